From an optimization exercise on the open Yosys and OpenROAD flow, aimed at small area; shortcuts taken in it are not production practice. RTL that was checked went through simulation tests only; none was proved equivalent to the original. Runs are listed by start time; runs that overlapped did not see each other's results, and the first one shown may already differ from the original design. Some runs may be left out. An edit can pass the tests and still lose a function that they never use. Function not checked in runs 1 to 4 and 6 to 8: the RTL went through the layout flow alone.

`flow/run.sh`:
```
#!/bin/bash
# synth_recipe.tcl (not shown) runs the flow's synth.tcl, then flattens the netlist and writes it again
# the make line also repeats each setting of config.mk as NAME=value (left out here)
make -C /OpenROAD-flow-scripts/flow DESIGN_CONFIG=/design/flow/config.mk WORK_HOME=/design/flow/orfs CLKGATE_MAP_FILE= SYNTH_SCRIPT=/design/flow/synth_recipe.tcl finish
```
`flow/config.mk`:
```
export PLATFORM = sky130hd
export DESIGN_NAME = R2Sdf
export DESIGN_NICKNAME = R2Sdf
export VERILOG_FILES = /design/flow/design.v
export SDC_FILE = /design/flow/constraint.sdc
export NUM_CORES = 4
export LEC_CHECK = 0
export CAP_MARGIN = 20
export CORE_MARGIN = 2
export CORE_UTILIZATION = 40
export SLEW_MARGIN = 20
```
`flow/constraint.sdc`:
```
create_clock -name core_clock -period 12.0 [get_ports {clk}]
set_input_delay 2.4000 -clock core_clock [delete_from_list [all_inputs] [get_ports {clk}]]
set_output_delay 2.4000 -clock core_clock [all_outputs]
set_load 0.01 [all_outputs]
```
`flow/design.v`:
```
package R2SdfDefinesPkg;
  localparam int DW = 16, FW = DW - 1;
  function automatic logic signed [DW-1:0] cmul_re(
      input logic signed [DW-1:0] ar, input logic signed [DW-1:0] ai,
      input logic signed [DW-1:0] br, input logic signed [DW-1:0] bi);
    logic signed [DW*2-1:0] p;
    p = (DW * 2)'(ar) * br - (DW * 2)'(ai) * bi;
    cmul_re = p[FW+DW-1:FW];
  endfunction
  function automatic logic signed [DW-1:0] cmul_im(
      input logic signed [DW-1:0] ar, input logic signed [DW-1:0] ai,
      input logic signed [DW-1:0] br, input logic signed [DW-1:0] bi);
    logic signed [DW*2-1:0] p;
    p = (DW * 2)'(ar) * bi + (DW * 2)'(ai) * br;
    cmul_im = p[FW+DW-1:FW];
  endfunction
  function automatic logic signed [DW-1:0] radd(
      input logic signed [DW-1:0] a, input logic signed [DW-1:0] b, input logic sc);
    logic signed [DW:0] s;
    s = ((DW + 1)'(a) + b) >>> sc;
    radd = s[DW-1:0];
  endfunction
  function automatic logic signed [DW-1:0] rsub(
      input logic signed [DW-1:0] a, input logic signed [DW-1:0] b, input logic sc);
    logic signed [DW:0] s;
    s = ((DW + 1)'(a) - b) >>> sc;
    rsub = s[DW-1:0];
  endfunction
endpackage
module DelayChain #(
    parameter int DW  = 8,
    parameter int LEN = 4
) (
    input  wire             clk,
    input  wire             rst_n,
    input  wire             en,
    input  wire  [DW-1 : 0] in,
    output logic [DW-1 : 0] out
);
  generate
    if (LEN == 0) begin : g_wire
      assign out = in;
    end else begin : g_chain
      logic [DW-1 : 0] dly[LEN];
      always_ff @(posedge clk, negedge rst_n) begin
        if (!rst_n) begin
          for (int i = 0; i < LEN; i++) dly[i] <= '0;
        end else if (en) begin
          dly[0] <= in;
          for (int i = 1; i < LEN; i++) dly[i] <= dly[i-1];
        end
      end
      assign out = dly[LEN-1];
    end
  endgenerate
endmodule
module DelayChainMem #(
    parameter int DW  = 8,
    parameter int LEN = 4
) (
    input  wire             clk,
    input  wire             rst_n,
    input  wire             en,
    input  wire  [DW-1 : 0] din,
    output logic [DW-1 : 0] dout
);
  logic [DW-1 : 0] dly[LEN];
  always_ff @(posedge clk) begin
    if (en) begin
      dly[0] <= din;
      for (int i = 1; i < LEN; i++) dly[i] <= dly[i-1];
    end
  end
  assign dout = dly[LEN-1];
endmodule
module R2SdfCoefRom #(
    parameter int    DW = 16,
    parameter int    AW = 8,
    parameter        RI = "Real"
) (
  input  wire                      clk,
  input  wire                      en,
  input  wire         [AW - 1 : 0] addr,
  output logic signed [DW - 1 : 0] qout
);
  logic signed [15:0] rom_q;
  generate
    if (AW == 1 && RI == "Real") begin : g_real1
      always_comb begin
        case (addr)
          1'd0: rom_q = 16'sd32767;
          1'd1: rom_q = 16'sd0;
          default: rom_q = 16'sd0;
        endcase
      end
    end
    else if (AW == 1 && RI == "Imag") begin : g_imag1
      always_comb begin
        case (addr)
          1'd0: rom_q = 16'sd0;
          1'd1: rom_q = 16'sd32767;
          default: rom_q = 16'sd0;
        endcase
      end
    end
    else if (AW == 2 && RI == "Real") begin : g_real2
      always_comb begin
        case (addr)
          2'd0: rom_q = 16'sd32767;
          2'd1: rom_q = 16'sd23170;
          2'd2: rom_q = 16'sd0;
          2'd3: rom_q = -16'sd23170;
          default: rom_q = 16'sd0;
        endcase
      end
    end
    else if (AW == 2 && RI == "Imag") begin : g_imag2
      always_comb begin
        case (addr)
          2'd0: rom_q = 16'sd0;
          2'd1: rom_q = 16'sd23170;
          2'd2: rom_q = 16'sd32767;
          2'd3: rom_q = 16'sd23170;
          default: rom_q = 16'sd0;
        endcase
      end
    end
    else if (AW == 3 && RI == "Real") begin : g_real3
      always_comb begin
        case (addr)
          3'd0: rom_q = 16'sd32767;
          3'd1: rom_q = 16'sd30273;
          3'd2: rom_q = 16'sd23170;
          3'd3: rom_q = 16'sd12539;
          3'd4: rom_q = 16'sd0;
          3'd5: rom_q = -16'sd12539;
          3'd6: rom_q = -16'sd23170;
          3'd7: rom_q = -16'sd30273;
          default: rom_q = 16'sd0;
        endcase
      end
    end
    else if (AW == 3 && RI == "Imag") begin : g_imag3
      always_comb begin
        case (addr)
          3'd0: rom_q = 16'sd0;
          3'd1: rom_q = 16'sd12539;
          3'd2: rom_q = 16'sd23170;
          3'd3: rom_q = 16'sd30273;
          3'd4: rom_q = 16'sd32767;
          3'd5: rom_q = 16'sd30273;
          3'd6: rom_q = 16'sd23170;
          3'd7: rom_q = 16'sd12539;
          default: rom_q = 16'sd0;
        endcase
      end
    end
    else if (AW == 4 && RI == "Real") begin : g_real4
      always_comb begin
        case (addr)
          4'd0: rom_q = 16'sd32767;
          4'd1: rom_q = 16'sd32137;
          4'd2: rom_q = 16'sd30273;
          4'd3: rom_q = 16'sd27245;
          4'd4: rom_q = 16'sd23170;
          4'd5: rom_q = 16'sd18204;
          4'd6: rom_q = 16'sd12539;
          4'd7: rom_q = 16'sd6393;
          4'd8: rom_q = 16'sd0;
          4'd9: rom_q = -16'sd6393;
          4'd10: rom_q = -16'sd12539;
          4'd11: rom_q = -16'sd18204;
          4'd12: rom_q = -16'sd23170;
          4'd13: rom_q = -16'sd27245;
          4'd14: rom_q = -16'sd30273;
          4'd15: rom_q = -16'sd32137;
          default: rom_q = 16'sd0;
        endcase
      end
    end
    else if (AW == 4 && RI == "Imag") begin : g_imag4
      always_comb begin
        case (addr)
          4'd0: rom_q = 16'sd0;
          4'd1: rom_q = 16'sd6393;
          4'd2: rom_q = 16'sd12539;
          4'd3: rom_q = 16'sd18204;
          4'd4: rom_q = 16'sd23170;
          4'd5: rom_q = 16'sd27245;
          4'd6: rom_q = 16'sd30273;
          4'd7: rom_q = 16'sd32137;
          4'd8: rom_q = 16'sd32767;
          4'd9: rom_q = 16'sd32137;
          4'd10: rom_q = 16'sd30273;
          4'd11: rom_q = 16'sd27245;
          4'd12: rom_q = 16'sd23170;
          4'd13: rom_q = 16'sd18204;
          4'd14: rom_q = 16'sd12539;
          4'd15: rom_q = 16'sd6393;
          default: rom_q = 16'sd0;
        endcase
      end
    end
    else if (AW == 5 && RI == "Real") begin : g_real5
      always_comb begin
        case (addr)
          5'd0: rom_q = 16'sd32767;
          5'd1: rom_q = 16'sd32609;
          5'd2: rom_q = 16'sd32137;
          5'd3: rom_q = 16'sd31356;
          5'd4: rom_q = 16'sd30273;
          5'd5: rom_q = 16'sd28898;
          5'd6: rom_q = 16'sd27245;
          5'd7: rom_q = 16'sd25329;
          5'd8: rom_q = 16'sd23170;
          5'd9: rom_q = 16'sd20787;
          5'd10: rom_q = 16'sd18204;
          5'd11: rom_q = 16'sd15446;
          5'd12: rom_q = 16'sd12539;
          5'd13: rom_q = 16'sd9512;
          5'd14: rom_q = 16'sd6393;
          5'd15: rom_q = 16'sd3212;
          5'd16: rom_q = 16'sd0;
          5'd17: rom_q = -16'sd3212;
          5'd18: rom_q = -16'sd6393;
          5'd19: rom_q = -16'sd9512;
          5'd20: rom_q = -16'sd12539;
          5'd21: rom_q = -16'sd15446;
          5'd22: rom_q = -16'sd18204;
          5'd23: rom_q = -16'sd20787;
          5'd24: rom_q = -16'sd23170;
          5'd25: rom_q = -16'sd25329;
          5'd26: rom_q = -16'sd27245;
          5'd27: rom_q = -16'sd28898;
          5'd28: rom_q = -16'sd30273;
          5'd29: rom_q = -16'sd31356;
          5'd30: rom_q = -16'sd32137;
          5'd31: rom_q = -16'sd32609;
          default: rom_q = 16'sd0;
        endcase
      end
    end
    else if (AW == 5 && RI == "Imag") begin : g_imag5
      always_comb begin
        case (addr)
          5'd0: rom_q = 16'sd0;
          5'd1: rom_q = 16'sd3212;
          5'd2: rom_q = 16'sd6393;
          5'd3: rom_q = 16'sd9512;
          5'd4: rom_q = 16'sd12539;
          5'd5: rom_q = 16'sd15446;
          5'd6: rom_q = 16'sd18204;
          5'd7: rom_q = 16'sd20787;
          5'd8: rom_q = 16'sd23170;
          5'd9: rom_q = 16'sd25329;
          5'd10: rom_q = 16'sd27245;
          5'd11: rom_q = 16'sd28898;
          5'd12: rom_q = 16'sd30273;
          5'd13: rom_q = 16'sd31356;
          5'd14: rom_q = 16'sd32137;
          5'd15: rom_q = 16'sd32609;
          5'd16: rom_q = 16'sd32767;
          5'd17: rom_q = 16'sd32609;
          5'd18: rom_q = 16'sd32137;
          5'd19: rom_q = 16'sd31356;
          5'd20: rom_q = 16'sd30273;
          5'd21: rom_q = 16'sd28898;
          5'd22: rom_q = 16'sd27245;
          5'd23: rom_q = 16'sd25329;
          5'd24: rom_q = 16'sd23170;
          5'd25: rom_q = 16'sd20787;
          5'd26: rom_q = 16'sd18204;
          5'd27: rom_q = 16'sd15446;
          5'd28: rom_q = 16'sd12539;
          5'd29: rom_q = 16'sd9512;
          5'd30: rom_q = 16'sd6393;
          5'd31: rom_q = 16'sd3212;
          default: rom_q = 16'sd0;
        endcase
      end
    end
    else begin : g_none
      always_comb rom_q = 16'sd0;
    end
  endgenerate
  always_ff @(posedge clk) begin
    if (en) qout <= DW'(rom_q);
  end
endmodule
module Bf2 (
    input  wire  signed [15:0] x0_re,
    input  wire  signed [15:0] x0_im,
    input  wire  signed [15:0] x1_re,
    input  wire  signed [15:0] x1_im,
    output logic signed [15:0] z0_re,
    output logic signed [15:0] z0_im,
    output logic signed [15:0] z1_re,
    output logic signed [15:0] z1_im,
    input  wire                sel,
    input  wire                scale
);
  always_comb z0_re = ~sel ? x0_re : R2SdfDefinesPkg::radd(x0_re, x1_re, scale);
  always_comb z0_im = ~sel ? x0_im : R2SdfDefinesPkg::radd(x0_im, x1_im, scale);
  always_comb z1_re = ~sel ? x1_re : R2SdfDefinesPkg::rsub(x0_re, x1_re, scale);
  always_comb z1_im = ~sel ? x1_im : R2SdfDefinesPkg::rsub(x0_im, x1_im, scale);
endmodule
module R2Sdf #(
    parameter int STG = 4
) (
    input  wire                clk,
    input  wire                rst_n,
    input  wire                en,
    input  wire                scale,
    input  wire                invexp,
    input  wire  signed [15:0] in_re,
    input  wire  signed [15:0] in_im,
    input  wire                in_sync,
    output logic signed [15:0] out_re,
    output logic signed [15:0] out_im,
    output logic               out_sync
);
  logic [STG - 1 : 0] ccnt, ccnt_next;
  assign ccnt_next = in_sync ? '0 : ccnt + 1'b1;
  always_ff @(posedge clk, negedge rst_n) begin
    if (!rst_n) ccnt <= '0;
    else if (en) ccnt <= ccnt_next;
  end
  always_ff @(posedge clk, negedge rst_n) begin
    if (!rst_n) out_sync <= '0;
    else if (en) out_sync <= ccnt == STG'(STG * 2 - 4);
  end
  logic [STG-1:0][15:0] bf2_x0_re, bf2_x1_re, bf2_z0_re, bf2_z1_re;
  logic [STG-1:0][15:0] bf2_x0_im, bf2_x1_im, bf2_z0_im, bf2_z1_im;
  assign bf2_x1_re[STG-1] = in_re;
  assign bf2_x1_im[STG-1] = in_im;
  always_ff @(posedge clk, negedge rst_n) begin
    if (!rst_n) begin
      out_re <= '0;
      out_im <= '0;
    end else if (en) begin
      out_re <= bf2_z0_re[0];
      out_im <= bf2_z0_im[0];
    end
  end
  generate
    for (genvar s = STG - 1; s >= 0; s--) begin : g_bfStg
      logic s_dly;
      DelayChain #(
          .DW(1),
          .LEN(2 * (STG - s - 1))
      ) dlyCnt (
          .clk  (clk),
          .rst_n(rst_n),
          .en   (en),
          .in   (ccnt[s]),
          .out  (s_dly)
      );
      Bf2 theBf2 (
          .x0_re(bf2_x0_re[s]),
          .x0_im(bf2_x0_im[s]),
          .x1_re(bf2_x1_re[s]),
          .x1_im(bf2_x1_im[s]),
          .z0_re(bf2_z0_re[s]),
          .z0_im(bf2_z0_im[s]),
          .z1_re(bf2_z1_re[s]),
          .z1_im(bf2_z1_im[s]),
          .sel  (s_dly),
          .scale(scale)
      );
      DelayChainMem #(
          .DW(32),
          .LEN(2 ** s)
      ) dcBf2Real (
          .clk  (clk),
          .rst_n(rst_n),
          .en   (en),
          .din  ({bf2_z1_re[s], bf2_z1_im[s]}),
          .dout ({bf2_x0_re[s], bf2_x0_im[s]})
      );
    end
  endgenerate
  generate
    for (genvar s = STG - 2; s >= 0; s--) begin : g_mulStg
      logic [s+1 : 0] cnt_dly;
      DelayChain #(
          .DW(s + 2),
          .LEN(2 * (STG - s - 2))
      ) dlyCnt (
          .clk  (clk),
          .rst_n(rst_n),
          .en   (en),
          .in   (ccnt[s+1 : 0]),
          .out  (cnt_dly)
      );
      logic signed [15:0] mulin_re, mulin_im, w_re, w_im, wc_im;
      logic [s : 0] waddr;
      always_ff @(posedge clk, negedge rst_n) begin
        if (!rst_n) begin
          mulin_re <= '0;
          mulin_im <= '0;
        end else if (en) begin
          mulin_re <= bf2_z0_re[s+1];
          mulin_im <= bf2_z0_im[s+1];
        end
      end
      assign waddr = cnt_dly[s+1] ? '0 : cnt_dly[s : 0];
      R2SdfCoefRom #(
          .DW(16),
          .AW(s + 1),
          .RI("Real")
      ) wReal (
          .clk (clk),
          .en  (en),
          .addr(waddr),
          .qout(w_re)
      );
      R2SdfCoefRom #(
          .DW(16),
          .AW(s + 1),
          .RI("Imag")
      ) wImag (
          .clk (clk),
          .en  (en),
          .addr(waddr),
          .qout(w_im)
      );
      assign wc_im = invexp ? -w_im : w_im;
      always_ff @(posedge clk, negedge rst_n) begin
        if (!rst_n) begin
          bf2_x1_re[s] <= '0;
          bf2_x1_im[s] <= '0;
        end else if (en) begin
          bf2_x1_re[s] <= R2SdfDefinesPkg::cmul_re(mulin_re, mulin_im, w_re, wc_im);
          bf2_x1_im[s] <= R2SdfDefinesPkg::cmul_im(mulin_re, mulin_im, w_re, wc_im);
        end
      end
    end
  endgenerate
endmodule
```
==> impl_metrics.tcl, run 1 <==
set metrics [dict create \
    synth_area_leaders "fa_1, edfxtp_1, ha_1, inv_1, dfrtp_1" \
    grt_setup_unrepaired "no" \
    initial_core_util_pct 40.3 \
    cts-buffers-inserted 85 \
    whs_ps 401 \
    synth.distinct_cells 87 \
    port_buffers 70 \
    wl_per_cell_um 18.8 \
    clockBufferDepth 3 \
    synth_top_area_cell "fa_1" \
    final_max_slew_viol_count 0 \
    yosys_warnings 26 \
    boundaryPins 71 \
    cap_violations 0 \
    cp_max_fo 17 \
    synth-seq-cells 749 \
    clkTransAtPathRegs_ps 90 \
    cts_resized 0 \
    grt_max_degree 194 \
    wl_met3_um 17500 \
    drt-initial-drc-count 5010 \
    grt_pass1_wl_um 543000 \
    period_needed_ps 10580 \
    place.gp.congestion 0.917 \
    dpl.cell_count 17700 \
    dieArea_um2 344000 \
    skew_ps 48.9 \
    drc 0 \
    hold_path_startpoint "g_bfStg[3].dcBf2Real.dly[6][3]" \
    yosys.area.top_type_share_pct 43.6 \
    synth_ff_type "edfxtp_1" \
    cts_hold_buf 0 \
    via_count 86000 \
    syn_area_um2 136000 \
    synth_nets 17500 \
    topRoutingLayerUsed "met5" \
    antenna_found_initial 12 \
    cp_data_arrival_time_ps 11170 \
    r2r_slack_ps 2970 \
    drt_pass1_iterations 6 \
    max_stage_delay_ps 700 \
    drive_gt1_share_pct 2.96 \
    postCtsSetupRepairBufs 0 \
    hp-class "register to register" \
    wl_met2_um 159000 \
    crit_type "input pin to register" \
    clock_latency_ps 730 \
    grt_pass1_vias 93200 \
    fin_setup_tns_ps 0 \
    cp_common_cell "fa_1" \
    min_delay_worst_endpoint "g_bfStg[3].dcBf2Real.dly[7][3]" \
    critPathCaptureType "register" \
    startpoint_type "input pin" \
    max-slew-margin-rel_pct 25.3 \
    timing.rr.start "g_mulStg[2].wImag.qout[13]" \
    m1WireLength_um 151000 \
    worst_pin_slew_ps 1120 \
    setup_viol 0 \
    nNetsFinal 17400 \
    hpwl_um 278000 \
    crit_slowest_cell "xnor2_2" \
    synthToLayoutAreaGrowth_pct 6.49 \
    cts_tree "done" \
    routed_wl_um 335000 \
    track_usage_pct 20.2 \
    final_cell_count_no_fill 17800 \
    die_x_um 587 \
    synthesis.instances 13400 \
    synthArstFlopShare_pct 32.2 \
    via_per_inst 4.83 \
    cp.required_ps 12590 \
    r2r_cells 31 \
    htree_num_levels 3 \
    synth_edf_count 508 \
    hold_path_depth 0 \
    hold_viol 0 \
    grt_overflow 0 \
    clock.fmax_mhz 94.6 \
    ant_nets 0 \
    finalCritPeriodShare_pct 88.1 \
    dieHeight_um 587 \
    seq_area_frac_synth_pct 15.7 \
    run_status "no timing/DRC/antenna violations" \
    clockRootBuffer "clkbuf_16" \
    cts.sinks 749 \
    r2r-end "bf2_x1_im[47]" \
    placementRows 213 \
    avgSynthCellArea_um2 10.1 \
    core-area_um2 337000 \
]
## metal layers
layer	global-route usage, %	vias to the layer above
li1	-	39700
met3	2.63	284
met2	33.0	1764
met4	3.63	6
met5	0	-
met1	28.9	44300
## Yosys cell counts (50+ instances only)
master and count:
o21ai_0 247, inv_1 3685, mux2i_1 172, edfxtp_1 508, and2_1 562, nand2b_1 112
dfrtp_1 241, nand2_1 901, a21oi_1 472, nor3_1 89, nor2_1 542, fa_1 2961
clkbuf_1 436, a211oi_1 50, a31oi_1 55, xor2_1 108, xnor2_1 351, nor2b_1 80
nand3_1 59, ha_1 1131
## worst max-delay path by stage
stage | cells after the start | start | slack (ps) | end
floorplan | 24 | invexp | 1390 | bf2_x1_re[30]
global placement | 29 | invexp | 670 | bf2_x1_im[42]
detailed placement | 29 | invexp | 500 | bf2_x1_im[42]
CTS | 29 | invexp | 1320 | bf2_x1_im[42]
global route | 29 | invexp | 900 | bf2_x1_im[15]
finish | 30 | invexp | 1420 | bf2_x1_im[47]
## state kept, by name, indices dropped and copies added (netlist names), 4 cells and up
register	count
g_mulStg.wReal.qout	17
g_mulStg.dlyCnt.g_chain.dly	10
out_re	16
out_im	16
g_mulStg.wImag.qout	11
g_bfStg.dcBf2Real.dly	480
bf2_x1_re	48
ccnt	4
g_mulStg.mulin_re	48
g_mulStg.mulin_im	48
bf2_x1_im	48
## through the flow
stage	util (%)	instance area (um2)	worst slack (ps)
6_report	42.9	145000	1420
5_1_grt	42.9	145000	897
4_1_cts	42.9	145000	1320
3_5_place_dp	42.0	142000	502
3_3_place_gp	42.0	142000	669
2_1_floorplan	-	136000	1390
## worst max-delay path: cells and delay by family
kind / cells / cell delay, ps
mux: 1 / 90
xor+xnor: 2 / 850
buf+inv: 9 / 1320
simple gates: 3 / 770
compound gates: 6 / 1450
fa+ha+maj: 9 / 4230
## logic make-up after synthesis
family | after synthesis | synth area share (%)
simple gates | 2509 | 8.83
flops | 749 | 15.7
xor+xnor | 459 | 2.96
buf+inv | 4164 | 11.5
fa+ha+maj | 4093 | 54.1
compound gates | 1209 | 5.43
other cells | 1 | 0.00276
mux | 207 | 1.56
## cell type report
| type | count | area, um2 |
|---|---|---|
| timing repair buffer | 219 | 1870 |
| clock inverter | 53 | 684 |
| inverter | 3689 | 13900 |
| tap | 4515 | 5650 |
| clock buffer | 104 | 2250 |
| sequential | 749 | 21300 |
| antenna | 3 | 7.51 |
| multi-input combinational | 8478 | 99100 |
| fill | 32600 | 193000 |
## layout by cell type (no fill, tap or decap), types with 43 or more instances in the layout
master           count
clkbuf_16           85
fa_1              2961
o21bai_1            46
nor3_1              89
edfxtp_1           508
mux2i_1            171
and2_1             562
a211oi_1            50
xnor2_1            344
nor2_1             542
o21ai_0            245
dfrtp_1            237
clkdlybuf4s50_1     66
a21o_1              46
nand2b_1           112
nor2b_1             79
nand2_1            901
xor2_1             108
a21oi_1            472
buf_4              146
nand3_1             59
o21a_1              43
a31oi_1             55
ha_1              1131
inv_1             3685
Power of run 1 is left out: the tool's default activity adds up to more than one toggle a clock period on the data nets, which glitch-free logic cannot reach.
==> run 2: changes to the inputs <==
==> flow/design.v (replaced) <==
package R2SdfDefinesPkg;
  localparam int DW = 16, FW = DW - 1;
endpackage
module Rca #(
    parameter int W = 8
) (
    input  wire [W-1:0] a,
    input  wire [W-1:0] b,
    input  wire         cin,
    output wire [W-1:0] s
);
  wire [W:0] c;
  assign c[0] = cin;
  for (genvar i = 0; i < W; i++) begin : g_bit
    assign s[i]   = a[i] ^ b[i] ^ c[i];
    assign c[i+1] = (a[i] & b[i]) | (c[i] & (a[i] ^ b[i]));
  end
endmodule
module ShAdd #(
    parameter int WA = 8,
    parameter int WB = 8,
    parameter int SH = 0,
    parameter int WO = 8
) (
    input  wire signed [WA-1:0] a,
    input  wire signed [WB-1:0] b,
    input  wire                 neg,
    output wire        [WO-1:0] y
);
  wire signed [WO-1:0] ae = a;
  wire signed [WO-SH-1:0] bx = b;
  wire [WO-SH-1:0] be = bx ^ {(WO - SH) {neg}};
  Rca #(WO - SH) u_add (
      .a  (ae[WO-1:SH]),
      .b  (be),
      .cin(neg),
      .s  (y[WO-1:SH])
  );
  if (SH > 0) begin : g_lo
    assign y[SH-1:0] = ae[SH-1:0];
  end
endmodule
module DelayChain #(
    parameter int DW  = 8,
    parameter int LEN = 4
) (
    input  wire             clk,
    input  wire             rst_n,
    input  wire             en,
    input  wire  [DW-1 : 0] in,
    output logic [DW-1 : 0] out
);
  generate
    if (LEN == 0) begin : g_wire
      assign out = in;
    end else begin : g_chain
      logic [DW-1 : 0] dly[LEN];
      always_ff @(posedge clk, negedge rst_n) begin
        if (!rst_n) begin
          for (int i = 0; i < LEN; i++) dly[i] <= '0;
        end else if (en) begin
          dly[0] <= in;
          for (int i = 1; i < LEN; i++) dly[i] <= dly[i-1];
        end
      end
      assign out = dly[LEN-1];
    end
  endgenerate
endmodule
module DelayChainMem #(
    parameter int DW  = 8,
    parameter int LEN = 4
) (
    input  wire             clk,
    input  wire             rst_n,
    input  wire             en,
    input  wire  [DW-1 : 0] din,
    output logic [DW-1 : 0] dout
);
  logic [DW-1 : 0] dly[LEN];
  always_ff @(posedge clk) begin
    if (en) begin
      dly[0] <= din;
      for (int i = 1; i < LEN; i++) dly[i] <= dly[i-1];
    end
  end
  assign dout = dly[LEN-1];
endmodule
module Inc16 (
    input  wire [15:0] q,
    input  wire        inc,
    output wire [15:0] y
);
  Rca #(16) u_inc (
      .a  (q),
      .b  (16'd0),
      .cin(inc),
      .s  (y)
  );
endmodule
module Triv1 (
    input  wire [15:0] x,
    input  wire        neg,
    output wire [15:0] y
);
  wire pos = ~x[15];
  wire nz = |x;
  wire d = neg ? pos : (pos & nz);
  wire [16:0] b;
  wire [15:0] dec;
  assign b[0] = d;
  for (genvar i = 0; i < 16; i++) begin : g_dec
    assign dec[i] = x[i] ^ b[i];
    assign b[i+1] = b[i] & ~x[i];
  end
  wire fix = ~neg & x[15] & ~(|x[14:0]);
  assign y = neg ? ~dec : {dec[15:1], dec[0] | fix};
endmodule
module RotTriv (
    input  wire [15:0] ar,
    input  wire [15:0] ai,
    input  wire        j,
    input  wire        inv,
    output wire [15:0] re,
    output wire [15:0] im
);
  Triv1 u_re (
      .x  (j ? ai : ar),
      .neg(j & ~inv),
      .y  (re)
  );
  Triv1 u_im (
      .x  (j ? ar : ai),
      .neg(j & inv),
      .y  (im)
  );
endmodule
module Rot1 (
    input  wire [15:0] ar,
    input  wire [15:0] ai,
    input  wire        k,
    input  wire        inv,
    output wire [15:0] re,
    output wire [15:0] im
);
  RotTriv u_t (
      .ar (ar),
      .ai (ai),
      .j  (k),
      .inv(inv),
      .re (re),
      .im (im)
  );
endmodule
module Mul23170 (
    input  wire [16:0] u,
    output wire [15:0] p,
    output wire        lz
);
  wire [19:0] u5;
  wire [23:0] u65;
  wire [22:0] u45;
  wire [29:0] u11585;
  ShAdd #(17, 17, 2, 20) a5 (.a(u), .b(u), .neg(1'b0), .y(u5));
  ShAdd #(17, 17, 6, 24) a65 (.a(u), .b(u), .neg(1'b0), .y(u65));
  ShAdd #(20, 20, 3, 23) a45 (.a(u5), .b(u5), .neg(1'b0), .y(u45));
  ShAdd #(24, 23, 8, 30) a11585 (.a(u65), .b(u45), .neg(1'b0), .y(u11585));
  assign p  = u11585[29:14];
  assign lz = ~(|u11585[13:0]);
endmodule
module Rot45Part (
    input  wire [15:0] ar,
    input  wire [15:0] ai,
    input  wire        na,
    input  wire        nb,
    output wire [15:0] y
);
  wire both = na & nb;
  wire ma = na & ~both;
  wire mb = nb & ~both;
  wire [16:0] u;
  Rca #(17) u_add (
      .a  ({ar[15], ar} ^ {17{ma}}),
      .b  ({ai[15], ai} ^ {17{mb}}),
      .cin(ma | mb),
      .s  (u)
  );
  wire [15:0] p;
  wire lz;
  Mul23170 u_mul (
      .u (u),
      .p (p),
      .lz(lz)
  );
  Inc16 u_fix (
      .q  (p ^ {16{both}}),
      .inc(both & lz),
      .y  (y)
  );
endmodule
module Rot2 (
    input  wire [15:0] ar,
    input  wire [15:0] ai,
    input  wire [ 1:0] k,
    input  wire        inv,
    output wire [15:0] re,
    output wire [15:0] im
);
  wire [15:0] t_re, t_im, m_re, m_im;
  RotTriv u_t (
      .ar (ar),
      .ai (ai),
      .j  (k[1]),
      .inv(inv),
      .re (t_re),
      .im (t_im)
  );
  Rot45Part u_re (
      .ar(ar),
      .ai(ai),
      .na(k[1]),
      .nb(~inv),
      .y (m_re)
  );
  Rot45Part u_im (
      .ar(ar),
      .ai(ai),
      .na(inv),
      .nb(k[1]),
      .y (m_im)
  );
  assign re = k[0] ? m_re : t_re;
  assign im = k[0] ? m_im : t_im;
endmodule
module Mcm3 (
    input  wire [15:0] x,
    output wire [30:0] p30273,
    output wire [30:0] n12539,
    output wire [30:0] p23170
);
  wire [18:0] x5;
  wire [22:0] x65;
  wire [21:0] x45;
  wire [27:0] t;
  wire [21:0] x49;
  wire [29:0] n12, x11585;
  ShAdd #(16, 16, 2, 19) a5 (.a(x), .b(x), .neg(1'b0), .y(x5));
  ShAdd #(16, 16, 6, 23) a65 (.a(x), .b(x), .neg(1'b0), .y(x65));
  ShAdd #(19, 19, 3, 22) a45 (.a(x5), .b(x5), .neg(1'b0), .y(x45));
  ShAdd #(23, 19, 9, 28) at (.a(x65), .b(x5), .neg(1'b1), .y(t));
  ShAdd #(28, 16, 15, 31) a30273 (.a(t), .b(x), .neg(1'b0), .y(p30273));
  ShAdd #(23, 16, 4, 22) a49 (.a(x65), .b(x), .neg(1'b1), .y(x49));
  ShAdd #(19, 22, 8, 30) a12539 (.a(x5), .b(x49), .neg(1'b1), .y(n12));
  ShAdd #(23, 22, 8, 30) a11585 (.a(x65), .b(x45), .neg(1'b0), .y(x11585));
  assign n12539 = {n12[29], n12};
  assign p23170 = {x11585, 1'b0};
endmodule
module Rot3Part (
    input  wire [30:0] xa0,   
    input  wire [30:0] xa1,   
    input  wire [30:0] xa2,   
    input  wire [15:0] xt,    
    input  wire [30:0] yb0,
    input  wire [30:0] yb1,
    input  wire [30:0] yb2,
    input  wire [15:0] yt,    
    input  wire [ 3:0] xs,    
    input  wire [ 3:0] ys,
    input  wire        nx,
    input  wire        ny,
    output wire [15:0] y
);
  wire [30:0] xv = ({31{xs[0]}} & xa0) | ({31{xs[1]}} & xa1) | ({31{xs[2]}} & xa2) |
                   ({31{xs[3]}} & {{15{xt[15]}}, xt});
  wire [30:0] yv = ({31{ys[0]}} & yb0) | ({31{ys[1]}} & yb1) | ({31{ys[2]}} & yb2) |
                   ({31{ys[3]}} & {yt, 15'd0});
  wire b = nx ^ ny;
  wire c = ~nx & ny;
  wire both = nx & ny;
  wire [30:0] p;
  Rca #(31) u_add (
      .a  (xv),
      .b  (yv ^ {31{b}}),
      .cin(c),
      .s  (p)
  );
  Inc16 u_fix (
      .q  (p[30:15] ^ {16{nx}}),
      .inc(both & ~(|p[14:0])),
      .y  (y)
  );
endmodule
module Rot3 (
    input  wire [15:0] ar,
    input  wire [15:0] ai,
    input  wire [ 2:0] k,
    input  wire        inv,
    output wire [15:0] re,
    output wire [15:0] im
);
  wire [30:0] a30, a12, a23, b30, b12, b23;
  Mcm3 u_ma (
      .x(ar),
      .p30273(a30),
      .n12539(a12),
      .p23170(a23)
  );
  Mcm3 u_mb (
      .x(ai),
      .p30273(b30),
      .n12539(b12),
      .p23170(b23)
  );
  logic [3:0] xs_re, ys_re, xs_im, ys_im;
  logic nx_re, ny_re, nx_im, ny_im;
  logic [15:0] xt_re, yt_re, xt_im, yt_im;
  logic [3:0] cm, sm;   
  always_comb begin
    case (k)
      3'd1, 3'd7: begin cm = 4'b0001; sm = 4'b0010; end
      3'd3, 3'd5: begin cm = 4'b0010; sm = 4'b0001; end
      3'd2, 3'd6: begin cm = 4'b0100; sm = 4'b0100; end
      default:    begin cm = 4'b1000; sm = 4'b1000; end
    endcase
    xt_re = ar; yt_re = ar; xt_im = ai; yt_im = ai;
    if (k[1:0] == 2'd0) begin
      if (!k[2]) begin
        xt_re = ar; yt_re = ar; nx_re = 1'b1; ny_re = 1'b0;
        xt_im = ai; yt_im = ai; nx_im = 1'b1; ny_im = 1'b0;
      end else begin
        xt_re = ai; yt_re = ai; nx_re = inv; ny_re = ~inv;
        xt_im = ar; yt_im = ar; nx_im = ~inv; ny_im = inv;
      end
      xs_re = 4'b1000; ys_re = 4'b1000; xs_im = 4'b1000; ys_im = 4'b1000;
    end else begin
      xs_re = cm; nx_re = k[2] ^ cm[1];
      ys_re = sm; ny_re = ~inv ^ sm[1];
      xs_im = sm; nx_im = inv ^ sm[1];
      ys_im = cm; ny_im = k[2] ^ cm[1];
    end
  end
  Rot3Part u_re (
      .xa0(a30), .xa1(a12), .xa2(a23), .xt(xt_re),
      .yb0(b30), .yb1(b12), .yb2(b23), .yt(yt_re),
      .xs(xs_re), .ys(ys_re), .nx(nx_re), .ny(ny_re), .y(re)
  );
  Rot3Part u_im (
      .xa0(a30), .xa1(a12), .xa2(a23), .xt(xt_im),
      .yb0(b30), .yb1(b12), .yb2(b23), .yt(yt_im),
      .xs(xs_im), .ys(ys_im), .nx(nx_im), .ny(ny_im), .y(im)
  );
endmodule
module Bf2Part (
    input  wire [15:0] x0,
    input  wire [15:0] x1,
    input  wire        sel,
    input  wire        sc,
    output wire [15:0] z0,
    output wire [15:0] z1
);
  wire [16:0] x0e = {x0[15], x0};
  wire [16:0] x1e = {x1[15], x1};
  wire [16:0] s, d;
  Rca #(17) u_sum (
      .a  (x0e),
      .b  (x1e & {17{sel}}),
      .cin(1'b0),
      .s  (s)
  );
  Rca #(17) u_dif (
      .a  (x0e & {17{sel}}),
      .b  (x1e ^ {17{sel}}),
      .cin(sel),
      .s  (d)
  );
  wire sh = sel & sc;
  assign z0 = sh ? s[16:1] : s[15:0];
  assign z1 = sh ? d[16:1] : d[15:0];
endmodule
module Bf2 (
    input  wire  signed [15:0] x0_re,
    input  wire  signed [15:0] x0_im,
    input  wire  signed [15:0] x1_re,
    input  wire  signed [15:0] x1_im,
    output logic signed [15:0] z0_re,
    output logic signed [15:0] z0_im,
    output logic signed [15:0] z1_re,
    output logic signed [15:0] z1_im,
    input  wire                sel,
    input  wire                scale
);
  Bf2Part u_re (
      .x0 (x0_re),
      .x1 (x1_re),
      .sel(sel),
      .sc (scale),
      .z0 (z0_re),
      .z1 (z1_re)
  );
  Bf2Part u_im (
      .x0 (x0_im),
      .x1 (x1_im),
      .sel(sel),
      .sc (scale),
      .z0 (z0_im),
      .z1 (z1_im)
  );
endmodule
module R2Sdf #(
    parameter int STG = 4
) (
    input  wire                clk,
    input  wire                rst_n,
    input  wire                en,
    input  wire                scale,
    input  wire                invexp,
    input  wire  signed [15:0] in_re,
    input  wire  signed [15:0] in_im,
    input  wire                in_sync,
    output logic signed [15:0] out_re,
    output logic signed [15:0] out_im,
    output logic               out_sync
);
  logic [3:0] ccnt, ccnt_next;
  assign ccnt_next = in_sync ? '0 : ccnt + 1'b1;
  always_ff @(posedge clk, negedge rst_n) begin
    if (!rst_n) ccnt <= '0;
    else if (en) ccnt <= ccnt_next;
  end
  always_ff @(posedge clk, negedge rst_n) begin
    if (!rst_n) out_sync <= '0;
    else if (en) out_sync <= ccnt == 4'd4;
  end
  logic [5:0] c0d;
  logic [3:0] c1d;
  logic [1:0] c2d;
  always_ff @(posedge clk, negedge rst_n) begin
    if (!rst_n) begin
      c0d <= '0;
      c1d <= '0;
      c2d <= '0;
    end else if (en) begin
      c0d <= {c0d[4:0], ccnt[0]};
      c1d <= {c1d[2:0], ccnt[1]};
      c2d <= {c2d[0], ccnt[2]};
    end
  end
  logic [15:0] x0_3re, x0_3im, z0_3re, z0_3im, z1_3re, z1_3im;
  Bf2 bf3 (
      .x0_re(x0_3re), .x0_im(x0_3im), .x1_re(in_re), .x1_im(in_im),
      .z0_re(z0_3re), .z0_im(z0_3im), .z1_re(z1_3re), .z1_im(z1_3im),
      .sel(ccnt[3]), .scale(scale)
  );
  DelayChainMem #(.DW(32), .LEN(8)) dl3 (
      .clk(clk), .rst_n(rst_n), .en(en),
      .din({z1_3re, z1_3im}), .dout({x0_3re, x0_3im})
  );
  logic [15:0] mi2_re, mi2_im, p2_re, p2_im, x1_2re, x1_2im;
  logic [2:0] k2;
  always_ff @(posedge clk) begin
    if (en) begin
      mi2_re <= z0_3re;
      mi2_im <= z0_3im;
      k2 <= ccnt[3] ? 3'd0 : ccnt[2:0];
    end
  end
  Rot3 rot2 (.ar(mi2_re), .ai(mi2_im), .k(k2), .inv(invexp), .re(p2_re), .im(p2_im));
  always_ff @(posedge clk) begin
    if (en) begin
      x1_2re <= p2_re;
      x1_2im <= p2_im;
    end
  end
  logic [15:0] x0_2re, x0_2im, z0_2re, z0_2im, z1_2re, z1_2im;
  Bf2 bf2 (
      .x0_re(x0_2re), .x0_im(x0_2im), .x1_re(x1_2re), .x1_im(x1_2im),
      .z0_re(z0_2re), .z0_im(z0_2im), .z1_re(z1_2re), .z1_im(z1_2im),
      .sel(c2d[1]), .scale(scale)
  );
  DelayChainMem #(.DW(32), .LEN(4)) dl2 (
      .clk(clk), .rst_n(rst_n), .en(en),
      .din({z1_2re, z1_2im}), .dout({x0_2re, x0_2im})
  );
  logic [15:0] mi1_re, mi1_im, p1_re, p1_im, x1_1re, x1_1im;
  logic [1:0] k1;
  always_ff @(posedge clk) begin
    if (en) begin
      mi1_re <= z0_2re;
      mi1_im <= z0_2im;
      k1 <= c2d[1] ? 2'd0 : {c1d[1], c0d[1]};
    end
  end
  Rot2 rot1 (.ar(mi1_re), .ai(mi1_im), .k(k1), .inv(invexp), .re(p1_re), .im(p1_im));
  always_ff @(posedge clk) begin
    if (en) begin
      x1_1re <= p1_re;
      x1_1im <= p1_im;
    end
  end
  logic [15:0] x0_1re, x0_1im, z0_1re, z0_1im, z1_1re, z1_1im;
  Bf2 bf1 (
      .x0_re(x0_1re), .x0_im(x0_1im), .x1_re(x1_1re), .x1_im(x1_1im),
      .z0_re(z0_1re), .z0_im(z0_1im), .z1_re(z1_1re), .z1_im(z1_1im),
      .sel(c1d[3]), .scale(scale)
  );
  DelayChainMem #(.DW(32), .LEN(2)) dl1 (
      .clk(clk), .rst_n(rst_n), .en(en),
      .din({z1_1re, z1_1im}), .dout({x0_1re, x0_1im})
  );
  logic [15:0] mi0_re, mi0_im, p0_re, p0_im, x1_0re, x1_0im;
  logic k0;
  always_ff @(posedge clk) begin
    if (en) begin
      mi0_re <= z0_1re;
      mi0_im <= z0_1im;
      k0 <= c1d[3] ? 1'b0 : c0d[3];
    end
  end
  Rot1 rot0 (.ar(mi0_re), .ai(mi0_im), .k(k0), .inv(invexp), .re(p0_re), .im(p0_im));
  always_ff @(posedge clk) begin
    if (en) begin
      x1_0re <= p0_re;
      x1_0im <= p0_im;
    end
  end
  logic [15:0] x0_0re, x0_0im, z0_0re, z0_0im, z1_0re, z1_0im;
  Bf2 bf0 (
      .x0_re(x0_0re), .x0_im(x0_0im), .x1_re(x1_0re), .x1_im(x1_0im),
      .z0_re(z0_0re), .z0_im(z0_0im), .z1_re(z1_0re), .z1_im(z1_0im),
      .sel(c0d[5]), .scale(scale)
  );
  DelayChainMem #(.DW(32), .LEN(1)) dl0 (
      .clk(clk), .rst_n(rst_n), .en(en),
      .din({z1_0re, z1_0im}), .dout({x0_0re, x0_0im})
  );
  always_ff @(posedge clk) begin
    if (en) begin
      out_re <= z0_0re;
      out_im <= z0_0im;
    end
  end
endmodule
==> impl_metrics.tcl, run 2 <==
set metrics [dict create \
    setup_viol 29 \
    synth_ff_type "edfxtp_1" \
    drt_pass1_iterations 5 \
    top_regs "dl3.dly: 256 flops, dl2.dly: 128 flops, dl1.dly: 64 flops" \
    synth_nets 4859 \
    crit_end "x1_2re[15]" \
    clockBufferDepth 3 \
    finalCritPeriodShare_pct 121 \
    placementRows 133 \
    hold_viol 0 \
    r2r_cells 47 \
    clkTransAtPathRegs_ps 80 \
    cts-buffers-inserted 81 \
    max_stage_delay_ps 460 \
    skew_ps 23.0 \
    port_buffers 70 \
    cts.sinks 727 \
    grt_setup_unrepaired "yes" \
    yosys_warnings 10 \
    cts_hold_buf 0 \
    nNetsFinal 5243 \
    clockRootBuffer "clkbuf_16" \
    synth-seq-cells 727 \
    largest_reg_flops 256 \
    core-area_um2 131000 \
    worst_pin_slew_ps 1150 \
    routed_wl_um 122000 \
    whs_ps 395 \
    cp_max_fo 6 \
    worst-path-buf-inv 4 \
    via_per_inst 4.93 \
    synthesis.instances 3785 \
    initial_core_util_pct 40.2 \
    dieArea_um2 135000 \
    synth.most_common_cell "fa_1" \
    clock.fmax_mhz 68.7 \
    synthArstFlopShare_pct 2.34 \
    syn_area_um2 52700 \
    synth_edf_count 710 \
    r2r-end "x1_2re[15]" \
    critPathLaunch "invexp" \
    top_register "dl3.dly" \
    postLayoutCoreUtil_pct 46.8 \
    timing.final.ws_setup_ps -2560 \
    cp_data_arrival_time_ps 14980 \
    die_x_um 367 \
    gr-usage-met2_pct 30.1 \
    ant_nets 0 \
    cts_tree "done" \
    drc 0 \
    final_max_slew_viol_count 0 \
    yosys-top-cells-count "fa_1, edfxtp_1, inv_1, ha_1, nand2_1" \
    fin_area_um2 61300 \
    cp_top_family "adder cells" \
    layout_commonest_cell "edfxtp_1" \
    diodes 0 \
    antenna_found_initial 2 \
    cap_violations 0 \
    fill_cells 11800 \
    crit_slowest_cell "fa_1" \
    via_count 29500 \
    track_usage_pct 18.6 \
    timing.rr.start "mi2_re[0]" \
    fin_setup_tns_ps -37020 \
    grt_pass1_vias 31800 \
    synth_area_leaders "edfxtp_1, fa_1, ha_1, inv_1, mux2i_1" \
    avgSynthCellArea_um2 13.9 \
    grt_pass1_wl_um 190000 \
    htree_num_levels 3 \
    place_area_um2 58300 \
    boundaryPins 71 \
    yosys.area.top_type_share_pct 40.5 \
    period_needed_ps 14560 \
    final_cell_mix "edfxtp_1, fa_1, inv_1, buf_4, ha_1" \
    drt-initial-drc-count 2214 \
    place.gp.congestion 0.944 \
    drive_gt1_share_pct 20.4 \
    synth.distinct_cells 60 \
    grt_max_degree 164 \
    max-slew-margin-rel_pct 23.4 \
    cp.required_ps 12410 \
    grtUsageMet3_pct 2.53 \
    critPathCaptureType "register" \
    run_status "finished with violations" \
    seq_area_frac_synth_pct 41.3 \
    wl_per_cell_um 20.3 \
    cp_common_cell "fa_2" \
    hp-class "register to register" \
    path_depth 44 \
    crit_type "input pin to register" \
    busiest_layer "met2" \
    dieHeight_um 367 \
    synthToLayoutAreaGrowth_pct 16.4 \
    violations "negative setup slack" \
    clock_latency_ps 680 \
    startpoint_type "input pin" \
    grt_use_met1_pct 25.6 \
    hpwl_um 93900 \
    grt_overflow 0 \
    synth_top_area_cell "edfxtp_1" \
    r2r_slack_ps -1880 \
]
-- run 2: changes by cell type in the layout (fill, tap and decap cells not counted), sizes merged, moves of 448 or more --
cell	change
inv	-3188
fa	-2215
ha	-841
nand2	-659
and2	-552
nor2	-448
-- run 2: area by class of cell --
class / count / area, um2 / share of cell area [%]
timing repair buffer: 454 / 3700 / 6.04
sequential: 727 / 21800 / 35.5
clock inverter: 45 / 554 / 0.904
multi-input combinational: 2401 / 29100 / 47.4
clock buffer: 103 / 2150 / 3.50
inverter: 504 / 1890 / 3.09
tap: 1755 / 2200 / 3.58
-- run 2: worst min-delay path by stage --
stage / end / cells after the start / from
2_1_floorplan: dl1.dly[1][0] / 0 / dl1.dly[0][0]
3_3_place_gp: dl1.dly[1][19] / 0 / dl1.dly[0][19]
3_5_place_dp: dl2.dly[1][13] / 0 / dl2.dly[0][13]
4_1_cts: dl2.dly[2][6] / 0 / dl2.dly[1][6]
5_1_grt: dl2.dly[2][6] / 0 / dl2.dly[1][6]
6_report: dl2.dly[2][6] / 0 / dl2.dly[1][6]
-- run 2: cell families (layout without fill, tap and decap cells) --
| family | after synthesis | count (layout) | synth area share, % |
|---|---|---|---|
| buf+inv | 657 | 1106 | 4.85 |
| flops | 727 | 727 | 41.3 |
| xor+xnor | 277 | 277 | 4.73 |
| fa+ha+maj | 1036 | 1036 | 35.2 |
| mux | 297 | 297 | 5.96 |
| simple gates | 429 | 429 | 3.47 |
| compound gates | 362 | 362 | 4.48 |
-- run 2: worst register-to-register path: cells and delay by family, from the launching register on --
kind | cells | cell delay, ps
adders and majority gates | 31 | 11320
xor gates and xnor gates | 6 | 940
buffers and inverters | 8 | 690
AOI/OAI and AO/OA | 1 | 220
and+or+nand+nor | 1 | 80
DFF | 1 | 360
-- run 2: metrics by stage --
step	std cells	setup WS (ps)
after floorplan	3785	-3230
after global placement	5831	-3510
after detailed placement	5831	-3690
after CTS	5987	-2540
after global routing	5989	-2860
final	5989	-2560
-- run 2: routing by layer --
| layer | routed length (um) | vias up |
|---|---|---|
| met5 | 13 | - |
| met4 | 4640 | 2 |
| met3 | 4900 | 210 |
| met2 | 58200 | 648 |
| met1 | 54100 | 15100 |
| li1 | - | 13600 |
-- run 2: what timing repair did --
action / CTS / global route
resized for setup: 72 / 24
setup buffers: 9 / 3
endpoints found under the setup margin: 34 / 32
pin swaps: 44 / 26
Power of run 2 is left out for the same reason.
==> run 3: changes to the inputs <==
--- a/flow/design.v
+++ b/flow/design.v
@@ -2,7 +2,8 @@
   localparam int DW = 16, FW = DW - 1;
 endpackage
 module Rca #(
-    parameter int W = 8
+    parameter int W  = 8,
+    parameter int FS = 1000
 ) (
     input  wire [W-1:0] a,
     input  wire [W-1:0] b,
@@ -12,15 +13,23 @@
   wire [W:0] c;
   assign c[0] = cin;
   for (genvar i = 0; i < W; i++) begin : g_bit
-    assign s[i]   = a[i] ^ b[i] ^ c[i];
-    assign c[i+1] = (a[i] & b[i]) | (c[i] & (a[i] ^ b[i]));
+    assign s[i] = a[i] ^ (b[i] ^ c[i]);
+    if (i >= FS + 3 && (i - FS) % 4 == 3) begin : g_la
+      wire [3:0] gg = a[i:i-3] & b[i:i-3];
+      wire [3:0] pp = a[i:i-3] | b[i:i-3];
+      assign c[i+1] = gg[3] | (pp[3] & gg[2]) | (pp[3] & pp[2] & gg[1]) |
+                      (pp[3] & pp[2] & pp[1] & gg[0]) | (&pp & c[i-3]);
+    end else begin : g_rc
+      assign c[i+1] = (a[i] & b[i]) | (a[i] & c[i]) | (b[i] & c[i]);
+    end
   end
 endmodule
 module ShAdd #(
     parameter int WA = 8,
     parameter int WB = 8,
     parameter int SH = 0,
-    parameter int WO = 8
+    parameter int WO = 8,
+    parameter int FA = 1000    
 ) (
     input  wire signed [WA-1:0] a,
     input  wire signed [WB-1:0] b,
@@ -30,12 +39,16 @@
   wire signed [WO-1:0] ae = a;
   wire signed [WO-SH-1:0] bx = b;
   wire [WO-SH-1:0] be = bx ^ {(WO - SH) {neg}};
-  Rca #(WO - SH) u_add (
-      .a  (ae[WO-1:SH]),
-      .b  (be),
-      .cin(neg),
-      .s  (y[WO-1:SH])
-  );
+  if (FA < 0) begin : g_ks
+    assign y[WO-1:SH] = ae[WO-1:SH] + be + neg;
+  end else begin : g_rc
+    Rca #(WO - SH, (FA > SH) ? FA - SH : 0) u_add (
+        .a  (ae[WO-1:SH]),
+        .b  (be),
+        .cin(neg),
+        .s  (y[WO-1:SH])
+    );
+  end
   if (SH > 0) begin : g_lo
     assign y[SH-1:0] = ae[SH-1:0];
   end
@@ -161,52 +174,24 @@
   wire [23:0] u65;
   wire [22:0] u45;
   wire [29:0] u11585;
-  ShAdd #(17, 17, 2, 20) a5 (.a(u), .b(u), .neg(1'b0), .y(u5));
-  ShAdd #(17, 17, 6, 24) a65 (.a(u), .b(u), .neg(1'b0), .y(u65));
-  ShAdd #(20, 20, 3, 23) a45 (.a(u5), .b(u5), .neg(1'b0), .y(u45));
-  ShAdd #(24, 23, 8, 30) a11585 (.a(u65), .b(u45), .neg(1'b0), .y(u11585));
+  ShAdd #(17, 17, 2, 20, 1000) a5 (.a(u), .b(u), .neg(1'b0), .y(u5));
+  ShAdd #(17, 17, 6, 24, 1000) a65 (.a(u), .b(u), .neg(1'b0), .y(u65));
+  ShAdd #(20, 20, 3, 23, 1000) a45 (.a(u5), .b(u5), .neg(1'b0), .y(u45));
+  ShAdd #(24, 23, 8, 30, 1000) a11585 (.a(u65), .b(u45), .neg(1'b0), .y(u11585));
   assign p  = u11585[29:14];
   assign lz = ~(|u11585[13:0]);
 endmodule
-module Rot45Part (
-    input  wire [15:0] ar,
-    input  wire [15:0] ai,
-    input  wire        na,
-    input  wire        nb,
-    output wire [15:0] y
-);
-  wire both = na & nb;
-  wire ma = na & ~both;
-  wire mb = nb & ~both;
-  wire [16:0] u;
-  Rca #(17) u_add (
-      .a  ({ar[15], ar} ^ {17{ma}}),
-      .b  ({ai[15], ai} ^ {17{mb}}),
-      .cin(ma | mb),
-      .s  (u)
-  );
-  wire [15:0] p;
-  wire lz;
-  Mul23170 u_mul (
-      .u (u),
-      .p (p),
-      .lz(lz)
-  );
-  Inc16 u_fix (
-      .q  (p ^ {16{both}}),
-      .inc(both & lz),
-      .y  (y)
-  );
-endmodule
 module Rot2 (
     input  wire [15:0] ar,
     input  wire [15:0] ai,
     input  wire [ 1:0] k,
     input  wire        inv,
     output wire [15:0] re,
-    output wire [15:0] im
+    output wire [15:0] im,
+    output wire        zre,
+    output wire        zim
 );
-  wire [15:0] t_re, t_im, m_re, m_im;
+  wire [15:0] t_re, t_im;
   RotTriv u_t (
       .ar (ar),
       .ai (ai),
@@ -215,22 +200,42 @@
       .re (t_re),
       .im (t_im)
   );
-  Rot45Part u_re (
-      .ar(ar),
-      .ai(ai),
-      .na(k[1]),
-      .nb(~inv),
-      .y (m_re)
-  );
-  Rot45Part u_im (
-      .ar(ar),
-      .ai(ai),
-      .na(inv),
-      .nb(k[1]),
-      .y (m_im)
+  wire [16:0] us, ud;
+  Rca #(17, 1000) u_s (
+      .a  ({ar[15], ar}),
+      .b  ({ai[15], ai}),
+      .cin(1'b0),
+      .s  (us)
   );
-  assign re = k[0] ? m_re : t_re;
-  assign im = k[0] ? m_im : t_im;
+  Rca #(17, 1000) u_d (
+      .a  ({ar[15], ar}),
+      .b  (~{ai[15], ai}),
+      .cin(1'b1),
+      .s  (ud)
+  );
+  wire [15:0] ms, md;
+  wire zs, zd;
+  Mul23170 u_ms (
+      .u (us),
+      .p (ms),
+      .lz(zs)
+  );
+  Mul23170 u_md (
+      .u (ud),
+      .p (md),
+      .lz(zd)
+  );
+  wire re_d = (k[1] == inv);
+  wire re_n = k[1];
+  wire im_n = inv;
+  wire [15:0] m_re = re_d ? md : ms;
+  wire [15:0] m_im = re_d ? ms : md;
+  wire l_re = re_d ? zd : zs;
+  wire l_im = re_d ? zs : zd;
+  assign re = k[0] ? (m_re ^ {16{re_n}}) : t_re;
+  assign im = k[0] ? (m_im ^ {16{im_n}}) : t_im;
+  assign zre = k[0] & re_n & l_re;
+  assign zim = k[0] & im_n & l_im;
 endmodule
 module Mcm3 (
     input  wire [15:0] x,
@@ -244,14 +249,14 @@
   wire [27:0] t;
   wire [21:0] x49;
   wire [29:0] n12, x11585;
-  ShAdd #(16, 16, 2, 19) a5 (.a(x), .b(x), .neg(1'b0), .y(x5));
-  ShAdd #(16, 16, 6, 23) a65 (.a(x), .b(x), .neg(1'b0), .y(x65));
-  ShAdd #(19, 19, 3, 22) a45 (.a(x5), .b(x5), .neg(1'b0), .y(x45));
-  ShAdd #(23, 19, 9, 28) at (.a(x65), .b(x5), .neg(1'b1), .y(t));
-  ShAdd #(28, 16, 15, 31) a30273 (.a(t), .b(x), .neg(1'b0), .y(p30273));
-  ShAdd #(23, 16, 4, 22) a49 (.a(x65), .b(x), .neg(1'b1), .y(x49));
-  ShAdd #(19, 22, 8, 30) a12539 (.a(x5), .b(x49), .neg(1'b1), .y(n12));
-  ShAdd #(23, 22, 8, 30) a11585 (.a(x65), .b(x45), .neg(1'b0), .y(x11585));
+  ShAdd #(16, 16, 2, 19, 1000) a5 (.a(x), .b(x), .neg(1'b0), .y(x5));
+  ShAdd #(16, 16, 6, 23, 1000) a65 (.a(x), .b(x), .neg(1'b0), .y(x65));
+  ShAdd #(19, 19, 3, 22, 1000) a45 (.a(x5), .b(x5), .neg(1'b0), .y(x45));
+  ShAdd #(23, 19, 9, 28, 1000) at (.a(x65), .b(x5), .neg(1'b1), .y(t));
+  ShAdd #(28, 16, 15, 31, 1000) a30273 (.a(t), .b(x), .neg(1'b0), .y(p30273));
+  ShAdd #(23, 16, 4, 22, 1000) a49 (.a(x65), .b(x), .neg(1'b1), .y(x49));
+  ShAdd #(19, 22, 8, 30, 1000) a12539 (.a(x5), .b(x49), .neg(1'b1), .y(n12));
+  ShAdd #(23, 22, 8, 30, 1000) a11585 (.a(x65), .b(x45), .neg(1'b0), .y(x11585));
   assign n12539 = {n12[29], n12};
   assign p23170 = {x11585, 1'b0};
 endmodule
@@ -268,7 +273,8 @@
     input  wire [ 3:0] ys,
     input  wire        nx,
     input  wire        ny,
-    output wire [15:0] y
+    output wire [15:0] y,     
+    output wire        z
 );
   wire [30:0] xv = ({31{xs[0]}} & xa0) | ({31{xs[1]}} & xa1) | ({31{xs[2]}} & xa2) |
                    ({31{xs[3]}} & {{15{xt[15]}}, xt});
@@ -278,17 +284,14 @@
   wire c = ~nx & ny;
   wire both = nx & ny;
   wire [30:0] p;
-  Rca #(31) u_add (
+  Rca #(31, 2) u_add (
       .a  (xv),
       .b  (yv ^ {31{b}}),
       .cin(c),
       .s  (p)
   );
-  Inc16 u_fix (
-      .q  (p[30:15] ^ {16{nx}}),
-      .inc(both & ~(|p[14:0])),
-      .y  (y)
-  );
+  assign y = p[30:15] ^ {16{nx}};
+  assign z = both & ~(|p[14:0]);
 endmodule
 module Rot3 (
     input  wire [15:0] ar,
@@ -296,7 +299,9 @@
     input  wire [ 2:0] k,
     input  wire        inv,
     output wire [15:0] re,
-    output wire [15:0] im
+    output wire [15:0] im,
+    output wire        zre,
+    output wire        zim
 );
   wire [30:0] a30, a12, a23, b30, b12, b23;
   Mcm3 u_ma (
@@ -342,46 +347,50 @@
   Rot3Part u_re (
       .xa0(a30), .xa1(a12), .xa2(a23), .xt(xt_re),
       .yb0(b30), .yb1(b12), .yb2(b23), .yt(yt_re),
-      .xs(xs_re), .ys(ys_re), .nx(nx_re), .ny(ny_re), .y(re)
+      .xs(xs_re), .ys(ys_re), .nx(nx_re), .ny(ny_re), .y(re), .z(zre)
   );
   Rot3Part u_im (
       .xa0(a30), .xa1(a12), .xa2(a23), .xt(xt_im),
       .yb0(b30), .yb1(b12), .yb2(b23), .yt(yt_im),
-      .xs(xs_im), .ys(ys_im), .nx(nx_im), .ny(ny_im), .y(im)
+      .xs(xs_im), .ys(ys_im), .nx(nx_im), .ny(ny_im), .y(im), .z(zim)
   );
 endmodule
 module Bf2Part (
     input  wire [15:0] x0,
-    input  wire [15:0] x1,
+    input  wire [15:0] x1v,   
+    input  wire        x1z,
     input  wire        sel,
     input  wire        sc,
     output wire [15:0] z0,
     output wire [15:0] z1
 );
   wire [16:0] x0e = {x0[15], x0};
-  wire [16:0] x1e = {x1[15], x1};
+  wire [16:0] x1e = {x1v[15], x1v};
+  wire ov = sel & x1z & (x1v == 16'h7fff);
   wire [16:0] s, d;
   Rca #(17) u_sum (
       .a  (x0e),
       .b  (x1e & {17{sel}}),
-      .cin(1'b0),
+      .cin(x1z & sel),
       .s  (s)
   );
   Rca #(17) u_dif (
       .a  (x0e & {17{sel}}),
       .b  (x1e ^ {17{sel}}),
-      .cin(sel),
+      .cin(x1z ^ sel),
       .s  (d)
   );
   wire sh = sel & sc;
-  assign z0 = sh ? s[16:1] : s[15:0];
-  assign z1 = sh ? d[16:1] : d[15:0];
+  assign z0 = sh ? {s[16] ^ ov, s[15:1]} : s[15:0];
+  assign z1 = sh ? {d[16] ^ ov, d[15:1]} : d[15:0];
 endmodule
 module Bf2 (
     input  wire  signed [15:0] x0_re,
     input  wire  signed [15:0] x0_im,
     input  wire  signed [15:0] x1_re,
     input  wire  signed [15:0] x1_im,
+    input  wire                x1z_re,
+    input  wire                x1z_im,
     output logic signed [15:0] z0_re,
     output logic signed [15:0] z0_im,
     output logic signed [15:0] z1_re,
@@ -391,7 +400,8 @@
 );
   Bf2Part u_re (
       .x0 (x0_re),
-      .x1 (x1_re),
+      .x1v(x1_re),
+      .x1z(x1z_re),
       .sel(sel),
       .sc (scale),
       .z0 (z0_re),
@@ -399,7 +409,8 @@
   );
   Bf2Part u_im (
       .x0 (x0_im),
-      .x1 (x1_im),
+      .x1v(x1_im),
+      .x1z(x1z_im),
       .sel(sel),
       .sc (scale),
       .z0 (z0_im),
@@ -447,7 +458,7 @@
   end
   logic [15:0] x0_3re, x0_3im, z0_3re, z0_3im, z1_3re, z1_3im;
   Bf2 bf3 (
-      .x0_re(x0_3re), .x0_im(x0_3im), .x1_re(in_re), .x1_im(in_im),
+      .x0_re(x0_3re), .x0_im(x0_3im), .x1_re(in_re), .x1_im(in_im), .x1z_re(1'b0), .x1z_im(1'b0),
       .z0_re(z0_3re), .z0_im(z0_3im), .z1_re(z1_3re), .z1_im(z1_3im),
       .sel(ccnt[3]), .scale(scale)
   );
@@ -464,16 +475,20 @@
       k2 <= ccnt[3] ? 3'd0 : ccnt[2:0];
     end
   end
-  Rot3 rot2 (.ar(mi2_re), .ai(mi2_im), .k(k2), .inv(invexp), .re(p2_re), .im(p2_im));
+  logic p2z_re, p2z_im, x1z_2re, x1z_2im;
+  Rot3 rot2 (.ar(mi2_re), .ai(mi2_im), .k(k2), .inv(invexp), .re(p2_re), .im(p2_im),
+             .zre(p2z_re), .zim(p2z_im));
   always_ff @(posedge clk) begin
     if (en) begin
       x1_2re <= p2_re;
       x1_2im <= p2_im;
+      x1z_2re <= p2z_re;
+      x1z_2im <= p2z_im;
     end
   end
   logic [15:0] x0_2re, x0_2im, z0_2re, z0_2im, z1_2re, z1_2im;
   Bf2 bf2 (
-      .x0_re(x0_2re), .x0_im(x0_2im), .x1_re(x1_2re), .x1_im(x1_2im),
+      .x0_re(x0_2re), .x0_im(x0_2im), .x1_re(x1_2re), .x1_im(x1_2im), .x1z_re(x1z_2re), .x1z_im(x1z_2im),
       .z0_re(z0_2re), .z0_im(z0_2im), .z1_re(z1_2re), .z1_im(z1_2im),
       .sel(c2d[1]), .scale(scale)
   );
@@ -490,16 +505,20 @@
       k1 <= c2d[1] ? 2'd0 : {c1d[1], c0d[1]};
     end
   end
-  Rot2 rot1 (.ar(mi1_re), .ai(mi1_im), .k(k1), .inv(invexp), .re(p1_re), .im(p1_im));
+  logic p1z_re, p1z_im, x1z_1re, x1z_1im;
+  Rot2 rot1 (.ar(mi1_re), .ai(mi1_im), .k(k1), .inv(invexp), .re(p1_re), .im(p1_im),
+             .zre(p1z_re), .zim(p1z_im));
   always_ff @(posedge clk) begin
     if (en) begin
       x1_1re <= p1_re;
       x1_1im <= p1_im;
+      x1z_1re <= p1z_re;
+      x1z_1im <= p1z_im;
     end
   end
   logic [15:0] x0_1re, x0_1im, z0_1re, z0_1im, z1_1re, z1_1im;
   Bf2 bf1 (
-      .x0_re(x0_1re), .x0_im(x0_1im), .x1_re(x1_1re), .x1_im(x1_1im),
+      .x0_re(x0_1re), .x0_im(x0_1im), .x1_re(x1_1re), .x1_im(x1_1im), .x1z_re(x1z_1re), .x1z_im(x1z_1im),
       .z0_re(z0_1re), .z0_im(z0_1im), .z1_re(z1_1re), .z1_im(z1_1im),
       .sel(c1d[3]), .scale(scale)
   );
@@ -525,7 +544,7 @@
   end
   logic [15:0] x0_0re, x0_0im, z0_0re, z0_0im, z1_0re, z1_0im;
   Bf2 bf0 (
-      .x0_re(x0_0re), .x0_im(x0_0im), .x1_re(x1_0re), .x1_im(x1_0im),
+      .x0_re(x0_0re), .x0_im(x0_0im), .x1_re(x1_0re), .x1_im(x1_0im), .x1z_re(1'b0), .x1z_im(1'b0),
       .z0_re(z0_0re), .z0_im(z0_0im), .z1_re(z1_0re), .z1_im(z1_0im),
       .sel(c0d[5]), .scale(scale)
   );
==> impl_metrics.tcl, run 3 <==
set metrics [dict create \
    via_per_inst 5.10 \
    cp_top_family "adder cells" \
    drt_pass1_iterations 6 \
    finalCritPeriodShare_pct 103 \
    max_stage_delay_ps 550 \
    clock_latency_ps 700 \
    fill_cells 12100 \
    postLayoutCoreUtil_pct 45.7 \
    worst-path-buf-inv 6 \
    top_regs "dl3.dly: 256 flops, dl2.dly: 128 flops, dl1.dly: 64 flops" \
    nNetsFinal 5416 \
    track_usage_pct 18.6 \
    layout_commonest_cell "edfxtp_1" \
    hpwl_um 98900 \
    grt_setup_unrepaired "yes" \
    synthesis.instances 4165 \
    yosys-top-cells-count "fa_1, edfxtp_1, inv_1, nand2_1, ha_1" \
    synthToLayoutAreaGrowth_pct 13.6 \
    fin_area_um2 62000 \
    cap_violations 0 \
    placementRows 135 \
    cp_common_cell "fa_2" \
    synth_edf_count 714 \
    port_buffers 70 \
    r2r_cells 43 \
    clockBufferDepth 3 \
    hold_path_startpoint "dl2.dly[2][1]" \
    seq_area_frac_synth_pct 40.1 \
    min_delay_worst_endpoint "dl2.dly[3][1]" \
    whs_ps 387 \
    cts.sinks 731 \
    dieHeight_um 373 \
    cts_tree "done" \
    drive_gt1_share_pct 17.4 \
    cts-buffers-inserted 80 \
    ant_nets 0 \
    initial_core_util_pct 40.3 \
    hold_viol 0 \
    grt_pass1_wl_um 200000 \
    r2r-end "x1_1im[15]" \
    r2r_slack_ps -410 \
    cp_data_arrival_time_ps 12820 \
    multi_input_area_um2 30400 \
    drt-initial-drc-count 2041 \
    synth.most_common_cell "fa_1" \
    max-slew-margin-rel_pct 18.4 \
    grt_max_degree 188 \
    timing.final.ws_setup_ps -412 \
    violations "negative setup slack" \
    startpoint_type "register" \
    synthArstFlopShare_pct 2.33 \
    clkTransAtPathRegs_ps 60 \
    fin_setup_tns_ps -1070 \
    skew_ps 44.6 \
    dieArea_um2 139000 \
    top_register "dl3.dly" \
    setup_viol 5 \
    htree_num_levels 3 \
    routed_wl_um 127000 \
    crit_type "register to register" \
    final_max_slew_viol_count 0 \
    yosys.area.top_type_share_pct 39.3 \
    wl_per_cell_um 20.4 \
    synth-seq-cells 731 \
    place_area_um2 58700 \
    clockRootBuffer "clkbuf_16" \
    antenna_found_initial 2 \
    core-area_um2 135000 \
    synth_top_area_cell "edfxtp_1" \
    crit_slowest_cell "fa_2" \
    grt_overflow 0 \
    synth_area_leaders "edfxtp_1, fa_1, ha_1, mux2i_1, inv_1" \
    boundaryPins 71 \
    place.gp.congestion 0.947 \
    timing.rr.start "mi1_re[0]" \
    synth_ff_type "edfxtp_1" \
    largest_reg_flops 256 \
    clock.fmax_mhz 80.6 \
    avgSynthCellArea_um2 13.1 \
    yosys_warnings 10 \
    synth_nets 5177 \
    final_cell_mix "edfxtp_1, fa_1, inv_1, nand2_1, ha_1" \
    hp-class "register to register" \
    run_status "finished with violations" \
    synth.distinct_cells 90 \
    drc 0 \
    register_area_um2 21900 \
    hold_path_depth 0 \
    worst_pin_slew_ps 1220 \
    critPathCaptureType "register" \
    period_needed_ps 12410 \
    grt_pass1_vias 34400 \
    cp_max_fo 3 \
    die_x_um 373 \
    cts_hold_buf 0 \
    via_count 31900 \
    syn_area_um2 54600 \
    cp.required_ps 12400 \
]
## run 3: cell types whose count changed after synthesis, moves of 27 or more
cell	delta
inv_1	+56
nand2b_1	+27
a21oi_1	+66
o21ai_0	-33
nand2_1	+87
xnor2_1	+94
xor2_1	-101
ha_1	-32
nor2_1	+39
fa_1	-30
mux2i_1	+77
nand4_1	+36
## run 3: worst reg2reg max path: cells and delay by family (launching register included)
kind | cells | cell delay (ps)
muxes | 1 | 130
adders and majority gates | 31 | 10490
AOI/OAI and AO/OA | 1 | 90
xor gates and xnor gates | 4 | 690
buffers and inverters | 6 | 320
DFF | 1 | 410
## run 3: per-layer routing
metal	wire [um]	GRT usage, %	part of all wire, %
met2	61600	30.9	48
met3	5620	2.63	4.4
met4	4990	7.16	3.9
met5	16	0	0.013
met1	55000	24.7	43
## run 3: per-stage QoR
| step | cells | setup slack, ps |
|---|---|---|
| after floorplan | 4165 | -267 |
| after global placement | 6091 | -510 |
| after detailed placement | 6091 | -736 |
| after CTS | 6239 | -456 |
| after global routing | 6247 | -843 |
| final | 6248 | -412 |
## run 3: timing repair
item	in CTS	in global routing
pin swaps	39	52
resized for setup	62	104
endpoints found under the setup margin	12	14
setup buffers	4	9
endpoints found under the hold margin	0	0
## run 3: area by class of cell
type	instances	area share (%)
multi-input cells	2716	49.1
flip-flops and latches	731	35.3
repair buffers	313	4.13
well taps	1781	3.60
inverters	562	3.40
clock buffers	91	3.30
clock inverters	53	1.18
diodes	1	0.00404
## run 3: logic make-up after synthesis
| group | count (synthesis) | share of synthesized area, % |
|---|---|---|
| buffers and inverters | 718 | 5.32 |
| XOR/XNOR | 269 | 4.39 |
| flip-flops | 731 | 40.1 |
| AND/OR/NAND/NOR | 658 | 5.48 |
| adder cells (fa/ha/maj) | 992 | 32.5 |
| multiplexers | 377 | 7.21 |
| AO/OA/AOI/OAI | 420 | 5.00 |
## run 3: how the worst max path moves through the flow
| stage | cells past startpoint | start | slack (ps) | to |
|---|---|---|---|---|
| floorplan | 43 | mi1_im[0] | -270 | x1_1im[15] |
| global placement | 43 | mi1_re[0] | -510 | x1_1im[15] |
| detailed placement | 43 | mi1_re[0] | -740 | x1_1im[15] |
| CTS | 43 | mi1_re[0] | -460 | x1_1im[15] |
| global route | 43 | mi1_re[0] | -840 | x1_1im[15] |
| finish | 43 | mi1_re[0] | -410 | x1_1im[15] |
Power of run 3 is left out for the same reason.
==> run 4: changes to the inputs <==
--- a/flow/design.v
+++ b/flow/design.v
@@ -284,7 +284,7 @@
   wire c = ~nx & ny;
   wire both = nx & ny;
   wire [30:0] p;
-  Rca #(31, 2) u_add (
+  Rca #(31, 1000) u_add (
       .a  (xv),
       .b  (yv ^ {31{b}}),
       .cin(c),
==> impl_metrics.tcl, run 4 <==
set metrics [dict create \
    cts-buffers-inserted 80 \
    placementRows 132 \
    synthToLayoutAreaGrowth_pct 15.1 \
    seq_area_frac_synth_pct 42.1 \
    yosys.area.top_type_share_pct 41.2 \
    layout_commonest_cell "edfxtp_1" \
    synth_ff_type "edfxtp_1" \
    via_per_inst 5.04 \
    yosys-top-cells-count "fa_1, edfxtp_1, inv_1, nand2_1, ha_1" \
    worst-path-buf-inv 4 \
    fill_cells 11400 \
    max_stage_delay_ps 600 \
    core-area_um2 129000 \
    hp-class "register to register" \
    dieHeight_um 365 \
    place.gp.congestion 0.933 \
    startpoint_type "register" \
    clockBufferDepth 3 \
    crit_slowest_cell "fa_2" \
    max-slew-margin-rel_pct 30.4 \
    wl_met3_um 5110 \
    avgSynthCellArea_um2 14.2 \
    cp_top_family "adder cells" \
    htree_num_levels 3 \
    worst_pin_slew_ps 1040 \
    drive_gt1_share_pct 20.4 \
    run_status "finished with violations" \
    grt_pass1_wl_um 187000 \
    yosys_warnings 10 \
    synth-seq-cells 731 \
    clock_latency_ps 680 \
    synthArstFlopShare_pct 2.33 \
    cp_common_cell "fa_2" \
    synthesis.instances 3673 \
    cap_violations 0 \
    period_needed_ps 12720 \
    skew_ps 40.2 \
    cp_max_fo 2 \
    critPathCaptureType "register" \
    grt_setup_unrepaired "yes" \
    ant_nets 0 \
    drt-initial-drc-count 2164 \
    drc 0 \
    clockRootBuffer "clkbuf_16" \
    crit_type "register to register" \
    via_count 28900 \
    synth_edf_count 714 \
    final_max_slew_viol_count 0 \
    synth_top_area_cell "edfxtp_1" \
    timing.final.ws_setup_ps -716 \
    top_register "dl3.dly" \
    wl_per_cell_um 20.8 \
    nNetsFinal 4959 \
    postLayoutCoreUtil_pct 46.3 \
    top_regs "dl3.dly: 256 flops, dl2.dly: 128 flops, dl1.dly: 64 flops" \
    port_buffers 70 \
    dieArea_um2 133000 \
    finalCritPeriodShare_pct 106 \
    initial_core_util_pct 40.2 \
    drt_pass1_iterations 5 \
    topRoutingLayerUsed "met5" \
    final_cell_mix "edfxtp_1, fa_1, inv_1, buf_4, nand2_1" \
    cp.required_ps 12390 \
    hpwl_um 93000 \
    grt_overflow 0 \
    synth_area_leaders "edfxtp_1, fa_1, ha_1, mux2i_1, inv_1" \
    setup_viol 11 \
    grt_max_degree 158 \
    cp_data_arrival_time_ps 13110 \
    clock.fmax_mhz 78.6 \
    die_x_um 365 \
    largest_reg_flops 256 \
    track_usage_pct 18.6 \
    cts.sinks 731 \
    cts_tree "done" \
    routed_wl_um 120000 \
    syn_area_um2 52000 \
    wl_met2_um 56900 \
    antenna_found_initial 3 \
    synth.distinct_cells 61 \
    violations "negative setup slack" \
    boundaryPins 71 \
    synth.most_common_cell "fa_1" \
    hold_viol 0 \
    synth_nets 4699 \
    grt_pass1_vias 31600 \
    m1WireLength_um 53700 \
    clkTransAtPathRegs_ps 60 \
]
[run 4: cell types whose count changed in the layout (fill, tap and decap cells not counted), sizes merged, moves of 24 or more]
| cell | before | now |
|---|---|---|
| a221oi | 5 | 34 |
| inv | 565 | 425 |
| nand2 | 329 | 242 |
| mux2i | 249 | 213 |
| xnor2 | 217 | 166 |
| a22oi | 43 | 15 |
| nor2 | 133 | 96 |
| nand4 | 42 | 18 |
| fa | 716 | 748 |
[run 4: worst register-to-register path, delay by kind of cell, from the launching register on]
family,cells,cell delay [ps]
flops,1,390
fa+ha+maj,31,10870
xor+xnor,4,750
buf+inv,4,230
compound gates,1,90
mux,1,140
[run 4: final timing paths]
path	start	to	slack (ps)	cells past startpoint
setup / recovery	mi1_re[0]	x1_1im[15]	-720	41
max in group asynchronous	rst_n	c1d[3]	9610	2
setup reg to reg	mi1_re[0]	x1_1im[15]	-720	41
hold / removal	dl3.dly[4][10]	dl3.dly[5][10]	400	0
min in group asynchronous	rst_n	c1d[1]	2100	2
hold reg to reg	dl3.dly[4][10]	dl3.dly[5][10]	400	0
[run 4: per-layer routing]
metal	up-vias	global-route usage, %
li1	13100	-
met1	14900	25.9
met2	633	30.2
met3	216	2.88
met4	6	5.73
met5	-	0
[run 4: stage by stage]
| step | instances | hold WS, ps | TNS, ps | area, um2 | worst slack [ps] |
|---|---|---|---|---|---|
| global placement | 5587 | 400 | -10020 | 56600 | -1180 |
| global route | 5737 | 412 | -7880 | 59800 | -1010 |
| floorplan | 3673 | 400 | -4610 | 52400 | -956 |
| detailed placement | 5587 | 405 | -12140 | 56600 | -1260 |
| CTS | 5734 | 399 | -4280 | 59600 | -694 |
| finish | 5738 | 400 | -4100 | 59800 | -716 |
[run 4: timing repair]
action,CTS,global route
hold buffers,0,0
pin swaps,63,54
setup endpoints to repair,16,16
resized for setup,120,51
buffers inserted,6,4
[run 4: cell type report]
type | count | area [um2] | area share, %
multi-input combinational | 2374 | 29000 | 48.5
sequential | 731 | 21900 | 36.6
timing repair buffer | 327 | 2730 | 4.56
tap | 1742 | 2180 | 3.64
clock buffer | 100 | 2100 | 3.51
inverter | 419 | 1580 | 2.64
clock inverter | 44 | 372 | 0.621
antenna | 1 | 2.50 | 0.00418
[run 4: kinds of logic after synthesis]
family,after synthesis,synth area share (%)
adders and majority gates,988,34.6
muxes,336,6.76
and+or+nand+nor,445,3.76
AOI/OAI and AO/OA,368,4.57
DFF,731,42.1
xor gates and xnor gates,237,4.08
buffers and inverters,568,4.18
Power of run 4 is left out for the same reason.
==> run 5: changes to the inputs <==
--- a/flow/design.v
+++ b/flow/design.v
@@ -99,18 +99,6 @@
   end
   assign dout = dly[LEN-1];
 endmodule
-module Inc16 (
-    input  wire [15:0] q,
-    input  wire        inc,
-    output wire [15:0] y
-);
-  Rca #(16) u_inc (
-      .a  (q),
-      .b  (16'd0),
-      .cin(inc),
-      .s  (y)
-  );
-endmodule
 module Triv1 (
     input  wire [15:0] x,
     input  wire        neg,
@@ -174,10 +162,10 @@
   wire [23:0] u65;
   wire [22:0] u45;
   wire [29:0] u11585;
-  ShAdd #(17, 17, 2, 20, 1000) a5 (.a(u), .b(u), .neg(1'b0), .y(u5));
-  ShAdd #(17, 17, 6, 24, 1000) a65 (.a(u), .b(u), .neg(1'b0), .y(u65));
-  ShAdd #(20, 20, 3, 23, 1000) a45 (.a(u5), .b(u5), .neg(1'b0), .y(u45));
-  ShAdd #(24, 23, 8, 30, 1000) a11585 (.a(u65), .b(u45), .neg(1'b0), .y(u11585));
+  ShAdd #(17, 17, 2, 20, 12) a5 (.a(u), .b(u), .neg(1'b0), .y(u5));
+  ShAdd #(17, 17, 6, 24, 12) a65 (.a(u), .b(u), .neg(1'b0), .y(u65));
+  ShAdd #(20, 20, 3, 23, 12) a45 (.a(u5), .b(u5), .neg(1'b0), .y(u45));
+  ShAdd #(24, 23, 8, 30, 12) a11585 (.a(u65), .b(u45), .neg(1'b0), .y(u11585));
   assign p  = u11585[29:14];
   assign lz = ~(|u11585[13:0]);
 endmodule
@@ -201,13 +189,13 @@
       .im (t_im)
   );
   wire [16:0] us, ud;
-  Rca #(17, 1000) u_s (
+  Rca #(17, 12) u_s (
       .a  ({ar[15], ar}),
       .b  ({ai[15], ai}),
       .cin(1'b0),
       .s  (us)
   );
-  Rca #(17, 1000) u_d (
+  Rca #(17, 12) u_d (
       .a  ({ar[15], ar}),
       .b  (~{ai[15], ai}),
       .cin(1'b1),
@@ -284,7 +272,7 @@
   wire c = ~nx & ny;
   wire both = nx & ny;
   wire [30:0] p;
-  Rca #(31, 1000) u_add (
+  Rca #(31, 8) u_add (
       .a  (xv),
       .b  (yv ^ {31{b}}),
       .cin(c),
==> impl_metrics.tcl, run 5 <==
set metrics [dict create \
    busiest_layer "met2" \
    register_area_um2 21900 \
    worst-path-buf-inv 2 \
    critPathLaunch "mi2_im[0]" \
    yosys.area.top_type_share_pct 38.9 \
    cts_hold_buf 0 \
    grt_pass1_wl_um 206000 \
    max-slew-margin-rel_pct 29.1 \
    hpwl_um 101000 \
    ant_nets 0 \
    clkTransAtPathRegs_ps 60 \
    synth-seq-cells 731 \
    clockBufferDepth 3 \
    placementRows 136 \
    synth.most_common_cell "edfxtp_1" \
    r2r_cells 32 \
    syn_area_um2 55100 \
    layout_commonest_cell "edfxtp_1" \
    clockRootBuffer "clkbuf_16" \
    drt-initial-drc-count 2277 \
    period_needed_ps 11780 \
    die_x_um 375 \
    yosys-top-cells-count "edfxtp_1, fa_1, inv_1, nand2_1, ha_1" \
    cts-buffers-inserted 82 \
    via_per_inst 5.15 \
    synthesis.instances 4243 \
    grtUsageMet3_pct 2.55 \
    worst_pin_slew_ps 1060 \
    crit_end "x1_2im[15]" \
    grt_setup_unrepaired "yes" \
    boundaryPins 71 \
    dieArea_um2 141000 \
    port_buffers 70 \
    largest_reg_flops 256 \
    cp_data_arrival_time_ps 12210 \
    grt_use_met1_pct 25.8 \
    top_register "dl3.dly" \
    timing.final.ws_setup_ps 224 \
    htree_num_levels 3 \
    r2r_slack_ps 220 \
    run_status "no timing/DRC/antenna violations" \
    hold_viol 0 \
    core-area_um2 137000 \
    synth_ff_type "edfxtp_1" \
    clock_latency_ps 700 \
    cts_tree "done" \
    synth_edf_count 714 \
    fill_cells 12300 \
    seq_area_frac_synth_pct 39.7 \
    dieHeight_um 375 \
    cp_top_family "adder cells" \
    initial_core_util_pct 40.2 \
    drt_pass1_iterations 5 \
    synth_area_leaders "edfxtp_1, fa_1, ha_1, mux2i_1, xnor2_1" \
    critPathCaptureType "register" \
    hold_path_startpoint "dl3.dly[3][22]" \
    cp.required_ps 12430 \
    final_cell_mix "edfxtp_1, fa_1, inv_1, nand2_1, ha_1" \
    synth_top_area_cell "edfxtp_1" \
    grt_max_degree 145 \
    multi_input_area_um2 31000 \
    finalCritPeriodShare_pct 98.1 \
    r2r-end "x1_2im[15]" \
    cap_violations 0 \
    avgSynthCellArea_um2 13.0 \
    top_regs "dl3.dly: 256 flops, dl2.dly: 128 flops, dl1.dly: 64 flops" \
    synth_nets 5243 \
    yosys_warnings 10 \
    synthToLayoutAreaGrowth_pct 12.9 \
    antenna_found_initial 2 \
    cp_common_cell "fa_1" \
    whs_ps 395 \
    skew_ps 42.7 \
    crit_slowest_cell "fa_1" \
    cp_max_fo 4 \
    place.gp.congestion 0.960 \
    max_stage_delay_ps 590 \
    wl_per_cell_um 20.8 \
    gr-usage-met2_pct 31.2 \
    drive_gt1_share_pct 14.9 \
    grt_overflow 0 \
    nNetsFinal 5450 \
    hp-class "register to register" \
    track_usage_pct 19.1 \
    cts.sinks 731 \
    clock.fmax_mhz 84.9 \
    drc 0 \
    routed_wl_um 131000 \
    path_depth 32 \
    crit_type "register to register" \
    via_count 32500 \
    grt_pass1_vias 34900 \
    synth.distinct_cells 87 \
    startpoint_type "register" \
    final_max_slew_viol_count 0 \
    synthArstFlopShare_pct 2.33 \
    setup_viol 0 \
    timing.rr.start "mi2_im[0]" \
    dp_worst_setup_slack_ps -349 \
]
run 5: changes by cell type after synthesis, sizes merged, moves of 28 or more:
cell,delta
xnor2,+72
fa,-48
nor2,+54
nand2,+76
o21ai,+28
mux2i,+29
inv,+88
maj3,+46
run 5: per-stage QoR:
step | area [um2] | util, % | cells | setup TNS [ps]
after global routing | 62200 | 45.4 | 6311 | -389
after CTS | 61900 | 45.2 | 6306 | 0
after floorplan | 55100 | - | 4243 | 0
final | 62200 | 45.4 | 6312 | 0
after detailed placement | 58900 | 43.0 | 6150 | -1640
after global placement | 58900 | 43.0 | 6150 | -784
run 5: how the worst min path moves through the flow:
stage	endpoint	slack, ps	depth (start not counted)
after floorplan	dl1.dly[1][0]	400	0
after global placement	dl3.dly[1][24]	400	0
after detailed placement	dl1.dly[1][14]	400	0
after CTS	dl3.dly[6][21]	380	0
after global routing	dl3.dly[6][24]	410	0
final	dl3.dly[4][22]	400	0
run 5: worst reg2reg max path, delay by kind of cell, from the launching register on:
family / cells / cell delay [ps]
buffers and inverters: 2 / 250
flip-flops: 1 / 440
adder cells (fa/ha/maj): 25 / 9920
XOR/XNOR: 3 / 490
AO/OA/AOI/OAI: 2 / 440
run 5: cell families after synthesis:
| family | share of synthesized area [%] |
|---|---|
| adder cells (fa/ha/maj) | 32.2 |
| flip-flops | 39.7 |
| AND/OR/NAND/NOR | 5.57 |
| buffers and inverters | 4.79 |
| AO/OA/AOI/OAI | 5.76 |
| multiplexers | 7.14 |
| XOR/XNOR | 4.78 |
run 5: routing by layer:
metal  part of all wire [%]  wire (um)
met1                     44      57500
met2                     47      62400
met3                    4.4       5750
met4                    4.4       5790
met5                      0          0
run 5: final cells by class:
class	instances	area share [%]
antenna	1	0.00402
multi-input combinational	2840	49.9
clock buffer	94	3.40
sequential	731	35.2
tap	1794	3.61
timing repair buffer	286	3.75
inverter	509	3.07
clock inverter	57	1.10
run 5: timing repair:
item / CTS / global route
hold endpoints to repair: 0 / 0
buffers inserted: 5 / 5
resized for setup: 42 / 101
pin swaps: 12 / 30
setup endpoints to repair: 8 / 17
Power of run 5 is left out for the same reason.
==> run 6: changes to the inputs <==
--- a/flow/design.v
+++ b/flow/design.v
@@ -272,7 +272,7 @@
   wire c = ~nx & ny;
   wire both = nx & ny;
   wire [30:0] p;
-  Rca #(31, 8) u_add (
+  Rca #(31, 12) u_add (
       .a  (xv),
       .b  (yv ^ {31{b}}),
       .cin(c),
--- a/flow/config.mk
+++ b/flow/config.mk
@@ -5,6 +5,7 @@
 export SDC_FILE = /design/flow/constraint.sdc
 export NUM_CORES = 4
 export LEC_CHECK = 0
+export ABC_AREA = 1
 export CAP_MARGIN = 20
 export CORE_MARGIN = 2
 export CORE_UTILIZATION = 40
==> impl_metrics.tcl, run 6 <==
set metrics [dict create \
    run_status "no timing/DRC/antenna violations" \
    synth_top_area_cell "edfxtp_1" \
    die_x_um 372 \
    critPathLaunch "mi2_im[0]" \
    yosys.area.top_type_share_pct 39.6 \
    track_usage_pct 19.0 \
    htree_num_levels 3 \
    seq_area_frac_synth_pct 40.3 \
    cap_violations 0 \
    initial_core_util_pct 40.2 \
    grt_max_degree 169 \
    cp_common_cell "fa_2" \
    max_stage_delay_ps 510 \
    clock.fmax_mhz 84.8 \
    place_area_um2 57700 \
    grt_pass1_vias 35000 \
    drc 0 \
    via_count 33700 \
    synth_top_family_by_area "adder cells" \
    top_regs "dl3.dly: 256 flops, dl2.dly: 128 flops, dl1.dly: 64 flops" \
    largest_reg_flops 256 \
    grt_overflow 0 \
    finalCritPeriodShare_pct 98.3 \
    hp-class "register to register" \
    final_max_slew_viol_count 0 \
    max-slew-margin-rel_pct 16.1 \
    cts.sinks 731 \
    ant_nets 0 \
    drive_gt1_share_pct 10.0 \
    drt_pass1_iterations 6 \
    port_buffers 70 \
    synthesis.instances 4714 \
    cp.required_ps 12450 \
    crit_slowest_cell "fa_1" \
    clockBufferDepth 3 \
    routed_wl_um 128000 \
    cts_tree "done" \
    setup_viol 0 \
    critPathCaptureType "register" \
    synth_nets 5716 \
    layout_commonest_cell "nand2_1" \
    dieHeight_um 372 \
    syn_area_um2 54200 \
    hold_viol 0 \
    hpwl_um 99600 \
    grt_setup_unrepaired "yes" \
    yosys-top-cells-count "nand2_1, edfxtp_1, inv_1, fa_1, o21ai_0" \
    crit_end "x1_2re[15]" \
    period_needed_ps 11790 \
    synthArstFlopShare_pct 2.33 \
    yosys_warnings 10 \
    skew_ps 60.2 \
    nNetsFinal 5894 \
    r2r-end "x1_2re[15]" \
    avgSynthCellArea_um2 11.5 \
    timing.rr.start "mi2_im[0]" \
    r2r_cells 49 \
    cp_max_fo 2 \
    crit_type "register to register" \
    synth_edf_count 714 \
    r2r_slack_ps 210 \
    synth_compound_area_share_pct 5.55 \
    wl_per_cell_um 19.0 \
    clkTransAtPathRegs_ps 60 \
    synth.distinct_cells 57 \
    place.gp.congestion 0.942 \
    synthMuxAreaShare_pct 1.90 \
    antenna_found_initial 1 \
    synth.most_common_cell "nand2_1" \
    yosys.area_share.simple_pct 10.1 \
    dieArea_um2 138000 \
    startpoint_type "register" \
    boundaryPins 71 \
    synth_area_leaders "edfxtp_1, fa_1, ha_1, nand2_1, inv_1" \
    cts-buffers-inserted 80 \
    synthToLayoutAreaGrowth_pct 12.1 \
    clock_latency_ps 700 \
    core-area_um2 135000 \
    final_cell_mix "nand2_1, edfxtp_1, inv_1, fa_1, o21ai_0" \
    cp_data_arrival_time_ps 12240 \
    drt-initial-drc-count 2632 \
    placementRows 135 \
    via_per_inst 5.00 \
    fin_area_um2 60800 \
    grt_pass1_wl_um 201000 \
    yosys.area_share.adder_pct 32.0 \
    worst_pin_slew_ps 1250 \
    synth_ff_type "edfxtp_1" \
    synth_xor_area_share_pct 3.84 \
    clockRootBuffer "clkbuf_16" \
    synth-seq-cells 731 \
    top_register "dl3.dly" \
]
==> run 6: changes by cell type after synthesis, moves of 85 or more <==
| cell | before | now |
|---|---|---|
| xnor2_1 | 237 | 82 |
| mux2i_1 | 242 | 96 |
| mux2_2 | 132 | 6 |
| o21ai_0 | 84 | 288 |
| inv_1 | 504 | 705 |
| nand3_1 | 18 | 103 |
| xor2_1 | 54 | 145 |
| nand2_1 | 318 | 806 |
==> run 6: worst max-delay path, delay by kind of cell, from the launching register on <==
family          cells  cell delay (ps)
compound gates      1               40
xor+xnor            4              650
fa+ha+maj          29             9320
simple gates        9              770
buf+inv             6              390
flops               1              360
==> run 6: worst min path at each step <==
stage | endpoint | depth (start not counted) | slack [ps] | start
after global routing | dl2.dly[2][8] | 0 | 400 | dl2.dly[1][8]
after detailed placement | dl1.dly[1][11] | 0 | 400 | dl1.dly[0][11]
after global placement | dl3.dly[5][22] | 0 | 400 | dl3.dly[4][22]
final | dl2.dly[1][21] | 0 | 390 | dl2.dly[0][21]
after CTS | dl1.dly[1][15] | 0 | 390 | dl1.dly[0][15]
after floorplan | dl1.dly[1][0] | 0 | 400 | dl1.dly[0][0]
==> run 6: timing repair <==
action / in CTS / in global routing
setup buffers: 11 / 5
endpoints found under the setup margin: 4 / 8
resized for setup: 52 / 60
hold buffers: 0 / 0
pin swaps: 13 / 28
==> run 6: layout make-up <==
type                       count  area (um2)
antenna                        1        2.50
clock buffer                 102        2120
clock inverter                44         505
fill                       12400       74200
inverter                     714        2680
multi-input combinational   3115       29300
sequential                   731       21900
tap                         1781        2230
timing repair buffer         250        2090
==> run 6: per-layer routing <==
metal / part of all wire (%) / global-route usage, % / wire length, um / vias up
met5: 0.010 / 0 / 13 / -
met4: 3.8 / 6.92 / 4850 / 2
met3: 4.5 / 2.81 / 5820 / 218
met2: 48 / 31.1 / 61400 / 786
met1: 44 / 25.7 / 56200 / 16900
li1: - / - / - / 15900
==> run 6: kinds of logic (layout without fill, tap and decap cells) <==
family | after synthesis | count (layout)
AO/OA/AOI/OAI | 531 | 531
XOR/XNOR | 232 | 232
adder cells (fa/ha/maj) | 967 | 967
buffers and inverters | 868 | 1110
flip-flops | 731 | 731
multiplexers | 102 | 102
other | 0 | 1
AND/OR/NAND/NOR | 1283 | 1283
==> run 6: stage by stage <==
stage	instances	hold WS, ps	util (%)	setup TNS (ps)	worst slack (ps)
after floorplan	4714	400	-	0	13.1
after global placement	6574	400	42.8	-782	-377
after detailed placement	6574	405	42.8	-1180	-448
after CTS	6731	391	44.9	0	2.59
after global routing	6737	396	45.0	-371	-183
final	6738	393	45.0	0	207
Power of run 6 is left out for the same reason.
==> run 7: changes to the inputs <==
--- a/flow/config.mk
+++ b/flow/config.mk
@@ -6,7 +6,7 @@
 export NUM_CORES = 4
 export LEC_CHECK = 0
 export ABC_AREA = 1
-export CAP_MARGIN = 20
+export CAP_MARGIN = 0
 export CORE_MARGIN = 2
 export CORE_UTILIZATION = 40
-export SLEW_MARGIN = 20
+export SLEW_MARGIN = 0
==> impl_metrics.tcl, run 7 <==
set metrics [dict create \
    place.gp.congestion 0.942 \
    cp_data_arrival_time_ps 12250 \
    largest_reg_flops 256 \
    clockRootBuffer "clkbuf_16" \
    worst_pin_slew_ps 1250 \
    htree_num_levels 3 \
    antenna_found_initial 1 \
    syn_area_um2 54200 \
    run_status "no timing/DRC/antenna violations" \
    dp_worst_setup_slack_ps -448 \
    dpl.cell_count 6574 \
    grt_overflow 0 \
    synth_ff_type "edfxtp_1" \
    timing.final.ws_setup_ps 199 \
    max-slew-margin-rel_pct 15.8 \
    dieArea_um2 138000 \
    initial_core_util_pct 40.2 \
    top_regs "dl3.dly: 256 flops, dl2.dly: 128 flops, dl1.dly: 64 flops" \
    grt_pass1_wl_um 201000 \
    synth.most_common_cell "nand2_1" \
    top_register "dl3.dly" \
    drt-initial-drc-count 2520 \
    synthToLayoutAreaGrowth_pct 12.1 \
    critPathCaptureType "register" \
    routed_wl_um 128000 \
    boundaryPins 71 \
    grt_setup_unrepaired "yes" \
    max_stage_delay_ps 510 \
    final_cell_mix "nand2_1, edfxtp_1, inv_1, fa_1, o21ai_0" \
    crit_slowest_cell "fa_1" \
    clock_latency_ps 700 \
    cp_max_fo 2 \
    startpoint_type "register" \
    cts-buffers-inserted 80 \
    cts.sinks 731 \
    period_needed_ps 11800 \
    yosys_warnings 10 \
    via_count 33700 \
    dieHeight_um 372 \
    crit_end "x1_2re[15]" \
    seq_area_frac_synth_pct 40.3 \
    track_usage_pct 19.0 \
    skew_ps 60.7 \
    cp.required_ps 12450 \
    crit_type "register to register" \
    synthesis.instances 4714 \
    hp-class "register to register" \
    cts_hold_buf 0 \
    final_cell_count_no_fill 6737 \
    fill_cells 12400 \
    fin_setup_tns_ps 0 \
    nNetsFinal 5893 \
    die_x_um 372 \
    wl_per_cell_um 19.0 \
    hold_viol 0 \
    cts_tree "done" \
    setup_viol 0 \
    yosys.area.top_type_share_pct 39.6 \
    synth_area_leaders "edfxtp_1, fa_1, ha_1, nand2_1, inv_1" \
    synth_edf_count 714 \
    cp_common_cell "fa_2" \
    drc 0 \
    synthArstFlopShare_pct 2.33 \
    core-area_um2 135000 \
    clkTransAtPathRegs_ps 60 \
    via_per_inst 5.01 \
    r2r_slack_ps 200 \
    timing.rr.start "mi2_im[0]" \
    r2r-end "x1_2re[15]" \
    drt_pass1_iterations 5 \
    cap_violations 0 \
    finalCritPeriodShare_pct 98.3 \
    clock.fmax_mhz 84.7 \
    avgSynthCellArea_um2 11.5 \
    hpwl_um 99600 \
    final_max_slew_viol_count 0 \
    layout_commonest_cell "nand2_1" \
    synth_top_area_cell "edfxtp_1" \
    port_buffers 70 \
    r2r_cells 49 \
    clockBufferDepth 3 \
    synth.distinct_cells 57 \
    yosys-top-cells-count "nand2_1, edfxtp_1, inv_1, fa_1, o21ai_0" \
    synth-seq-cells 731 \
    drive_gt1_share_pct 9.97 \
    critPathLaunch "mi2_im[0]" \
    grt_pass1_vias 35000 \
    grt_max_degree 169 \
    ant_nets 0 \
    synth_nets 5716 \
    placementRows 135 \
]
-- run 7: kinds of logic after synthesis --
| family | count (synthesis) | synth area share [%] |
|---|---|---|
| adder cells (fa/ha/maj) | 967 | 32.0 |
| AO/OA/AOI/OAI | 531 | 5.55 |
| buffers and inverters | 868 | 6.25 |
| flip-flops | 731 | 40.3 |
| multiplexers | 102 | 1.90 |
| XOR/XNOR | 232 | 3.84 |
| AND/OR/NAND/NOR | 1283 | 10.1 |
-- run 7: through the flow --
stage / util, % / cell area, um2 / hold WS [ps]
after floorplan: - / 54200 / 400
final: 45.0 / 60700 / 394
after detailed placement: 42.8 / 57700 / 405
after CTS: 44.9 / 60500 / 391
after global placement: 42.8 / 57700 / 400
after global routing: 45.0 / 60700 / 396
-- run 7: layer usage --
metal / part of all wire, % / GRT usage (%) / up-vias
met3: 4.6 / 2.81 / 225
met1: 44 / 25.7 / 16900
met4: 3.8 / 6.92 / 2
met5: 0.010 / 0 / -
met2: 48 / 31.1 / 780
li1: - / - / 15900
-- run 7: worst min path at each step --
stage | start | to | depth (start not counted) | slack, ps
2_1_floorplan | dl1.dly[0][0] | dl1.dly[1][0] | 0 | 400
3_3_place_gp | dl3.dly[4][22] | dl3.dly[5][22] | 0 | 400
3_5_place_dp | dl1.dly[0][11] | dl1.dly[1][11] | 0 | 400
4_1_cts | dl1.dly[0][15] | dl1.dly[1][15] | 0 | 390
5_1_grt | dl2.dly[1][8] | dl2.dly[2][8] | 0 | 400
6_report | dl2.dly[0][21] | dl2.dly[1][21] | 0 | 390
-- run 7: area by class of cell --
| cell class | count | area, um2 | area share (%) |
|---|---|---|---|
| sequential | 731 | 21900 | 36.0 |
| clock inverter | 44 | 505 | 0.832 |
| tap | 1781 | 2230 | 3.67 |
| timing repair buffer | 249 | 2070 | 3.42 |
| inverter | 714 | 2680 | 4.41 |
| multi-input combinational | 3115 | 29300 | 48.2 |
| antenna | 1 | 2.50 | 0.00412 |
| clock buffer | 102 | 2120 | 3.48 |
-- run 7: worst max-delay path, delay by kind of cell (launching register included) --
family / cells / cell delay (ps)
adder cells (fa/ha/maj): 29 / 9310
AND/OR/NAND/NOR: 9 / 780
XOR/XNOR: 4 / 640
buffers and inverters: 6 / 390
flip-flops: 1 / 360
AO/OA/AOI/OAI: 1 / 40
-- run 7: repair_timing --
| action | in CTS | in global routing |
|---|---|---|
| pin swaps | 13 | 28 |
| buffers inserted | 11 | 5 |
| gates cloned | 0 | 0 |
| resized for setup | 52 | 60 |
| endpoints found under the setup margin | 4 | 8 |
Power of run 7 is left out for the same reason.
==> run 8: changes to the inputs <==
--- a/flow/config.mk
+++ b/flow/config.mk
@@ -6,7 +6,7 @@
 export NUM_CORES = 4
 export LEC_CHECK = 0
 export ABC_AREA = 1
-export CAP_MARGIN = 0
+export CAP_MARGIN = 20
 export CORE_MARGIN = 2
-export CORE_UTILIZATION = 40
-export SLEW_MARGIN = 0
+export CORE_UTILIZATION = 60
+export SLEW_MARGIN = 20
==> impl_metrics.tcl, run 8 <==
set metrics [dict create \
    run_status "no timing/DRC/antenna violations" \
    grt_overflow 0 \
    core-area_um2 89700 \
    grt_setup_unrepaired "yes" \
    drc 0 \
    cp_data_arrival_time_ps 12220 \
    wl_met2_um 60600 \
    m1WireLength_um 55000 \
    clock.fmax_mhz 84.7 \
    hold_path_depth 0 \
    fin_setup_tns_ps 0 \
    htree_num_levels 3 \
    seq_area_frac_synth_pct 40.3 \
    routed_wl_um 129000 \
    synthesis.instances 4714 \
    via_count 34300 \
    cts_hold_buf 0 \
    cts_tree "done" \
    synth-seq-cells 731 \
    startpoint_type "register" \
    synth_ff_type "edfxtp_1" \
    wl_per_cell_um 21.0 \
    track_usage_pct 28.7 \
    fin_area_um2 60100 \
    place.gp.congestion 0.978 \
    period_needed_ps 11810 \
    crit_slowest_cell "fa_1" \
    die_x_um 305 \
    whs_ps 391 \
    synth_top_family_by_area "adder cells" \
    critPathLaunch "mi2_im[0]" \
    placementRows 110 \
    cp_common_cell "fa_2" \
    dp_worst_setup_slack_ps -362 \
    yosys_warnings 10 \
    wl_met3_um 6870 \
    crit_type "register to register" \
    cts-buffers-inserted 80 \
    hpwl_um 99800 \
    drt_pass1_iterations 6 \
    top_regs "dl3.dly: 256 flops, dl2.dly: 128 flops, dl1.dly: 64 flops" \
    synth_nets 5716 \
    cp.required_ps 12410 \
    avgSynthCellArea_um2 11.5 \
    antenna_found_initial 2 \
    largest_reg_flops 256 \
    skew_ps 55.4 \
    dieHeight_um 305 \
    cp_top_family "adder cells" \
    final_max_slew_viol_count 0 \
    ant_nets 0 \
    drive_gt1_share_pct 10.3 \
    initial_core_util_pct 60.4 \
    via_per_inst 5.59 \
    max-slew-margin-rel_pct 29.2 \
    synth_area_leaders "edfxtp_1, fa_1, ha_1, nand2_1, inv_1" \
    clock_latency_ps 700 \
    yosys.area_share.adder_pct 32.0 \
    critPathCaptureType "register" \
    cap_violations 0 \
    finalCritPeriodShare_pct 98.4 \
    nNetsFinal 5886 \
    grt_pass1_vias 35200 \
    grt_pass1_wl_um 202000 \
    max_stage_delay_ps 550 \
    synthMuxAreaShare_pct 1.90 \
    worst_pin_slew_ps 1060 \
    clockRootBuffer "clkbuf_16" \
    cp_max_fo 2 \
    place_area_um2 57000 \
    layout_commonest_cell "nand2_1" \
    synthToLayoutAreaGrowth_pct 10.9 \
    yosys-top-cells-count "nand2_1, edfxtp_1, inv_1, fa_1, o21ai_0" \
    path_depth 49 \
    hp-class "register to register" \
    r2r_cells 49 \
    yosys.area.top_type_share_pct 39.6 \
    synth_top_area_cell "edfxtp_1" \
    clockBufferDepth 3 \
    boundaryPins 71 \
    top_register "dl3.dly" \
    fill_cells 6908 \
    grt_max_degree 180 \
    dieArea_um2 92800 \
    clkTransAtPathRegs_ps 70 \
    synth.distinct_cells 57 \
    synth_edf_count 714 \
    timing.rr.start "mi2_im[0]" \
    topRoutingLayerUsed "met4" \
    timing.final.ws_setup_ps 192 \
    hold_path_startpoint "dl1.dly[0][14]" \
    drt-initial-drc-count 2679 \
    synthArstFlopShare_pct 2.33 \
    cts.sinks 731 \
    port_buffers 70 \
    synth_compound_area_share_pct 5.55 \
    setup_viol 0 \
    final_cell_mix "nand2_1, edfxtp_1, inv_1, fa_1, o21ai_0" \
    synth.most_common_cell "nand2_1" \
    worst-path-buf-inv 6 \
    hold_viol 0 \
    yosys.area_share.simple_pct 10.1 \
    syn_area_um2 54200 \
    synth_xor_area_share_pct 3.84 \
]
==> run 8: per-layer routing <==
| layer | vias to the layer above | global-route usage (%) |
|---|---|---|
| met3 | 267 | 3.29 |
| met5 | - | 0 |
| met2 | 1087 | 45.6 |
| met1 | 17000 | 40.1 |
| li1 | 15900 | - |
| met4 | 0 | 13.4 |
==> run 8: cell families after synthesis <==
group	Yosys count
compound gates	531
flops	731
mux	102
simple gates	1283
xor+xnor	232
buf+inv	868
fa+ha+maj	967
==> run 8: final timing paths <==
check	to	slack [ps]
max	x1_2re[15]	190
min	dl1.dly[1][14]	390
max reg2reg	x1_2re[15]	190
min reg2reg	dl1.dly[1][14]	390
max in group asynchronous	ccnt[3]	9050
min in group asynchronous	ccnt[2]	2280
==> run 8: metrics by stage <==
stage / utilization [%] / cells
final: 67.0 / 6128
after global routing: 67.0 / 6128
after CTS: 66.8 / 6123
after detailed placement: 63.5 / 5967
after global placement: 63.5 / 5967
after floorplan: - / 4714
==> run 8: final cells by class <==
class | instances | area (um2) | share of cell area, %
multi-input combinational | 3115 | 29300 | 48.7
sequential | 731 | 21900 | 36.4
inverter | 714 | 2680 | 4.46
clock buffer | 93 | 2070 | 3.44
timing repair buffer | 242 | 2030 | 3.38
tap | 1176 | 1470 | 2.45
clock inverter | 56 | 713 | 1.19
antenna | 1 | 2.50 | 0.00416
==> run 8: timing repair <==
| item | CTS | global route |
|---|---|---|
| endpoints found under the setup margin | 4 | 13 |
| gates resized for setup | 54 | 65 |
| pin swaps | 14 | 27 |
| setup buffers | 7 | 4 |
| gates cloned | 0 | 0 |
Power of run 8 is left out for the same reason.
==> run 9: changes to the inputs <==
--- a/flow/design.v
+++ b/flow/design.v
@@ -362,12 +362,14 @@
       .cin(x1z & sel),
       .s  (s)
   );
+  wire [16:0] nd;
   Rca #(17) u_dif (
-      .a  (x0e & {17{sel}}),
-      .b  (x1e ^ {17{sel}}),
-      .cin(x1z ^ sel),
-      .s  (d)
+      .a  (~(x0e & {17{sel}})),
+      .b  (~(x1e ^ {17{sel}})),
+      .cin(~(x1z ^ sel)),
+      .s  (nd)
   );
+  assign d = ~nd;
   wire sh = sel & sc;
   assign z0 = sh ? {s[16] ^ ov, s[15:1]} : s[15:0];
   assign z1 = sh ? {d[16] ^ ov, d[15:1]} : d[15:0];
--- a/flow/config.mk
+++ b/flow/config.mk
@@ -8,5 +8,6 @@
 export ABC_AREA = 1
 export CAP_MARGIN = 20
 export CORE_MARGIN = 2
-export CORE_UTILIZATION = 60
+export CORE_UTILIZATION = 40
+export CTS_BUF_LIST = sky130_fd_sc_hd__clkbuf_4
 export SLEW_MARGIN = 20
==> impl_metrics.tcl, run 9 <==
set metrics [dict create \
    run_status "no timing/DRC/antenna violations" \
    period_needed_ps 11760 \
    final_cell_mix "nand2_1, edfxtp_1, inv_1, fa_1, clkbuf_4" \
    timing.rr.start "mi2_im[0]" \
    whs_ps 346 \
    antenna_found_initial 4 \
    via_count 34600 \
    nNetsFinal 5971 \
    port_buffers 70 \
    synth_nets 5679 \
    layout_commonest_cell "nand2_1" \
    crit_type "register to register" \
    cts_tree "done" \
    cp.required_ps 12890 \
    cts.sinks 731 \
    critPathCaptureType "register" \
    clock.fmax_mhz 85.0 \
    core-area_um2 134000 \
    setup_viol 0 \
    placementRows 134 \
    grt_overflow 0 \
    finalCritPeriodShare_pct 98.0 \
    synthArstFlopShare_pct 2.33 \
    cp_data_arrival_time_ps 12650 \
    hold_path_startpoint "dl2.dly[2][16]" \
    fin_setup_tns_ps 0 \
    synthesis.instances 4685 \
    synth_ff_type "edfxtp_1" \
    boundaryPins 71 \
    cts_hold_buf 0 \
    cp_max_fo 3 \
    wl_per_cell_um 19.7 \
    avgSynthCellArea_um2 11.5 \
    dieArea_um2 138000 \
    largest_reg_flops 256 \
    grt_pass1_wl_um 212000 \
    synth_area_leaders "edfxtp_1, fa_1, ha_1, nand2_1, inv_1" \
    synth_edf_count 714 \
    hp-class "register to register" \
    drt-initial-drc-count 2494 \
    synth.most_common_cell "nand2_1" \
    max_stage_delay_ps 460 \
    clockBufferDepth 3 \
    drc 0 \
    final_max_slew_viol_count 0 \
    drt_pass1_iterations 6 \
    yosys_warnings 10 \
    routed_wl_um 136000 \
    drive_gt1_share_pct 14.0 \
    die_x_um 371 \
    startpoint_type "register" \
    cts-buffers-inserted 197 \
    hpwl_um 105000 \
    grt_max_degree 184 \
    synth.distinct_cells 60 \
    worst_pin_slew_ps 1050 \
    synth-seq-cells 731 \
    clockRootBuffer "clkbuf_4" \
    fill_cells 12400 \
    seq_area_frac_synth_pct 40.5 \
    synthToLayoutAreaGrowth_pct 12.1 \
    htree_num_levels 4 \
    place.gp.congestion 0.951 \
    max-slew-margin-rel_pct 29.9 \
    via_per_inst 5.01 \
    grt_setup_unrepaired "yes" \
    skew_ps 117 \
    hold_viol 0 \
    cp_common_cell "fa_2" \
    clock_latency_ps 1180 \
    initial_core_util_pct 40.4 \
    syn_area_um2 54000 \
    track_usage_pct 20.3 \
    crit_slowest_cell "fa_1" \
    critPathLaunch "mi2_im[0]" \
    yosys-top-cells-count "nand2_1, edfxtp_1, fa_1, inv_1, ha_1" \
    top_register "dl3.dly" \
    grt_pass1_vias 36100 \
    dieHeight_um 371 \
    synth_top_area_cell "edfxtp_1" \
    ant_nets 0 \
    cap_violations 0 \
    yosys.area.top_type_share_pct 39.7 \
    top_regs "dl3.dly: 256 flops, dl2.dly: 128 flops, dl1.dly: 64 flops" \
    clkTransAtPathRegs_ps 70 \
]
==> run 9: worst paths after layout <==
check                                 endpoint  slack (ps)  cells after the start
max in group asynchronous               c1d[3]        9680                      1
worst max-delay path                x1_2re[15]         240                     48
min in group asynchronous             out_sync        1740                      1
worst min register to register  dl2.dly[3][16]         350                      0
worst max register to register      x1_2re[15]         240                     48
worst min-delay path            dl2.dly[3][16]         350                      0
==> run 9: metal layers <==
metal  global-route usage (%)  part of all wire [%]  vias up
met3                     3.17                   4.8      241
li1                         -                     -    16200
met5                        0                     0        -
met1                     26.8                    44    17200
met2                     33.8                    48      959
met4                     7.41                   3.4        0
==> run 9: per-stage QoR <==
stage | instances | utilization (%) | instance area, um2 | setup WS (ps)
6_report | 6905 | 45.3 | 60500 | 240
5_1_grt | 6905 | 45.3 | 60500 | -163
4_1_cts | 6891 | 45.1 | 60200 | 8.46
3_5_place_dp | 6536 | 43.1 | 57500 | -416
3_3_place_gp | 6536 | 43.1 | 57500 | -343
2_1_floorplan | 4685 | - | 54000 | 6.26
==> run 9: area by class of cell <==
type | count | area (um2) | share of cell area [%]
inverters | 700 | 2640 | 4.36
flip-flops and latches | 731 | 21900 | 36.2
clock inverters | 75 | 444 | 0.734
clock buffers | 278 | 2090 | 3.45
multi-input cells | 3099 | 29100 | 48.2
repair buffers | 248 | 2080 | 3.44
well taps | 1768 | 2210 | 3.66
diodes | 6 | 15.0 | 0.0248
==> run 9: timing repair <==
| item | in CTS | in global routing |
|---|---|---|
| endpoints found under the hold margin | 0 | 0 |
| pin swaps | 8 | 18 |
| buffers inserted | 2 | 8 |
| endpoints found under the setup margin | 4 | 10 |
| resized for setup | 58 | 68 |
==> run 9: cells by family (layout without fill, tap and decap cells) <==
family | Yosys count | in the layout | share of synthesized area (%)
xor+xnor | 230 | 230 | 3.86
flops | 731 | 731 | 40.5
buf+inv | 855 | 1301 | 6.19
compound gates | 508 | 508 | 5.45
mux | 94 | 94 | 1.77
simple gates | 1307 | 1307 | 10.3
fa+ha+maj | 960 | 960 | 31.9
other cells | 0 | 6 | 0
==> run 9: critical path, delay by kind of cell (launching register included) <==
family | cells | cell delay (ps)
compound gates | 2 | 120
xor+xnor | 4 | 650
fa+ha+maj | 29 | 9200
buf+inv | 8 | 560
flops | 1 | 370
simple gates | 5 | 660
Power of run 9 is left out for the same reason.
==> run 10: changes to the inputs <==
--- a/flow/config.mk
+++ b/flow/config.mk
@@ -9,5 +9,5 @@
 export CAP_MARGIN = 20
 export CORE_MARGIN = 2
 export CORE_UTILIZATION = 40
-export CTS_BUF_LIST = sky130_fd_sc_hd__clkbuf_4
+export CTS_BUF_LIST = sky130_fd_sc_hd__clkbuf_8
 export SLEW_MARGIN = 20
==> impl_metrics.tcl, run 10 <==
set metrics [dict create \
    antenna_found_initial 4 \
    yosys_warnings 10 \
    synthToLayoutAreaGrowth_pct 11.8 \
    r2r_slack_ps 190 \
    synth-seq-cells 731 \
    cts_tree "done" \
    via_count 34200 \
    drc 0 \
    top_register "dl3.dly" \
    hpwl_um 105000 \
    cp_common_cell "fa_1" \
    via_per_inst 5.04 \
    seq_area_frac_synth_pct 40.5 \
    dieHeight_um 371 \
    synth.distinct_cells 60 \
    cts.sinks 731 \
    htree_num_levels 4 \
    drive_gt1_share_pct 11.6 \
    synthArstFlopShare_pct 2.33 \
    synth_top_family_by_area "adder cells" \
    clockBufferDepth 3 \
    crit_type "register to register" \
    whs_ps 392 \
    synthMuxAreaShare_pct 1.77 \
    synth_top_area_cell "edfxtp_1" \
    yosys.area.top_type_share_pct 39.7 \
    die_x_um 371 \
    place.gp.congestion 0.951 \
    routed_wl_um 135000 \
    hp-class "register to register" \
    core-area_um2 134000 \
    port_buffers 70 \
    critPathCaptureType "register" \
    final_cell_mix "nand2_1, edfxtp_1, inv_1, fa_1, ha_1" \
    hold_path_startpoint "dl2.dly[1][23]" \
    max_stage_delay_ps 460 \
    min_delay_worst_endpoint "dl2.dly[2][23]" \
    top_regs "dl3.dly: 256 flops, dl2.dly: 128 flops, dl1.dly: 64 flops" \
    skew_ps 43.7 \
    cts-buffers-inserted 133 \
    synth_ff_type "edfxtp_1" \
    clock_latency_ps 840 \
    placementRows 134 \
    synthesis.instances 4685 \
    grt_setup_unrepaired "yes" \
    layout_commonest_cell "nand2_1" \
    grt_overflow 0 \
    worst_pin_slew_ps 1070 \
    synth_edf_count 714 \
    drt-initial-drc-count 2552 \
    synth_xor_area_share_pct 3.86 \
    synth_compound_area_share_pct 5.45 \
    crit_slowest_cell "fa_2" \
    grt_pass1_vias 35400 \
    setup_viol 0 \
    ant_nets 0 \
    synth_area_leaders "edfxtp_1, fa_1, ha_1, nand2_1, inv_1" \
    initial_core_util_pct 40.4 \
    cts_hold_buf 0 \
    startpoint_type "register" \
    cp.required_ps 12590 \
    run_status "no timing/DRC/antenna violations" \
    final_max_slew_viol_count 0 \
    syn_area_um2 54000 \
    dieArea_um2 138000 \
    grt_pass1_wl_um 211000 \
    yosys.area_share.simple_pct 10.3 \
    period_needed_ps 11810 \
    r2r-end "x1_2im[15]" \
    track_usage_pct 20.2 \
    synth.most_common_cell "nand2_1" \
    fill_cells 12400 \
    hold_viol 0 \
    fin_setup_tns_ps 0 \
    cap_violations 0 \
    cp_max_fo 3 \
    drt_pass1_iterations 6 \
    finalCritPeriodShare_pct 98.4 \
    yosys.area_share.adder_pct 31.9 \
    clockRootBuffer "clkbuf_8" \
    avgSynthCellArea_um2 11.5 \
    largest_reg_flops 256 \
    nNetsFinal 5907 \
    synth_nets 5679 \
    yosys-top-cells-count "nand2_1, edfxtp_1, fa_1, inv_1, ha_1" \
    timing.rr.start "mi2_re[0]" \
    cp_data_arrival_time_ps 12400 \
    r2r_cells 35 \
    clock.fmax_mhz 84.7 \
    max-slew-margin-rel_pct 28.7 \
    hold_path_depth 0 \
    grt_max_degree 184 \
    boundaryPins 71 \
    wl_per_cell_um 20.0 \
    clkTransAtPathRegs_ps 70 \
]
[run 10: cell counts after synthesis]
Identical to the previous run, type by type.
[run 10: final cells by class]
type	count	area, um2	area share [%]
multi-input cells	3099	29100	48.3
flip-flops and latches	731	21900	36.2
inverters	700	2640	4.37
well taps	1768	2210	3.67
repair buffers	248	2080	3.45
clock buffers	137	1890	3.12
clock inverters	94	532	0.881
diodes	3	7.51	0.0124
[run 10: worst max path at each step]
stage,cells past startpoint,end,slack (ps),from
2_1_floorplan,40,x1_2re[15],6,mi2_im[0]
3_3_place_gp,40,x1_2re[15],-340,mi2_im[0]
3_5_place_dp,47,x1_2re[15],-420,mi2_im[0]
4_1_cts,47,x1_2re[15],10,mi2_re[0]
5_1_grt,48,x1_2re[15],-220,mi2_im[0]
6_report,35,x1_2im[15],190,mi2_re[0]
[run 10: repair_timing]
action                     4_1_cts  5_1_grt
resized for setup               61       66
pin swaps                        8       14
cloned                           0        0
setup endpoints to repair        4       10
setup buffers                    2        8
[run 10: layer usage]
metal	vias up	track usage, %	wire [um]	part of all wire [%]
met4	2	6.87	4740	3.5
met5	-	0	13	0.0096
met1	17100	26.9	59200	44
met2	871	33.7	64900	48
met3	267	3.37	6630	4.9
li1	15900	-	-	-
[run 10: worst max-delay path: cells and delay by family, from the launching register on]
family | cells | cell delay, ps
compound gates | 1 | 90
xor+xnor | 3 | 480
fa+ha+maj | 25 | 9790
buf+inv | 4 | 460
flops | 1 | 410
simple gates | 2 | 300
[run 10: kinds of logic (layout without fill, tap and decap cells)]
logic type | Yosys count | after routing
other | 0 | 3
muxes | 94 | 94
and+or+nand+nor | 1307 | 1307
xor gates and xnor gates | 230 | 230
AOI/OAI and AO/OA | 508 | 508
buffers and inverters | 855 | 1179
adders and majority gates | 960 | 960
DFF | 731 | 731
[run 10: per-stage QoR]
step           instances  cell area [um2]  setup slack (ps)  utilization, %
2_1_floorplan       4685            54000              6.26               -
3_5_place_dp        6536            57500              -416            43.1
3_3_place_gp        6536            57500              -343            43.1
5_1_grt             6779            60400              -215            45.2
6_report            6780            60400               189            45.2
4_1_cts             6769            60100              10.6            45.0
Power of run 10 is left out for the same reason.
==> run 11: changes to the inputs <==
--- a/flow/config.mk
+++ b/flow/config.mk
@@ -9,5 +9,7 @@
 export CAP_MARGIN = 20
 export CORE_MARGIN = 2
 export CORE_UTILIZATION = 40
-export CTS_BUF_LIST = sky130_fd_sc_hd__clkbuf_8
+export CTS_CLUSTER_DIAMETER = 100
+export CTS_CLUSTER_SIZE = 20
+export SETUP_SLACK_MARGIN = 0.3
 export SLEW_MARGIN = 20
==> impl_metrics.tcl, run 11 <==
set metrics [dict create \
    run_status "no timing/DRC/antenna violations" \
    max_stage_delay_ps 540 \
    fin_area_um2 59500 \
    htree_num_levels 2 \
    cap_violations 0 \
    synth_edf_count 714 \
    setup_viol 0 \
    synth.distinct_cells 60 \
    critPathLaunch "mi2_im[0]" \
    synth.most_common_cell "nand2_1" \
    cts_hold_buf 0 \
    startpoint_type "register" \
    final_max_slew_viol_count 0 \
    yosys.area_share.simple_pct 10.3 \
    cts-buffers-inserted 47 \
    antenna_found_initial 2 \
    hpwl_um 104000 \
    final_cell_count_no_fill 6605 \
    clockRootBuffer "clkbuf_16" \
    synth_xor_area_share_pct 3.86 \
    via_count 33600 \
    synthToLayoutAreaGrowth_pct 10.2 \
    critPathCaptureType "register" \
    largest_reg_flops 256 \
    drc 0 \
    max-slew-margin-rel_pct 34.6 \
    drt-initial-drc-count 2644 \
    via_per_inst 5.08 \
    synthMuxAreaShare_pct 1.77 \
    synth_ff_type "edfxtp_1" \
    dpl.cell_count 6509 \
    syn_area_um2 54000 \
    timing.rr.start "mi2_im[0]" \
    worst_pin_slew_ps 979 \
    hold_path_startpoint "dl3.dly[3][6]" \
    routed_wl_um 131000 \
    r2r_slack_ps 290 \
    synth_top_family_by_area "adder cells" \
    cts_tree "done" \
    crit_slowest_cell "fa_2" \
    grt_pass1_wl_um 205000 \
    yosys_warnings 10 \
    top_register "dl3.dly" \
    layout_commonest_cell "nand2_1" \
    whs_ps 373 \
    synth_top_area_cell "edfxtp_1" \
    dieArea_um2 138000 \
    final_cell_mix "nand2_1, edfxtp_1, inv_1, fa_1, ha_1" \
    synth_nets 5679 \
    wl_per_cell_um 19.9 \
    grt_overflow 0 \
    top_regs "dl3.dly: 256 flops, dl2.dly: 128 flops, dl1.dly: 64 flops" \
    boundaryPins 71 \
    hold_viol 0 \
    dieHeight_um 371 \
    avgSynthCellArea_um2 11.5 \
    synthArstFlopShare_pct 2.33 \
    synth-seq-cells 731 \
    core-area_um2 134000 \
    yosys-top-cells-count "nand2_1, edfxtp_1, fa_1, inv_1, ha_1" \
    yosys.area_share.adder_pct 31.9 \
    port_buffers 70 \
    ant_nets 0 \
    skew_ps 68.3 \
    cp_max_fo 3 \
    nNetsFinal 5802 \
    grt_max_degree 170 \
    grt_setup_unrepaired "yes" \
    finalCritPeriodShare_pct 97.6 \
    place.gp.congestion 0.946 \
    fill_cells 12300 \
    clockBufferDepth 3 \
    cp_data_arrival_time_ps 12090 \
    grt_pass1_vias 34600 \
    period_needed_ps 11710 \
    cts.sinks 731 \
    cp_common_cell "fa_2" \
    clock.fmax_mhz 85.4 \
    clock_latency_ps 690 \
    die_x_um 371 \
    clkTransAtPathRegs_ps 80 \
    synth_area_leaders "edfxtp_1, fa_1, ha_1, nand2_1, inv_1" \
    crit_type "register to register" \
    place_area_um2 57500 \
    cp.required_ps 12380 \
    synth_compound_area_share_pct 5.45 \
    track_usage_pct 19.4 \
    placementRows 134 \
    initial_core_util_pct 40.4 \
    drive_gt1_share_pct 10.8 \
    yosys.area.top_type_share_pct 39.7 \
    drt_pass1_iterations 6 \
    hp-class "register to register" \
    synthesis.instances 4685 \
    seq_area_frac_synth_pct 40.5 \
]
run 11: cell types whose count changed in the layout (fill, tap and decap cells not counted), sizes merged:
cell / previous run / this run
buf: 179 / 160
bufinv: 2 / 0
clkbuf: 137 / 64
clkinv: 49 / 9
clkinvlp: 5 / 2
diode: 3 / 1
inv: 738 / 702
run 11: final cells by class:
cell class                      instances  area (um2)  share of cell area (%)
Multi-Input combinational cell       3099       29400                    49.4
Sequential cell                       731       21900                    36.8
Inverter                              700        2650                    4.45
Tap cell                             1768        2210                    3.72
Timing Repair Buffer                  229        1920                    3.24
Clock buffer                           64        1260                    2.12
Clock inverter                         13         188                   0.316
Antenna cell                            1        2.50                 0.00421
run 11: critical path: cells and delay by family (launching register included):
family / cells / cell delay, ps
flip-flops: 1 / 400
buffers and inverters: 7 / 430
adder cells (fa/ha/maj): 29 / 9240
AO/OA/AOI/OAI: 3 / 340
AND/OR/NAND/NOR: 4 / 390
XOR/XNOR: 4 / 590
run 11: final timing paths:
kind | endpoint | depth (start not counted)
worst max-delay path | x1_2re[15] | 47
worst min-delay path | dl3.dly[4][6] | 0
worst max register to register | x1_2re[15] | 47
worst min register to register | dl3.dly[4][6] | 0
max in group asynchronous | c0d[5] | 1
min in group asynchronous | out_sync | 1
run 11: logic make-up (layout without fill, tap and decap cells):
group	count (synthesis)	after routing
AO/OA/AOI/OAI	508	508
other	0	1
flip-flops	731	731
XOR/XNOR	230	230
AND/OR/NAND/NOR	1307	1307
multiplexers	94	94
adder cells (fa/ha/maj)	960	960
buffers and inverters	855	1006
run 11: routing by layer:
metal  vias to the layer above  wire [um]  share of wire [%]  GRT usage [%]
li1                      15700          -                  -              -
met1                     16900      56900                 43           26.4
met2                       799      63800                 49           32.8
met3                       207       6170                4.7           2.03
met4                         2       4360                3.3           5.92
met5                         -         13             0.0099              0
run 11: metrics by stage:
stage / setup TNS (ps) / worst slack, ps / utilization (%)
2_1_floorplan: 0 / 304 / -
3_3_place_gp: 0 / 12.5 / 43.0
3_5_place_dp: -86.8 / -86.8 / 43.0
4_1_cts: 0 / 163 / 44.2
5_1_grt: -53.5 / -53.5 / 44.5
6_report: 0 / 293 / 44.5
run 11: repair_timing:
action,CTS,global route
endpoints found under the hold margin,0,0
setup endpoints to repair,4,17
pin swaps,20,31
gates resized for setup,51,85
setup buffers,2,16
Power of run 11 is left out for the same reason.
==> run 12: changes to the inputs <==
--- a/flow/config.mk
+++ b/flow/config.mk
@@ -9,7 +9,7 @@
 export CAP_MARGIN = 20
 export CORE_MARGIN = 2
 export CORE_UTILIZATION = 40
-export CTS_CLUSTER_DIAMETER = 100
-export CTS_CLUSTER_SIZE = 20
+export CTS_CLUSTER_DIAMETER = 120
+export CTS_CLUSTER_SIZE = 25
 export SETUP_SLACK_MARGIN = 0.3
 export SLEW_MARGIN = 20
==> impl_metrics.tcl, run 12 <==
set metrics [dict create \
    busiest_layer "met2" \
    drt_pass1_iterations 6 \
    grt_pass1_vias 34500 \
    yosys.area_share.simple_pct 10.3 \
    cp.required_ps 12390 \
    synth_ff_type "edfxtp_1" \
    run_status "no timing/DRC/antenna violations" \
    grt_pass1_wl_um 205000 \
    grt_setup_unrepaired "yes" \
    grtUsageMet3_pct 2.00 \
    hold_viol 0 \
    largest_reg_flops 256 \
    htree_num_levels 2 \
    avgSynthCellArea_um2 11.5 \
    synth_xor_area_share_pct 3.86 \
    track_usage_pct 19.4 \
    cts_tree "done" \
    critPathCaptureType "register" \
    hpwl_um 104000 \
    port_buffers 70 \
    syn_area_um2 54000 \
    place.gp.congestion 0.946 \
    clkTransAtPathRegs_ps 100 \
    drive_gt1_share_pct 10.5 \
    worst_pin_slew_ps 981 \
    grt_overflow 0 \
    synthMuxAreaShare_pct 1.77 \
    antenna_found_initial 1 \
    die_x_um 371 \
    place_area_um2 57500 \
    synth_edf_count 714 \
    synth_top_family_by_area "adder cells" \
    fill_cells 12300 \
    max_stage_delay_ps 570 \
    cap_violations 0 \
    yosys.area.top_type_share_pct 39.7 \
    synth-seq-cells 731 \
    synth_top_area_cell "edfxtp_1" \
    dieArea_um2 138000 \
    clockBufferDepth 3 \
    postLayoutCoreUtil_pct 44.3 \
    yosys_warnings 10 \
    synth.distinct_cells 60 \
    cp_max_fo 3 \
    crit_type "register to register" \
    boundaryPins 71 \
    nNetsFinal 5793 \
    synthToLayoutAreaGrowth_pct 9.75 \
    seq_area_frac_synth_pct 40.5 \
    crit_slowest_cell "fa_2" \
    grt_use_met1_pct 26.5 \
    whs_ps 410 \
    startpoint_type "register" \
    period_needed_ps 11730 \
    gr-usage-met2_pct 32.7 \
    skew_ps 44.0 \
    via_per_inst 5.09 \
    top_regs "dl3.dly: 256 flops, dl2.dly: 128 flops, dl1.dly: 64 flops" \
    final_max_slew_viol_count 0 \
    synth_area_leaders "edfxtp_1, fa_1, ha_1, nand2_1, inv_1" \
    initial_core_util_pct 40.4 \
    dieHeight_um 371 \
    clock.fmax_mhz 85.3 \
    wl_per_cell_um 19.9 \
    synth_nets 5679 \
    cp_data_arrival_time_ps 12120 \
    ant_nets 0 \
    yosys.area_share.adder_pct 31.9 \
    placementRows 134 \
    core-area_um2 134000 \
    via_count 33500 \
    max-slew-margin-rel_pct 34.5 \
    clock_latency_ps 660 \
    layout_commonest_cell "nand2_1" \
    synth_compound_area_share_pct 5.45 \
    synthArstFlopShare_pct 2.33 \
    cts.sinks 731 \
    fin_area_um2 59200 \
    final_cell_mix "nand2_1, edfxtp_1, inv_1, fa_1, ha_1" \
    cp_common_cell "fa_2" \
    drt-initial-drc-count 2794 \
    grt_max_degree 170 \
    routed_wl_um 131000 \
    clockRootBuffer "clkbuf_16" \
    synthesis.instances 4685 \
    synth.most_common_cell "nand2_1" \
    yosys-top-cells-count "nand2_1, edfxtp_1, fa_1, inv_1, ha_1" \
    diodes 0 \
    cts_hold_buf 0 \
    top_register "dl3.dly" \
    hp-class "register to register" \
    setup_viol 0 \
    cts-buffers-inserted 40 \
    finalCritPeriodShare_pct 97.7 \
    drc 0 \
]
run 12: metal layers:
| layer | vias up | part of all wire [%] |
|---|---|---|
| met5 | - | 0.0099 |
| met4 | 2 | 3.5 |
| met3 | 218 | 4.4 |
| met2 | 826 | 49 |
| met1 | 16900 | 43 |
| li1 | 15600 | - |
run 12: kinds of logic after synthesis:
family / Yosys count
AOI/OAI and AO/OA: 508
muxes: 94
buffers and inverters: 855
xor gates and xnor gates: 230
DFF: 731
adders and majority gates: 960
and+or+nand+nor: 1307
run 12: area by class of cell:
class | instances | area [um2] | area share [%]
timing repair buffer | 227 | 1910 | 3.23
clock buffer | 50 | 1040 | 1.75
sequential | 731 | 21900 | 36.9
multi-input combinational | 3099 | 29300 | 49.5
clock inverter | 14 | 240 | 0.406
tap | 1768 | 2210 | 3.73
inverter | 700 | 2650 | 4.46
run 12: stage by stage:
stage / worst slack [ps] / cells / setup TNS, ps
after global placement: 12.5 / 6509 / 0
after floorplan: 304 / 4685 / 0
after detailed placement: -86.8 / 6509 / -86.8
after global routing: -114 / 6589 / -197
after CTS: 241 / 6576 / 0
final: 272 / 6589 / 0
run 12: final timing paths:
| path | start | end | slack, ps | cells after the start |
|---|---|---|---|---|
| hold reg to reg | dl2.dly[2][21] | dl2.dly[3][21] | 410 | 0 |
| hold / removal | dl2.dly[2][21] | dl2.dly[3][21] | 410 | 0 |
| min in group asynchronous | rst_n | out_sync | 2180 | 1 |
| max in group asynchronous | rst_n | c2d[1] | 9260 | 1 |
| setup / recovery | mi2_im[1] | x1_2im[15] | 270 | 39 |
| setup reg to reg | mi2_im[1] | x1_2im[15] | 270 | 39 |
run 12: critical path: cells and delay by family (launching register included):
family,cells,cell delay (ps)
adder cells (fa/ha/maj),25,9370
XOR/XNOR,4,600
flip-flops,1,440
AND/OR/NAND/NOR,5,680
buffers and inverters,3,250
AO/OA/AOI/OAI,2,130
run 12: what timing repair did:
action | 4_1_cts | 5_1_grt
setup endpoints to repair | 4 | 17
pin swaps | 13 | 26
buffers inserted | 3 | 13
gates resized for setup | 52 | 71
Power of run 12 is left out for the same reason.
==> run 13: changes to the inputs <==
--- a/flow/design.v
+++ b/flow/design.v
@@ -272,7 +272,7 @@
   wire c = ~nx & ny;
   wire both = nx & ny;
   wire [30:0] p;
-  Rca #(31, 12) u_add (
+  Rca #(31, 24) u_add (
       .a  (xv),
       .b  (yv ^ {31{b}}),
       .cin(c),
==> impl_metrics.tcl, run 13 <==
set metrics [dict create \
    drive_gt1_share_pct 13.3 \
    dieHeight_um 369 \
    diodes 0 \
    min_delay_worst_endpoint "dl2.dly[3][31]" \
    synthesis.instances 4494 \
    timing.rr.start "mi2_re[0]" \
    grt_pass1_wl_um 197000 \
    worst_pin_slew_ps 1030 \
    setup_viol 0 \
    run_status "no timing/DRC/antenna violations" \
    wl_per_cell_um 19.4 \
    synthToLayoutAreaGrowth_pct 11.0 \
    port_buffers 70 \
    synth_top_area_cell "edfxtp_1" \
    yosys_warnings 10 \
    hpwl_um 99800 \
    synth_ff_type "edfxtp_1" \
    dp_worst_setup_slack_ps -531 \
    drc 0 \
    place.gp.congestion 0.969 \
    cts.sinks 731 \
    max-slew-margin-rel_pct 30.9 \
    critPathCaptureType "register" \
    postLayoutCoreUtil_pct 44.6 \
    clock_latency_ps 640 \
    ant_nets 0 \
    die_x_um 369 \
    via_per_inst 5.01 \
    nNetsFinal 5665 \
    yosys-top-cells-count "edfxtp_1, fa_1, nand2_1, inv_1, ha_1" \
    cts-buffers-inserted 37 \
    r2r-end "x1_2im[15]" \
    cts_hold_buf 0 \
    drt_pass1_iterations 6 \
    synth_area_leaders "edfxtp_1, fa_1, ha_1, nand2_1, inv_1" \
    final_max_slew_viol_count 0 \
    top_regs "dl3.dly: 256 flops, dl2.dly: 128 flops, dl1.dly: 64 flops" \
    via_count 32400 \
    crit_type "register to register" \
    hp-class "register to register" \
    hold_viol 0 \
    max_stage_delay_ps 540 \
    top_register "dl3.dly" \
    initial_core_util_pct 40.2 \
    drt-initial-drc-count 2539 \
    synth_nets 5494 \
    finalCritPeriodShare_pct 96.6 \
    crit_slowest_cell "fa_2" \
    synth.most_common_cell "edfxtp_1" \
    core-area_um2 133000 \
    clock.fmax_mhz 86.3 \
    cp.required_ps 12400 \
    grt_max_degree 186 \
    yosys.area.top_type_share_pct 40.2 \
    avgSynthCellArea_um2 11.9 \
    hold_path_startpoint "dl2.dly[2][31]" \
    skew_ps 30.1 \
    seq_area_frac_synth_pct 41.0 \
    cts_tree "done" \
    startpoint_type "register" \
    track_usage_pct 18.7 \
    synth-seq-cells 731 \
    layout_commonest_cell "edfxtp_1" \
    largest_reg_flops 256 \
    period_needed_ps 11590 \
    grt_overflow 0 \
    routed_wl_um 125000 \
    synth.distinct_cells 62 \
    htree_num_levels 2 \
    clkTransAtPathRegs_ps 100 \
    r2r_cells 44 \
    cap_violations 0 \
    hold_path_depth 0 \
    cp_max_fo 4 \
    antenna_found_initial 3 \
    clockRootBuffer "clkbuf_16" \
    grt_setup_unrepaired "yes" \
    r2r_slack_ps 410 \
    synth_edf_count 714 \
    cp_common_cell "fa_2" \
    boundaryPins 71 \
    timing.final.ws_setup_ps 414 \
    dieArea_um2 136000 \
    final_cell_mix "edfxtp_1, nand2_1, inv_1, fa_1, ha_1" \
    placementRows 134 \
    cp_data_arrival_time_ps 11990 \
    synthArstFlopShare_pct 2.33 \
    syn_area_um2 53400 \
    clockBufferDepth 3 \
    grt_pass1_vias 33600 \
]
run 13: worst max-delay path by stage:
stage                          from         end  slack, ps  cells after the start
after floorplan              invexp  x1_2im[15]        210                     50
after global placement       invexp  x1_2re[15]       -540                     45
after detailed placement     invexp  x1_2re[15]       -530                     45
after CTS                 mi2_re[0]  x1_2re[15]        310                     44
after global routing      mi2_im[0]  x1_2im[15]         30                     49
final                     mi2_re[0]  x1_2im[15]        410                     44
run 13: stage by stage:
step           std cells  TNS, ps  instance area, um2  hold slack, ps
2_1_floorplan       4494        0               53600             400
3_3_place_gp        6377    -2260               57400             400
3_5_place_dp        6377    -2710               57400             405
4_1_cts             6443        0               58800             404
5_1_grt             6455        0               59300             411
6_report            6455        0               59300             403
run 13: layout make-up:
class                      count  area, um2
fill                       12200      73700
multi-input combinational   2932      29100
sequential                   731      21900
inverter                     682       2570
timing repair buffer         281       2330
tap                         1768       2210
clock buffer                  52       1000
clock inverter                 9        139
run 13: worst max-delay path, delay by kind of cell, from the launching register on:
family                   cells  cell delay, ps
XOR/XNOR                     2             300
adder cells (fa/ha/maj)     26            9400
AO/OA/AOI/OAI                1             120
AND/OR/NAND/NOR              8             740
flip-flops                   1             410
buffers and inverters        7             380
run 13: kinds of logic after synthesis:
family	count (synthesis)	synth area share, %
xor+xnor	229	3.79
mux	106	2.04
compound gates	528	5.76
simple gates	1103	8.92
fa+ha+maj	966	32.5
buf+inv	831	6.07
flops	731	41.0
run 13: per-layer routing:
metal  global-route usage (%)  wire length (um)  vias up
met5                        0                10        -
met4                     4.76              3440        2
met3                     2.61              6090      174
met2                     30.8             59800      716
met1                     26.1             56000    16300
li1                         -                 -    15200
run 13: what timing repair did:
item,CTS,global route
pin swaps,21,41
buffers inserted,5,12
setup endpoints to repair,10,18
gates resized for setup,88,89
Power of run 13 is left out for the same reason.
==> run 14: changes to the inputs <==
--- a/flow/design.v
+++ b/flow/design.v
@@ -272,7 +272,7 @@
   wire c = ~nx & ny;
   wire both = nx & ny;
   wire [30:0] p;
-  Rca #(31, 24) u_add (
+  Rca #(31, 12) u_add (
       .a  (xv),
       .b  (yv ^ {31{b}}),
       .cin(c),
==> flow/flow/run.sh (new file) <==
#!/bin/bash
# Own flow: the standard layout (standard.sh, standard synthesis unchanged) with two
# changes: the port buffers use the smallest buffer cell, and CTS adds no dummy loads.
# Clustering is the same as config.mk's CTS_CLUSTER_SIZE / CTS_CLUSTER_DIAMETER.
export BUFFER_PORTS_ARGS="-buffer_cell sky130_fd_sc_hd__buf_1"
export CTS_ARGS="-sink_clustering_enable -repair_clock_nets -sink_clustering_size 25 -sink_clustering_max_diameter 120 -dont_use_dummy_load"
bash standard.sh > standard.log 2>&1
==> flow/standard.sh (new file) <==
#!/bin/bash
# synth_recipe.tcl (not shown) runs the flow's synth.tcl, then flattens the netlist and writes it again
# the make line also repeats each setting of config.mk as NAME=value (left out here)
make -C /OpenROAD-flow-scripts/flow DESIGN_CONFIG=/design/flow/config.mk WORK_HOME=/design/flow/orfs CLKGATE_MAP_FILE= SYNTH_SCRIPT=/design/flow/synth_recipe.tcl "${@:-finish}"
removed: flow/run.sh
==> impl_metrics.tcl, run 14 <==
set metrics [dict create \
    cp_common_cell "fa_2" \
    seq_area_frac_synth_pct 40.5 \
    hold_path_startpoint "dl2.dly[1][23]" \
    routed_wl_um 133000 \
    synth_area_leaders "edfxtp_1, fa_1, ha_1, nand2_1, inv_1" \
    crit_type "register to register" \
    hp-class "register to register" \
    synth_xor_area_share_pct 3.86 \
    ant_nets 0 \
    finalCritPeriodShare_pct 98.7 \
    setup_viol 0 \
    largest_reg_flops 256 \
    top_register "dl3.dly" \
    track_usage_pct 19.7 \
    grt_overflow 0 \
    yosys_warnings 10 \
    period_needed_ps 11840 \
    avgSynthCellArea_um2 11.5 \
    placementRows 134 \
    synthArstFlopShare_pct 2.33 \
    boundaryPins 71 \
    crit_slowest_cell "fa_2" \
    clkTransAtPathRegs_ps 100 \
    grt_max_degree 163 \
    place.gp.congestion 0.921 \
    cap_violations 0 \
    die_x_um 371 \
    cts_hold_buf 0 \
    cts-buffers-inserted 39 \
    synth.distinct_cells 60 \
    via_count 33400 \
    diodes 0 \
    synth_top_family_by_area "adder cells" \
    final_max_slew_viol_count 0 \
    startpoint_type "register" \
    worst_pin_slew_ps 1000 \
    cts.sinks 731 \
    skew_ps 100 \
    cts_tree "done" \
    clock.fmax_mhz 84.4 \
    max_stage_delay_ps 570 \
    synth_compound_area_share_pct 5.45 \
    dieArea_um2 138000 \
    path_depth 40 \
    yosys.area_share.simple_pct 10.3 \
    grt_setup_unrepaired "yes" \
    core-area_um2 134000 \
    cp_data_arrival_time_ps 12160 \
    cp_top_family "adder cells" \
    synth_edf_count 714 \
    synth_top_area_cell "edfxtp_1" \
    nNetsFinal 5795 \
    drt-initial-drc-count 2428 \
    synthesis.instances 4685 \
    synth_nets 5679 \
    grt_pass1_wl_um 206000 \
    hpwl_um 105000 \
    critPathLaunch "mi2_im[0]" \
    grt_pass1_vias 34400 \
    via_per_inst 5.08 \
    final_cell_mix "nand2_1, edfxtp_1, inv_1, fa_1, ha_1" \
    clock_latency_ps 660 \
    synth_ff_type "edfxtp_1" \
    drt_pass1_iterations 6 \
    cp.required_ps 12320 \
    drc 0 \
    dieHeight_um 371 \
    yosys-top-cells-count "nand2_1, edfxtp_1, fa_1, inv_1, ha_1" \
    yosys.area_share.adder_pct 31.9 \
    place_area_um2 57100 \
    max-slew-margin-rel_pct 33.2 \
    port_buffers 70 \
    synth.most_common_cell "nand2_1" \
    fin_area_um2 58600 \
    initial_core_util_pct 40.4 \
    timing.rr.start "mi2_im[0]" \
    final_cell_count_no_fill 6567 \
    yosys.area.top_type_share_pct 39.7 \
    dpl.cell_count 6513 \
    synth-seq-cells 731 \
    critPathCaptureType "register" \
    drive_gt1_share_pct 10.3 \
    cp_max_fo 3 \
    clockRootBuffer "clkbuf_16" \
    htree_num_levels 2 \
    wl_per_cell_um 20.2 \
    synthMuxAreaShare_pct 1.77 \
    layout_commonest_cell "nand2_1" \
    hold_path_depth 0 \
    synthToLayoutAreaGrowth_pct 8.61 \
    syn_area_um2 54000 \
    clockBufferDepth 3 \
    worst-path-buf-inv 3 \
    hold_viol 0 \
    run_status "no timing/DRC/antenna violations" \
    antenna_found_initial 1 \
    top_regs "dl3.dly: 256 flops, dl2.dly: 128 flops, dl1.dly: 64 flops" \
    r2r_cells 40 \
]
==> run 14: changes by cell type in the layout (fill, tap and decap cells not counted), moves of 16 or more <==
cell and delta:
clkdlybuf4s50_1 -68, nand4_1 +34, inv_1 +21, fa_2 -41, nand2_1 +134, fa_1 +35, nor3_1 -16, buf_4 -50
nand3_1 +37, buf_1 +68, nor2_1 +32, xor2_1 -16
==> run 14: layer usage <==
metal,vias to the layer above,global-route usage [%],routed length [um]
met2,750,33.7,65000
met4,0,4.87,3900
met5,-,0,0
li1,15600,-,-
met1,16900,26.6,58400
met3,157,2.24,5410
==> run 14: layout make-up <==
class | instances | area (um2)
Multi-Input combinational cell | 3099 | 29400
Tap cell | 1768 | 2210
Sequential cell | 731 | 21900
Inverter | 700 | 2650
Clock buffer | 39 | 976
Fill cell | 12400 | 75000
Timing Repair Buffer | 230 | 1510
==> run 14: what timing repair did <==
item | 4_1_cts | 5_1_grt
buffers inserted | 2 | 12
pin swaps | 15 | 32
endpoints found under the hold margin | 0 | 0
gates resized for setup | 46 | 78
setup endpoints to repair | 4 | 16
==> run 14: final timing paths <==
check                           slack (ps)              to
worst max register to register         160      x1_2re[15]
worst max-delay path                   160      x1_2re[15]
max in group asynchronous             9930          c0d[5]
worst min register to register         360  dl2.dly[2][23]
min in group asynchronous             1720         ccnt[3]
worst min-delay path                   360  dl2.dly[2][23]
==> run 14: kinds of logic after synthesis <==
family | after synthesis
mux | 94
fa+ha+maj | 960
simple gates | 1307
flops | 731
compound gates | 508
buf+inv | 855
xor+xnor | 230
==> run 14: through the flow <==
stage	worst slack [ps]	util (%)	hold slack [ps]	setup TNS, ps
detailed placement	-100	42.7	405	-141
CTS	153	43.5	363	0
floorplan	304	-	400	0
finish	157	43.9	364	0
global route	-191	43.9	377	-301
global placement	-9.49	42.7	400	-9.49
Power of run 14 is left out for the same reason.
==> run 15: changes to the inputs <==
--- a/flow/design.v
+++ b/flow/design.v
@@ -272,7 +272,7 @@
   wire c = ~nx & ny;
   wire both = nx & ny;
   wire [30:0] p;
-  Rca #(31, 12) u_add (
+  Rca #(31, 24) u_add (
       .a  (xv),
       .b  (yv ^ {31{b}}),
       .cin(c),
==> flow/run.sh (new file) <==
#!/bin/bash
# synth_recipe.tcl (not shown) runs the flow's synth.tcl, then flattens the netlist and writes it again
# the make line also repeats each setting of config.mk as NAME=value (left out here)
make -C /OpenROAD-flow-scripts/flow DESIGN_CONFIG=/design/flow/config.mk WORK_HOME=/design/flow/orfs CLKGATE_MAP_FILE= SYNTH_SCRIPT=/design/flow/synth_recipe.tcl finish
--- a/flow/config.mk
+++ b/flow/config.mk
@@ -11,5 +11,5 @@
 export CORE_UTILIZATION = 40
 export CTS_CLUSTER_DIAMETER = 120
 export CTS_CLUSTER_SIZE = 25
-export SETUP_SLACK_MARGIN = 0.3
+export SETUP_SLACK_MARGIN = 0.05
 export SLEW_MARGIN = 20
removed: flow/flow/run.sh
removed: flow/standard.sh
==> impl_metrics.tcl, run 15 <==
set metrics [dict create \
    final_cell_mix "edfxtp_1, nand2_1, inv_1, fa_1, ha_1" \
    final_cell_count_no_fill 6445 \
    period_needed_ps 11870 \
    synthArstFlopShare_pct 2.33 \
    syn_area_um2 53400 \
    synthMuxAreaShare_pct 2.04 \
    grt_pass1_wl_um 196000 \
    synth_area_leaders "edfxtp_1, fa_1, ha_1, nand2_1, inv_1" \
    setup_viol 0 \
    seq_area_frac_synth_pct 41.0 \
    track_usage_pct 18.6 \
    cts-buffers-inserted 39 \
    yosys.area_share.adder_pct 32.5 \
    synthesis.instances 4494 \
    startpoint_type "register" \
    die_x_um 369 \
    clock_latency_ps 640 \
    cts.sinks 731 \
    cp_max_fo 3 \
    drt-initial-drc-count 2527 \
    antenna_found_initial 1 \
    routed_wl_um 124000 \
    yosys_warnings 10 \
    clkTransAtPathRegs_ps 100 \
    synthToLayoutAreaGrowth_pct 10.6 \
    via_count 32400 \
    clockBufferDepth 3 \
    synth_nets 5494 \
    dp_worst_setup_slack_ps -700 \
    synth.distinct_cells 62 \
    timing.rr.start "mi2_im[0]" \
    finalCritPeriodShare_pct 98.9 \
    cp_data_arrival_time_ps 12250 \
    yosys.area_share.simple_pct 8.92 \
    critPathCaptureType "register" \
    crit_type "register to register" \
    hold_path_startpoint "dl3.dly[5][9]" \
    port_buffers 70 \
    yosys-top-cells-count "edfxtp_1, fa_1, nand2_1, inv_1, ha_1" \
    synth_top_area_cell "edfxtp_1" \
    top_regs "dl3.dly: 256 flops, dl2.dly: 128 flops, dl1.dly: 64 flops" \
    cts_hold_buf 0 \
    cts_tree "done" \
    r2r_cells 44 \
    grt_pass1_vias 33400 \
    wl_per_cell_um 19.3 \
    core-area_um2 133000 \
    nNetsFinal 5660 \
    hold_path_depth 0 \
    via_per_inst 5.03 \
    synth_compound_area_share_pct 5.76 \
    htree_num_levels 2 \
    synth_ff_type "edfxtp_1" \
    initial_core_util_pct 40.2 \
    timing.final.ws_setup_ps 135 \
    clockRootBuffer "clkbuf_16" \
    cp.required_ps 12380 \
    synth_xor_area_share_pct 3.79 \
    fin_setup_tns_ps 0 \
    max_stage_delay_ps 490 \
    placementRows 134 \
    dieArea_um2 136000 \
    synth_top_family_by_area "adder cells" \
    ant_nets 0 \
    hp-class "register to register" \
    layout_commonest_cell "edfxtp_1" \
    place.gp.congestion 0.929 \
    synth_edf_count 714 \
    dpl.cell_count 6374 \
    hold_viol 0 \
    drc 0 \
    whs_ps 413 \
    cap_violations 0 \
    synth.most_common_cell "edfxtp_1" \
    crit_slowest_cell "fa_2" \
    grt_max_degree 175 \
    max-slew-margin-rel_pct 24.3 \
    hpwl_um 98400 \
    yosys.area.top_type_share_pct 40.2 \
    final_max_slew_viol_count 0 \
    dieHeight_um 369 \
    drive_gt1_share_pct 12.0 \
    synth-seq-cells 731 \
    grt_overflow 0 \
    run_status "no timing/DRC/antenna violations" \
    largest_reg_flops 256 \
    critPathLaunch "mi2_im[0]" \
    worst_pin_slew_ps 1130 \
    boundaryPins 71 \
    clock.fmax_mhz 84.3 \
    cp_common_cell "fa_2" \
    avgSynthCellArea_um2 11.9 \
    drt_pass1_iterations 5 \
    grt_setup_unrepaired "yes" \
    top_register "dl3.dly" \
    skew_ps 38.5 \
]
-- run 15: cell type report --
| cell class | count | area (um2) |
|---|---|---|
| antenna | 1 | 2.50 |
| timing repair buffer | 274 | 2280 |
| tap | 1768 | 2210 |
| fill | 12200 | 73900 |
| clock inverter | 11 | 170 |
| inverter | 682 | 2560 |
| clock buffer | 46 | 1020 |
| multi-input combinational | 2932 | 28900 |
| sequential | 731 | 21900 |
-- run 15: cell families (layout without fill, tap and decap cells) --
family,Yosys count,in the layout
xor+xnor,229,229
buf+inv,831,1013
compound gates,528,528
other cells,0,1
flops,731,731
mux,106,106
simple gates,1103,1103
fa+ha+maj,966,966
-- run 15: routing by layer --
metal	track usage [%]	wire [um]	vias to the layer above	part of all wire (%)
met1	26.2	55700	16300	45
met2	30.9	59900	744	48
met4	4.72	3420	0	2.7
met5	0	0	-	0
li1	-	-	15200	-
met3	1.90	5380	161	4.3
-- run 15: worst max-delay path: cells and delay by family (launching register included) --
kind,cells,cell delay (ps)
and+or+nand+nor,2,110
AOI/OAI and AO/OA,1,280
buffers and inverters,8,620
adders and majority gates,30,9710
DFF,1,390
xor gates and xnor gates,3,480
-- run 15: metrics by stage --
step                      area [um2]  utilization (%)
after floorplan                53500                -
after global placement         57300             43.1
after detailed placement       57300             43.1
after CTS                      58700             44.1
after global routing           59100             44.4
final                          59100             44.4
-- run 15: path summary, 6_finish.rpt --
path	to	slack, ps
setup / recovery	x1_2re[15]	130
hold / removal	dl3.dly[6][9]	410
setup reg to reg	x1_2re[15]	130
hold reg to reg	dl3.dly[6][9]	410
max in group asynchronous	ccnt[3]	9180
min in group asynchronous	ccnt[1]	2240
-- run 15: repair_timing --
action | CTS | global route
endpoints found under the setup margin | 10 | 18
buffers inserted | 8 | 5
gates resized for setup | 68 | 96
pin swaps | 15 | 29
Power of run 15 is left out for the same reason.
==> run 16: changes to the inputs <==
==> flow/flow/run.sh (new file) <==
#!/bin/bash
# Own flow: the standard layout (standard.sh, standard synthesis unchanged) with two
# changes: the port buffers use the smallest buffer cell, and CTS adds no dummy loads.
# Clustering is the same as config.mk's CTS_CLUSTER_SIZE / CTS_CLUSTER_DIAMETER.
export BUFFER_PORTS_ARGS="-buffer_cell sky130_fd_sc_hd__buf_1"
export CTS_ARGS="-sink_clustering_enable -repair_clock_nets -sink_clustering_size 25 -sink_clustering_max_diameter 120 -dont_use_dummy_load"
bash standard.sh > standard.log 2>&1
==> flow/standard.sh (new file) <==
#!/bin/bash
# synth_recipe.tcl (not shown) runs the flow's synth.tcl, then flattens the netlist and writes it again
# the make line also repeats each setting of config.mk as NAME=value (left out here)
make -C /OpenROAD-flow-scripts/flow DESIGN_CONFIG=/design/flow/config.mk WORK_HOME=/design/flow/orfs CLKGATE_MAP_FILE= SYNTH_SCRIPT=/design/flow/synth_recipe.tcl "${@:-finish}"
--- a/flow/config.mk
+++ b/flow/config.mk
@@ -11,5 +11,5 @@
 export CORE_UTILIZATION = 40
 export CTS_CLUSTER_DIAMETER = 120
 export CTS_CLUSTER_SIZE = 25
-export SETUP_SLACK_MARGIN = 0.05
+export SETUP_SLACK_MARGIN = 0.3
 export SLEW_MARGIN = 20
removed: flow/run.sh
==> impl_metrics.tcl, run 16 <==
set metrics [dict create \
    core-area_um2 133000 \
    avgSynthCellArea_um2 11.9 \
    synth_top_area_cell "edfxtp_1" \
    dpl.cell_count 6368 \
    cp_top_family "adder cells" \
    synth_ff_type "edfxtp_1" \
    setup_viol 0 \
    dp_worst_setup_slack_ps -213 \
    timing.rr.start "mi2_im[0]" \
    drt-initial-drc-count 2732 \
    synth_nets 5494 \
    cts.sinks 731 \
    seq_area_frac_synth_pct 41.0 \
    boundaryPins 71 \
    final_cell_count_no_fill 6420 \
    period_needed_ps 11680 \
    yosys.area_share.adder_pct 32.5 \
    placementRows 134 \
    synthMuxAreaShare_pct 2.04 \
    r2r-end "x1_2im[15]" \
    r2r_slack_ps 320 \
    synthArstFlopShare_pct 2.33 \
    cp_common_cell "fa_2" \
    clkTransAtPathRegs_ps 90 \
    max-slew-margin-rel_pct 26.9 \
    dieHeight_um 369 \
    drt_pass1_iterations 5 \
    yosys_warnings 10 \
    min_delay_worst_endpoint "dl3.dly[7][5]" \
    hold_viol 0 \
    top_regs "dl3.dly: 256 flops, dl2.dly: 128 flops, dl1.dly: 64 flops" \
    wl_per_cell_um 19.5 \
    layout_commonest_cell "edfxtp_1" \
    run_status "no timing/DRC/antenna violations" \
    synthToLayoutAreaGrowth_pct 9.67 \
    htree_num_levels 2 \
    top_register "dl3.dly" \
    cp_data_arrival_time_ps 12060 \
    yosys.area.top_type_share_pct 40.2 \
    worst_pin_slew_ps 1100 \
    initial_core_util_pct 40.2 \
    hold_path_depth 0 \
    synth.distinct_cells 62 \
    place.gp.congestion 0.970 \
    cts_hold_buf 0 \
    largest_reg_flops 256 \
    grt_pass1_vias 33200 \
    diodes 0 \
    final_max_slew_viol_count 0 \
    hpwl_um 99900 \
    final_cell_mix "edfxtp_1, nand2_1, inv_1, fa_1, ha_1" \
    antenna_found_initial 1 \
    synth_xor_area_share_pct 3.79 \
    crit_slowest_cell "fa_2" \
    clockRootBuffer "clkbuf_16" \
    grt_max_degree 185 \
    synth_area_leaders "edfxtp_1, fa_1, ha_1, nand2_1, inv_1" \
    ant_nets 0 \
    cp_max_fo 3 \
    hold_path_startpoint "dl3.dly[6][5]" \
    startpoint_type "register" \
    multi_input_area_um2 29100 \
    synthesis.instances 4494 \
    timing.final.ws_setup_ps 319 \
    register_area_um2 21900 \
    routed_wl_um 125000 \
    grt_pass1_wl_um 196000 \
    via_per_inst 5.05 \
    drc 0 \
    track_usage_pct 18.7 \
    crit_type "register to register" \
    synth_top_family_by_area "adder cells" \
    drive_gt1_share_pct 12.8 \
    synth_edf_count 714 \
    finalCritPeriodShare_pct 97.3 \
    grt_overflow 0 \
    yosys.area_share.simple_pct 8.92 \
    hp-class "register to register" \
    cap_violations 0 \
    cts_tree "done" \
    clock.fmax_mhz 85.6 \
    critPathCaptureType "register" \
    cp.required_ps 12380 \
    port_buffers 70 \
    grt_setup_unrepaired "yes" \
    dieArea_um2 136000 \
    nNetsFinal 5654 \
    worst-path-buf-inv 8 \
    yosys-top-cells-count "edfxtp_1, fa_1, nand2_1, inv_1, ha_1" \
    via_count 32400 \
    r2r_cells 43 \
    skew_ps 75.5 \
    clockBufferDepth 3 \
    synth.most_common_cell "edfxtp_1" \
    clock_latency_ps 640 \
    cts-buffers-inserted 39 \
    synth-seq-cells 731 \
    die_x_um 369 \
    syn_area_um2 53400 \
    fill_cells 12300 \
    max_stage_delay_ps 560 \
    synth_compound_area_share_pct 5.76 \
]
run 16: changes by cell type in the layout (fill, tap and decap cells not counted), sizes merged, moves of 5 or more:
| cell | before | now |
|---|---|---|
| clkdlybuf4s50 | 68 | 0 |
| buf | 205 | 267 |
| clkbuf | 46 | 40 |
| clkinv | 7 | 1 |
| inv | 686 | 681 |
run 16: logic make-up after synthesis:
family                   count (synthesis)
buffers and inverters                  831
AND/OR/NAND/NOR                       1103
flip-flops                             731
AO/OA/AOI/OAI                          528
XOR/XNOR                               229
adder cells (fa/ha/maj)                966
multiplexers                           106
run 16: cell type report:
class | count | area share, %
Sequential cell | 731 | 37.4
Inverter | 682 | 4.39
Tap cell | 1768 | 3.78
Multi-Input combinational cell | 2932 | 49.7
Clock buffer | 39 | 1.67
Timing Repair Buffer | 268 | 3.06
run 16: worst max-delay path by stage:
stage                       to  cells after the start      start  slack, ps
CTS                 x1_2im[15]                     46  mi2_im[2]        260
detailed placement  x1_2re[15]                     44  mi2_im[0]       -210
floorplan           x1_2im[15]                     50     invexp        210
global route        x1_2im[15]                     47  mi2_im[0]          3
global placement    x1_2re[15]                     45     invexp       -150
finish              x1_2im[15]                     43  mi2_im[0]        320
run 16: layer usage:
layer	vias to the layer above	track usage, %	routed length, um
met4	0	4.94	3610
met3	158	2.10	5790
met5	-	0	0
met1	16400	26.8	56600
met2	784	30.3	59100
li1	15100	-	-
run 16: metrics by stage:
step                      area [um2]  hold slack (ps)  util [%]  TNS (ps)
after floorplan                53600              400         -         0
after global placement         56900              400      42.8      -227
after detailed placement       56900              405      42.8      -639
after CTS                      58100              375      43.7         0
after global routing           58500              374      44.0         0
final                          58500              368      44.0         0
run 16: what timing repair did:
| action | 4_1_cts | 5_1_grt |
|---|---|---|
| pin swaps | 22 | 51 |
| endpoints found under the setup margin | 10 | 19 |
| setup buffers | 5 | 8 |
| resized for setup | 68 | 102 |
Power of run 16 is left out for the same reason.
==> run 17: changes to the inputs <==
--- a/flow/design.v
+++ b/flow/design.v
@@ -162,10 +162,10 @@
   wire [23:0] u65;
   wire [22:0] u45;
   wire [29:0] u11585;
-  ShAdd #(17, 17, 2, 20, 12) a5 (.a(u), .b(u), .neg(1'b0), .y(u5));
-  ShAdd #(17, 17, 6, 24, 12) a65 (.a(u), .b(u), .neg(1'b0), .y(u65));
-  ShAdd #(20, 20, 3, 23, 12) a45 (.a(u5), .b(u5), .neg(1'b0), .y(u45));
-  ShAdd #(24, 23, 8, 30, 12) a11585 (.a(u65), .b(u45), .neg(1'b0), .y(u11585));
+  ShAdd #(17, 17, 2, 20, 16) a5 (.a(u), .b(u), .neg(1'b0), .y(u5));
+  ShAdd #(17, 17, 6, 24, 16) a65 (.a(u), .b(u), .neg(1'b0), .y(u65));
+  ShAdd #(20, 20, 3, 23, 16) a45 (.a(u5), .b(u5), .neg(1'b0), .y(u45));
+  ShAdd #(24, 23, 8, 30, 16) a11585 (.a(u65), .b(u45), .neg(1'b0), .y(u11585));
   assign p  = u11585[29:14];
   assign lz = ~(|u11585[13:0]);
 endmodule
@@ -189,13 +189,13 @@
       .im (t_im)
   );
   wire [16:0] us, ud;
-  Rca #(17, 12) u_s (
+  Rca #(17, 16) u_s (
       .a  ({ar[15], ar}),
       .b  ({ai[15], ai}),
       .cin(1'b0),
       .s  (us)
   );
-  Rca #(17, 12) u_d (
+  Rca #(17, 16) u_d (
       .a  ({ar[15], ar}),
       .b  (~{ai[15], ai}),
       .cin(1'b1),
==> impl_metrics.tcl, run 17 <==
set metrics [dict create \
    cap_violations 0 \
    grt_setup_unrepaired "yes" \
    cp.required_ps 12350 \
    place.gp.congestion 0.935 \
    drt_pass1_iterations 6 \
    drc 0 \
    multi_input_area_um2 28800 \
    synthesis.instances 4508 \
    initial_core_util_pct 40.3 \
    final_max_slew_viol_count 0 \
    postLayoutCoreUtil_pct 44.3 \
    wl_per_cell_um 19.8 \
    hold_viol 0 \
    critPathCaptureType "register" \
    crit_type "register to register" \
    htree_num_levels 2 \
    drive_gt1_share_pct 12.4 \
    fin_area_um2 58300 \
    dieArea_um2 135000 \
    startpoint_type "register" \
    via_per_inst 5.04 \
    run_status "no timing/DRC/antenna violations" \
    antenna_found_initial 4 \
    synth.distinct_cells 47 \
    hp-class "register to register" \
    ant_nets 0 \
    track_usage_pct 19.1 \
    via_count 32400 \
    largest_reg_flops 256 \
    yosys-top-cells-count "nand2_1, edfxtp_1, fa_1, inv_1, ha_1" \
    whs_ps 369 \
    routed_wl_um 127000 \
    clock.fmax_mhz 85.6 \
    cts.sinks 731 \
    yosys.area.top_type_share_pct 40.4 \
    syn_area_um2 53000 \
    cts_tree "done" \
    cp_top_family "adder cells" \
    crit_slowest_cell "fa_2" \
    place_area_um2 56600 \
    dieHeight_um 368 \
    clock_latency_ps 650 \
    cp_common_cell "fa_2" \
    max_stage_delay_ps 560 \
    cp_data_arrival_time_ps 12020 \
    synth_top_area_cell "edfxtp_1" \
    period_needed_ps 11680 \
    clockBufferDepth 3 \
    grt_pass1_wl_um 199000 \
    hpwl_um 100000 \
    cts_hold_buf 0 \
    top_regs "dl3.dly: 256 flops, dl2.dly: 128 flops, dl1.dly: 64 flops" \
    worst-path-buf-inv 9 \
    synthArstFlopShare_pct 2.33 \
    max-slew-margin-rel_pct 27.9 \
    synth_nets 5520 \
    clkTransAtPathRegs_ps 100 \
    grt_overflow 0 \
    core-area_um2 131000 \
    synth_area_leaders "edfxtp_1, fa_1, ha_1, nand2_1, inv_1" \
    nNetsFinal 5695 \
    port_buffers 70 \
    final_cell_mix "nand2_1, edfxtp_1, inv_1, fa_1, ha_1" \
    synthToLayoutAreaGrowth_pct 9.90 \
    synth_edf_count 714 \
    cts-buffers-inserted 36 \
    register_area_um2 21900 \
    synth_ff_type "edfxtp_1" \
    fin_setup_tns_ps 0 \
    setup_viol 0 \
    avgSynthCellArea_um2 11.8 \
    drt-initial-drc-count 2625 \
    synth.most_common_cell "nand2_1" \
    seq_area_frac_synth_pct 41.2 \
    die_x_um 368 \
    placementRows 133 \
    grt_max_degree 191 \
    skew_ps 70.0 \
    synth-seq-cells 731 \
    top_register "dl3.dly" \
    grt_pass1_vias 33600 \
    diodes 0 \
    layout_commonest_cell "nand2_1" \
    finalCritPeriodShare_pct 97.3 \
    clockRootBuffer "clkbuf_16" \
    worst_pin_slew_ps 1080 \
    boundaryPins 71 \
    cp_max_fo 3 \
    fill_cells 12200 \
    yosys_warnings 10 \
]
## run 17: per-stage QoR
| stage | setup WS (ps) | std cells |
|---|---|---|
| floorplan | 111 | 4508 |
| global placement | -175 | 6368 |
| detailed placement | -286 | 6368 |
| CTS | 249 | 6413 |
| global route | -7.75 | 6436 |
| finish | 324 | 6436 |
## run 17: path summary, 6_finish.rpt
kind | startpoint | end | slack, ps | depth (start not counted)
worst min register to register | dl1.dly[0][1] | dl1.dly[1][1] | 370 | 0
worst max-delay path | mi2_im[0] | x1_2re[15] | 320 | 48
worst min-delay path | dl1.dly[0][1] | dl1.dly[1][1] | 370 | 0
max in group asynchronous | rst_n | ccnt[3] | 9940 | 2
min in group asynchronous | rst_n | c0d[3] | 1730 | 2
worst max register to register | mi2_im[0] | x1_2re[15] | 320 | 48
## run 17: timing repair
item,4_1_cts,5_1_grt
hold endpoints to repair,0,0
gates resized for setup,76,133
setup buffers,9,23
endpoints found under the setup margin,12,20
pin swaps,12,45
## run 17: cells by family after synthesis
kind of cell	count (synthesis)	synth area share, %
and+or+nand+nor	1176	9.26
adders and majority gates	974	33.0
buffers and inverters	833	6.03
DFF	731	41.2
AOI/OAI and AO/OA	498	5.32
xor gates and xnor gates	207	3.42
muxes	89	1.69
## run 17: final cells by class
class	instances	area share (%)
Multi-Input combinational cell	2944	49.4
Timing Repair Buffer	282	3.27
Tap cell	1755	3.77
Sequential cell	731	37.5
Inverter	688	4.46
Clock buffer	36	1.55
## run 17: metal layers
layer	global-route usage [%]	wire [um]
met1	26.2	55900
met2	31.7	61300
met3	2.27	5860
met4	5.68	4230
met5	0	40
## run 17: worst reg2reg max path, delay by kind of cell (launching register included)
family | cells | cell delay, ps
fa+ha+maj | 27 | 9100
buf+inv | 9 | 660
xor+xnor | 3 | 460
flops | 1 | 390
simple gates | 6 | 390
compound gates | 3 | 380
Power of run 17 is left out for the same reason.
==> run 18: changes to the inputs <==
--- a/flow/design.v
+++ b/flow/design.v
@@ -162,10 +162,10 @@
   wire [23:0] u65;
   wire [22:0] u45;
   wire [29:0] u11585;
-  ShAdd #(17, 17, 2, 20, 16) a5 (.a(u), .b(u), .neg(1'b0), .y(u5));
-  ShAdd #(17, 17, 6, 24, 16) a65 (.a(u), .b(u), .neg(1'b0), .y(u65));
-  ShAdd #(20, 20, 3, 23, 16) a45 (.a(u5), .b(u5), .neg(1'b0), .y(u45));
-  ShAdd #(24, 23, 8, 30, 16) a11585 (.a(u65), .b(u45), .neg(1'b0), .y(u11585));
+  ShAdd #(17, 17, 2, 20, 20) a5 (.a(u), .b(u), .neg(1'b0), .y(u5));
+  ShAdd #(17, 17, 6, 24, 20) a65 (.a(u), .b(u), .neg(1'b0), .y(u65));
+  ShAdd #(20, 20, 3, 23, 20) a45 (.a(u5), .b(u5), .neg(1'b0), .y(u45));
+  ShAdd #(24, 23, 8, 30, 20) a11585 (.a(u65), .b(u45), .neg(1'b0), .y(u11585));
   assign p  = u11585[29:14];
   assign lz = ~(|u11585[13:0]);
 endmodule
@@ -189,13 +189,13 @@
       .im (t_im)
   );
   wire [16:0] us, ud;
-  Rca #(17, 16) u_s (
+  Rca #(17, 20) u_s (
       .a  ({ar[15], ar}),
       .b  ({ai[15], ai}),
       .cin(1'b0),
       .s  (us)
   );
-  Rca #(17, 16) u_d (
+  Rca #(17, 20) u_d (
       .a  ({ar[15], ar}),
       .b  (~{ai[15], ai}),
       .cin(1'b1),
==> impl_metrics.tcl, run 18 <==
set metrics [dict create \
    cp_max_fo 6 \
    finalCritPeriodShare_pct 97.0 \
    grt_pass1_vias 33500 \
    boundaryPins 71 \
    critPathCaptureType "register" \
    synth_edf_count 714 \
    diodes 0 \
    clockBufferDepth 3 \
    synth-seq-cells 731 \
    yosys.area.top_type_share_pct 40.7 \
    synth.most_common_cell "fa_1" \
    drc 0 \
    timing.rr.start "mi2_im[2]" \
    hpwl_um 97700 \
    dp_worst_setup_slack_ps -369 \
    avgSynthCellArea_um2 12.0 \
    cts_tree "done" \
    clockRootBuffer "clkbuf_16" \
    grt_pass1_wl_um 194000 \
    grt_overflow 0 \
    place.gp.congestion 0.955 \
    synth_nets 5404 \
    place_area_um2 56400 \
    synthesis.instances 4392 \
    worst_pin_slew_ps 1030 \
    synth_ff_type "edfxtp_1" \
    setup_viol 0 \
    final_max_slew_viol_count 0 \
    routed_wl_um 124000 \
    hp-class "register to register" \
    synthToLayoutAreaGrowth_pct 10.5 \
    clock_latency_ps 640 \
    cts-buffers-inserted 37 \
    seq_area_frac_synth_pct 41.5 \
    skew_ps 50.0 \
    layout_commonest_cell "edfxtp_1" \
    ant_nets 0 \
    crit_type "register to register" \
    final_cell_mix "edfxtp_1, nand2_1, inv_1, fa_1, ha_1" \
    crit_slowest_cell "fa_2" \
    timing.final.ws_setup_ps 356 \
    dieHeight_um 367 \
    cp.required_ps 12390 \
    clock.fmax_mhz 85.9 \
    largest_reg_flops 256 \
    initial_core_util_pct 40.2 \
    period_needed_ps 11640 \
    min_delay_worst_endpoint "dl1.dly[1][20]" \
    cp_common_cell "fa_2" \
    core-area_um2 131000 \
    clkTransAtPathRegs_ps 100 \
    wl_per_cell_um 19.6 \
    hold_path_depth 0 \
    drive_gt1_share_pct 15.0 \
    run_status "no timing/DRC/antenna violations" \
    fin_area_um2 58300 \
    placementRows 133 \
    track_usage_pct 18.7 \
    dieArea_um2 135000 \
    r2r_slack_ps 360 \
    max_stage_delay_ps 600 \
    hold_viol 0 \
    yosys_warnings 10 \
    drt-initial-drc-count 2324 \
    grt_max_degree 177 \
    startpoint_type "register" \
    postLayoutCoreUtil_pct 44.4 \
    cap_violations 0 \
    die_x_um 367 \
    yosys-top-cells-count "fa_1, edfxtp_1, nand2_1, inv_1, ha_1" \
    syn_area_um2 52700 \
    top_register "dl3.dly" \
    r2r-end "x1_2im[15]" \
    cts.sinks 731 \
    cp_data_arrival_time_ps 12040 \
    hold_path_startpoint "dl1.dly[0][20]" \
    drt_pass1_iterations 5 \
    synthArstFlopShare_pct 2.33 \
    r2r_cells 39 \
    critPathLaunch "mi2_im[2]" \
    nNetsFinal 5591 \
    synth.distinct_cells 47 \
    max-slew-margin-rel_pct 31.3 \
    grt_setup_unrepaired "yes" \
    antenna_found_initial 0 \
    htree_num_levels 2 \
    synth_area_leaders "edfxtp_1, fa_1, ha_1, nand2_1, inv_1" \
    via_per_inst 5.00 \
    whs_ps 373 \
    port_buffers 70 \
    synth_top_area_cell "edfxtp_1" \
    top_regs "dl3.dly: 256 flops, dl2.dly: 128 flops, dl1.dly: 64 flops" \
    via_count 31700 \
]
==> run 18: cell count changes after synthesis, sizes merged, moves of 13 or more <==
| cell | before | now |
|---|---|---|
| nor2 | 147 | 171 |
| mux2 | 6 | 24 |
| o21ai | 261 | 218 |
| nand3 | 112 | 99 |
| xnor2 | 65 | 25 |
| nand2 | 766 | 691 |
| a21oi | 121 | 145 |
| xor2 | 142 | 168 |
==> run 18: kinds of logic after synthesis <==
logic type / synth area share (%)
flops: 41.5
compound gates: 5.30
buf+inv: 6.13
simple gates: 8.72
mux: 1.88
fa+ha+maj: 33.3
xor+xnor: 3.21
==> run 18: worst max-delay path by stage <==
stage | endpoint | slack (ps) | cells after the start
CTS | x1_1im[13] | 290 | 42
global route | x1_2re[15] | -50 | 41
floorplan | x1_2re[15] | 280 | 48
global placement | x1_2re[15] | -340 | 47
detailed placement | x1_2re[12] | -370 | 41
finish | x1_2im[15] | 360 | 39
==> run 18: routing by layer <==
layer | up-vias | part of all wire, % | global-route usage, %
li1 | 14800 | - | -
met1 | 15900 | 42 | 24.5
met2 | 754 | 50 | 32.2
met3 | 200 | 4.7 | 2.73
met4 | 0 | 3.4 | 5.72
met5 | - | 0 | 0
==> run 18: what timing repair did <==
item	4_1_cts	5_1_grt
buffers inserted	12	14
pin swaps	33	70
hold buffers	0	0
gates resized for setup	109	124
setup endpoints to repair	15	16
==> run 18: metrics by stage <==
| stage | setup TNS [ps] | std cells |
|---|---|---|
| 3_5_place_dp | -3200 | 6268 |
| 2_1_floorplan | 0 | 4392 |
| 4_1_cts | 0 | 6317 |
| 3_3_place_gp | -2170 | 6268 |
| 5_1_grt | -45.8 | 6332 |
| 6_report | 0 | 6332 |
==> run 18: worst max-delay path: cells and delay by family (launching register included) <==
kind,cells,cell delay [ps]
buffers and inverters,6,670
flip-flops,1,370
AND/OR/NAND/NOR,6,510
adder cells (fa/ha/maj),25,9500
XOR/XNOR,2,380
==> run 18: area by class of cell <==
| class | instances | area [um2] |
|---|---|---|
| fillers | 12100 | 72900 |
| flip-flops and latches | 731 | 21900 |
| repair buffers | 295 | 2000 |
| multi-input cells | 2841 | 28700 |
| clock buffers | 37 | 926 |
| inverters | 673 | 2540 |
| well taps | 1755 | 2200 |
Power of run 18 is left out for the same reason.
==> run 19: changes to the inputs <==
--- a/flow/design.v
+++ b/flow/design.v
@@ -162,10 +162,10 @@
   wire [23:0] u65;
   wire [22:0] u45;
   wire [29:0] u11585;
-  ShAdd #(17, 17, 2, 20, 20) a5 (.a(u), .b(u), .neg(1'b0), .y(u5));
-  ShAdd #(17, 17, 6, 24, 20) a65 (.a(u), .b(u), .neg(1'b0), .y(u65));
-  ShAdd #(20, 20, 3, 23, 20) a45 (.a(u5), .b(u5), .neg(1'b0), .y(u45));
-  ShAdd #(24, 23, 8, 30, 20) a11585 (.a(u65), .b(u45), .neg(1'b0), .y(u11585));
+  ShAdd #(17, 17, 2, 20, 16) a5 (.a(u), .b(u), .neg(1'b0), .y(u5));
+  ShAdd #(17, 17, 6, 24, 16) a65 (.a(u), .b(u), .neg(1'b0), .y(u65));
+  ShAdd #(20, 20, 3, 23, 16) a45 (.a(u5), .b(u5), .neg(1'b0), .y(u45));
+  ShAdd #(24, 23, 8, 30, 16) a11585 (.a(u65), .b(u45), .neg(1'b0), .y(u11585));
   assign p  = u11585[29:14];
   assign lz = ~(|u11585[13:0]);
 endmodule
@@ -189,13 +189,13 @@
       .im (t_im)
   );
   wire [16:0] us, ud;
-  Rca #(17, 20) u_s (
+  Rca #(17, 16) u_s (
       .a  ({ar[15], ar}),
       .b  ({ai[15], ai}),
       .cin(1'b0),
       .s  (us)
   );
-  Rca #(17, 20) u_d (
+  Rca #(17, 16) u_d (
       .a  ({ar[15], ar}),
       .b  (~{ai[15], ai}),
       .cin(1'b1),
--- a/flow/config.mk
+++ b/flow/config.mk
@@ -11,5 +11,5 @@
 export CORE_UTILIZATION = 40
 export CTS_CLUSTER_DIAMETER = 120
 export CTS_CLUSTER_SIZE = 25
-export SETUP_SLACK_MARGIN = 0.3
+export SETUP_SLACK_MARGIN = 0.05
 export SLEW_MARGIN = 20
==> impl_metrics.tcl, run 19 <==
set metrics [dict create \
    fin_setup_tns_ps 0 \
    cap_violations 0 \
    grt_max_degree 155 \
    synth_area_leaders "edfxtp_1, fa_1, ha_1, nand2_1, inv_1" \
    place.gp.congestion 0.924 \
    cts-buffers-inserted 36 \
    htree_num_levels 2 \
    drive_gt1_share_pct 11.2 \
    top_register "dl3.dly" \
    cp_data_arrival_time_ps 11990 \
    register_area_um2 21900 \
    drt-initial-drc-count 2503 \
    via_count 32400 \
    yosys_warnings 10 \
    die_x_um 368 \
    yosys.area.top_type_share_pct 40.4 \
    crit_type "input pin to register" \
    synth_nets 5520 \
    port_buffers 70 \
    run_status "no timing/DRC/antenna violations" \
    yosys-top-cells-count "nand2_1, edfxtp_1, fa_1, inv_1, ha_1" \
    setup_viol 0 \
    synthToLayoutAreaGrowth_pct 9.43 \
    via_per_inst 5.04 \
    largest_reg_flops 256 \
    core-area_um2 131000 \
    clock.fmax_mhz 85.7 \
    synthesis.instances 4508 \
    cts.sinks 731 \
    startpoint_type "input pin" \
    final_max_slew_viol_count 0 \
    crit_slowest_cell "fa_1" \
    synth.most_common_cell "nand2_1" \
    fill_cells 12300 \
    timing.final.ws_setup_ps 330 \
    initial_core_util_pct 40.3 \
    hpwl_um 100000 \
    grt_pass1_vias 33500 \
    layout_commonest_cell "nand2_1" \
    finalCritPeriodShare_pct 97.3 \
    cts_hold_buf 0 \
    period_needed_ps 11670 \
    grt_setup_unrepaired "yes" \
    skew_ps 77.5 \
    dieHeight_um 368 \
    postLayoutCoreUtil_pct 44.1 \
    wl_per_cell_um 19.8 \
    worst-path-buf-inv 7 \
    final_cell_count_no_fill 6430 \
    dpl.cell_count 6376 \
    nNetsFinal 5688 \
    hp-class "register to register" \
    placementRows 133 \
    synth_top_area_cell "edfxtp_1" \
    cp.required_ps 12320 \
    hold_viol 0 \
    grt_overflow 0 \
    synth_ff_type "edfxtp_1" \
    final_cell_mix "nand2_1, edfxtp_1, inv_1, fa_1, ha_1" \
    clkTransAtPathRegs_ps 100 \
    boundaryPins 71 \
    dieArea_um2 135000 \
    clockRootBuffer "clkbuf_16" \
    cp_common_cell "fa_2" \
    routed_wl_um 127000 \
    avgSynthCellArea_um2 11.8 \
    cp_top_family "adder cells" \
    max-slew-margin-rel_pct 30.4 \
    synth_edf_count 714 \
    antenna_found_initial 4 \
    worst_pin_slew_ps 1040 \
    clockBufferDepth 3 \
    grt_pass1_wl_um 198000 \
    drt_pass1_iterations 6 \
    clock_latency_ps 630 \
    cp_max_fo 3 \
    seq_area_frac_synth_pct 41.2 \
    synth.distinct_cells 47 \
    critPathCaptureType "register" \
    ant_nets 0 \
    multi_input_area_um2 28600 \
    syn_area_um2 53000 \
    track_usage_pct 19.1 \
    cts_tree "done" \
    synthArstFlopShare_pct 2.33 \
    drc 0 \
    synth-seq-cells 731 \
    max_stage_delay_ps 430 \
    dp_worst_setup_slack_ps -279 \
    top_regs "dl3.dly: 256 flops, dl2.dly: 128 flops, dl1.dly: 64 flops" \
]
[run 19: changes by cell type after synthesis, sizes merged, moves of 11 or more]
cell / change
a21oi: -24
a221oi: -11
mux2: -18
mux2i: +11
nand2: +75
nand3: +13
nor2: -24
o21ai: +43
xnor2: +40
xor2: -26
[run 19: cells by family after synthesis]
kind of cell	synth area share (%)
buf+inv	6.03
flops	41.2
fa+ha+maj	33.0
compound gates	5.32
mux	1.69
simple gates	9.26
xor+xnor	3.42
[run 19: per-layer routing]
metal | track usage, % | part of all wire [%]
met5 | 0 | 0.012
met4 | 5.13 | 2.9
met3 | 2.08 | 4.6
met2 | 32.1 | 49
met1 | 26.3 | 44
[run 19: cell type report]
type	count	area share, %
multi-input cells	2944	49.3
diodes	1	0.00431
clock buffers	36	1.55
flip-flops and latches	731	37.7
repair buffers	275	3.20
inverters	688	4.46
well taps	1755	3.78
[run 19: stage by stage]
step,cell area [um2],hold WS [ps]
after floorplan,53200,400
after global placement,56500,400
after detailed placement,56500,405
after CTS,57600,391
after global routing,58000,393
final,58000,388
[run 19: repair_timing]
action	CTS	global route
hold endpoints to repair	0	0
resized for setup	70	117
buffers inserted	2	15
pin swaps	12	39
endpoints found under the setup margin	4	16
[run 19: path summary, 6_finish.rpt]
| path | slack [ps] | depth (start not counted) | startpoint | endpoint |
|---|---|---|---|---|
| max reg2reg | 350 | 47 | mi2_re[0] | x1_2re[15] |
| min | 390 | 0 | dl2.dly[2][4] | dl2.dly[3][4] |
| min reg2reg | 390 | 0 | dl2.dly[2][4] | dl2.dly[3][4] |
| min in group asynchronous | 1700 | 1 | rst_n | c0d[5] |
| max | 330 | 47 | invexp | x1_2im[15] |
| max in group asynchronous | 9860 | 1 | rst_n | c2d[1] |
Power of run 19 is left out for the same reason.
==> run 20: changes to the inputs <==
--- a/flow/config.mk
+++ b/flow/config.mk
@@ -11,5 +11,5 @@
 export CORE_UTILIZATION = 40
 export CTS_CLUSTER_DIAMETER = 120
 export CTS_CLUSTER_SIZE = 25
-export SETUP_SLACK_MARGIN = 0.05
+export SETUP_SLACK_MARGIN = 0.15
 export SLEW_MARGIN = 20
==> impl_metrics.tcl, run 20 <==
set metrics [dict create \
    syn_area_um2 53000 \
    dieArea_um2 135000 \
    die_x_um 368 \
    hold_viol 0 \
    finalCritPeriodShare_pct 96.8 \
    timing.final.ws_setup_ps 386 \
    clock.fmax_mhz 86.1 \
    worst-path-buf-inv 4 \
    grt_max_degree 167 \
    dp_worst_setup_slack_ps -300 \
    hpwl_um 98000 \
    routed_wl_um 125000 \
    hp-class "register to register" \
    clockRootBuffer "clkbuf_16" \
    cap_violations 0 \
    setup_viol 0 \
    cts_hold_buf 0 \
    avgSynthCellArea_um2 11.8 \
    boundaryPins 71 \
    synthArstFlopShare_pct 2.33 \
    drc 0 \
    synthToLayoutAreaGrowth_pct 9.16 \
    period_needed_ps 11610 \
    yosys.area.top_type_share_pct 40.4 \
    synth_ff_type "edfxtp_1" \
    max_stage_delay_ps 460 \
    synth.distinct_cells 47 \
    grt_setup_unrepaired "yes" \
    core-area_um2 131000 \
    clock_latency_ps 630 \
    grt_pass1_wl_um 193000 \
    clkTransAtPathRegs_ps 100 \
    path_depth 37 \
    grt_pass1_vias 32900 \
    cts.sinks 731 \
    critPathCaptureType "register" \
    port_buffers 70 \
    startpoint_type "register" \
    ant_nets 0 \
    worst_pin_slew_ps 1090 \
    track_usage_pct 18.5 \
    cp_common_cell "fa_1" \
    cp.required_ps 12360 \
    nNetsFinal 5678 \
    synthesis.instances 4508 \
    crit_type "register to register" \
    drt_pass1_iterations 6 \
    dieHeight_um 368 \
    synth_edf_count 714 \
    yosys-top-cells-count "nand2_1, edfxtp_1, fa_1, inv_1, ha_1" \
    cts_tree "done" \
    synth_top_area_cell "edfxtp_1" \
    skew_ps 30.0 \
    layout_commonest_cell "nand2_1" \
    drt-initial-drc-count 2562 \
    clockBufferDepth 3 \
    r2r_cells 37 \
    final_max_slew_viol_count 0 \
    placementRows 133 \
    top_regs "dl3.dly: 256 flops, dl2.dly: 128 flops, dl1.dly: 64 flops" \
    largest_reg_flops 256 \
    cp_max_fo 2 \
    crit_slowest_cell "fa_1" \
    seq_area_frac_synth_pct 41.2 \
    synth.most_common_cell "nand2_1" \
    antenna_found_initial 4 \
    cp_data_arrival_time_ps 11980 \
    run_status "no timing/DRC/antenna violations" \
    synth-seq-cells 731 \
    final_cell_mix "nand2_1, edfxtp_1, inv_1, fa_1, ha_1" \
    cp_top_family "adder cells" \
    hold_path_depth 0 \
    via_per_inst 5.01 \
    wl_per_cell_um 19.4 \
    initial_core_util_pct 40.3 \
    htree_num_levels 2 \
    drive_gt1_share_pct 10.9 \
    top_register "dl3.dly" \
    synth_nets 5520 \
    max-slew-margin-rel_pct 26.9 \
    synth_area_leaders "edfxtp_1, fa_1, ha_1, nand2_1, inv_1" \
    via_count 32200 \
    place.gp.congestion 0.940 \
    grt_overflow 0 \
    cts-buffers-inserted 35 \
    yosys_warnings 10 \
]
==> run 20: final timing paths <==
| kind | endpoint | start | slack (ps) |
|---|---|---|---|
| worst max-delay path | x1_2im[15] | mi2_im[0] | 390 |
| worst min register to register | dl3.dly[6][5] | dl3.dly[5][5] | 400 |
| worst min-delay path | dl3.dly[6][5] | dl3.dly[5][5] | 400 |
| max in group asynchronous | ccnt[3] | rst_n | 9970 |
| min in group asynchronous | c0d[5] | rst_n | 1750 |
| worst max register to register | x1_2im[15] | mi2_im[0] | 390 |
==> run 20: worst register-to-register path, delay by kind of cell, from the launching register on <==
| kind | cells | cell delay (ps) |
|---|---|---|
| xor gates and xnor gates | 2 | 270 |
| adders and majority gates | 25 | 9490 |
| buffers and inverters | 4 | 460 |
| DFF | 1 | 410 |
| and+or+nand+nor | 6 | 750 |
==> run 20: logic make-up after synthesis <==
kind of cell	count (synthesis)	share of synthesized area (%)
AOI/OAI and AO/OA	498	5.32
xor gates and xnor gates	207	3.42
adders and majority gates	974	33.0
buffers and inverters	833	6.03
DFF	731	41.2
muxes	89	1.69
and+or+nand+nor	1176	9.26
==> run 20: final cells by class <==
type	instances	area [um2]
well taps	1755	2200
diodes	1	2.50
fillers	12300	73600
multi-input cells	2944	28600
repair buffers	266	1770
inverters	688	2590
clock buffers	35	876
flip-flops and latches	731	21900
==> run 20: repair_timing <==
item	in CTS	in global routing
setup buffers	3	22
resized for setup	51	108
pin swaps	5	29
setup endpoints to repair	4	20
==> run 20: stage by stage <==
step	setup TNS [ps]	util, %	std cells	instance area (um2)	hold slack (ps)
after floorplan	0	-	4508	53200	400
after global placement	-261	42.9	6358	56400	400
after detailed placement	-724	42.9	6358	56400	405
after CTS	0	43.7	6396	57400	400
after global routing	-63.3	44.0	6420	57900	400
final	0	44.0	6420	57900	403
==> run 20: per-layer routing <==
| layer | routed length [um] | GRT usage, % |
|---|---|---|
| met5 | 0 | 0 |
| met4 | 3940 | 5.68 |
| met3 | 6120 | 2.61 |
| met2 | 59600 | 30.2 |
| met1 | 54900 | 25.7 |
Power of run 20 is left out for the same reason.
==> run 21: changes to the inputs <==
--- a/flow/design.v
+++ b/flow/design.v
@@ -162,10 +162,10 @@
   wire [23:0] u65;
   wire [22:0] u45;
   wire [29:0] u11585;
-  ShAdd #(17, 17, 2, 20, 16) a5 (.a(u), .b(u), .neg(1'b0), .y(u5));
-  ShAdd #(17, 17, 6, 24, 16) a65 (.a(u), .b(u), .neg(1'b0), .y(u65));
-  ShAdd #(20, 20, 3, 23, 16) a45 (.a(u5), .b(u5), .neg(1'b0), .y(u45));
-  ShAdd #(24, 23, 8, 30, 16) a11585 (.a(u65), .b(u45), .neg(1'b0), .y(u11585));
+  ShAdd #(17, 17, 2, 20, 20) a5 (.a(u), .b(u), .neg(1'b0), .y(u5));
+  ShAdd #(17, 17, 6, 24, 20) a65 (.a(u), .b(u), .neg(1'b0), .y(u65));
+  ShAdd #(20, 20, 3, 23, 20) a45 (.a(u5), .b(u5), .neg(1'b0), .y(u45));
+  ShAdd #(24, 23, 8, 30, 20) a11585 (.a(u65), .b(u45), .neg(1'b0), .y(u11585));
   assign p  = u11585[29:14];
   assign lz = ~(|u11585[13:0]);
 endmodule
@@ -189,13 +189,13 @@
       .im (t_im)
   );
   wire [16:0] us, ud;
-  Rca #(17, 16) u_s (
+  Rca #(17, 20) u_s (
       .a  ({ar[15], ar}),
       .b  ({ai[15], ai}),
       .cin(1'b0),
       .s  (us)
   );
-  Rca #(17, 16) u_d (
+  Rca #(17, 20) u_d (
       .a  ({ar[15], ar}),
       .b  (~{ai[15], ai}),
       .cin(1'b1),
==> impl_metrics.tcl, run 21 <==
set metrics [dict create \
    track_usage_pct 18.5 \
    final_cell_mix "edfxtp_1, nand2_1, inv_1, fa_1, ha_1" \
    nNetsFinal 5595 \
    port_buffers 70 \
    finalCritPeriodShare_pct 97.3 \
    dp_worst_setup_slack_ps -683 \
    synth_compound_area_share_pct 5.30 \
    via_per_inst 4.99 \
    drt_pass1_iterations 6 \
    via_count 31600 \
    worst_pin_slew_ps 1150 \
    grt_max_degree 187 \
    final_max_slew_viol_count 0 \
    synth_area_leaders "edfxtp_1, fa_1, ha_1, nand2_1, inv_1" \
    hp-class "register to register" \
    cts-buffers-inserted 38 \
    ant_nets 0 \
    largest_reg_flops 256 \
    drive_gt1_share_pct 14.0 \
    cp_data_arrival_time_ps 12030 \
    period_needed_ps 11680 \
    timing.final.ws_setup_ps 320 \
    cts.sinks 731 \
    cap_violations 0 \
    startpoint_type "register" \
    routed_wl_um 122000 \
    boundaryPins 71 \
    yosys.area.top_type_share_pct 40.7 \
    skew_ps 109 \
    grt_setup_unrepaired "yes" \
    setup_viol 0 \
    cp_common_cell "fa_2" \
    clockRootBuffer "clkbuf_16" \
    initial_core_util_pct 40.2 \
    synth-seq-cells 731 \
    synth_top_family_by_area "adder cells" \
    placementRows 133 \
    wl_per_cell_um 19.3 \
    syn_area_um2 52700 \
    synth.distinct_cells 47 \
    drc 0 \
    htree_num_levels 2 \
    synthArstFlopShare_pct 2.33 \
    synth_ff_type "edfxtp_1" \
    yosys.area_share.simple_pct 8.72 \
    clkTransAtPathRegs_ps 100 \
    cp_top_family "adder cells" \
    core-area_um2 131000 \
    top_register "dl3.dly" \
    grt_pass1_vias 33300 \
    clock.fmax_mhz 85.6 \
    avgSynthCellArea_um2 12.0 \
    synth_top_area_cell "edfxtp_1" \
    synth.most_common_cell "fa_1" \
    cp.required_ps 12350 \
    hold_viol 0 \
    hpwl_um 96400 \
    max-slew-margin-rel_pct 23.2 \
    dieHeight_um 367 \
    crit_type "register to register" \
    cts_tree "done" \
    yosys_warnings 10 \
    synthToLayoutAreaGrowth_pct 10.2 \
    clockBufferDepth 3 \
    clock_latency_ps 660 \
    synth_nets 5404 \
    max_stage_delay_ps 570 \
    synthMuxAreaShare_pct 1.88 \
    seq_area_frac_synth_pct 41.5 \
    grt_pass1_wl_um 193000 \
    cp_max_fo 3 \
    yosys.area_share.adder_pct 33.3 \
    antenna_found_initial 3 \
    layout_commonest_cell "edfxtp_1" \
    synth_xor_area_share_pct 3.21 \
    worst-path-buf-inv 4 \
    yosys-top-cells-count "fa_1, edfxtp_1, nand2_1, inv_1, ha_1" \
    crit_slowest_cell "fa_2" \
    grt_overflow 0 \
    run_status "no timing/DRC/antenna violations" \
    dieArea_um2 135000 \
    place.gp.congestion 0.951 \
    top_regs "dl3.dly: 256 flops, dl2.dly: 128 flops, dl1.dly: 64 flops" \
    synthesis.instances 4392 \
    critPathCaptureType "register" \
    synth_edf_count 714 \
    die_x_um 367 \
    drt-initial-drc-count 2226 \
]
## run 21: changes by cell type in the layout (fill, tap and decap cells not counted), sizes merged, moves of 11 or more
cell / delta
a21oi: +24
xor2: +26
o21ai: -43
a221oi: +11
nor2: +24
xnor2: -40
buf: +33
nand2: -75
mux2i: -11
nand3: -13
mux2: +18
## run 21: what timing repair did
action	CTS	global route
setup buffers	4	6
setup endpoints to repair	17	16
resized for setup	108	129
pin swaps	28	59
hold buffers	0	0
## run 21: layout make-up
type,instances,area (um2)
diodes,1,2.50
clock buffers,38,951
fillers,12100,73000
inverters,673,2530
multi-input cells,2841,28600
flip-flops and latches,731,21900
well taps,1755,2200
repair buffers,298,2010
## run 21: final timing paths
path | slack, ps | from | to | depth (start not counted)
max reg2reg | 320 | mi2_re[0] | x1_2im[15] | 38
max | 320 | mi2_re[0] | x1_2im[15] | 38
max in group asynchronous | 10040 | rst_n | c1d[2] | 2
min | 380 | dl3.dly[3][14] | dl3.dly[4][14] | 0
min reg2reg | 380 | dl3.dly[3][14] | dl3.dly[4][14] | 0
min in group asynchronous | 1710 | rst_n | c2d[1] | 2
## run 21: cell families (layout without fill, tap and decap cells)
logic type | Yosys count | count (layout)
other cells | 0 | 1
simple gates | 1094 | 1094
mux | 96 | 96
flops | 731 | 731
buf+inv | 820 | 1009
compound gates | 484 | 484
xor+xnor | 193 | 193
fa+ha+maj | 974 | 974
## run 21: per-stage QoR
step                      utilization [%]  setup TNS (ps)  hold WS (ps)  instance area (um2)  instances
after detailed placement             43.0           -6960           405                56400       6288
after global placement               43.0           -5980           400                56400       6288
after global routing                 44.3           -22.6           386                58100       6336
final                                44.3               0           376                58100       6337
after floorplan                         -               0           400                53000       4392
after CTS                            44.0               0           385                57700       6330
## run 21: layer usage
layer,routed length [um],up-vias,global-route usage [%],share of wire [%]
li1,-,14800,-,-
met1,52500,15900,24.6,43
met2,60400,717,31.7,49
met3,5440,177,2.53,4.4
met4,3810,0,5.37,3.1
met5,0,-,0,0
Power of run 21 is left out for the same reason.
==> run 22: changes to the inputs <==
--- a/flow/design.v
+++ b/flow/design.v
@@ -162,10 +162,10 @@
   wire [23:0] u65;
   wire [22:0] u45;
   wire [29:0] u11585;
-  ShAdd #(17, 17, 2, 20, 20) a5 (.a(u), .b(u), .neg(1'b0), .y(u5));
-  ShAdd #(17, 17, 6, 24, 20) a65 (.a(u), .b(u), .neg(1'b0), .y(u65));
-  ShAdd #(20, 20, 3, 23, 20) a45 (.a(u5), .b(u5), .neg(1'b0), .y(u45));
-  ShAdd #(24, 23, 8, 30, 20) a11585 (.a(u65), .b(u45), .neg(1'b0), .y(u11585));
+  ShAdd #(17, 17, 2, 20, 16) a5 (.a(u), .b(u), .neg(1'b0), .y(u5));
+  ShAdd #(17, 17, 6, 24, 16) a65 (.a(u), .b(u), .neg(1'b0), .y(u65));
+  ShAdd #(20, 20, 3, 23, 16) a45 (.a(u5), .b(u5), .neg(1'b0), .y(u45));
+  ShAdd #(24, 23, 8, 30, 16) a11585 (.a(u65), .b(u45), .neg(1'b0), .y(u11585));
   assign p  = u11585[29:14];
   assign lz = ~(|u11585[13:0]);
 endmodule
@@ -189,13 +189,13 @@
       .im (t_im)
   );
   wire [16:0] us, ud;
-  Rca #(17, 20) u_s (
+  Rca #(17, 16) u_s (
       .a  ({ar[15], ar}),
       .b  ({ai[15], ai}),
       .cin(1'b0),
       .s  (us)
   );
-  Rca #(17, 20) u_d (
+  Rca #(17, 16) u_d (
       .a  ({ar[15], ar}),
       .b  (~{ai[15], ai}),
       .cin(1'b1),
--- a/flow/config.mk
+++ b/flow/config.mk
@@ -11,5 +11,6 @@
 export CORE_UTILIZATION = 40
 export CTS_CLUSTER_DIAMETER = 120
 export CTS_CLUSTER_SIZE = 25
+export PLACE_DENSITY = 0.7
 export SETUP_SLACK_MARGIN = 0.15
 export SLEW_MARGIN = 20
==> impl_metrics.tcl, run 22 <==
set metrics [dict create \
    startpoint_type "register" \
    period_needed_ps 11660 \
    routed_wl_um 123000 \
    skew_ps 92.4 \
    grt_setup_unrepaired "yes" \
    track_usage_pct 18.4 \
    final_max_slew_viol_count 0 \
    final_cell_mix "nand2_1, edfxtp_1, inv_1, fa_1, ha_1" \
    cp_top_family "adder cells" \
    via_per_inst 5.08 \
    synthesis.instances 4508 \
    antenna_found_initial 3 \
    synthArstFlopShare_pct 2.33 \
    die_x_um 368 \
    hpwl_um 96200 \
    cts.sinks 731 \
    cp_data_arrival_time_ps 11980 \
    layout_commonest_cell "nand2_1" \
    drt-initial-drc-count 2640 \
    core-area_um2 131000 \
    critPathCaptureType "register" \
    cts-buffers-inserted 37 \
    drc 0 \
    nNetsFinal 5662 \
    diodes 0 \
    grt_pass1_wl_um 193000 \
    placementRows 133 \
    avgSynthCellArea_um2 11.8 \
    dieArea_um2 135000 \
    largest_reg_flops 256 \
    hp-class "register to register" \
    ant_nets 0 \
    hold_viol 0 \
    yosys_warnings 10 \
    port_buffers 70 \
    timing.final.ws_setup_ps 337 \
    clkTransAtPathRegs_ps 100 \
    top_register "dl3.dly" \
    clock.fmax_mhz 85.7 \
    initial_core_util_pct 40.3 \
    grt_max_degree 177 \
    synth-seq-cells 731 \
    drt_pass1_iterations 6 \
    dpl.cell_count 6352 \
    grt_pass1_vias 34000 \
    top_regs "dl3.dly: 256 flops, dl2.dly: 128 flops, dl1.dly: 64 flops" \
    yosys.area.top_type_share_pct 40.4 \
    boundaryPins 71 \
    cap_violations 0 \
    worst-path-buf-inv 3 \
    synth.most_common_cell "nand2_1" \
    cp_max_fo 3 \
    clock_latency_ps 620 \
    grt_overflow 0 \
    synth.distinct_cells 47 \
    synth_nets 5520 \
    synth_ff_type "edfxtp_1" \
    worst_pin_slew_ps 1060 \
    dp_worst_setup_slack_ps -269 \
    synth_area_leaders "edfxtp_1, fa_1, ha_1, nand2_1, inv_1" \
    clockBufferDepth 3 \
    run_status "no timing/DRC/antenna violations" \
    max-slew-margin-rel_pct 29.2 \
    syn_area_um2 53000 \
    crit_type "register to register" \
    finalCritPeriodShare_pct 97.2 \
    final_cell_count_no_fill 6403 \
    cp_common_cell "fa_1" \
    synthToLayoutAreaGrowth_pct 9.23 \
    via_count 32500 \
    max_stage_delay_ps 490 \
    yosys-top-cells-count "nand2_1, edfxtp_1, fa_1, inv_1, ha_1" \
    setup_viol 0 \
    dieHeight_um 368 \
    place.gp.congestion 1.00 \
    synth_top_area_cell "edfxtp_1" \
    htree_num_levels 2 \
    crit_slowest_cell "fa_1" \
    seq_area_frac_synth_pct 41.2 \
    drive_gt1_share_pct 11.4 \
    cp.required_ps 12320 \
    wl_per_cell_um 19.2 \
    clockRootBuffer "clkbuf_16" \
    synth_edf_count 714 \
    cts_tree "done" \
]
## run 22: cell count changes in the layout (fill, tap and decap cells not counted), moves of 18 or more
cell	change
buf_4	-48
a21oi_1	-22
nand2_1	+88
xor2_1	-29
nor2_1	-25
mux2_2	-18
xnor2_1	+43
fa_1	+31
o21ai_0	+45
fa_2	-37
## run 22: metrics by stage
| stage | util [%] | setup TNS [ps] | hold slack, ps | cell area, um2 |
|---|---|---|---|---|
| 2_1_floorplan | - | 0 | 400 | 53200 |
| 3_3_place_gp | 42.9 | -622 | 400 | 56400 |
| 3_5_place_dp | 42.9 | -1180 | 405 | 56400 |
| 4_1_cts | 43.7 | 0 | 319 | 57500 |
| 5_1_grt | 44.1 | 0 | 322 | 57900 |
| 6_report | 44.1 | 0 | 325 | 57900 |
## run 22: final timing paths
kind / startpoint / endpoint / slack, ps / depth (start not counted)
max in group asynchronous: rst_n / ccnt[3] / 9970 / 2
max reg2reg: mi2_re[0] / x1_2im[15] / 340 / 35
min: dl3.dly[4][3] / dl3.dly[5][3] / 330 / 0
max: mi2_re[0] / x1_2im[15] / 340 / 35
min in group asynchronous: rst_n / c0d[5] / 1740 / 2
min reg2reg: dl3.dly[4][3] / dl3.dly[5][3] / 330 / 0
## run 22: cell type report
cell class                 instances  area [um2]
fill                           12000       73500
multi-input combinational       2944       28700
sequential                       731       21900
inverter                         688        2590
tap                             1755        2200
timing repair buffer             248        1640
clock buffer                      37         926
## run 22: cells by family (layout without fill, tap and decap cells)
family	Yosys count	count (layout)	share of synthesized area (%)
AO/OA/AOI/OAI	498	498	5.32
XOR/XNOR	207	207	3.42
adder cells (fa/ha/maj)	974	974	33.0
buffers and inverters	833	973	6.03
flip-flops	731	731	41.2
multiplexers	89	89	1.69
AND/OR/NAND/NOR	1176	1176	9.26
## run 22: timing repair
| item | CTS | global route |
|---|---|---|
| pin swaps | 12 | 32 |
| endpoints found under the setup margin | 9 | 21 |
| setup buffers | 1 | 13 |
| resized for setup | 71 | 131 |
| hold buffers | 0 | 0 |
## run 22: layer usage
layer  GRT usage, %  share of wire, %
met1           24.1                42
met2           31.6                50
met3           2.08               5.1
met4           6.39               3.7
met5              0             0.011
Power of run 22 is left out for the same reason.
==> run 23: changes to the inputs <==
--- a/flow/config.mk
+++ b/flow/config.mk
@@ -11,6 +11,6 @@
 export CORE_UTILIZATION = 40
 export CTS_CLUSTER_DIAMETER = 120
 export CTS_CLUSTER_SIZE = 25
-export PLACE_DENSITY = 0.7
+export PLACE_DENSITY = 0.5
 export SETUP_SLACK_MARGIN = 0.15
 export SLEW_MARGIN = 20
==> impl_metrics.tcl, run 23 <==
set metrics [dict create \
    grt_overflow 0 \
    crit_slowest_cell "fa_2" \
    cp_common_cell "fa_2" \
    drc 0 \
    yosys-top-cells-count "nand2_1, edfxtp_1, fa_1, inv_1, ha_1" \
    cts_tree "done" \
    yosys.area_share.simple_pct 9.26 \
    syn_area_um2 53000 \
    synthToLayoutAreaGrowth_pct 9.36 \
    cap_violations 0 \
    cts.sinks 731 \
    synth-seq-cells 731 \
    synth_top_area_cell "edfxtp_1" \
    core-area_um2 131000 \
    max_stage_delay_ps 390 \
    htree_num_levels 2 \
    dieArea_um2 135000 \
    synth_nets 5520 \
    yosys.area.top_type_share_pct 40.4 \
    synth.most_common_cell "nand2_1" \
    synth_edf_count 714 \
    critPathCaptureType "register" \
    setup_viol 0 \
    grt_pass1_wl_um 200000 \
    dp_worst_setup_slack_ps -257 \
    dieHeight_um 368 \
    cp_data_arrival_time_ps 12040 \
    fill_cells 12300 \
    clkTransAtPathRegs_ps 100 \
    die_x_um 368 \
    routed_wl_um 128000 \
    nNetsFinal 5676 \
    synth_xor_area_share_pct 3.42 \
    clockBufferDepth 3 \
    seq_area_frac_synth_pct 41.2 \
    initial_core_util_pct 40.3 \
    via_per_inst 4.98 \
    clock.fmax_mhz 85.8 \
    timing.final.ws_setup_ps 341 \
    layout_commonest_cell "nand2_1" \
    synth_ff_type "edfxtp_1" \
    synthMuxAreaShare_pct 1.69 \
    top_register "dl3.dly" \
    drt_pass1_iterations 6 \
    drive_gt1_share_pct 11.3 \
    wl_per_cell_um 20.0 \
    hpwl_um 101000 \
    place.gp.congestion 0.918 \
    multi_input_area_um2 28600 \
    grt_setup_unrepaired "yes" \
    synthesis.instances 4508 \
    grt_pass1_vias 33000 \
    top_regs "dl3.dly: 256 flops, dl2.dly: 128 flops, dl1.dly: 64 flops" \
    yosys_warnings 10 \
    fin_setup_tns_ps 0 \
    synth_top_family_by_area "adder cells" \
    cp_max_fo 3 \
    synth_compound_area_share_pct 5.32 \
    final_cell_mix "nand2_1, edfxtp_1, inv_1, fa_1, ha_1" \
    synthArstFlopShare_pct 2.33 \
    synth.distinct_cells 47 \
    run_status "no timing/DRC/antenna violations" \
    yosys.area_share.adder_pct 33.0 \
    cts-buffers-inserted 37 \
    dpl.cell_count 6364 \
    hp-class "register to register" \
    cp.required_ps 12380 \
    synth_area_leaders "edfxtp_1, fa_1, ha_1, nand2_1, inv_1" \
    hold_path_depth 0 \
    antenna_found_initial 1 \
    via_count 31900 \
    port_buffers 70 \
    boundaryPins 71 \
    register_area_um2 21900 \
    skew_ps 65.3 \
    worst_pin_slew_ps 1080 \
    clock_latency_ps 610 \
    ant_nets 0 \
    period_needed_ps 11660 \
    crit_type "input pin to register" \
    avgSynthCellArea_um2 11.8 \
    r2r_cells 39 \
    finalCritPeriodShare_pct 97.2 \
    max-slew-margin-rel_pct 27.8 \
    final_max_slew_viol_count 0 \
    startpoint_type "input pin" \
    clockRootBuffer "clkbuf_16" \
    placementRows 133 \
    largest_reg_flops 256 \
    track_usage_pct 19.3 \
    final_cell_count_no_fill 6417 \
    diodes 0 \
    drt-initial-drc-count 2303 \
    hold_viol 0 \
    grt_max_degree 184 \
]
## run 23: path summary, 6_finish.rpt
check / slack, ps / endpoint / start
setup / recovery: 340 / x1_2re[15] / invexp
hold / removal: 370 / dl2.dly[3][31] / dl2.dly[2][31]
setup reg to reg: 350 / x1_2re[15] / mi2_re[0]
hold reg to reg: 370 / dl2.dly[3][31] / dl2.dly[2][31]
max in group asynchronous: 10000 / ccnt[3] / rst_n
min in group asynchronous: 1740 / c0d[5] / rst_n
## run 23: layout make-up
class	instances	area share [%]
timing repair buffer	262	3.04
tap	1755	3.79
inverter	688	4.47
sequential	731	37.7
multi-input combinational	2944	49.4
clock buffer	37	1.60
## run 23: repair_timing
item,CTS,global route
endpoints found under the setup margin,4,17
gates resized for setup,63,117
hold buffers,0,0
pin swaps,16,45
buffers inserted,0,15
## run 23: critical path, delay by kind of cell
kind / cells / cell delay [ps]
adders and majority gates: 27 / 7450
xor gates and xnor gates: 2 / 360
and+or+nand+nor: 12 / 1060
buffers and inverters: 7 / 780
## run 23: logic make-up after synthesis
group,after synthesis
AO/OA/AOI/OAI,498
flip-flops,731
adder cells (fa/ha/maj),974
AND/OR/NAND/NOR,1176
XOR/XNOR,207
buffers and inverters,833
multiplexers,89
## run 23: metrics by stage
step	hold slack [ps]	utilization, %	area (um2)
2_1_floorplan	400	-	53200
3_3_place_gp	400	42.9	56500
3_5_place_dp	405	42.9	56500
4_1_cts	384	43.7	57500
5_1_grt	380	44.1	58000
6_report	371	44.1	58000
## run 23: layer usage
layer,wire (um),vias to the layer above,GRT usage [%]
li1,-,15100,-
met1,58500,16100,27.5
met2,61900,615,32.0
met3,4770,139,1.91
met4,3130,0,4.22
met5,0,-,0
Power of run 23 is left out for the same reason.
==> run 24: changes to the inputs <==
==> flow/flow/run.sh (replaced) <==
#!/bin/bash
# Own flow: the standard layout (standard.sh, standard synthesis unchanged) with two
# changes: the port buffers use the smallest buffer cell, and CTS adds no dummy loads.
# Clustering is the same as config.mk's CTS_CLUSTER_SIZE / CTS_CLUSTER_DIAMETER.
export BUFFER_PORTS_ARGS="-buffer_cell sky130_fd_sc_hd__buf_1"
export CTS_ARGS="-sink_clustering_enable -repair_clock_nets -sink_clustering_size 30 -sink_clustering_max_diameter 100 -dont_use_dummy_load"
bash standard.sh > standard.log 2>&1
--- a/flow/config.mk
+++ b/flow/config.mk
@@ -9,8 +9,7 @@
 export CAP_MARGIN = 20
 export CORE_MARGIN = 2
 export CORE_UTILIZATION = 40
-export CTS_CLUSTER_DIAMETER = 120
-export CTS_CLUSTER_SIZE = 25
-export PLACE_DENSITY = 0.5
+export CTS_CLUSTER_DIAMETER = 100
+export CTS_CLUSTER_SIZE = 30
 export SETUP_SLACK_MARGIN = 0.15
 export SLEW_MARGIN = 20
==> impl_metrics.tcl, run 24 <==
set metrics [dict create \
    place.gp.congestion 0.940 \
    syn_area_um2 53000 \
    r2r_slack_ps 280 \
    placementRows 133 \
    r2r_cells 37 \
    hpwl_um 98000 \
    cp_common_cell "fa_1" \
    synthToLayoutAreaGrowth_pct 9.14 \
    timing.rr.start "mi2_im[0]" \
    fin_setup_tns_ps 0 \
    crit_slowest_cell "fa_1" \
    synth_nets 5520 \
    dieArea_um2 135000 \
    cap_violations 0 \
    worst_pin_slew_ps 1090 \
    final_cell_mix "nand2_1, edfxtp_1, inv_1, fa_1, ha_1" \
    critPathCaptureType "register" \
    hold_path_depth 0 \
    clockRootBuffer "clkbuf_16" \
    dieHeight_um 368 \
    max-slew-margin-rel_pct 27.2 \
    drc 0 \
    fill_cells 12300 \
    grt_pass1_wl_um 192000 \
    clockBufferDepth 3 \
    cp_data_arrival_time_ps 12020 \
    seq_area_frac_synth_pct 41.2 \
    via_count 32100 \
    grt_setup_unrepaired "yes" \
    max_stage_delay_ps 460 \
    cts-buffers-inserted 34 \
    synth_edf_count 714 \
    hold_viol 0 \
    port_buffers 70 \
    clock_latency_ps 620 \
    core-area_um2 131000 \
    ant_nets 0 \
    synth_area_leaders "edfxtp_1, fa_1, ha_1, nand2_1, inv_1" \
    period_needed_ps 11720 \
    run_status "no timing/DRC/antenna violations" \
    antenna_found_initial 4 \
    cp_max_fo 2 \
    nNetsFinal 5676 \
    yosys.area.top_type_share_pct 40.4 \
    initial_core_util_pct 40.3 \
    top_regs "dl3.dly: 256 flops, dl2.dly: 128 flops, dl1.dly: 64 flops" \
    grt_pass1_vias 32800 \
    whs_ps 376 \
    synth_top_area_cell "edfxtp_1" \
    hold_path_startpoint "dl2.dly[0][28]" \
    htree_num_levels 2 \
    drive_gt1_share_pct 11.0 \
    track_usage_pct 18.5 \
    drt-initial-drc-count 2592 \
    cp.required_ps 12290 \
    wl_per_cell_um 19.3 \
    layout_commonest_cell "nand2_1" \
    hp-class "register to register" \
    cts_tree "done" \
    routed_wl_um 124000 \
    setup_viol 0 \
    die_x_um 368 \
    clkTransAtPathRegs_ps 110 \
    postLayoutCoreUtil_pct 44.0 \
    startpoint_type "register" \
    drt_pass1_iterations 6 \
    crit_type "register to register" \
    boundaryPins 71 \
    clock.fmax_mhz 85.3 \
    yosys_warnings 10 \
    yosys-top-cells-count "nand2_1, edfxtp_1, fa_1, inv_1, ha_1" \
    synth.most_common_cell "nand2_1" \
    min_delay_worst_endpoint "dl2.dly[1][28]" \
    timing.final.ws_setup_ps 278 \
    via_per_inst 5.00 \
    grt_max_degree 167 \
    dp_worst_setup_slack_ps -300 \
    final_max_slew_viol_count 0 \
    synth-seq-cells 731 \
    top_register "dl3.dly" \
    synth_ff_type "edfxtp_1" \
    finalCritPeriodShare_pct 97.7 \
    avgSynthCellArea_um2 11.8 \
    skew_ps 94.0 \
    synth.distinct_cells 47 \
    cts.sinks 731 \
    r2r-end "x1_2im[15]" \
    synthesis.instances 4508 \
    largest_reg_flops 256 \
    grt_overflow 0 \
    synthArstFlopShare_pct 2.33 \
]
-- run 24: cell counts after synthesis --
Identical to the previous run, type by type.
-- run 24: cell families after synthesis --
logic type	synth area share [%]
and+or+nand+nor	9.26
buffers and inverters	6.03
adders and majority gates	33.0
muxes	1.69
AOI/OAI and AO/OA	5.32
xor gates and xnor gates	3.42
DFF	41.2
-- run 24: worst max path at each step --
stage,slack (ps),startpoint,endpoint,cells after the start
after detailed placement,-300,mi2_im[0],x1_2re[15],48
final,280,mi2_im[0],x1_2im[15],37
after floorplan,80,invexp,x1_2re[15],50
after global placement,-160,mi2_im[0],x1_2re[15],48
after global routing,-60,mi2_re[0],x1_2im[15],48
after CTS,130,mi2_im[0],x1_2re[15],48
-- run 24: metal layers --
layer	global-route usage, %	part of all wire (%)
met1	25.6	44
met2	30.1	48
met3	2.63	4.8
met4	5.65	3.1
met5	0	0
-- run 24: repair_timing --
| action | in CTS | in global routing |
|---|---|---|
| endpoints found under the hold margin | 0 | 0 |
| hold buffers | 0 | 0 |
| resized for setup | 59 | 107 |
| buffers inserted | 2 | 22 |
| setup endpoints to repair | 4 | 21 |
| pin swaps | 5 | 31 |
-- run 24: layout make-up --
cell class	instances	area, um2	area share [%]
timing repair buffer	265	1760	3.05
antenna	1	2.50	0.00432
multi-input combinational	2944	28600	49.4
inverter	688	2590	4.47
tap	1755	2200	3.79
sequential	731	21900	37.8
clock buffer	34	851	1.47
-- run 24: critical path: cells and delay by family (launching register included) --
family	cells	cell delay (ps)
simple gates	6	750
xor+xnor	2	270
fa+ha+maj	25	9490
flops	1	420
buf+inv	4	460
-- run 24: metrics by stage --
step | instance area (um2) | cells
2_1_floorplan | 53200 | 4508
3_3_place_gp | 56400 | 6358
3_5_place_dp | 56400 | 6358
4_1_cts | 57400 | 6394
5_1_grt | 57900 | 6418
6_report | 57900 | 6418
Power of run 24 is left out for the same reason.
==> run 25: changes to the inputs <==
==> flow/flow/run.sh (replaced) <==
#!/bin/bash
# Own flow: the standard layout (standard.sh, standard synthesis unchanged) with two
# changes: the port buffers use the smallest buffer cell, and CTS adds no dummy loads.
# Clustering is the same as config.mk's CTS_CLUSTER_SIZE / CTS_CLUSTER_DIAMETER.
export BUFFER_PORTS_ARGS="-buffer_cell sky130_fd_sc_hd__buf_1"
export CTS_ARGS="-sink_clustering_enable -repair_clock_nets -sink_clustering_size 28 -sink_clustering_max_diameter 110 -dont_use_dummy_load"
bash standard.sh > standard.log 2>&1
--- a/flow/config.mk
+++ b/flow/config.mk
@@ -9,7 +9,7 @@
 export CAP_MARGIN = 20
 export CORE_MARGIN = 2
 export CORE_UTILIZATION = 40
-export CTS_CLUSTER_DIAMETER = 100
-export CTS_CLUSTER_SIZE = 30
+export CTS_CLUSTER_DIAMETER = 110
+export CTS_CLUSTER_SIZE = 28
 export SETUP_SLACK_MARGIN = 0.15
 export SLEW_MARGIN = 20
==> impl_metrics.tcl, run 25 <==
set metrics [dict create \
    routed_wl_um 124000 \
    top_register "dl3.dly" \
    htree_num_levels 1 \
    avgSynthCellArea_um2 11.8 \
    grt_max_degree 167 \
    drt_pass1_iterations 5 \
    fill_cells 12300 \
    syn_area_um2 53000 \
    wl_per_cell_um 19.4 \
    cp_top_family "adder cells" \
    synthArstFlopShare_pct 2.33 \
    dieHeight_um 368 \
    place.gp.congestion 0.940 \
    synth_area_leaders "edfxtp_1, fa_1, ha_1, nand2_1, inv_1" \
    cp_common_cell "fa_1" \
    grt_pass1_vias 32800 \
    worst_pin_slew_ps 1130 \
    yosys.area_share.adder_pct 33.0 \
    cts-buffers-inserted 31 \
    finalCritPeriodShare_pct 97.3 \
    cts_tree "done" \
    synthesis.instances 4508 \
    max_stage_delay_ps 460 \
    clkTransAtPathRegs_ps 110 \
    synthMuxAreaShare_pct 1.69 \
    grt_setup_unrepaired "yes" \
    synth_ff_type "edfxtp_1" \
    yosys-top-cells-count "nand2_1, edfxtp_1, fa_1, inv_1, ha_1" \
    yosys.area_share.simple_pct 9.26 \
    run_status "no timing/DRC/antenna violations" \
    drt-initial-drc-count 2624 \
    skew_ps 71.3 \
    synth_nets 5520 \
    startpoint_type "register" \
    critPathCaptureType "register" \
    period_needed_ps 11670 \
    hp-class "register to register" \
    largest_reg_flops 256 \
    via_count 32100 \
    dpl.cell_count 6358 \
    final_cell_mix "nand2_1, edfxtp_1, inv_1, fa_1, ha_1" \
    clock_latency_ps 690 \
    setup_viol 0 \
    cp_max_fo 2 \
    initial_core_util_pct 40.3 \
    placementRows 133 \
    yosys.area.top_type_share_pct 40.4 \
    cp_data_arrival_time_ps 12080 \
    port_buffers 70 \
    drive_gt1_share_pct 10.7 \
    ant_nets 0 \
    grt_pass1_wl_um 192000 \
    track_usage_pct 18.4 \
    via_per_inst 5.00 \
    synth-seq-cells 731 \
    antenna_found_initial 4 \
    crit_type "register to register" \
    synth_top_family_by_area "adder cells" \
    synthToLayoutAreaGrowth_pct 8.91 \
    boundaryPins 71 \
    drc 0 \
    synth.distinct_cells 47 \
    cap_violations 0 \
    layout_commonest_cell "nand2_1" \
    synth.most_common_cell "nand2_1" \
    synth_top_area_cell "edfxtp_1" \
    hold_viol 0 \
    core-area_um2 131000 \
    synth_compound_area_share_pct 5.32 \
    dieArea_um2 135000 \
    hpwl_um 98000 \
    nNetsFinal 5673 \
    top_regs "dl3.dly: 256 flops, dl2.dly: 128 flops, dl1.dly: 64 flops" \
    worst-path-buf-inv 5 \
    cts.sinks 731 \
    synth_edf_count 714 \
    clockBufferDepth 3 \
    die_x_um 368 \
    crit_slowest_cell "fa_1" \
    grt_overflow 0 \
    max-slew-margin-rel_pct 24.2 \
    clockRootBuffer "clkbuf_16" \
    seq_area_frac_synth_pct 41.2 \
    clock.fmax_mhz 85.7 \
    cp.required_ps 12400 \
    yosys_warnings 10 \
    final_max_slew_viol_count 0 \
    final_cell_count_no_fill 6415 \
    synth_xor_area_share_pct 3.42 \
]
[run 25: worst reg2reg max path, delay by kind of cell, from the launching register on]
kind                       cells  cell delay, ps
adders and majority gates     25            9500
DFF                            1             410
buffers and inverters          5             520
and+or+nand+nor                6             730
xor gates and xnor gates       2             260
[run 25: worst paths after layout]
check | startpoint | end | slack, ps | cells after the start
max | mi2_im[0] | x1_2re[15] | 330 | 38
min | dl2.dly[0][16] | dl2.dly[1][16] | 400 | 0
max reg2reg | mi2_im[0] | x1_2re[15] | 330 | 38
min reg2reg | dl2.dly[0][16] | dl2.dly[1][16] | 400 | 0
max in group asynchronous | rst_n | ccnt[3] | 10030 | 2
min in group asynchronous | rst_n | c0d[4] | 1700 | 2
[run 25: repair_timing]
action | CTS | global route
cloned | 0 | 0
pin swaps | 5 | 32
endpoints found under the setup margin | 4 | 20
hold buffers | 0 | 0
resized for setup | 52 | 102
hold endpoints to repair | 0 | 0
buffers inserted | 3 | 21
[run 25: layout make-up]
type / instances / area [um2] / area share [%]
diodes: 1 / 2.50 / 0.00433
clock buffers: 31 / 776 / 1.34
inverters: 688 / 2590 / 4.48
multi-input cells: 2944 / 28500 / 49.4
flip-flops and latches: 731 / 21900 / 37.9
well taps: 1755 / 2200 / 3.80
repair buffers: 265 / 1760 / 3.06
[run 25: kinds of logic (layout without fill, tap and decap cells)]
group | Yosys count | after routing
other | 0 | 1
xor gates and xnor gates | 207 | 207
buffers and inverters | 833 | 984
and+or+nand+nor | 1176 | 1176
muxes | 89 | 89
AOI/OAI and AO/OA | 498 | 498
adders and majority gates | 974 | 974
DFF | 731 | 731
[run 25: routing by layer]
| metal | track usage, % | up-vias | share of wire (%) |
|---|---|---|---|
| met5 | 0 | - | 0 |
| met4 | 5.80 | 0 | 3.4 |
| met3 | 2.52 | 173 | 5.1 |
| met2 | 30.0 | 783 | 48 |
| met1 | 25.4 | 16100 | 44 |
| li1 | - | 15100 | - |
[run 25: stage by stage]
| stage | utilization (%) | setup slack, ps | area [um2] | hold slack, ps | TNS (ps) |
|---|---|---|---|---|---|
| 2_1_floorplan | - | 81.9 | 53200 | 400 | 0 |
| 3_3_place_gp | 42.9 | -164 | 56400 | 400 | -261 |
| 3_5_place_dp | 42.9 | -300 | 56400 | 405 | -724 |
| 4_1_cts | 43.6 | 151 | 57300 | 400 | 0 |
| 5_1_grt | 43.9 | -25.5 | 57700 | 408 | -32.2 |
| 6_report | 43.9 | 327 | 57700 | 399 | 0 |
Power of run 25 is left out for the same reason.

==> static timing again, ports no longer ideal <==
How much do the figures lean on ideal ports? The routed layouts below were timed once more, with nothing changed but the port constraints. Step 1: set_driving_cell puts a clkbuf_16 on clk and a buf_2 on each other input, an assumption about the parent block. Step 2 also shifts input and output timing later by t, the mid clock arrival at the registers, as if the neighbouring blocks saw the same clock. a / b / c = ideal ports / drivers / drivers and shift; a / b = the first two.
run | t, ns | setup slack, ns | worst setup path at the end | clock arrival spread, ns | worst register clock-pin slew, ns
run 1 | 0.770 | 1.425 / 1.464 / 0.694 | input to register | 0.050 / 0.050 | 0.09 / 0.09
run 2 | 0.747 | -2.563 / -2.536 / -3.283 | input to register | 0.032 / 0.032 | 0.08 / 0.08
run 3 | 0.763 | -0.412 / -0.412 / -0.412 | register to register | 0.052 / 0.052 | 0.06 / 0.06
run 4 | 0.736 | -0.716 / -0.716 / -1.080 | input to register | 0.041 / 0.041 | 0.06 / 0.06
run 5 | 0.755 | 0.224 / 0.224 / 0.224 | register to register | 0.048 / 0.048 | 0.09 / 0.09
run 6 | 0.754 | 0.207 / 0.207 / 0.207 | register to register | 0.071 / 0.071 | 0.07 / 0.07
run 7 | 0.752 | 0.199 / 0.199 / 0.199 | register to register | 0.070 / 0.069 | 0.07 / 0.07
run 8 | 0.738 | 0.192 / 0.192 / 0.192 | register to register | 0.071 / 0.071 | 0.07 / 0.07
run 9 | 1.191 | 0.240 / 0.240 / 0.240 | register to register | 0.118 / 0.118 | 0.08 / 0.08
run 10 | 0.887 | 0.189 / 0.189 / 0.189 | register to register | 0.053 / 0.053 | 0.07 / 0.07
run 11 | 0.722 | 0.293 / 0.293 / 0.293 | register to register | 0.069 / 0.069 | 0.09 / 0.09
run 12 | 0.712 | 0.272 / 0.272 / 0.272 | register to register | 0.052 / 0.052 | 0.11 / 0.11
run 13 | 0.692 | 0.414 / 0.414 / -0.098 | input to register | 0.037 / 0.037 | 0.11 / 0.11
run 14 | 0.679 | 0.157 / 0.157 / 0.157 | register to register | 0.106 / 0.107 | 0.10 / 0.10
run 15 | 0.683 | 0.135 / 0.135 / -0.124 | input to register | 0.048 / 0.048 | 0.11 / 0.11
run 16 | 0.668 | 0.319 / 0.319 / -0.164 | input to register | 0.094 / 0.094 | 0.10 / 0.10
run 17 | 0.682 | 0.324 / 0.324 / -0.172 | input to register | 0.087 / 0.087 | 0.10 / 0.10
run 18 | 0.685 | 0.356 / 0.356 / -0.072 | input to register | 0.053 / 0.053 | 0.10 / 0.10
run 19 | 0.669 | 0.330 / 0.307 / -0.363 | input to register | 0.091 / 0.091 | 0.11 / 0.11
run 20 | 0.686 | 0.386 / 0.386 / -0.269 | input to register | 0.045 / 0.046 | 0.11 / 0.11
run 21 | 0.684 | 0.320 / 0.320 / -0.303 | input to register | 0.112 / 0.111 | 0.11 / 0.11
run 22 | 0.656 | 0.337 / 0.337 / -0.272 | input to register | 0.097 / 0.097 | 0.10 / 0.10
run 23 | 0.668 | 0.341 / 0.295 / -0.373 | input to register | 0.080 / 0.080 | 0.10 / 0.10
run 24 | 0.658 | 0.278 / 0.278 / -0.278 | input to register | 0.108 / 0.107 | 0.11 / 0.11
run 25 | 0.724 | 0.327 / 0.327 / -0.281 | input to register | 0.071 / 0.071 | 0.11 / 0.11
Met with ideal ports but missed after step 2: setup timing in 12 of these runs. For run 1, which loses most, drivers alone change the setup slack by +0.039 ns; drivers and shift together by -0.731 ns.
